What follows belongs to an exercise in optimizing a design on an open flow for small area, a short achievable clock period and few clock cycles per item; a production flow would make more cautious choices.
Function was checked by simulation only, so behaviour that the tests miss may differ from the original.
Order is by start time. A run may have started before the one above it ended, and the first run may already hold edits.
Not every run is shown, and edits may drop behaviour that the tests do not exercise.
Power is estimated from default activity; no workload was simulated.

==> design/flow/design.v <==
module CONFIG (
	input clk,
	input rst_n,
	input [7:0] data_in,
	input config_data_enable,
	input config_enable,
	output reg [7:0] h_0, h_1, h_2, h_3, h_4, h_5, h_6, h_7, h_8, h_9, h_10, h_11, h_12, h_13, h_14, h_15,
	output reg [3:0] tap_num		
);
always @ (posedge clk)
    begin
        if(!rst_n)
        	begin 
        		h_0 <= 8'b0100_0000;
        		h_1 <= 8'b0100_0000;
        		h_2 <= 8'b0100_0000;
        		h_3 <= 8'b0100_0000;
        		h_4 <= 8'b0100_0000;
        		h_5 <= 8'b0100_0000;
        		h_6 <= 8'b0100_0000;
        		h_7 <= 8'b0100_0000;
        		h_8 <= 8'b0100_0000;
        		h_9 <= 8'b0100_0000;
        		h_10 <= 8'b0100_0000;
        		h_11 <= 8'b0100_0000;
        		h_12 <= 8'b0100_0000;
        		h_13 <= 8'b0100_0000;
        		h_14 <= 8'b0100_0000;
        		h_15 <= 8'b0100_0000;
        		tap_num <= 4'd15; 
        	end
        else
        	begin
        		if (config_enable) 
        		    begin
        		        if (config_data_enable) 
        		            begin
        		                h_0 <= data_in;
								h_1 <=  h_0;
								h_2 <= h_1;
								h_3 <= h_2;
								h_4 <= h_3;
								h_5 <= h_4;
								h_6 <= h_5;
								h_7 <= h_6;
								h_8 <= h_7;
								h_9 <= h_8;
								h_10 <=h_9;
								h_11 <=h_10;
								h_12 <=h_11;
								h_13 <=h_12;
								h_14 <=h_13;
								h_15 <= h_14;
								tap_num <=h_15[3:0];
        		            end
        		        else 
        		            begin
        		                h_0 <=  h_0;
								h_1 <= h_1;
								h_2 <= h_2;
								h_3 <= h_3;
								h_4 <= h_4;
								h_5 <= h_5;
								h_6 <= h_6;
								h_7 <= h_7;
								h_8 <= h_8;
								h_9 <= h_9;
								h_10 <=h_10;
								h_11 <=h_11;
								h_12 <=h_12;
								h_13 <=h_13;
								h_14 <=h_14;
								h_15 <=h_15;
								tap_num <= tap_num;
        		            end
        		    end
        		else 
        		    begin
        		         h_0 <= h_0;
						 h_1 <= h_1;
						 h_2 <= h_2;
						 h_3 <= h_3;
						 h_4 <= h_4;
						 h_5 <= h_5;
						 h_6 <= h_6;
						 h_7 <= h_7;
						 h_8 <= h_8;
						 h_9 <= h_9;
						 h_10 <=h_10;
						 h_11 <=h_11;
						 h_12 <=h_12;
						 h_13 <=h_13;
						 h_14 <=h_14;
						 h_15 <=h_15;
						 tap_num <= tap_num;
        		    end
        	end
    end
endmodule
module FIR_control (
	input clk,
	input rst_n,
	input [0:0] enable,
	input [3:0] tap_num, 
	input [0:0] mac_done, 
	input [0:0] configuration, 
	output reg done, 
	output reg load_enable,
	output reg add_enable,
    output reg expand_enable,
    output reg judge_enable, 
	output reg mac_1_enable, 
	output reg mac_2_enable, 
	output reg mac_3_enable, 
	output reg mac_4_enable, 
	output reg config_enable		
);
reg [7:0] state, next_state;
localparam 
IDLE = 8'b00000001,
LOAD = 8'b00000010,
CALCU = 8'b00000100,
EXPAND = 8'b00001000,
ADD = 8'b00010000,
JUDGE = 8'b00100000,
DONE = 8'b01000000,
CONFIG = 8'b10000000;
always @ (*)
     begin
     	next_state = state;
        case (state)
            IDLE:
                begin
                	if (configuration == 1'b0) 
                	    begin
                    		if (enable) 
                    		    begin
                    		        next_state = LOAD;
                    		    end
                    		else 
                    		    begin
                    		        next_state = IDLE;
                    		    end
			    end
                    else
                    	begin
                    		next_state = CONFIG;
                    	end
                end
            LOAD:
                begin
                	if (configuration == 1'b0) 
                	    begin
                	        next_state = CALCU;
                	    end
                	else 
                	    begin
                	        next_state =  CONFIG;
                	    end
                end
            CALCU:
                begin
                    if(configuration == 1'b0)
                    	if (mac_done) 
                    	    begin
                    	        next_state = EXPAND;
                    	    end
                    	else 
                    	    begin
                    	        next_state = state;
                    	    end
                    else 
                        begin
                            next_state = CONFIG;
                        end
                end
            EXPAND:
            	begin
            		if (configuration == 1'b0) 
            		    begin
            		        next_state = ADD;
            		    end
            		else 
            		    begin
            		        next_state = CONFIG;
            		    end
            	end
            ADD:
                begin
                    if (configuration == 1'b0) 
                        begin
                            next_state = JUDGE;
                        end
                    else 
                        begin
                            next_state = CONFIG;
                        end
                end
            JUDGE:
                begin
                    if (configuration == 1'b0) 
                        begin
                            next_state = DONE;
                        end
                    else 
                        begin
                            next_state = CONFIG;
                        end
                end
            DONE:
                begin
                    if (configuration == 1'b0) 
                        begin
                            next_state =  IDLE;
                        end
                    else 
                        begin
                            next_state = CONFIG;
                        end
                end
            CONFIG:
                begin
                    if (configuration == 1'b0) 
                        begin
                            next_state = IDLE;
                        end
                    else 
                        begin
                            next_state = state;
                        end
                end
        endcase
     end
always @ (posedge clk)
	begin
		if (!rst_n) 
		    begin
		      	state <= IDLE;		  
		    end
		else 
		    begin
		        state <= next_state;
		    end
	end
always @ (*) 
     begin
          case (state)
               IDLE:
               	    begin
                    	mac_1_enable = 1'b0;
                    	mac_2_enable = 1'b0;
                    	mac_3_enable = 1'b0;
                    	mac_4_enable = 1'b0;
                    	load_enable = 1'b0;
                    	add_enable = 1'b0;
                    	done = 1'b0;
                    	config_enable = 1'b0;
                        expand_enable = 1'b0;
                        judge_enable = 1'b0;
                    end
               LOAD:
               		begin
                     	mac_1_enable = 1'b0;
                    	mac_2_enable = 1'b0;
                    	mac_3_enable = 1'b0;
                    	mac_4_enable = 1'b0;
                    	load_enable = 1'b1;
                    	add_enable = 1'b0;
                    	done = 1'b0;
                    	config_enable = 1'b0;  
                        expand_enable = 1'b0;
                        judge_enable = 1'b0;            			
               		end
               CALCU:
                    begin
                    	load_enable = 1'b0;
                    	add_enable = 1'b0;
                    	done = 1'b0;
                    	config_enable = 1'b0;
                        expand_enable = 1'b0;
                        judge_enable =1'b0;
                    	if (tap_num ==4'd15 | tap_num == 4'd14 | tap_num == 4'd13 | tap_num == 4'd12) 
                    	    begin
                    			mac_1_enable = 1'b1;
                    			mac_2_enable = 1'b1;
                    			mac_3_enable = 1'b1;
                    			mac_4_enable = 1'b1;                    	        
                    	    end
                    	else if(tap_num ==4'd11 | tap_num == 4'd10 | tap_num == 4'd9 | tap_num == 4'd8) 
                    		begin
                    			mac_1_enable = 1'b1;
                    			mac_2_enable = 1'b1;
                    			mac_3_enable = 1'b1;
                    			mac_4_enable = 1'b0;
                    		end
                    	else if (tap_num ==4'd4 | tap_num == 4'd7 | tap_num == 4'd6 | tap_num == 4'd5) 
                    		begin
                        		mac_1_enable = 1'b1;
                    			mac_2_enable = 1'b1;
                    			mac_3_enable = 1'b0;
                    			mac_4_enable = 1'b0;
                    		end
                    	else if(tap_num ==4'd0 | tap_num == 4'd1 | tap_num == 4'd2 | tap_num == 4'd3) 
                    	    begin
                    			mac_1_enable = 1'b1;
                    			mac_2_enable = 1'b0;
                    			mac_3_enable = 1'b0;
                    			mac_4_enable = 1'b0;
                    	    end
                        else 
                            begin
                                mac_1_enable = 1'b0;
                                mac_2_enable = 1'b0;
                                mac_3_enable = 1'b0;
                                mac_4_enable = 1'b0;                               
                            end
                    end
               EXPAND:
                    begin
                        mac_1_enable = 1'b0;
                        mac_2_enable = 1'b0;
                        mac_3_enable = 1'b0;
                        mac_4_enable = 1'b0;
                        load_enable = 1'b0;
                        add_enable = 1'b0;
                        done = 1'b0;
                        config_enable = 1'b0;  
                        expand_enable = 1'b1;
                        judge_enable = 1'b0;                     
                    end
               ADD:
                    begin
                      	mac_1_enable = 1'b0;
                    	mac_2_enable = 1'b0;
                    	mac_3_enable = 1'b0;
                    	mac_4_enable = 1'b0;
                    	load_enable = 1'b0;
                    	add_enable = 1'b1;
                    	done = 1'b0;
                    	config_enable = 1'b0;
                        expand_enable = 1'b0;
                        judge_enable = 1'b0;                  
                    end
               JUDGE:
                    begin
                        mac_1_enable = 1'b0;
                        mac_2_enable = 1'b0;
                        mac_3_enable = 1'b0;
                        mac_4_enable = 1'b0;
                        load_enable = 1'b0;
                        add_enable = 1'b0;
                        done = 1'b0;
                        config_enable = 1'b0;
                        expand_enable = 1'b0;
                        judge_enable = 1'b1;                         
                    end
               DONE:
                    begin
                     	mac_1_enable = 1'b0;
                    	mac_2_enable = 1'b0;
                    	mac_3_enable = 1'b0;
                    	mac_4_enable = 1'b0;
                    	load_enable = 1'b0;
                    	add_enable = 1'b0;
                    	done = 1'b1;
                    	config_enable = 1'b0; 
                        expand_enable = 1'b0;
                        judge_enable = 1'b0;                  
                    end
               CONFIG:
               		begin
                    	mac_1_enable = 1'b0;
                    	mac_2_enable = 1'b0;
                    	mac_3_enable = 1'b0;
                    	mac_4_enable = 1'b0;
                    	load_enable = 1'b0;
                    	add_enable = 1'b0;
                    	done = 1'b0;
                    	config_enable = 1'b1; 
                        expand_enable = 1'b0;
                        judge_enable =1'b0;              		            		
               		end
               default:
                    begin
                        mac_1_enable = 1'b0;
                        mac_2_enable = 1'b0;
                        mac_3_enable = 1'b0;
                        mac_4_enable = 1'b0;
                        load_enable = 1'b0;
                        add_enable = 1'b0;
                        done = 1'b0;
                        config_enable = 1'b0;
                        expand_enable = 1'b0;
                        judge_enable = 1'b0;
                    end
          endcase
     end
endmodule
module MAC (
	input clk,
	input rst_n,
	input [0:0] mac_enable, 
	input [7:0] h_0,
	input [7:0] h_1,
	input [7:0] h_2,
	input [7:0] h_3,
	input [7:0] data_0,
	input [7:0] data_1,
	input [7:0] data_2,
	input [7:0] data_3,
	output reg[10:0] data_out, 
	output reg [0:0] mac_done 
);
reg [2:0] cnt;
reg [7:0] op_1;
reg [7:0] op_2;
reg [10:0] ac_sum_old;
wire [10:0] ac_sum_new;
always @ (posedge clk)
    begin
        if(!rst_n)
        	begin
        		cnt <= 3'd0;
        	end
        else if(mac_enable)
        	begin
        		if (cnt == 3'd4) 
        		    begin
        		        cnt <= 0;
        		    end
        		else 
        		    begin
        		        cnt <= cnt +1'b1;
        		    end
        	end
        else 
            begin
                cnt <= 0;
            end
    end
always @ (posedge clk)
    begin
        if(!rst_n)
        	begin
        		op_1 <= 0;
        		op_2 <= 0;
        		ac_sum_old <= 0;
        		mac_done <= 0;
        	end
        else if(cnt == 3'd0 && mac_enable)
        	begin
        		op_1 <= h_0;
        		op_2 <= data_0;
        		ac_sum_old <= 0;
        		mac_done <= 1'b0;
        	end
        else if (cnt == 3'd1 && mac_enable) 
            begin
                op_1 <= h_1;
                op_2 <= data_1;
                ac_sum_old <= ac_sum_new;
                mac_done <= 1'b0;
            end
        else if(cnt == 3'd2 && mac_enable)
            begin
                op_1 <= h_2;
                op_2 <= data_2;
                ac_sum_old <= ac_sum_new;
                mac_done <= 1'b0;
            end
        else if(cnt == 3'd3 && mac_enable)
        	begin
        		op_1 <= h_3;
        		op_2 <= data_3;
        		ac_sum_old <= ac_sum_new;
        		mac_done <= 1'b0;
        	end
        else  if(cnt == 3'd4 && mac_enable)
            begin
                mac_done <= 1'b1;
                data_out <= ac_sum_new;
            end
        else  
            begin
                mac_done <= 1'b0; 
                data_out <= 0;
            end
    end
mac_operate mac_operate_inst(
	.op_1(op_1),
	.op_2(op_2),
	.ac_sum_old(ac_sum_old),
	.ac_sum_new(ac_sum_new)
	);
endmodule
module mac_operate(
	input [7:0] op_1,
	input [7:0] op_2,
	input [10:0] ac_sum_old,
	output wire[10:0] ac_sum_new
	);
    wire [7:0] op_1_ori; 
    wire [7:0] op_2_ori; 
    wire [15:0] mul_temp;
    wire [7:0] mul_cut;
    wire [10:0] mul; 
    wire flag;
    assign op_1_ori = (op_1[7] == 1) ? (~op_1 + 8'd1) : (op_1); 
    assign op_2_ori = (op_2[7] == 1) ? (~op_2 + 8'd1) : (op_2); 
    assign flag = op_1[7] ^ op_2[7];
    assign mul_temp = op_1_ori * op_2_ori;
    assign mul_cut = mul_temp[14:7]; 
    assign mul = (flag == 1'b1) ? (11'd0 - {3'b000,mul_cut}) : ({3'b000,mul_cut}); 
	assign ac_sum_new = ac_sum_old + mul;
endmodule
module FIR (
	input clk,
	input rst_n,
	input [7:0] data_in,
	input enable,
	input configuration, 
	input config_data_enable, 
	output reg [7:0] data_out,
	output reg [1:0] overflow_flag, 
	output [0:0] done
);
wire [3:0] tap_num; 
wire [7:0] h_0, h_1, h_2, h_3, h_4, h_5, h_6, h_7, h_8, h_9, h_10, h_11, h_12, h_13, h_14, h_15; 
reg [7:0] data_0, data_1, data_2, data_3, data_4, data_5, data_6, data_7, data_8, data_9, data_10, data_11, data_12, data_13, data_14, data_15; 
wire[10:0] sum_1, sum_2, sum_3, sum_4; 
reg [12:0] sum_1_1, sum_2_2, sum_3_3, sum_4_4; 
reg [12:0] sum; 
wire mac_1_enable, mac_2_enable, mac_3_enable, mac_4_enable;
wire mac_1_done, mac_2_done, mac_3_done, mac_4_done;
wire mac_done;
assign mac_done = mac_1_done || mac_2_done || mac_3_done || mac_4_done; 
wire load_enable;
wire add_enable;
wire config_enable;
wire expand_enable;
wire judge_enable;
FIR_control FIR_control_inst(
	.clk(clk),
	.rst_n(rst_n),
	.enable(enable),
	.tap_num(tap_num), 
	.mac_done(mac_done), 
	.configuration(configuration), 
	.done(done), 
	.load_enable(load_enable),
	.add_enable(add_enable),
	.mac_1_enable(mac_1_enable), 
	.mac_2_enable(mac_2_enable), 
	.mac_3_enable(mac_3_enable), 
	.mac_4_enable(mac_4_enable), 
	.config_enable(config_enable),
	.expand_enable(expand_enable),
	.judge_enable(judge_enable)		
);
always @ (posedge clk)
    begin
        if(!rst_n)
        	begin
        		data_0 <= 0;
        		data_1 <= 0;
        		data_2 <= 0;
        		data_3 <= 0;
        		data_4 <= 0;
        		data_5 <= 0;
        		data_6 <= 0;
        		data_7 <= 0;
        		data_8 <= 0;
        		data_9 <= 0;
        		data_10 <= 0;
        		data_11 <= 0;
        		data_12 <= 0;
        		data_13 <= 0;
        		data_14<= 0;
        		data_15<= 0;
        	end
        else
        	begin
        		if (load_enable) 
        		    begin
        				data_0  <= data_in;
        				data_1  <= data_0;
        				data_2  <= data_1;
        				data_3  <= data_2;
        				data_4  <= data_3; 
        				data_5  <= data_4; 
        				data_6  <= data_5; 
        				data_7  <= data_6; 
        				data_8  <= data_7; 
        				data_9  <= data_8; 
        				data_10 <= data_9; 
        				data_11 <= data_10;
        				data_12 <= data_11;
        				data_13 <= data_12;
        				data_14 <= data_13;
        				data_15 <= data_14;      		        
        		    end
        		else 
        		    begin
						data_0  <= data_0; 
						data_1  <= data_1; 
						data_2  <= data_2; 
						data_3  <= data_3; 
						data_4  <= data_4; 
						data_5  <= data_5; 
						data_6  <= data_6; 
						data_7  <= data_7; 
						data_8  <= data_8; 
						data_9  <= data_9; 
						data_10 <= data_10;
						data_11 <= data_11;
						data_12 <= data_12;
						data_13 <= data_13;
						data_14 <= data_14;
						data_15 <= data_15;       		        
        		    end
        	end
    end
MAC MAC_inst_1(
	.clk(clk),
	.rst_n(rst_n),
	.mac_enable(mac_1_enable), 
	.h_0(h_0),
	.h_1(h_1),
	.h_2(h_2),
	.h_3(h_3),
	.data_0(data_0),
	.data_1(data_1),
	.data_2(data_2),
	.data_3(data_3),
	.data_out(sum_1), 
	.mac_done(mac_1_done) 
);
MAC MAC_inst_2(
	.clk(clk),
	.rst_n(rst_n),
	.mac_enable(mac_2_enable), 
	.h_0(h_4),
	.h_1(h_5),
	.h_2(h_6),
	.h_3(h_7),
	.data_0(data_4),
	.data_1(data_5),
	.data_2(data_6),
	.data_3(data_7),
	.data_out(sum_2), 
	.mac_done(mac_2_done) 
);
MAC MAC_inst_3(
	.clk(clk),
	.rst_n(rst_n),
	.mac_enable(mac_3_enable), 
	.h_0(h_8),
	.h_1(h_9),
	.h_2(h_10),
	.h_3(h_11),
	.data_0(data_8),
	.data_1(data_9),
	.data_2(data_10),
	.data_3(data_11),
	.data_out(sum_3), 
	.mac_done(mac_3_done) 
);
MAC MAC_inst_4(
	.clk(clk),
	.rst_n(rst_n),
	.mac_enable(mac_4_enable), 
	.h_0(h_12),
	.h_1(h_13),
	.h_2(h_14),
	.h_3(h_15),
	.data_0(data_12),
	.data_1(data_13),
	.data_2(data_14),
	.data_3(data_15),
	.data_out(sum_4), 
	.mac_done(mac_4_done) 
);
always @ (posedge clk)
    begin
        if(!rst_n)
        	begin
        		sum_1_1 <= 0;
        		sum_2_2 <= 0;
        		sum_3_3 <= 0;
        		sum_4_4 <= 0;
        	end
        else 
        	begin
        		if (expand_enable) 
        		    begin
        		    	sum_1_1 <= (sum_1[10]==1) ? ({1'b1,1'b1,sum_1}) : ({1'b0,1'b0,sum_1});
        		    	sum_2_2 <= (sum_2[10]==1) ? ({1'b1,1'b1,sum_2}) : ({1'b0,1'b0,sum_2});
        		    	sum_3_3 <= (sum_3[10]==1) ? ({1'b1,1'b1,sum_3}) : ({1'b0,1'b0,sum_3});
        		    	sum_4_4 <= (sum_4[10]==1) ? ({1'b1,1'b1,sum_4}) : ({1'b0,1'b0,sum_4});
        		    end
        		else 
        		    begin
       		            sum_1_1 <= sum_1_1;
						sum_2_2 <= sum_2_2;
						sum_3_3 <= sum_3_3;
       		            sum_4_4 <= sum_4_4;
        		    end
        	end
    end
always @ (posedge clk)
    begin
        if(!rst_n)
        	begin
        		sum <= 0;
        	end
        else
        	begin
        		if (add_enable) 
        		    begin
        		         sum <= sum_1_1 + sum_2_2 + sum_3_3 + sum_4_4;
        		    end
        		else 
        		    begin
        		        sum <= sum;
        		    end
        	end
    end
always @ (posedge clk)
   begin
        if(!rst_n)
        	begin
        		data_out <= 0;
        		overflow_flag <= 0;
        	end
        else
        	begin
        		if (judge_enable) 
        		    begin
        		        if (sum[12] == 1) 
        		            begin
        		                if (sum[11]==0||sum[10]==0||sum[9]==0||sum[8]==0||sum[7]==0) 
        		                    begin
        		                        data_out <= 8'b1000_0000; 
        		                        overflow_flag <= 2'b10;
        		                    end
        		                else 
        		                    begin
        		                        data_out <= sum[7:0];
        		                        overflow_flag <= 2'b00;
        		                    end
        		            end
        		        else 
        		            begin
        		                if (sum[11]==1||sum[10]==1||sum[9]==1||sum[8]==1||sum[7]==1) 
        		                    begin
        		                        data_out <= 8'b0111_1111; 
        		                        overflow_flag <= 2'b01;
        		                    end
        		                else 
        		                    begin
        		                        data_out <= sum[7:0];
        		                        overflow_flag <= 2'b00;
        		                    end
        		            end
        		    end
        		else 
        		    begin
        		        overflow_flag <= overflow_flag;
        		        data_out <= data_out;
        		    end
        	end
    end
CONFIG CONFIG_inst(
	.clk(clk),
	.rst_n(rst_n),
	.data_in(data_in),
	.config_data_enable(config_data_enable),
	.config_enable(config_enable),
	.h_0(h_0), 
	.h_1(h_1), 
	.h_2(h_2), 
	.h_3(h_3), 
	.h_4(h_4), 
	.h_5(h_5), 
	.h_6(h_6), 
	.h_7(h_7), 
	.h_8(h_8), 
	.h_9(h_9), 
	.h_10(h_10), 
	.h_11(h_11), 
	.h_12(h_12), 
	.h_13(h_13), 
	.h_14(h_14), 
	.h_15(h_15),
	.tap_num(tap_num)		
);
endmodule
==> design/flow/run.sh <==
#!/bin/bash
# synth_recipe.tcl (not shown) runs the flow's synth.tcl, then flattens the netlist and writes it again
# the make line also repeats each setting of config.mk as NAME=value (left out here)
make -C /OpenROAD-flow-scripts/flow DESIGN_CONFIG=/design/flow/config.mk WORK_HOME=/design/flow/orfs CLKGATE_MAP_FILE= SYNTH_SCRIPT=/design/flow/synth_recipe.tcl finish
==> design/flow/config.mk <==
export PLATFORM = sky130hd
export DESIGN_NAME = FIR
export DESIGN_NICKNAME = FIR
export VERILOG_FILES = /design/flow/design.v
export SDC_FILE = /design/flow/constraint.sdc
export NUM_CORES = 4
export LEC_CHECK = 0
export CAP_MARGIN = 20
export CORE_MARGIN = 2
export CORE_UTILIZATION = 40
export SLEW_MARGIN = 20
==> design/flow/constraint.sdc <==
create_clock -name core_clock -period 10.0 [get_ports {clk}]
set_input_delay 2.0000 -clock core_clock [delete_from_list [all_inputs] [get_ports {clk}]]
set_output_delay 2.0000 -clock core_clock [all_outputs]
set_load 0.01 [all_outputs]
==> results of run 1 <==
[stage by stage]
step | power [W] | instance area, µm² | cells | setup slack [ns]
after global routing | 0.00448 | 34100 | 4810 | 1.25
after global placement | 0.00223 | 32200 | 4705 | 1.88
after detailed placement | 0.00223 | 32200 | 4705 | 1.81
after floorplan | 0.00219 | 31100 | 3805 | 2.29
final | 0.00434 | 34100 | 4810 | 1.80
after CTS | 0.00439 | 34100 | 4810 | 1.83
[where the power goes]
group          leakage (nW)  switching, W  total, W  internal [W]
clock network         0.952      0.000864   0.00215       0.00129
logic                  8.88      0.000108  0.000138     0.0000300
registers              4.14     0.0000150   0.00205       0.00204
total                  14.0      0.000987   0.00434       0.00336
[area by class of cell]
type	instances	area [µm²]
multi-input cells	2842	18900
repair buffers	51	448
inverters	271	1020
well taps	1040	1300
clock buffers	82	1620
clock inverters	23	335
flip-flops and latches	501	10500
fillers	7759	43100
[cells by family after synthesis]
group / synth area share (%)
multiplexers: 3.16
flip-flops: 33.6
AO/OA/AOI/OAI: 14.6
AND/OR/NAND/NOR: 19.2
adder cells (fa/ha/maj): 19.0
XOR/XNOR: 4.66
buffers and inverters: 5.72
[placed cells by master, fill, tap and decap left out, types with 22 or more instances in the layout]
master / synthesis / final
xnor2_1: 96 / 96
xor2_1: 68 / 68
inv_1: 268 / 268
o21ai_0: 33 / 32
clkdlybuf4s50_1: 0 / 22
ha_1: 212 / 212
a211oi_1: 72 / 72
a22oi_1: 23 / 23
buf_4: 3 / 27
edfxtp_1: 44 / 44
o211ai_1: 26 / 26
nand3_1: 30 / 30
fa_1: 163 / 163
o21ai_1: 33 / 32
nor2_1: 472 / 472
dfxtp_1: 457 / 457
clkbuf_16: 0 / 58
nand2_1: 754 / 753
or2_2: 28 / 28
a21oi_1: 447 / 447
mux2i_1: 96 / 96
[per-layer routing]
metal	GRT usage, %	part of all wire, %	wire length, µm	up-vias
li1	-	-	-	12500
met1	24.9	48	34700	11700
met2	29.7	47	33800	352
met3	2.27	3.3	2370	84
met4	3.63	1.7	1240	0
met5	0	0	0	-
[state kept, by name, indices dropped and copies added, names as in the netlist, 11 cells and up]
signal,flops
MAC_inst_4.data_out,11
MAC_inst_1.data_out,11
MAC_inst_2.ac_sum_old,11
sum_2_2,11
sum_1_1,11
sum,13
sum_3_3,11
MAC_inst_1.ac_sum_old,11
sum_4_4,11
MAC_inst_3.ac_sum_old,11
MAC_inst_4.ac_sum_old,11
MAC_inst_2.data_out,11
MAC_inst_3.data_out,11
[worst paths after layout]
check | end | slack [ns] | depth (start not counted) | startpoint
worst max-delay path | MAC_inst_4.data_out[10] | 1.80 | 28 | MAC_inst_4.op_2[0]
worst min-delay path | CONFIG_inst.h_12[0] | 0.45 | 2 | CONFIG_inst.h_11[0]
worst max register to register | MAC_inst_4.data_out[10] | 1.80 | 28 | MAC_inst_4.op_2[0]
worst min register to register | CONFIG_inst.h_12[0] | 0.45 | 2 | CONFIG_inst.h_11[0]
[synth_stat cells, types with 28 or more instances]
cell type	count	area, µm²
nand2_1	754	2830
nor2_1	472	1770
dfxtp_1	457	9150
a21oi_1	447	2240
inv_1	268	1010
ha_1	212	2650
clkbuf_1	175	657
fa_1	163	3260
mux2i_1	96	961
xnor2_1	96	841
a211oi_1	72	541
xor2_1	68	596
edfxtp_1	44	1320
o21ai_0	33	165
o21ai_1	33	165
nand3_1	30	150
or2_2	28	175
[worst max-delay path: cells and delay by family, from the launching register on]
family          cells  cell delay [ns]
fa+ha+maj           6             2.74
simple gates        9             2.57
compound gates      8             1.83
flops               1             0.35
xor+xnor            2             0.33
buf+inv             3             0.14
==> results_dict.tcl, run 1 <==
set metrics [dict create \
    critPathMaxStageDelay_ns 0.66 \
    leakage_nw 14.0 \
    port-buffer-count 23 \
    drt_wl_total_um 72200 \
    power.density_nw_per_um2 127 \
    antenna_found_initial 0 \
    maxSlewViolCount 0 \
    vias_per_cell 5.11 \
    tightest_slew_ns 1.11 \
    vias 24600 \
    cts_max_level 2 \
    die_h_um 283 \
    cts_root_buf "clkbuf_16" \
    core_area_um2 77200 \
    synth_nets 4193 \
    crit_path_end_kind "register" \
    arrival_ns 8.57 \
    critical_path_required_ns 10.37 \
    max_clock_freq_mhz 122 \
    cts-buffers-inserted 56 \
    synth_warnings 4 \
    finalCritPeriodShare_pct 82.0 \
    grt_max_degree 223 \
    syn_avg_cell_area_um2 8.18 \
    synthFlopType "dfxtp_1" \
    first_iter_violations 1723 \
    area_growth_pct 9.65 \
    cts_hold_buf 0 \
    fin_setup_tns_ns 0 \
    wl_per_cell_um 15.0 \
    critPathKind "reg2reg" \
    n_antenna_cell 0 \
    grt_pass1_wl_um 121000 \
    critPathMaxFanout 8 \
    cts_buffer_depth 3 \
    ys_types 91 \
    crit_slowest_cell "or4b_1" \
    clk_latency_ns 0.63 \
    timing.hold.ws_ns 0.447 \
    overflow 0 \
    fin_util_pct 44.2 \
    synth-edff-count 44 \
    cts-resized-gates 0 \
    rsz0062_at_grt "no" \
    async_flop_share_pct 0 \
    die_w_um 283 \
    period_minus_slack_ns 8.20 \
    num_rows 102 \
    synthesis.instances 3805 \
    drt_first_pass_iters 5 \
    syn_area_um2 31100 \
    synth-seq-cells 501 \
    ios 24 \
    place_congestion 0.839 \
    cap_viol_max_count 0 \
    layout-drive-gt1-share_pct 4.75 \
    peakVddDrop_uv 122 \
    hp-class "reg2reg" \
    cts_sinks 501 \
    nets 4111 \
    status "no timing/DRC/antenna violations" \
    postRouteAntennaNets 0 \
    relSlewSlack_pct 26.0 \
    cts_tree "built" \
    crit_path_frequent_cell "fa_1" \
    initial_utilization_pct 40.3 \
    die_area_um2 80100 \
    grt_use_total_pct 17.9 \
    setup_viol_count_final 0 \
    seq_area_frac_synth_pct 33.6 \
    dpl.hpwl_um 51200 \
    grt_pass1_vias 23900 \
    cp-start-kind "register" \
    hold_violations 0 \
    fin_worst_skew_ns 0.0557 \
    post_cts_buffers 0 \
    drc_errors 0 \
    clkTransAtPathRegs_ns 0.06 \
]
Testbench counts, summed over its fixed seeds: cycles 57,600, items 4,800.
==> run 2, diff against run 1 <==
==> design/flow/design.v (replaced) <==
module CONFIG (
	input clk,
	input rst_n,
	input [7:0] data_in,
	input config_data_enable,
	input config_enable,
	output reg [7:0] h_0, h_1, h_2, h_3, h_4, h_5, h_6, h_7, h_8, h_9, h_10, h_11, h_12, h_13, h_14, h_15,
	output reg [3:0] tap_num
);
always @ (posedge clk) begin
	if (!rst_n) begin
		h_0 <= 8'h40; h_1 <= 8'h40; h_2 <= 8'h40; h_3 <= 8'h40;
		h_4 <= 8'h40; h_5 <= 8'h40; h_6 <= 8'h40; h_7 <= 8'h40;
		h_8 <= 8'h40; h_9 <= 8'h40; h_10 <= 8'h40; h_11 <= 8'h40;
		h_12 <= 8'h40; h_13 <= 8'h40; h_14 <= 8'h40; h_15 <= 8'h40;
		tap_num <= 4'd15;
	end else if (config_enable && config_data_enable) begin
		h_0 <= data_in; h_1 <= h_0; h_2 <= h_1; h_3 <= h_2;
		h_4 <= h_3; h_5 <= h_4; h_6 <= h_5; h_7 <= h_6;
		h_8 <= h_7; h_9 <= h_8; h_10 <= h_9; h_11 <= h_10;
		h_12 <= h_11; h_13 <= h_12; h_14 <= h_13; h_15 <= h_14;
		tap_num <= h_15[3:0];
	end
end
endmodule
module FIR_control (
	input clk,
	input rst_n,
	input enable,
	input configuration,
	input config_data_enable,
	output reg done,
	output config_enable
);
reg cfg_q; 
always @ (posedge clk) begin
	if (!rst_n) begin
		done <= 1'b0;
		cfg_q <= 1'b0;
	end else begin
		done <= enable;
		cfg_q <= configuration;
	end
end
assign config_enable = cfg_q & configuration & rst_n;
endmodule
module MAC (
	input [7:0] a,
	input [7:0] b,
	output [8:0] p
);
wire signed [7:0] sa = a;
wire signed [7:0] sb = b;
wire signed [15:0] prod = sa * sb;
assign p = prod[15:7] + {8'd0, prod[15] & (|prod[6:0])};
endmodule
module MAC4 (
	input [7:0] h_0, h_1, h_2, h_3,
	input [7:0] d_0, d_1, d_2, d_3,
	output [10:0] s
);
wire [8:0] p0, p1, p2, p3;
MAC m0 (.a(h_0), .b(d_0), .p(p0));
MAC m1 (.a(h_1), .b(d_1), .p(p1));
MAC m2 (.a(h_2), .b(d_2), .p(p2));
MAC m3 (.a(h_3), .b(d_3), .p(p3));
assign s = {{2{p0[8]}}, p0} + {{2{p1[8]}}, p1} + {{2{p2[8]}}, p2} + {{2{p3[8]}}, p3};
endmodule
module FIR (
	input clk,
	input rst_n,
	input [7:0] data_in,
	input enable,
	input configuration, 
	input config_data_enable,
	output [7:0] data_out,
	output [1:0] overflow_flag, 
	output [0:0] done
);
wire [3:0] tap_num;
wire [7:0] h_0, h_1, h_2, h_3, h_4, h_5, h_6, h_7, h_8, h_9, h_10, h_11, h_12, h_13, h_14, h_15;
wire config_enable;
reg [7:0] x_1, x_2, x_3, x_4, x_5, x_6, x_7, x_8, x_9, x_10, x_11, x_12, x_13, x_14, x_15;
FIR_control FIR_control_inst (
	.clk(clk),
	.rst_n(rst_n),
	.enable(enable),
	.configuration(configuration),
	.config_data_enable(config_data_enable),
	.done(done),
	.config_enable(config_enable)
);
CONFIG CONFIG_inst (
	.clk(clk),
	.rst_n(rst_n),
	.data_in(data_in),
	.config_data_enable(config_data_enable),
	.config_enable(config_enable),
	.h_0(h_0), .h_1(h_1), .h_2(h_2), .h_3(h_3),
	.h_4(h_4), .h_5(h_5), .h_6(h_6), .h_7(h_7),
	.h_8(h_8), .h_9(h_9), .h_10(h_10), .h_11(h_11),
	.h_12(h_12), .h_13(h_13), .h_14(h_14), .h_15(h_15),
	.tap_num(tap_num)
);
always @ (posedge clk) begin
	if (!rst_n) begin
		x_1 <= 0; x_2 <= 0; x_3 <= 0; x_4 <= 0; x_5 <= 0;
		x_6 <= 0; x_7 <= 0; x_8 <= 0; x_9 <= 0; x_10 <= 0;
		x_11 <= 0; x_12 <= 0; x_13 <= 0; x_14 <= 0; x_15 <= 0;
	end else if (enable) begin
		x_1 <= data_in; x_2 <= x_1; x_3 <= x_2; x_4 <= x_3; x_5 <= x_4;
		x_6 <= x_5; x_7 <= x_6; x_8 <= x_7; x_9 <= x_8; x_10 <= x_9;
		x_11 <= x_10; x_12 <= x_11; x_13 <= x_12; x_14 <= x_13; x_15 <= x_14;
	end
end
wire [10:0] g_0, g_1, g_2, g_3;
MAC4 group_0 (.h_0(8'd0), .h_1(h_1), .h_2(h_2), .h_3(h_3),
	.d_0(8'd0), .d_1(x_1), .d_2(x_2), .d_3(x_3), .s(g_0));
MAC4 group_1 (.h_0(h_4), .h_1(h_5), .h_2(h_6), .h_3(h_7),
	.d_0(x_4), .d_1(x_5), .d_2(x_6), .d_3(x_7), .s(g_1));
MAC4 group_2 (.h_0(h_8), .h_1(h_9), .h_2(h_10), .h_3(h_11),
	.d_0(x_8), .d_1(x_9), .d_2(x_10), .d_3(x_11), .s(g_2));
MAC4 group_3 (.h_0(h_12), .h_1(h_13), .h_2(h_14), .h_3(h_15),
	.d_0(x_12), .d_1(x_13), .d_2(x_14), .d_3(x_15), .s(g_3));
reg [10:0] gs_0, gs_1, gs_2, gs_3;
always @ (posedge clk) begin
	if (!rst_n) begin
		gs_0 <= 0; gs_1 <= 0; gs_2 <= 0; gs_3 <= 0;
	end else begin
		gs_0 <= g_0;
		gs_1 <= (tap_num[3:2] != 2'd0) ? g_1 : 11'd0;
		gs_2 <= tap_num[3] ? g_2 : 11'd0;
		gs_3 <= (tap_num[3:2] == 2'd3) ? g_3 : 11'd0;
	end
end
wire [12:0] s_rest = {{2{gs_0[10]}}, gs_0} + {{2{gs_1[10]}}, gs_1} + {{2{gs_2[10]}}, gs_2} + {{2{gs_3[10]}}, gs_3};
wire [8:0] p_0;
MAC tap_0 (.a(h_0), .b(data_in), .p(p_0));
reg [12:0] rest;
reg [8:0] prod_0;
always @ (posedge clk) begin
	if (!rst_n) begin
		rest <= 0;
		prod_0 <= 0;
	end else if (enable) begin
		rest <= s_rest;
		prod_0 <= p_0;
	end
end
wire [12:0] sum = rest + {{4{prod_0[8]}}, prod_0};
wire pos_ovf = !sum[12] && (sum[11:7] != 5'b00000);
wire neg_ovf = sum[12] && (sum[11:7] != 5'b11111);
assign data_out = pos_ovf ? 8'h7f : (neg_ovf ? 8'h80 : sum[7:0]);
assign overflow_flag = {neg_ovf, pos_ovf};
endmodule
==> run 2 against run 1 <==
Net effect: still clean on timing, DRC and antenna; clock skew fell by 0.033 ns; flip-flop and latch count fell by 183; clock-buffer cell count fell by 28; wire length rose by 89%; largest power group unchanged.
==> results_dict.tcl, run 2 <==
set metrics [dict create \
    status "no timing/DRC/antenna violations" \
    die_w_um 386 \
    layout-drive-gt1-share_pct 2.07 \
    drt_wl_total_um 136000 \
    hold_depth 2 \
    post_cts_buffers 0 \
    core_area_um2 145000 \
    reg2reg_depth 32 \
    yosys.area_share.simple_pct 17.8 \
    tightest_slew_ns 1.16 \
    vias_per_cell 5.03 \
    postRouteAntennaNets 0 \
    hold_violations 0 \
    cts_root_buf "clkbuf_16" \
    grt_use_total_pct 18.9 \
    synthesis.instances 6700 \
    die_area_um2 149000 \
    clk_latency_ns 0.63 \
    cts_max_level 2 \
    largest_reg_flops 13 \
    fin_worst_skew_ns 0.0228 \
    drt_first_pass_iters 7 \
    synth_most_common_cell "inv_1" \
    grt_max_degree 113 \
    synth_nets 8248 \
    synth_fa_ha_area_share_pct 45.1 \
    rrSetupSlack_ns 1.60 \
    timing.rr.start "x_9[3]" \
    cp-start-kind "register" \
    synth.top_cells.by_count "inv_1, fa_1, nand2_1" \
    nets 8030 \
    cts_hold_buf 0 \
    cap_viol_max_count 0 \
    ios 24 \
    vias 42400 \
    drc_errors 0 \
    worstReg2RegEnd "gs_2[9]" \
    muxShareOfSynthArea_pct 2.42 \
    critPathMaxFanout 10 \
    maxSlewViolCount 0 \
    async_flop_share_pct 0 \
    regMostFlops "rest" \
    cts-buffers-inserted 43 \
    synth-edff-count 0 \
    synth-seq-cells 318 \
    relSlewSlack_pct 22.4 \
    wl_per_cell_um 16.2 \
    arrival_ns 8.92 \
    period_minus_slack_ns 8.40 \
    cts_buffer_depth 3 \
    cts-resized-gates 0 \
    cts_sinks 318 \
    critPathKind "reg2reg" \
    critical_path_required_ns 10.52 \
    synth_top_family_by_area "adder cells" \
    ys_types 86 \
    critPathMaxStageDelay_ns 0.64 \
    hp-class "reg2reg" \
    overflow 0 \
    max_clock_freq_mhz 119 \
    cts_tree "built" \
    initial_utilization_pct 40.2 \
    leakage_nw 28.9 \
    seq_area_frac_synth_pct 10.9 \
    met3_usage_pct 1.58 \
    mostFrequentLayoutCell "inv_1" \
    grtUsageMet1_pct 25.2 \
    synth_xor_area_share_pct 6.37 \
    place_congestion 0.867 \
    synthDominantCellAreaShare_pct 32.3 \
    antenna_found_initial 1 \
    synth_compound_area_share_pct 7.57 \
    n_antenna_cell 0 \
    synth_warnings 3 \
    area_growth_pct 5.27 \
    met2_usage_pct 33.3 \
    crit_path_end_kind "register" \
    num_rows 140 \
    synth_area_leaders "fa_1, ha_1, dfxtp_1, inv_1, and2_1" \
    layout_common_cells "inv_1, fa_1, nand2_1" \
    dpl.hpwl_um 109000 \
    power.density_nw_per_um2 56.6 \
    finalCritPeriodShare_pct 84.0 \
    grt_pass1_wl_um 230000 \
    die_h_um 386 \
    syn_avg_cell_area_um2 8.71 \
    port-buffer-count 23 \
    fin_setup_tns_ns 0 \
    clkTransAtPathRegs_ns 0.06 \
    synthFlopType "dfxtp_1" \
    yosys.area.top_type "fa_1" \
    first_iter_violations 2101 \
    rsz0062_at_grt "no" \
    hp-start "prod_0[3]" \
    syn_area_um2 58300 \
    setup_viol_count_final 0 \
    holdPathEnd "prod_0[3]" \
    crit_slowest_cell "dfxtp_1" \
    grt_pass1_vias 44200 \
    timing.hold.ws_ns 0.493 \
    grt-busiest-layer "met2" \
    peakVddDrop_uv 101 \
]
run 2: changes by cell type in the layout (fill, tap and decap cells not counted), moves of 168 or more:
cell     previous run  this run
and2_1              7       626
a21oi_1           447       276
ha_1              212       593
fa_1              163       942
inv_1             268      1244
nor2_1            472       304
xnor2_1            96       310
run 2: logic make-up (layout without fill, tap and decap cells):
group                      count (synthesis)  in the layout
DFF                                      318            318
adders and majority gates               1535           1535
buffers and inverters                   1540           1354
and+or+nand+nor                         2047           2047
AOI/OAI and AO/OA                        696            696
muxes                                    140            140
xor gates and xnor gates                 424            424
run 2: report_power, final:
| part | total (W) | internal [W] | switching, W | leakage (nW) |
|---|---|---|---|---|
| Sequential | 0.00132 | 0.00129 | 0.0000328 | 2.57 |
| Clock | 0.00165 | 0.000959 | 0.000696 | 0.693 |
| Combinational | 0.000497 | 0.000206 | 0.000291 | 25.6 |
run 2: worst max-delay path by stage:
stage / start / to / cells after the start
4_1_cts: CONFIG_inst.h_8[6] / gs_2[10] / 33
5_1_grt: x_13[2] / gs_3[10] / 34
2_1_floorplan: CONFIG_inst.h_4[7] / gs_1[10] / 35
3_5_place_dp: CONFIG_inst.h_8[6] / gs_2[10] / 33
3_3_place_gp: x_9[2] / gs_2[9] / 33
6_report: x_9[3] / gs_2[9] / 32
run 2: area by class of cell:
type / count / area [µm²]
Tap cell: 1917 / 2400
Clock inverter: 23 / 272
Sequential cell: 318 / 6370
Multi-Input combinational cell: 4842 / 46200
Clock buffer: 54 / 1200
Inverter: 1245 / 4680
Fill cell: 14300 / 83800
Timing Repair Buffer: 32 / 297
run 2: critical path, delay by kind of cell (launching register included):
family / cells / cell delay (ns)
adders and majority gates: 10 / 3.80
xor gates and xnor gates: 2 / 0.64
and+or+nand+nor: 5 / 0.98
DFF: 1 / 0.64
buffers and inverters: 3 / 0.14
AOI/OAI and AO/OA: 12 / 2.09
run 2: per-layer routing:
layer  wire length, µm  share of wire [%]
met5                13             0.0095
met4              2970                2.2
met3              4630                3.4
met2             67400                 49
met1             61200                 45
run 2: per-stage QoR:
stage               total power [W]  utilization (%)  cells  instance area (µm²)  setup slack [ns]
floorplan                   0.00170                -   6700                58300              2.19
global placement            0.00184             41.3   8354                59900              1.66
detailed placement          0.00185             41.3   8354                59900              1.57
CTS                         0.00352             42.3   8431                61400              1.54
global route                0.00362             42.3   8431                61400             0.829
finish                      0.00347             42.3   8431                61400              1.60
Testbench counts for the RTL of run 2, summed over its fixed seeds: cycles 9,600, items 4,800.
==> run 3, diff against run 2 <==
==> design/flow/design.v (replaced) <==
module CONFIG (
	input clk,
	input rst_n,
	input [7:0] data_in,
	input config_data_enable,
	input config_enable,
	output reg [7:0] h_0, h_1, h_2, h_3, h_4, h_5, h_6, h_7, h_8, h_9, h_10, h_11, h_12, h_13, h_14, h_15,
	output reg [3:0] tap_num
);
always @ (posedge clk) begin
	if (!rst_n) begin
		h_0 <= 8'h40; h_1 <= 8'h40; h_2 <= 8'h40; h_3 <= 8'h40;
		h_4 <= 8'h40; h_5 <= 8'h40; h_6 <= 8'h40; h_7 <= 8'h40;
		h_8 <= 8'h40; h_9 <= 8'h40; h_10 <= 8'h40; h_11 <= 8'h40;
		h_12 <= 8'h40; h_13 <= 8'h40; h_14 <= 8'h40; h_15 <= 8'h40;
		tap_num <= 4'd15;
	end else if (config_enable && config_data_enable) begin
		h_0 <= data_in; h_1 <= h_0; h_2 <= h_1; h_3 <= h_2;
		h_4 <= h_3; h_5 <= h_4; h_6 <= h_5; h_7 <= h_6;
		h_8 <= h_7; h_9 <= h_8; h_10 <= h_9; h_11 <= h_10;
		h_12 <= h_11; h_13 <= h_12; h_14 <= h_13; h_15 <= h_14;
		tap_num <= h_15[3:0];
	end
end
endmodule
module FIR_control (
	input clk,
	input rst_n,
	input enable,
	input configuration,
	input [3:0] tap_num,
	output reg done,
	output config_enable,
	output reg sel_a, sel_bo, sel_be, sel_co, sel_ce, sel_do, sel_de,
	output reg fresh,
	output n_sel_a, n_sel_b, n_sel_c, n_sel_d, 
	output p_load,
	output v_e, 
	output q_load, 
	output q2_load
);
reg cfg_q; 
reg busy;
reg recomp;
reg ve;
reg dirty;
reg [1:0] k;
wire [1:0] g = tap_num[3:2];
wire g0 = (g == 2'd0);
wire m_a = done | cfg_q;
wire m_e = !m_a && !busy && !recomp; 
assign p_load = m_a || busy || recomp || ((enable || ve) && m_e && !g0);
assign v_e = (enable && !busy && !recomp && !ve && !(dirty && !g0)) || ve;
assign q_load = (v_e && !g[1]) || (busy && k == g - 2'd1);
assign q2_load = v_e && g[1];
assign config_enable = cfg_q & configuration & rst_n;
reg n_busy, n_recomp, n_ve, n_dirty;
reg [1:0] n_k;
always @ (*) begin
	n_busy = busy;
	n_recomp = recomp;
	n_ve = 1'b0;
	n_k = k;
	n_dirty = dirty;
	if (cfg_q) n_dirty = 1'b1;
	else if (v_e) n_dirty = 1'b0;
	if (v_e) begin
		n_busy = g[1];
		n_k = 2'd1;
	end else if (busy) begin
		if (k == g - 2'd1) n_busy = 1'b0;
		n_k = k + 2'd1;
	end else if (recomp) begin
		if (k == g) begin
			n_recomp = 1'b0;
			n_ve = 1'b1;
		end
		n_k = k + 2'd1;
	end else if (enable && dirty && !g0) begin
		if (g == 2'd1) n_ve = 1'b1;
		else begin
			n_recomp = 1'b1;
			n_k = 2'd2;
		end
	end
end
wire n_m_a = q_load | configuration;
wire n_m_e = !n_m_a && !n_busy && !n_recomp;
wire n_rec_e = n_m_e && n_dirty && !n_ve && !g0;
wire [1:0] n_gk = g - n_k;
wire n_sel_bo = (n_busy && n_gk == 2'd1) || (n_recomp && n_k == 2'd1) || n_rec_e;
wire n_sel_co = (n_busy && n_gk == 2'd2) || (n_recomp && n_k == 2'd2);
wire n_sel_do = n_recomp && n_k == 2'd3;
wire n_sel_be = n_m_e && !n_rec_e && g == 2'd1;
wire n_sel_ce = n_m_e && !n_rec_e && g == 2'd2;
wire n_sel_de = n_m_e && !n_rec_e && g == 2'd3;
assign n_sel_a = n_m_a;
assign n_sel_b = n_sel_bo | n_sel_be;
assign n_sel_c = n_sel_co | n_sel_ce;
assign n_sel_d = n_sel_do | n_sel_de;
always @ (posedge clk) begin
	if (!rst_n) begin
		done <= 1'b0;
		cfg_q <= 1'b0;
		busy <= 1'b0;
		recomp <= 1'b0;
		ve <= 1'b0;
		dirty <= 1'b0;
		k <= 2'd0;
		sel_a <= 1'b0; sel_bo <= 1'b0; sel_be <= 1'b0; sel_co <= 1'b0;
		sel_ce <= 1'b0; sel_do <= 1'b0; sel_de <= 1'b1; 
		fresh <= 1'b1;
	end else begin
		done <= q_load;
		cfg_q <= configuration;
		busy <= n_busy;
		recomp <= n_recomp;
		ve <= n_ve;
		dirty <= n_dirty;
		k <= n_k;
		sel_a <= n_m_a;
		sel_bo <= n_sel_bo;
		sel_co <= n_sel_co;
		sel_do <= n_sel_do;
		sel_be <= n_sel_be;
		sel_ce <= n_sel_ce;
		sel_de <= n_sel_de;
		fresh <= configuration || (q_load && g0) || (n_m_e && !n_rec_e);
	end
end
endmodule
module MAC_group (
	input [7:0] a0, a1, a2, a3,
	input [7:0] b0, b1, b2, b3,
	input [12:0] pin_s, pin_c,
	output [12:0] ps, pc
);
wire m0_one0 = a0[0] ^ 1'b0;
wire m0_two0 = (a0[1] & ~a0[0] & ~1'b0) | (~a0[1] & a0[0] & 1'b0);
wire m0_r0_0 = ((m0_one0 & b0[0]) | (m0_two0 & 1'b0)) ^ a0[1];
wire m0_r0_1 = ((m0_one0 & b0[1]) | (m0_two0 & b0[0])) ^ a0[1];
wire m0_r0_2 = ((m0_one0 & b0[2]) | (m0_two0 & b0[1])) ^ a0[1];
wire m0_r0_3 = ((m0_one0 & b0[3]) | (m0_two0 & b0[2])) ^ a0[1];
wire m0_r0_4 = ((m0_one0 & b0[4]) | (m0_two0 & b0[3])) ^ a0[1];
wire m0_r0_5 = ((m0_one0 & b0[5]) | (m0_two0 & b0[4])) ^ a0[1];
wire m0_r0_6 = ((m0_one0 & b0[6]) | (m0_two0 & b0[5])) ^ a0[1];
wire m0_r0_7 = ((m0_one0 & b0[7]) | (m0_two0 & b0[6])) ^ a0[1];
wire m0_r0_8 = ~(((m0_one0 | m0_two0) & b0[7]) ^ a0[1]);
wire m0_one1 = a0[2] ^ a0[1];
wire m0_two1 = (a0[3] & ~a0[2] & ~a0[1]) | (~a0[3] & a0[2] & a0[1]);
wire m0_r1_0 = ((m0_one1 & b0[0]) | (m0_two1 & 1'b0)) ^ a0[3];
wire m0_r1_1 = ((m0_one1 & b0[1]) | (m0_two1 & b0[0])) ^ a0[3];
wire m0_r1_2 = ((m0_one1 & b0[2]) | (m0_two1 & b0[1])) ^ a0[3];
wire m0_r1_3 = ((m0_one1 & b0[3]) | (m0_two1 & b0[2])) ^ a0[3];
wire m0_r1_4 = ((m0_one1 & b0[4]) | (m0_two1 & b0[3])) ^ a0[3];
wire m0_r1_5 = ((m0_one1 & b0[5]) | (m0_two1 & b0[4])) ^ a0[3];
wire m0_r1_6 = ((m0_one1 & b0[6]) | (m0_two1 & b0[5])) ^ a0[3];
wire m0_r1_7 = ((m0_one1 & b0[7]) | (m0_two1 & b0[6])) ^ a0[3];
wire m0_r1_8 = ~(((m0_one1 | m0_two1) & b0[7]) ^ a0[3]);
wire m0_one2 = a0[4] ^ a0[3];
wire m0_two2 = (a0[5] & ~a0[4] & ~a0[3]) | (~a0[5] & a0[4] & a0[3]);
wire m0_r2_0 = ((m0_one2 & b0[0]) | (m0_two2 & 1'b0)) ^ a0[5];
wire m0_r2_1 = ((m0_one2 & b0[1]) | (m0_two2 & b0[0])) ^ a0[5];
wire m0_r2_2 = ((m0_one2 & b0[2]) | (m0_two2 & b0[1])) ^ a0[5];
wire m0_r2_3 = ((m0_one2 & b0[3]) | (m0_two2 & b0[2])) ^ a0[5];
wire m0_r2_4 = ((m0_one2 & b0[4]) | (m0_two2 & b0[3])) ^ a0[5];
wire m0_r2_5 = ((m0_one2 & b0[5]) | (m0_two2 & b0[4])) ^ a0[5];
wire m0_r2_6 = ((m0_one2 & b0[6]) | (m0_two2 & b0[5])) ^ a0[5];
wire m0_r2_7 = ((m0_one2 & b0[7]) | (m0_two2 & b0[6])) ^ a0[5];
wire m0_r2_8 = ~(((m0_one2 | m0_two2) & b0[7]) ^ a0[5]);
wire m0_one3 = a0[6] ^ a0[5];
wire m0_two3 = (a0[7] & ~a0[6] & ~a0[5]) | (~a0[7] & a0[6] & a0[5]);
wire m0_r3_0 = ((m0_one3 & b0[0]) | (m0_two3 & 1'b0)) ^ a0[7];
wire m0_r3_1 = ((m0_one3 & b0[1]) | (m0_two3 & b0[0])) ^ a0[7];
wire m0_r3_2 = ((m0_one3 & b0[2]) | (m0_two3 & b0[1])) ^ a0[7];
wire m0_r3_3 = ((m0_one3 & b0[3]) | (m0_two3 & b0[2])) ^ a0[7];
wire m0_r3_4 = ((m0_one3 & b0[4]) | (m0_two3 & b0[3])) ^ a0[7];
wire m0_r3_5 = ((m0_one3 & b0[5]) | (m0_two3 & b0[4])) ^ a0[7];
wire m0_r3_6 = ((m0_one3 & b0[6]) | (m0_two3 & b0[5])) ^ a0[7];
wire m0_r3_7 = ((m0_one3 & b0[7]) | (m0_two3 & b0[6])) ^ a0[7];
wire m0_r3_8 = ~(((m0_one3 | m0_two3) & b0[7]) ^ a0[7]);
wire m0_bias = a0[7] ^ b0[7];
wire m0l_s1 = a0[1] ^ m0_bias;
wire m0l_c1 = a0[1] & m0_bias;
wire m0l_s2 = m0_bias ^ m0l_c1;
wire m0l_c2 = m0_bias & m0l_c1;
wire m0l_s3 = a0[3] ^ m0_bias ^ m0_r0_2;
wire m0l_c3 = (a0[3] & m0_bias) | (a0[3] & m0_r0_2) | (m0_bias & m0_r0_2);
wire m0l_s4 = m0_r1_0 ^ m0l_c2;
wire m0l_c4 = m0_r1_0 & m0l_c2;
wire m0l_s5 = m0_bias ^ m0_r0_3 ^ m0_r1_1;
wire m0l_c5 = (m0_bias & m0_r0_3) | (m0_bias & m0_r1_1) | (m0_r0_3 & m0_r1_1);
wire m0l_s6 = m0l_c4 ^ m0l_c3;
wire m0l_c6 = m0l_c4 & m0l_c3;
wire m0l_s7 = a0[5] ^ m0_bias ^ m0_r0_4;
wire m0l_c7 = (a0[5] & m0_bias) | (a0[5] & m0_r0_4) | (m0_bias & m0_r0_4);
wire m0l_s8 = m0_r1_2 ^ m0_r2_0 ^ m0l_c5;
wire m0l_c8 = (m0_r1_2 & m0_r2_0) | (m0_r1_2 & m0l_c5) | (m0_r2_0 & m0l_c5);
wire m0l_s9 = m0l_s7 ^ m0l_c6;
wire m0l_c9 = m0l_s7 & m0l_c6;
wire m0l_s10 = m0_bias ^ m0_r0_5 ^ m0_r1_3;
wire m0l_c10 = (m0_bias & m0_r0_5) | (m0_bias & m0_r1_3) | (m0_r0_5 & m0_r1_3);
wire m0l_s11 = m0_r2_1 ^ m0l_c7 ^ m0l_s10;
wire m0l_c11 = (m0_r2_1 & m0l_c7) | (m0_r2_1 & m0l_s10) | (m0l_c7 & m0l_s10);
wire m0l_s12 = m0l_c8 ^ m0l_c9;
wire m0l_c12 = m0l_c8 & m0l_c9;
wire m0l_s13 = a0[7] ^ m0_bias ^ m0_r0_6;
wire m0l_c13 = (a0[7] & m0_bias) | (a0[7] & m0_r0_6) | (m0_bias & m0_r0_6);
wire m0l_s14 = m0_r1_4 ^ m0_r2_2 ^ m0_r3_0;
wire m0l_c14 = (m0_r1_4 & m0_r2_2) | (m0_r1_4 & m0_r3_0) | (m0_r2_2 & m0_r3_0);
wire m0l_s15 = m0l_c10 ^ m0l_s13 ^ m0l_s14;
wire m0l_c15 = (m0l_c10 & m0l_s13) | (m0l_c10 & m0l_s14) | (m0l_s13 & m0l_s14);
wire m0l_s16 = m0l_c11 ^ m0l_s15;
wire m0l_c16 = m0l_c11 & m0l_s15;
wire m0_lc = ((m0l_c12 & m0l_s16) | ((m0l_c12 | m0l_s16) & ((m0l_s11 & m0l_s12) | ((m0l_s11 | m0l_s12) & ((m0l_s8 & m0l_s9) | ((m0l_s8 | m0l_s9) & ((m0l_s5 & m0l_s6) | ((m0l_s5 | m0l_s6) & ((m0l_s3 & m0l_s4) | ((m0l_s3 | m0l_s4) & ((m0_r0_1 & m0l_s2) | ((m0_r0_1 | m0l_s2) & ((m0_r0_0 & m0l_s1) | ((m0_r0_0 | m0l_s1) & 1'b0))))))))))))));
wire m1_one0 = a1[0] ^ 1'b0;
wire m1_two0 = (a1[1] & ~a1[0] & ~1'b0) | (~a1[1] & a1[0] & 1'b0);
wire m1_r0_0 = ((m1_one0 & b1[0]) | (m1_two0 & 1'b0)) ^ a1[1];
wire m1_r0_1 = ((m1_one0 & b1[1]) | (m1_two0 & b1[0])) ^ a1[1];
wire m1_r0_2 = ((m1_one0 & b1[2]) | (m1_two0 & b1[1])) ^ a1[1];
wire m1_r0_3 = ((m1_one0 & b1[3]) | (m1_two0 & b1[2])) ^ a1[1];
wire m1_r0_4 = ((m1_one0 & b1[4]) | (m1_two0 & b1[3])) ^ a1[1];
wire m1_r0_5 = ((m1_one0 & b1[5]) | (m1_two0 & b1[4])) ^ a1[1];
wire m1_r0_6 = ((m1_one0 & b1[6]) | (m1_two0 & b1[5])) ^ a1[1];
wire m1_r0_7 = ((m1_one0 & b1[7]) | (m1_two0 & b1[6])) ^ a1[1];
wire m1_r0_8 = ~(((m1_one0 | m1_two0) & b1[7]) ^ a1[1]);
wire m1_one1 = a1[2] ^ a1[1];
wire m1_two1 = (a1[3] & ~a1[2] & ~a1[1]) | (~a1[3] & a1[2] & a1[1]);
wire m1_r1_0 = ((m1_one1 & b1[0]) | (m1_two1 & 1'b0)) ^ a1[3];
wire m1_r1_1 = ((m1_one1 & b1[1]) | (m1_two1 & b1[0])) ^ a1[3];
wire m1_r1_2 = ((m1_one1 & b1[2]) | (m1_two1 & b1[1])) ^ a1[3];
wire m1_r1_3 = ((m1_one1 & b1[3]) | (m1_two1 & b1[2])) ^ a1[3];
wire m1_r1_4 = ((m1_one1 & b1[4]) | (m1_two1 & b1[3])) ^ a1[3];
wire m1_r1_5 = ((m1_one1 & b1[5]) | (m1_two1 & b1[4])) ^ a1[3];
wire m1_r1_6 = ((m1_one1 & b1[6]) | (m1_two1 & b1[5])) ^ a1[3];
wire m1_r1_7 = ((m1_one1 & b1[7]) | (m1_two1 & b1[6])) ^ a1[3];
wire m1_r1_8 = ~(((m1_one1 | m1_two1) & b1[7]) ^ a1[3]);
wire m1_one2 = a1[4] ^ a1[3];
wire m1_two2 = (a1[5] & ~a1[4] & ~a1[3]) | (~a1[5] & a1[4] & a1[3]);
wire m1_r2_0 = ((m1_one2 & b1[0]) | (m1_two2 & 1'b0)) ^ a1[5];
wire m1_r2_1 = ((m1_one2 & b1[1]) | (m1_two2 & b1[0])) ^ a1[5];
wire m1_r2_2 = ((m1_one2 & b1[2]) | (m1_two2 & b1[1])) ^ a1[5];
wire m1_r2_3 = ((m1_one2 & b1[3]) | (m1_two2 & b1[2])) ^ a1[5];
wire m1_r2_4 = ((m1_one2 & b1[4]) | (m1_two2 & b1[3])) ^ a1[5];
wire m1_r2_5 = ((m1_one2 & b1[5]) | (m1_two2 & b1[4])) ^ a1[5];
wire m1_r2_6 = ((m1_one2 & b1[6]) | (m1_two2 & b1[5])) ^ a1[5];
wire m1_r2_7 = ((m1_one2 & b1[7]) | (m1_two2 & b1[6])) ^ a1[5];
wire m1_r2_8 = ~(((m1_one2 | m1_two2) & b1[7]) ^ a1[5]);
wire m1_one3 = a1[6] ^ a1[5];
wire m1_two3 = (a1[7] & ~a1[6] & ~a1[5]) | (~a1[7] & a1[6] & a1[5]);
wire m1_r3_0 = ((m1_one3 & b1[0]) | (m1_two3 & 1'b0)) ^ a1[7];
wire m1_r3_1 = ((m1_one3 & b1[1]) | (m1_two3 & b1[0])) ^ a1[7];
wire m1_r3_2 = ((m1_one3 & b1[2]) | (m1_two3 & b1[1])) ^ a1[7];
wire m1_r3_3 = ((m1_one3 & b1[3]) | (m1_two3 & b1[2])) ^ a1[7];
wire m1_r3_4 = ((m1_one3 & b1[4]) | (m1_two3 & b1[3])) ^ a1[7];
wire m1_r3_5 = ((m1_one3 & b1[5]) | (m1_two3 & b1[4])) ^ a1[7];
wire m1_r3_6 = ((m1_one3 & b1[6]) | (m1_two3 & b1[5])) ^ a1[7];
wire m1_r3_7 = ((m1_one3 & b1[7]) | (m1_two3 & b1[6])) ^ a1[7];
wire m1_r3_8 = ~(((m1_one3 | m1_two3) & b1[7]) ^ a1[7]);
wire m1_bias = a1[7] ^ b1[7];
wire m1l_s1 = a1[1] ^ m1_bias;
wire m1l_c1 = a1[1] & m1_bias;
wire m1l_s2 = m1_bias ^ m1l_c1;
wire m1l_c2 = m1_bias & m1l_c1;
wire m1l_s3 = a1[3] ^ m1_bias ^ m1_r0_2;
wire m1l_c3 = (a1[3] & m1_bias) | (a1[3] & m1_r0_2) | (m1_bias & m1_r0_2);
wire m1l_s4 = m1_r1_0 ^ m1l_c2;
wire m1l_c4 = m1_r1_0 & m1l_c2;
wire m1l_s5 = m1_bias ^ m1_r0_3 ^ m1_r1_1;
wire m1l_c5 = (m1_bias & m1_r0_3) | (m1_bias & m1_r1_1) | (m1_r0_3 & m1_r1_1);
wire m1l_s6 = m1l_c4 ^ m1l_c3;
wire m1l_c6 = m1l_c4 & m1l_c3;
wire m1l_s7 = a1[5] ^ m1_bias ^ m1_r0_4;
wire m1l_c7 = (a1[5] & m1_bias) | (a1[5] & m1_r0_4) | (m1_bias & m1_r0_4);
wire m1l_s8 = m1_r1_2 ^ m1_r2_0 ^ m1l_c5;
wire m1l_c8 = (m1_r1_2 & m1_r2_0) | (m1_r1_2 & m1l_c5) | (m1_r2_0 & m1l_c5);
wire m1l_s9 = m1l_s7 ^ m1l_c6;
wire m1l_c9 = m1l_s7 & m1l_c6;
wire m1l_s10 = m1_bias ^ m1_r0_5 ^ m1_r1_3;
wire m1l_c10 = (m1_bias & m1_r0_5) | (m1_bias & m1_r1_3) | (m1_r0_5 & m1_r1_3);
wire m1l_s11 = m1_r2_1 ^ m1l_c7 ^ m1l_s10;
wire m1l_c11 = (m1_r2_1 & m1l_c7) | (m1_r2_1 & m1l_s10) | (m1l_c7 & m1l_s10);
wire m1l_s12 = m1l_c8 ^ m1l_c9;
wire m1l_c12 = m1l_c8 & m1l_c9;
wire m1l_s13 = a1[7] ^ m1_bias ^ m1_r0_6;
wire m1l_c13 = (a1[7] & m1_bias) | (a1[7] & m1_r0_6) | (m1_bias & m1_r0_6);
wire m1l_s14 = m1_r1_4 ^ m1_r2_2 ^ m1_r3_0;
wire m1l_c14 = (m1_r1_4 & m1_r2_2) | (m1_r1_4 & m1_r3_0) | (m1_r2_2 & m1_r3_0);
wire m1l_s15 = m1l_c10 ^ m1l_s13 ^ m1l_s14;
wire m1l_c15 = (m1l_c10 & m1l_s13) | (m1l_c10 & m1l_s14) | (m1l_s13 & m1l_s14);
wire m1l_s16 = m1l_c11 ^ m1l_s15;
wire m1l_c16 = m1l_c11 & m1l_s15;
wire m1_lc = ((m1l_c12 & m1l_s16) | ((m1l_c12 | m1l_s16) & ((m1l_s11 & m1l_s12) | ((m1l_s11 | m1l_s12) & ((m1l_s8 & m1l_s9) | ((m1l_s8 | m1l_s9) & ((m1l_s5 & m1l_s6) | ((m1l_s5 | m1l_s6) & ((m1l_s3 & m1l_s4) | ((m1l_s3 | m1l_s4) & ((m1_r0_1 & m1l_s2) | ((m1_r0_1 | m1l_s2) & ((m1_r0_0 & m1l_s1) | ((m1_r0_0 | m1l_s1) & 1'b0))))))))))))));
wire m2_one0 = a2[0] ^ 1'b0;
wire m2_two0 = (a2[1] & ~a2[0] & ~1'b0) | (~a2[1] & a2[0] & 1'b0);
wire m2_r0_0 = ((m2_one0 & b2[0]) | (m2_two0 & 1'b0)) ^ a2[1];
wire m2_r0_1 = ((m2_one0 & b2[1]) | (m2_two0 & b2[0])) ^ a2[1];
wire m2_r0_2 = ((m2_one0 & b2[2]) | (m2_two0 & b2[1])) ^ a2[1];
wire m2_r0_3 = ((m2_one0 & b2[3]) | (m2_two0 & b2[2])) ^ a2[1];
wire m2_r0_4 = ((m2_one0 & b2[4]) | (m2_two0 & b2[3])) ^ a2[1];
wire m2_r0_5 = ((m2_one0 & b2[5]) | (m2_two0 & b2[4])) ^ a2[1];
wire m2_r0_6 = ((m2_one0 & b2[6]) | (m2_two0 & b2[5])) ^ a2[1];
wire m2_r0_7 = ((m2_one0 & b2[7]) | (m2_two0 & b2[6])) ^ a2[1];
wire m2_r0_8 = ~(((m2_one0 | m2_two0) & b2[7]) ^ a2[1]);
wire m2_one1 = a2[2] ^ a2[1];
wire m2_two1 = (a2[3] & ~a2[2] & ~a2[1]) | (~a2[3] & a2[2] & a2[1]);
wire m2_r1_0 = ((m2_one1 & b2[0]) | (m2_two1 & 1'b0)) ^ a2[3];
wire m2_r1_1 = ((m2_one1 & b2[1]) | (m2_two1 & b2[0])) ^ a2[3];
wire m2_r1_2 = ((m2_one1 & b2[2]) | (m2_two1 & b2[1])) ^ a2[3];
wire m2_r1_3 = ((m2_one1 & b2[3]) | (m2_two1 & b2[2])) ^ a2[3];
wire m2_r1_4 = ((m2_one1 & b2[4]) | (m2_two1 & b2[3])) ^ a2[3];
wire m2_r1_5 = ((m2_one1 & b2[5]) | (m2_two1 & b2[4])) ^ a2[3];
wire m2_r1_6 = ((m2_one1 & b2[6]) | (m2_two1 & b2[5])) ^ a2[3];
wire m2_r1_7 = ((m2_one1 & b2[7]) | (m2_two1 & b2[6])) ^ a2[3];
wire m2_r1_8 = ~(((m2_one1 | m2_two1) & b2[7]) ^ a2[3]);
wire m2_one2 = a2[4] ^ a2[3];
wire m2_two2 = (a2[5] & ~a2[4] & ~a2[3]) | (~a2[5] & a2[4] & a2[3]);
wire m2_r2_0 = ((m2_one2 & b2[0]) | (m2_two2 & 1'b0)) ^ a2[5];
wire m2_r2_1 = ((m2_one2 & b2[1]) | (m2_two2 & b2[0])) ^ a2[5];
wire m2_r2_2 = ((m2_one2 & b2[2]) | (m2_two2 & b2[1])) ^ a2[5];
wire m2_r2_3 = ((m2_one2 & b2[3]) | (m2_two2 & b2[2])) ^ a2[5];
wire m2_r2_4 = ((m2_one2 & b2[4]) | (m2_two2 & b2[3])) ^ a2[5];
wire m2_r2_5 = ((m2_one2 & b2[5]) | (m2_two2 & b2[4])) ^ a2[5];
wire m2_r2_6 = ((m2_one2 & b2[6]) | (m2_two2 & b2[5])) ^ a2[5];
wire m2_r2_7 = ((m2_one2 & b2[7]) | (m2_two2 & b2[6])) ^ a2[5];
wire m2_r2_8 = ~(((m2_one2 | m2_two2) & b2[7]) ^ a2[5]);
wire m2_one3 = a2[6] ^ a2[5];
wire m2_two3 = (a2[7] & ~a2[6] & ~a2[5]) | (~a2[7] & a2[6] & a2[5]);
wire m2_r3_0 = ((m2_one3 & b2[0]) | (m2_two3 & 1'b0)) ^ a2[7];
wire m2_r3_1 = ((m2_one3 & b2[1]) | (m2_two3 & b2[0])) ^ a2[7];
wire m2_r3_2 = ((m2_one3 & b2[2]) | (m2_two3 & b2[1])) ^ a2[7];
wire m2_r3_3 = ((m2_one3 & b2[3]) | (m2_two3 & b2[2])) ^ a2[7];
wire m2_r3_4 = ((m2_one3 & b2[4]) | (m2_two3 & b2[3])) ^ a2[7];
wire m2_r3_5 = ((m2_one3 & b2[5]) | (m2_two3 & b2[4])) ^ a2[7];
wire m2_r3_6 = ((m2_one3 & b2[6]) | (m2_two3 & b2[5])) ^ a2[7];
wire m2_r3_7 = ((m2_one3 & b2[7]) | (m2_two3 & b2[6])) ^ a2[7];
wire m2_r3_8 = ~(((m2_one3 | m2_two3) & b2[7]) ^ a2[7]);
wire m2_bias = a2[7] ^ b2[7];
wire m2l_s1 = a2[1] ^ m2_bias;
wire m2l_c1 = a2[1] & m2_bias;
wire m2l_s2 = m2_bias ^ m2l_c1;
wire m2l_c2 = m2_bias & m2l_c1;
wire m2l_s3 = a2[3] ^ m2_bias ^ m2_r0_2;
wire m2l_c3 = (a2[3] & m2_bias) | (a2[3] & m2_r0_2) | (m2_bias & m2_r0_2);
wire m2l_s4 = m2_r1_0 ^ m2l_c2;
wire m2l_c4 = m2_r1_0 & m2l_c2;
wire m2l_s5 = m2_bias ^ m2_r0_3 ^ m2_r1_1;
wire m2l_c5 = (m2_bias & m2_r0_3) | (m2_bias & m2_r1_1) | (m2_r0_3 & m2_r1_1);
wire m2l_s6 = m2l_c4 ^ m2l_c3;
wire m2l_c6 = m2l_c4 & m2l_c3;
wire m2l_s7 = a2[5] ^ m2_bias ^ m2_r0_4;
wire m2l_c7 = (a2[5] & m2_bias) | (a2[5] & m2_r0_4) | (m2_bias & m2_r0_4);
wire m2l_s8 = m2_r1_2 ^ m2_r2_0 ^ m2l_c5;
wire m2l_c8 = (m2_r1_2 & m2_r2_0) | (m2_r1_2 & m2l_c5) | (m2_r2_0 & m2l_c5);
wire m2l_s9 = m2l_s7 ^ m2l_c6;
wire m2l_c9 = m2l_s7 & m2l_c6;
wire m2l_s10 = m2_bias ^ m2_r0_5 ^ m2_r1_3;
wire m2l_c10 = (m2_bias & m2_r0_5) | (m2_bias & m2_r1_3) | (m2_r0_5 & m2_r1_3);
wire m2l_s11 = m2_r2_1 ^ m2l_c7 ^ m2l_s10;
wire m2l_c11 = (m2_r2_1 & m2l_c7) | (m2_r2_1 & m2l_s10) | (m2l_c7 & m2l_s10);
wire m2l_s12 = m2l_c8 ^ m2l_c9;
wire m2l_c12 = m2l_c8 & m2l_c9;
wire m2l_s13 = a2[7] ^ m2_bias ^ m2_r0_6;
wire m2l_c13 = (a2[7] & m2_bias) | (a2[7] & m2_r0_6) | (m2_bias & m2_r0_6);
wire m2l_s14 = m2_r1_4 ^ m2_r2_2 ^ m2_r3_0;
wire m2l_c14 = (m2_r1_4 & m2_r2_2) | (m2_r1_4 & m2_r3_0) | (m2_r2_2 & m2_r3_0);
wire m2l_s15 = m2l_c10 ^ m2l_s13 ^ m2l_s14;
wire m2l_c15 = (m2l_c10 & m2l_s13) | (m2l_c10 & m2l_s14) | (m2l_s13 & m2l_s14);
wire m2l_s16 = m2l_c11 ^ m2l_s15;
wire m2l_c16 = m2l_c11 & m2l_s15;
wire m2_lc = ((m2l_c12 & m2l_s16) | ((m2l_c12 | m2l_s16) & ((m2l_s11 & m2l_s12) | ((m2l_s11 | m2l_s12) & ((m2l_s8 & m2l_s9) | ((m2l_s8 | m2l_s9) & ((m2l_s5 & m2l_s6) | ((m2l_s5 | m2l_s6) & ((m2l_s3 & m2l_s4) | ((m2l_s3 | m2l_s4) & ((m2_r0_1 & m2l_s2) | ((m2_r0_1 | m2l_s2) & ((m2_r0_0 & m2l_s1) | ((m2_r0_0 | m2l_s1) & 1'b0))))))))))))));
wire m3_one0 = a3[0] ^ 1'b0;
wire m3_two0 = (a3[1] & ~a3[0] & ~1'b0) | (~a3[1] & a3[0] & 1'b0);
wire m3_r0_0 = ((m3_one0 & b3[0]) | (m3_two0 & 1'b0)) ^ a3[1];
wire m3_r0_1 = ((m3_one0 & b3[1]) | (m3_two0 & b3[0])) ^ a3[1];
wire m3_r0_2 = ((m3_one0 & b3[2]) | (m3_two0 & b3[1])) ^ a3[1];
wire m3_r0_3 = ((m3_one0 & b3[3]) | (m3_two0 & b3[2])) ^ a3[1];
wire m3_r0_4 = ((m3_one0 & b3[4]) | (m3_two0 & b3[3])) ^ a3[1];
wire m3_r0_5 = ((m3_one0 & b3[5]) | (m3_two0 & b3[4])) ^ a3[1];
wire m3_r0_6 = ((m3_one0 & b3[6]) | (m3_two0 & b3[5])) ^ a3[1];
wire m3_r0_7 = ((m3_one0 & b3[7]) | (m3_two0 & b3[6])) ^ a3[1];
wire m3_r0_8 = ~(((m3_one0 | m3_two0) & b3[7]) ^ a3[1]);
wire m3_one1 = a3[2] ^ a3[1];
wire m3_two1 = (a3[3] & ~a3[2] & ~a3[1]) | (~a3[3] & a3[2] & a3[1]);
wire m3_r1_0 = ((m3_one1 & b3[0]) | (m3_two1 & 1'b0)) ^ a3[3];
wire m3_r1_1 = ((m3_one1 & b3[1]) | (m3_two1 & b3[0])) ^ a3[3];
wire m3_r1_2 = ((m3_one1 & b3[2]) | (m3_two1 & b3[1])) ^ a3[3];
wire m3_r1_3 = ((m3_one1 & b3[3]) | (m3_two1 & b3[2])) ^ a3[3];
wire m3_r1_4 = ((m3_one1 & b3[4]) | (m3_two1 & b3[3])) ^ a3[3];
wire m3_r1_5 = ((m3_one1 & b3[5]) | (m3_two1 & b3[4])) ^ a3[3];
wire m3_r1_6 = ((m3_one1 & b3[6]) | (m3_two1 & b3[5])) ^ a3[3];
wire m3_r1_7 = ((m3_one1 & b3[7]) | (m3_two1 & b3[6])) ^ a3[3];
wire m3_r1_8 = ~(((m3_one1 | m3_two1) & b3[7]) ^ a3[3]);
wire m3_one2 = a3[4] ^ a3[3];
wire m3_two2 = (a3[5] & ~a3[4] & ~a3[3]) | (~a3[5] & a3[4] & a3[3]);
wire m3_r2_0 = ((m3_one2 & b3[0]) | (m3_two2 & 1'b0)) ^ a3[5];
wire m3_r2_1 = ((m3_one2 & b3[1]) | (m3_two2 & b3[0])) ^ a3[5];
wire m3_r2_2 = ((m3_one2 & b3[2]) | (m3_two2 & b3[1])) ^ a3[5];
wire m3_r2_3 = ((m3_one2 & b3[3]) | (m3_two2 & b3[2])) ^ a3[5];
wire m3_r2_4 = ((m3_one2 & b3[4]) | (m3_two2 & b3[3])) ^ a3[5];
wire m3_r2_5 = ((m3_one2 & b3[5]) | (m3_two2 & b3[4])) ^ a3[5];
wire m3_r2_6 = ((m3_one2 & b3[6]) | (m3_two2 & b3[5])) ^ a3[5];
wire m3_r2_7 = ((m3_one2 & b3[7]) | (m3_two2 & b3[6])) ^ a3[5];
wire m3_r2_8 = ~(((m3_one2 | m3_two2) & b3[7]) ^ a3[5]);
wire m3_one3 = a3[6] ^ a3[5];
wire m3_two3 = (a3[7] & ~a3[6] & ~a3[5]) | (~a3[7] & a3[6] & a3[5]);
wire m3_r3_0 = ((m3_one3 & b3[0]) | (m3_two3 & 1'b0)) ^ a3[7];
wire m3_r3_1 = ((m3_one3 & b3[1]) | (m3_two3 & b3[0])) ^ a3[7];
wire m3_r3_2 = ((m3_one3 & b3[2]) | (m3_two3 & b3[1])) ^ a3[7];
wire m3_r3_3 = ((m3_one3 & b3[3]) | (m3_two3 & b3[2])) ^ a3[7];
wire m3_r3_4 = ((m3_one3 & b3[4]) | (m3_two3 & b3[3])) ^ a3[7];
wire m3_r3_5 = ((m3_one3 & b3[5]) | (m3_two3 & b3[4])) ^ a3[7];
wire m3_r3_6 = ((m3_one3 & b3[6]) | (m3_two3 & b3[5])) ^ a3[7];
wire m3_r3_7 = ((m3_one3 & b3[7]) | (m3_two3 & b3[6])) ^ a3[7];
wire m3_r3_8 = ~(((m3_one3 | m3_two3) & b3[7]) ^ a3[7]);
wire m3_bias = a3[7] ^ b3[7];
wire m3l_s1 = a3[1] ^ m3_bias;
wire m3l_c1 = a3[1] & m3_bias;
wire m3l_s2 = m3_bias ^ m3l_c1;
wire m3l_c2 = m3_bias & m3l_c1;
wire m3l_s3 = a3[3] ^ m3_bias ^ m3_r0_2;
wire m3l_c3 = (a3[3] & m3_bias) | (a3[3] & m3_r0_2) | (m3_bias & m3_r0_2);
wire m3l_s4 = m3_r1_0 ^ m3l_c2;
wire m3l_c4 = m3_r1_0 & m3l_c2;
wire m3l_s5 = m3_bias ^ m3_r0_3 ^ m3_r1_1;
wire m3l_c5 = (m3_bias & m3_r0_3) | (m3_bias & m3_r1_1) | (m3_r0_3 & m3_r1_1);
wire m3l_s6 = m3l_c4 ^ m3l_c3;
wire m3l_c6 = m3l_c4 & m3l_c3;
wire m3l_s7 = a3[5] ^ m3_bias ^ m3_r0_4;
wire m3l_c7 = (a3[5] & m3_bias) | (a3[5] & m3_r0_4) | (m3_bias & m3_r0_4);
wire m3l_s8 = m3_r1_2 ^ m3_r2_0 ^ m3l_c5;
wire m3l_c8 = (m3_r1_2 & m3_r2_0) | (m3_r1_2 & m3l_c5) | (m3_r2_0 & m3l_c5);
wire m3l_s9 = m3l_s7 ^ m3l_c6;
wire m3l_c9 = m3l_s7 & m3l_c6;
wire m3l_s10 = m3_bias ^ m3_r0_5 ^ m3_r1_3;
wire m3l_c10 = (m3_bias & m3_r0_5) | (m3_bias & m3_r1_3) | (m3_r0_5 & m3_r1_3);
wire m3l_s11 = m3_r2_1 ^ m3l_c7 ^ m3l_s10;
wire m3l_c11 = (m3_r2_1 & m3l_c7) | (m3_r2_1 & m3l_s10) | (m3l_c7 & m3l_s10);
wire m3l_s12 = m3l_c8 ^ m3l_c9;
wire m3l_c12 = m3l_c8 & m3l_c9;
wire m3l_s13 = a3[7] ^ m3_bias ^ m3_r0_6;
wire m3l_c13 = (a3[7] & m3_bias) | (a3[7] & m3_r0_6) | (m3_bias & m3_r0_6);
wire m3l_s14 = m3_r1_4 ^ m3_r2_2 ^ m3_r3_0;
wire m3l_c14 = (m3_r1_4 & m3_r2_2) | (m3_r1_4 & m3_r3_0) | (m3_r2_2 & m3_r3_0);
wire m3l_s15 = m3l_c10 ^ m3l_s13 ^ m3l_s14;
wire m3l_c15 = (m3l_c10 & m3l_s13) | (m3l_c10 & m3l_s14) | (m3l_s13 & m3l_s14);
wire m3l_s16 = m3l_c11 ^ m3l_s15;
wire m3l_c16 = m3l_c11 & m3l_s15;
wire m3_lc = ((m3l_c12 & m3l_s16) | ((m3l_c12 | m3l_s16) & ((m3l_s11 & m3l_s12) | ((m3l_s11 | m3l_s12) & ((m3l_s8 & m3l_s9) | ((m3l_s8 | m3l_s9) & ((m3l_s5 & m3l_s6) | ((m3l_s5 | m3l_s6) & ((m3l_s3 & m3l_s4) | ((m3l_s3 | m3l_s4) & ((m3_r0_1 & m3l_s2) | ((m3_r0_1 | m3l_s2) & ((m3_r0_0 & m3l_s1) | ((m3_r0_0 | m3l_s1) & 1'b0))))))))))))));
wire t1_s1 = pin_s[0] ^ pin_c[0] ^ m0_r0_7;
wire t1_c1 = (pin_s[0] & pin_c[0]) | (pin_s[0] & m0_r0_7) | (pin_c[0] & m0_r0_7);
wire t1_s2 = m0_r1_5 ^ m0_r2_3 ^ m0_r3_1;
wire t1_c2 = (m0_r1_5 & m0_r2_3) | (m0_r1_5 & m0_r3_1) | (m0_r2_3 & m0_r3_1);
wire t1_s3 = m1_r0_7 ^ m1_r1_5 ^ m1_r2_3;
wire t1_c3 = (m1_r0_7 & m1_r1_5) | (m1_r0_7 & m1_r2_3) | (m1_r1_5 & m1_r2_3);
wire t1_s4 = m1_r3_1 ^ m2_r0_7 ^ m2_r1_5;
wire t1_c4 = (m1_r3_1 & m2_r0_7) | (m1_r3_1 & m2_r1_5) | (m2_r0_7 & m2_r1_5);
wire t1_s5 = m2_r2_3 ^ m2_r3_1 ^ m3_r0_7;
wire t1_c5 = (m2_r2_3 & m2_r3_1) | (m2_r2_3 & m3_r0_7) | (m2_r3_1 & m3_r0_7);
wire t1_s6 = m3_r1_5 ^ m3_r2_3 ^ m3_r3_1;
wire t1_c6 = (m3_r1_5 & m3_r2_3) | (m3_r1_5 & m3_r3_1) | (m3_r2_3 & m3_r3_1);
wire t1_s7 = m0l_c13 ^ m0l_c14 ^ m1l_c13;
wire t1_c7 = (m0l_c13 & m0l_c14) | (m0l_c13 & m1l_c13) | (m0l_c14 & m1l_c13);
wire t1_s8 = m1l_c14 ^ m2l_c13 ^ m2l_c14;
wire t1_c8 = (m1l_c14 & m2l_c13) | (m1l_c14 & m2l_c14) | (m2l_c13 & m2l_c14);
wire t1_s9 = m3l_c13 ^ m3l_c14 ^ t1_s1;
wire t1_c9 = (m3l_c13 & m3l_c14) | (m3l_c13 & t1_s1) | (m3l_c14 & t1_s1);
wire t1_s10 = t1_s2 ^ t1_s3 ^ t1_s4;
wire t1_c10 = (t1_s2 & t1_s3) | (t1_s2 & t1_s4) | (t1_s3 & t1_s4);
wire t1_s11 = t1_s5 ^ t1_s6 ^ m0l_c15;
wire t1_c11 = (t1_s5 & t1_s6) | (t1_s5 & m0l_c15) | (t1_s6 & m0l_c15);
wire t1_s12 = m1l_c15 ^ m2l_c15 ^ m3l_c15;
wire t1_c12 = (m1l_c15 & m2l_c15) | (m1l_c15 & m3l_c15) | (m2l_c15 & m3l_c15);
wire t1_s13 = t1_s7 ^ t1_s8 ^ t1_s9;
wire t1_c13 = (t1_s7 & t1_s8) | (t1_s7 & t1_s9) | (t1_s8 & t1_s9);
wire t1_s14 = t1_s10 ^ m0l_c16 ^ m1l_c16;
wire t1_c14 = (t1_s10 & m0l_c16) | (t1_s10 & m1l_c16) | (m0l_c16 & m1l_c16);
wire t1_s15 = m2l_c16 ^ m3l_c16 ^ t1_s11;
wire t1_c15 = (m2l_c16 & m3l_c16) | (m2l_c16 & t1_s11) | (m3l_c16 & t1_s11);
wire t1_s16 = t1_s12 ^ t1_s13 ^ t1_s14;
wire t1_c16 = (t1_s12 & t1_s13) | (t1_s12 & t1_s14) | (t1_s13 & t1_s14);
wire t1_s17 = m0_lc ^ m1_lc ^ m2_lc;
wire t1_c17 = (m0_lc & m1_lc) | (m0_lc & m2_lc) | (m1_lc & m2_lc);
wire t1_s18 = m3_lc ^ t1_s15 ^ t1_s16;
wire t1_c18 = (m3_lc & t1_s15) | (m3_lc & t1_s16) | (t1_s15 & t1_s16);
wire t1_s19 = pin_s[1] ^ pin_c[1] ^ m0_r0_8;
wire t1_c19 = (pin_s[1] & pin_c[1]) | (pin_s[1] & m0_r0_8) | (pin_c[1] & m0_r0_8);
wire t1_s20 = m0_r1_6 ^ m0_r2_4 ^ m0_r3_2;
wire t1_c20 = (m0_r1_6 & m0_r2_4) | (m0_r1_6 & m0_r3_2) | (m0_r2_4 & m0_r3_2);
wire t1_s21 = m1_r0_8 ^ m1_r1_6 ^ m1_r2_4;
wire t1_c21 = (m1_r0_8 & m1_r1_6) | (m1_r0_8 & m1_r2_4) | (m1_r1_6 & m1_r2_4);
wire t1_s22 = m1_r3_2 ^ m2_r0_8 ^ m2_r1_6;
wire t1_c22 = (m1_r3_2 & m2_r0_8) | (m1_r3_2 & m2_r1_6) | (m2_r0_8 & m2_r1_6);
wire t1_s23 = m2_r2_4 ^ m2_r3_2 ^ m3_r0_8;
wire t1_c23 = (m2_r2_4 & m2_r3_2) | (m2_r2_4 & m3_r0_8) | (m2_r3_2 & m3_r0_8);
wire t1_s24 = m3_r1_6 ^ m3_r2_4 ^ m3_r3_2;
wire t1_c24 = (m3_r1_6 & m3_r2_4) | (m3_r1_6 & m3_r3_2) | (m3_r2_4 & m3_r3_2);
wire t1_s25 = t1_c1 ^ t1_c2 ^ t1_c3;
wire t1_c25 = (t1_c1 & t1_c2) | (t1_c1 & t1_c3) | (t1_c2 & t1_c3);
wire t1_s26 = t1_c4 ^ t1_c5 ^ t1_c6;
wire t1_c26 = (t1_c4 & t1_c5) | (t1_c4 & t1_c6) | (t1_c5 & t1_c6);
wire t1_s27 = t1_s19 ^ t1_s20 ^ t1_s21;
wire t1_c27 = (t1_s19 & t1_s20) | (t1_s19 & t1_s21) | (t1_s20 & t1_s21);
wire t1_s28 = t1_s22 ^ t1_s23 ^ t1_s24;
wire t1_c28 = (t1_s22 & t1_s23) | (t1_s22 & t1_s24) | (t1_s23 & t1_s24);
wire t1_s29 = t1_c7 ^ t1_c8 ^ t1_c9;
wire t1_c29 = (t1_c7 & t1_c8) | (t1_c7 & t1_c9) | (t1_c8 & t1_c9);
wire t1_s30 = t1_c10 ^ t1_s25 ^ t1_s26;
wire t1_c30 = (t1_c10 & t1_s25) | (t1_c10 & t1_s26) | (t1_s25 & t1_s26);
wire t1_s31 = t1_s27 ^ t1_s28 ^ t1_c11;
wire t1_c31 = (t1_s27 & t1_s28) | (t1_s27 & t1_c11) | (t1_s28 & t1_c11);
wire t1_s32 = t1_c12 ^ t1_c13 ^ t1_s29;
wire t1_c32 = (t1_c12 & t1_c13) | (t1_c12 & t1_s29) | (t1_c13 & t1_s29);
wire t1_s33 = t1_s30 ^ t1_c14 ^ t1_c15;
wire t1_c33 = (t1_s30 & t1_c14) | (t1_s30 & t1_c15) | (t1_c14 & t1_c15);
wire t1_s34 = t1_s31 ^ t1_s32 ^ t1_c16;
wire t1_c34 = (t1_s31 & t1_s32) | (t1_s31 & t1_c16) | (t1_s32 & t1_c16);
wire t1_s35 = t1_c17 ^ t1_s33 ^ t1_c18;
wire t1_c35 = (t1_c17 & t1_s33) | (t1_c17 & t1_c18) | (t1_s33 & t1_c18);
wire t1_s36 = pin_s[2] ^ pin_c[2] ^ m0_r1_7;
wire t1_c36 = (pin_s[2] & pin_c[2]) | (pin_s[2] & m0_r1_7) | (pin_c[2] & m0_r1_7);
wire t1_s37 = m0_r2_5 ^ m0_r3_3 ^ m1_r1_7;
wire t1_c37 = (m0_r2_5 & m0_r3_3) | (m0_r2_5 & m1_r1_7) | (m0_r3_3 & m1_r1_7);
wire t1_s38 = m1_r2_5 ^ m1_r3_3 ^ m2_r1_7;
wire t1_c38 = (m1_r2_5 & m1_r3_3) | (m1_r2_5 & m2_r1_7) | (m1_r3_3 & m2_r1_7);
wire t1_s39 = m2_r2_5 ^ m2_r3_3 ^ m3_r1_7;
wire t1_c39 = (m2_r2_5 & m2_r3_3) | (m2_r2_5 & m3_r1_7) | (m2_r3_3 & m3_r1_7);
wire t1_s40 = m3_r2_5 ^ m3_r3_3 ^ t1_c19;
wire t1_c40 = (m3_r2_5 & m3_r3_3) | (m3_r2_5 & t1_c19) | (m3_r3_3 & t1_c19);
wire t1_s41 = t1_c20 ^ t1_c21 ^ t1_c22;
wire t1_c41 = (t1_c20 & t1_c21) | (t1_c20 & t1_c22) | (t1_c21 & t1_c22);
wire t1_s42 = t1_c23 ^ t1_c24 ^ t1_s36;
wire t1_c42 = (t1_c23 & t1_c24) | (t1_c23 & t1_s36) | (t1_c24 & t1_s36);
wire t1_s43 = t1_s37 ^ t1_s38 ^ t1_s39;
wire t1_c43 = (t1_s37 & t1_s38) | (t1_s37 & t1_s39) | (t1_s38 & t1_s39);
wire t1_s44 = t1_c25 ^ t1_c26 ^ t1_c27;
wire t1_c44 = (t1_c25 & t1_c26) | (t1_c25 & t1_c27) | (t1_c26 & t1_c27);
wire t1_s45 = t1_c28 ^ t1_s40 ^ t1_s41;
wire t1_c45 = (t1_c28 & t1_s40) | (t1_c28 & t1_s41) | (t1_s40 & t1_s41);
wire t1_s46 = t1_s42 ^ t1_s43 ^ t1_c29;
wire t1_c46 = (t1_s42 & t1_s43) | (t1_s42 & t1_c29) | (t1_s43 & t1_c29);
wire t1_s47 = t1_c30 ^ t1_s44 ^ t1_s45;
wire t1_c47 = (t1_c30 & t1_s44) | (t1_c30 & t1_s45) | (t1_s44 & t1_s45);
wire t1_s48 = t1_c31 ^ t1_c32 ^ t1_s46;
wire t1_c48 = (t1_c31 & t1_c32) | (t1_c31 & t1_s46) | (t1_c32 & t1_s46);
wire t1_s49 = t1_s47 ^ t1_c33 ^ t1_s48;
wire t1_c49 = (t1_s47 & t1_c33) | (t1_s47 & t1_s48) | (t1_c33 & t1_s48);
wire t1_s50 = t1_c34 ^ t1_s49;
wire t1_c50 = t1_c34 & t1_s49;
wire t1_s51 = 1'b1 ^ pin_s[3] ^ pin_c[3];
wire t1_c51 = (1'b1 & pin_s[3]) | (1'b1 & pin_c[3]) | (pin_s[3] & pin_c[3]);
wire t1_s52 = t1_s51 ^ m0_r1_8 ^ m0_r2_6;
wire t1_c52 = (t1_s51 & m0_r1_8) | (t1_s51 & m0_r2_6) | (m0_r1_8 & m0_r2_6);
wire t1_s53 = m0_r3_4 ^ m1_r1_8 ^ m1_r2_6;
wire t1_c53 = (m0_r3_4 & m1_r1_8) | (m0_r3_4 & m1_r2_6) | (m1_r1_8 & m1_r2_6);
wire t1_s54 = m1_r3_4 ^ m2_r1_8 ^ m2_r2_6;
wire t1_c54 = (m1_r3_4 & m2_r1_8) | (m1_r3_4 & m2_r2_6) | (m2_r1_8 & m2_r2_6);
wire t1_s55 = m2_r3_4 ^ m3_r1_8 ^ m3_r2_6;
wire t1_c55 = (m2_r3_4 & m3_r1_8) | (m2_r3_4 & m3_r2_6) | (m3_r1_8 & m3_r2_6);
wire t1_s56 = m3_r3_4 ^ t1_c36 ^ t1_c37;
wire t1_c56 = (m3_r3_4 & t1_c36) | (m3_r3_4 & t1_c37) | (t1_c36 & t1_c37);
wire t1_s57 = t1_c38 ^ t1_c39 ^ t1_s52;
wire t1_c57 = (t1_c38 & t1_c39) | (t1_c38 & t1_s52) | (t1_c39 & t1_s52);
wire t1_s58 = t1_s53 ^ t1_s54 ^ t1_s55;
wire t1_c58 = (t1_s53 & t1_s54) | (t1_s53 & t1_s55) | (t1_s54 & t1_s55);
wire t1_s59 = t1_c40 ^ t1_c41 ^ t1_c42;
wire t1_c59 = (t1_c40 & t1_c41) | (t1_c40 & t1_c42) | (t1_c41 & t1_c42);
wire t1_s60 = t1_c43 ^ t1_s56 ^ t1_s57;
wire t1_c60 = (t1_c43 & t1_s56) | (t1_c43 & t1_s57) | (t1_s56 & t1_s57);
wire t1_s61 = t1_s58 ^ t1_c44 ^ t1_c45;
wire t1_c61 = (t1_s58 & t1_c44) | (t1_s58 & t1_c45) | (t1_c44 & t1_c45);
wire t1_s62 = t1_s59 ^ t1_s60 ^ t1_c46;
wire t1_c62 = (t1_s59 & t1_s60) | (t1_s59 & t1_c46) | (t1_s60 & t1_c46);
wire t1_s63 = t1_c47 ^ t1_s61 ^ t1_c48;
wire t1_c63 = (t1_c47 & t1_s61) | (t1_c47 & t1_c48) | (t1_s61 & t1_c48);
wire t1_s64 = t1_s62 ^ t1_s63 ^ t1_c49;
wire t1_c64 = (t1_s62 & t1_s63) | (t1_s62 & t1_c49) | (t1_s63 & t1_c49);
wire t1_s65 = 1'b1 ^ pin_s[4] ^ pin_c[4];
wire t1_c65 = (1'b1 & pin_s[4]) | (1'b1 & pin_c[4]) | (pin_s[4] & pin_c[4]);
wire t1_s66 = t1_c51 ^ t1_s65 ^ m0_r2_7;
wire t1_c66 = (t1_c51 & t1_s65) | (t1_c51 & m0_r2_7) | (t1_s65 & m0_r2_7);
wire t1_s67 = m0_r3_5 ^ m1_r2_7 ^ m1_r3_5;
wire t1_c67 = (m0_r3_5 & m1_r2_7) | (m0_r3_5 & m1_r3_5) | (m1_r2_7 & m1_r3_5);
wire t1_s68 = m2_r2_7 ^ m2_r3_5 ^ m3_r2_7;
wire t1_c68 = (m2_r2_7 & m2_r3_5) | (m2_r2_7 & m3_r2_7) | (m2_r3_5 & m3_r2_7);
wire t1_s69 = m3_r3_5 ^ t1_c52 ^ t1_c53;
wire t1_c69 = (m3_r3_5 & t1_c52) | (m3_r3_5 & t1_c53) | (t1_c52 & t1_c53);
wire t1_s70 = t1_c54 ^ t1_c55 ^ t1_s66;
wire t1_c70 = (t1_c54 & t1_c55) | (t1_c54 & t1_s66) | (t1_c55 & t1_s66);
wire t1_s71 = t1_s67 ^ t1_s68 ^ t1_c56;
wire t1_c71 = (t1_s67 & t1_s68) | (t1_s67 & t1_c56) | (t1_s68 & t1_c56);
wire t1_s72 = t1_c57 ^ t1_c58 ^ t1_s69;
wire t1_c72 = (t1_c57 & t1_c58) | (t1_c57 & t1_s69) | (t1_c58 & t1_s69);
wire t1_s73 = t1_s70 ^ t1_c59 ^ t1_s71;
wire t1_c73 = (t1_s70 & t1_c59) | (t1_s70 & t1_s71) | (t1_c59 & t1_s71);
wire t1_s74 = t1_c60 ^ t1_s72 ^ t1_c61;
wire t1_c74 = (t1_c60 & t1_s72) | (t1_c60 & t1_c61) | (t1_s72 & t1_c61);
wire t1_s75 = t1_s73 ^ t1_c62 ^ t1_s74;
wire t1_c75 = (t1_s73 & t1_c62) | (t1_s73 & t1_s74) | (t1_c62 & t1_s74);
wire t1_s76 = t1_c63 ^ t1_s75;
wire t1_c76 = t1_c63 & t1_s75;
wire t1_s77 = pin_s[5] ^ pin_c[5] ^ t1_c65;
wire t1_c77 = (pin_s[5] & pin_c[5]) | (pin_s[5] & t1_c65) | (pin_c[5] & t1_c65);
wire t1_s78 = t1_s77 ^ m0_r2_8 ^ m0_r3_6;
wire t1_c78 = (t1_s77 & m0_r2_8) | (t1_s77 & m0_r3_6) | (m0_r2_8 & m0_r3_6);
wire t1_s79 = m1_r2_8 ^ m1_r3_6 ^ m2_r2_8;
wire t1_c79 = (m1_r2_8 & m1_r3_6) | (m1_r2_8 & m2_r2_8) | (m1_r3_6 & m2_r2_8);
wire t1_s80 = m2_r3_6 ^ m3_r2_8 ^ m3_r3_6;
wire t1_c80 = (m2_r3_6 & m3_r2_8) | (m2_r3_6 & m3_r3_6) | (m3_r2_8 & m3_r3_6);
wire t1_s81 = t1_c66 ^ t1_c67 ^ t1_c68;
wire t1_c81 = (t1_c66 & t1_c67) | (t1_c66 & t1_c68) | (t1_c67 & t1_c68);
wire t1_s82 = t1_s78 ^ t1_s79 ^ t1_s80;
wire t1_c82 = (t1_s78 & t1_s79) | (t1_s78 & t1_s80) | (t1_s79 & t1_s80);
wire t1_s83 = t1_c69 ^ t1_c70 ^ t1_s81;
wire t1_c83 = (t1_c69 & t1_c70) | (t1_c69 & t1_s81) | (t1_c70 & t1_s81);
wire t1_s84 = t1_s82 ^ t1_c71 ^ t1_c72;
wire t1_c84 = (t1_s82 & t1_c71) | (t1_s82 & t1_c72) | (t1_c71 & t1_c72);
wire t1_s85 = t1_s83 ^ t1_c73 ^ t1_s84;
wire t1_c85 = (t1_s83 & t1_c73) | (t1_s83 & t1_s84) | (t1_c73 & t1_s84);
wire t1_s86 = t1_c74 ^ t1_s85 ^ t1_c75;
wire t1_c86 = (t1_c74 & t1_s85) | (t1_c74 & t1_c75) | (t1_s85 & t1_c75);
wire t1_s87 = 1'b1 ^ pin_s[6] ^ pin_c[6];
wire t1_c87 = (1'b1 & pin_s[6]) | (1'b1 & pin_c[6]) | (pin_s[6] & pin_c[6]);
wire t1_s88 = t1_s87 ^ t1_c77 ^ m0_r3_7;
wire t1_c88 = (t1_s87 & t1_c77) | (t1_s87 & m0_r3_7) | (t1_c77 & m0_r3_7);
wire t1_s89 = m1_r3_7 ^ m2_r3_7 ^ m3_r3_7;
wire t1_c89 = (m1_r3_7 & m2_r3_7) | (m1_r3_7 & m3_r3_7) | (m2_r3_7 & m3_r3_7);
wire t1_s90 = t1_c78 ^ t1_c79 ^ t1_c80;
wire t1_c90 = (t1_c78 & t1_c79) | (t1_c78 & t1_c80) | (t1_c79 & t1_c80);
wire t1_s91 = t1_s88 ^ t1_s89 ^ t1_c81;
wire t1_c91 = (t1_s88 & t1_s89) | (t1_s88 & t1_c81) | (t1_s89 & t1_c81);
wire t1_s92 = t1_c82 ^ t1_s90 ^ t1_c83;
wire t1_c92 = (t1_c82 & t1_s90) | (t1_c82 & t1_c83) | (t1_s90 & t1_c83);
wire t1_s93 = t1_s91 ^ t1_c84 ^ t1_s92;
wire t1_c93 = (t1_s91 & t1_c84) | (t1_s91 & t1_s92) | (t1_c84 & t1_s92);
wire t1_s94 = t1_c85 ^ t1_s93;
wire t1_c94 = t1_c85 & t1_s93;
wire t1_s95 = pin_s[7] ^ pin_c[7] ^ t1_c87;
wire t1_c95 = (pin_s[7] & pin_c[7]) | (pin_s[7] & t1_c87) | (pin_c[7] & t1_c87);
wire t1_s96 = t1_s95 ^ m0_r3_8 ^ m1_r3_8;
wire t1_c96 = (t1_s95 & m0_r3_8) | (t1_s95 & m1_r3_8) | (m0_r3_8 & m1_r3_8);
wire t1_s97 = m2_r3_8 ^ m3_r3_8 ^ t1_c88;
wire t1_c97 = (m2_r3_8 & m3_r3_8) | (m2_r3_8 & t1_c88) | (m3_r3_8 & t1_c88);
wire t1_s98 = t1_c89 ^ t1_s96 ^ t1_c90;
wire t1_c98 = (t1_c89 & t1_s96) | (t1_c89 & t1_c90) | (t1_s96 & t1_c90);
wire t1_s99 = t1_s97 ^ t1_c91 ^ t1_s98;
wire t1_c99 = (t1_s97 & t1_c91) | (t1_s97 & t1_s98) | (t1_c91 & t1_s98);
wire t1_s100 = t1_c92 ^ t1_s99 ^ t1_c93;
wire t1_c100 = (t1_c92 & t1_s99) | (t1_c92 & t1_c93) | (t1_s99 & t1_c93);
wire t1_s101 = 1'b1 ^ pin_s[8] ^ pin_c[8];
wire t1_c101 = (1'b1 & pin_s[8]) | (1'b1 & pin_c[8]) | (pin_s[8] & pin_c[8]);
wire t1_s102 = t1_s101 ^ t1_c95 ^ t1_c96;
wire t1_c102 = (t1_s101 & t1_c95) | (t1_s101 & t1_c96) | (t1_c95 & t1_c96);
wire t1_s103 = t1_c97 ^ t1_s102 ^ t1_c98;
wire t1_c103 = (t1_c97 & t1_s102) | (t1_c97 & t1_c98) | (t1_s102 & t1_c98);
wire t1_s104 = t1_c99 ^ t1_s103;
wire t1_c104 = t1_c99 & t1_s103;
wire t1_s105 = pin_s[9] ^ pin_c[9] ^ t1_c101;
wire t1_c105 = (pin_s[9] & pin_c[9]) | (pin_s[9] & t1_c101) | (pin_c[9] & t1_c101);
wire t1_s106 = t1_s105 ^ t1_c102 ^ t1_c103;
wire t1_c106 = (t1_s105 & t1_c102) | (t1_s105 & t1_c103) | (t1_c102 & t1_c103);
wire t1_s107 = 1'b1 ^ pin_s[10] ^ pin_c[10];
wire t1_c107 = (1'b1 & pin_s[10]) | (1'b1 & pin_c[10]) | (pin_s[10] & pin_c[10]);
wire t1_s108 = t1_s107 ^ t1_c105;
wire t1_c108 = t1_s107 & t1_c105;
wire t1_s109 = 1'b1 ^ pin_s[11] ^ pin_c[11];
wire t1_c109 = (1'b1 & pin_s[11]) | (1'b1 & pin_c[11]) | (pin_s[11] & pin_c[11]);
wire t1_s110 = t1_c107 ^ t1_s109;
wire t1_c110 = t1_c107 & t1_s109;
wire t1_s111 = 1'b1 ^ pin_s[12] ^ pin_c[12];
wire t1_c111 = (1'b1 & pin_s[12]) | (1'b1 & pin_c[12]) | (pin_s[12] & pin_c[12]);
wire t1_s112 = t1_c109 ^ t1_s111;
wire t1_c112 = t1_c109 & t1_s111;
assign ps = {t1_c110, t1_c108, t1_c106, t1_c104, t1_c100, t1_c94, t1_c86, t1_c76, t1_c64, t1_c50, t1_c35, t1_s34, t1_s17};
assign pc = {t1_s112, t1_s110, t1_s108, t1_s106, t1_s104, t1_s100, t1_s94, t1_s86, t1_s76, t1_s64, t1_s50, t1_s35, t1_s18};
endmodule
module MAC_tap0 (
	input [7:0] h,
	input [7:0] x,
	input [12:0] qin_s, qin_c,
	output [19:0] qs, qc
);
wire t_one0 = h[0] ^ 1'b0;
wire t_two0 = (h[1] & ~h[0] & ~1'b0) | (~h[1] & h[0] & 1'b0);
wire t_r0_0 = ((t_one0 & x[0]) | (t_two0 & 1'b0)) ^ h[1];
wire t_r0_1 = ((t_one0 & x[1]) | (t_two0 & x[0])) ^ h[1];
wire t_r0_2 = ((t_one0 & x[2]) | (t_two0 & x[1])) ^ h[1];
wire t_r0_3 = ((t_one0 & x[3]) | (t_two0 & x[2])) ^ h[1];
wire t_r0_4 = ((t_one0 & x[4]) | (t_two0 & x[3])) ^ h[1];
wire t_r0_5 = ((t_one0 & x[5]) | (t_two0 & x[4])) ^ h[1];
wire t_r0_6 = ((t_one0 & x[6]) | (t_two0 & x[5])) ^ h[1];
wire t_r0_7 = ((t_one0 & x[7]) | (t_two0 & x[6])) ^ h[1];
wire t_r0_8 = ~(((t_one0 | t_two0) & x[7]) ^ h[1]);
wire t_one1 = h[2] ^ h[1];
wire t_two1 = (h[3] & ~h[2] & ~h[1]) | (~h[3] & h[2] & h[1]);
wire t_r1_0 = ((t_one1 & x[0]) | (t_two1 & 1'b0)) ^ h[3];
wire t_r1_1 = ((t_one1 & x[1]) | (t_two1 & x[0])) ^ h[3];
wire t_r1_2 = ((t_one1 & x[2]) | (t_two1 & x[1])) ^ h[3];
wire t_r1_3 = ((t_one1 & x[3]) | (t_two1 & x[2])) ^ h[3];
wire t_r1_4 = ((t_one1 & x[4]) | (t_two1 & x[3])) ^ h[3];
wire t_r1_5 = ((t_one1 & x[5]) | (t_two1 & x[4])) ^ h[3];
wire t_r1_6 = ((t_one1 & x[6]) | (t_two1 & x[5])) ^ h[3];
wire t_r1_7 = ((t_one1 & x[7]) | (t_two1 & x[6])) ^ h[3];
wire t_r1_8 = ~(((t_one1 | t_two1) & x[7]) ^ h[3]);
wire t_one2 = h[4] ^ h[3];
wire t_two2 = (h[5] & ~h[4] & ~h[3]) | (~h[5] & h[4] & h[3]);
wire t_r2_0 = ((t_one2 & x[0]) | (t_two2 & 1'b0)) ^ h[5];
wire t_r2_1 = ((t_one2 & x[1]) | (t_two2 & x[0])) ^ h[5];
wire t_r2_2 = ((t_one2 & x[2]) | (t_two2 & x[1])) ^ h[5];
wire t_r2_3 = ((t_one2 & x[3]) | (t_two2 & x[2])) ^ h[5];
wire t_r2_4 = ((t_one2 & x[4]) | (t_two2 & x[3])) ^ h[5];
wire t_r2_5 = ((t_one2 & x[5]) | (t_two2 & x[4])) ^ h[5];
wire t_r2_6 = ((t_one2 & x[6]) | (t_two2 & x[5])) ^ h[5];
wire t_r2_7 = ((t_one2 & x[7]) | (t_two2 & x[6])) ^ h[5];
wire t_r2_8 = ~(((t_one2 | t_two2) & x[7]) ^ h[5]);
wire t_one3 = h[6] ^ h[5];
wire t_two3 = (h[7] & ~h[6] & ~h[5]) | (~h[7] & h[6] & h[5]);
wire t_r3_0 = ((t_one3 & x[0]) | (t_two3 & 1'b0)) ^ h[7];
wire t_r3_1 = ((t_one3 & x[1]) | (t_two3 & x[0])) ^ h[7];
wire t_r3_2 = ((t_one3 & x[2]) | (t_two3 & x[1])) ^ h[7];
wire t_r3_3 = ((t_one3 & x[3]) | (t_two3 & x[2])) ^ h[7];
wire t_r3_4 = ((t_one3 & x[4]) | (t_two3 & x[3])) ^ h[7];
wire t_r3_5 = ((t_one3 & x[5]) | (t_two3 & x[4])) ^ h[7];
wire t_r3_6 = ((t_one3 & x[6]) | (t_two3 & x[5])) ^ h[7];
wire t_r3_7 = ((t_one3 & x[7]) | (t_two3 & x[6])) ^ h[7];
wire t_r3_8 = ~(((t_one3 | t_two3) & x[7]) ^ h[7]);
wire t_bias = h[7] ^ x[7];
wire t2_s1 = h[1] ^ t_bias;
wire t2_c1 = h[1] & t_bias;
wire t2_s2 = t_bias ^ t_r0_1;
wire t2_c2 = t_bias & t_r0_1;
wire t2_s3 = h[3] ^ t_bias ^ t_r0_2;
wire t2_c3 = (h[3] & t_bias) | (h[3] & t_r0_2) | (t_bias & t_r0_2);
wire t2_s4 = t_r1_0 ^ t2_c2;
wire t2_c4 = t_r1_0 & t2_c2;
wire t2_s5 = t_bias ^ t_r0_3 ^ t_r1_1;
wire t2_c5 = (t_bias & t_r0_3) | (t_bias & t_r1_1) | (t_r0_3 & t_r1_1);
wire t2_s6 = t2_c3 ^ t2_c4;
wire t2_c6 = t2_c3 & t2_c4;
wire t2_s7 = h[5] ^ t_bias ^ t_r0_4;
wire t2_c7 = (h[5] & t_bias) | (h[5] & t_r0_4) | (t_bias & t_r0_4);
wire t2_s8 = t_r1_2 ^ t_r2_0 ^ t2_c5;
wire t2_c8 = (t_r1_2 & t_r2_0) | (t_r1_2 & t2_c5) | (t_r2_0 & t2_c5);
wire t2_s9 = t2_s7 ^ t2_c6;
wire t2_c9 = t2_s7 & t2_c6;
wire t2_s10 = t_bias ^ t_r0_5 ^ t_r1_3;
wire t2_c10 = (t_bias & t_r0_5) | (t_bias & t_r1_3) | (t_r0_5 & t_r1_3);
wire t2_s11 = t_r2_1 ^ t2_c7 ^ t2_s10;
wire t2_c11 = (t_r2_1 & t2_c7) | (t_r2_1 & t2_s10) | (t2_c7 & t2_s10);
wire t2_s12 = t2_c8 ^ t2_c9;
wire t2_c12 = t2_c8 & t2_c9;
wire t2_s13 = h[7] ^ t_bias ^ t_r0_6;
wire t2_c13 = (h[7] & t_bias) | (h[7] & t_r0_6) | (t_bias & t_r0_6);
wire t2_s14 = t_r1_4 ^ t_r2_2 ^ t_r3_0;
wire t2_c14 = (t_r1_4 & t_r2_2) | (t_r1_4 & t_r3_0) | (t_r2_2 & t_r3_0);
wire t2_s15 = t2_c10 ^ t2_s13 ^ t2_s14;
wire t2_c15 = (t2_c10 & t2_s13) | (t2_c10 & t2_s14) | (t2_s13 & t2_s14);
wire t2_s16 = t2_c11 ^ t2_s15;
wire t2_c16 = t2_c11 & t2_s15;
wire t2_s17 = qin_s[0] ^ qin_c[0] ^ t_r0_7;
wire t2_c17 = (qin_s[0] & qin_c[0]) | (qin_s[0] & t_r0_7) | (qin_c[0] & t_r0_7);
wire t2_s18 = t_r1_5 ^ t_r2_3 ^ t_r3_1;
wire t2_c18 = (t_r1_5 & t_r2_3) | (t_r1_5 & t_r3_1) | (t_r2_3 & t_r3_1);
wire t2_s19 = t2_c13 ^ t2_c14 ^ t2_s17;
wire t2_c19 = (t2_c13 & t2_c14) | (t2_c13 & t2_s17) | (t2_c14 & t2_s17);
wire t2_s20 = t2_s18 ^ t2_c15 ^ t2_s19;
wire t2_c20 = (t2_s18 & t2_c15) | (t2_s18 & t2_s19) | (t2_c15 & t2_s19);
wire t2_s21 = qin_s[1] ^ qin_c[1] ^ t_r0_8;
wire t2_c21 = (qin_s[1] & qin_c[1]) | (qin_s[1] & t_r0_8) | (qin_c[1] & t_r0_8);
wire t2_s22 = t_r1_6 ^ t_r2_4 ^ t_r3_2;
wire t2_c22 = (t_r1_6 & t_r2_4) | (t_r1_6 & t_r3_2) | (t_r2_4 & t_r3_2);
wire t2_s23 = t2_c17 ^ t2_c18 ^ t2_s21;
wire t2_c23 = (t2_c17 & t2_c18) | (t2_c17 & t2_s21) | (t2_c18 & t2_s21);
wire t2_s24 = t2_s22 ^ t2_c19 ^ t2_s23;
wire t2_c24 = (t2_s22 & t2_c19) | (t2_s22 & t2_s23) | (t2_c19 & t2_s23);
wire t2_s25 = qin_s[2] ^ qin_c[2] ^ t_r1_7;
wire t2_c25 = (qin_s[2] & qin_c[2]) | (qin_s[2] & t_r1_7) | (qin_c[2] & t_r1_7);
wire t2_s26 = t_r2_5 ^ t_r3_3 ^ t2_c21;
wire t2_c26 = (t_r2_5 & t_r3_3) | (t_r2_5 & t2_c21) | (t_r3_3 & t2_c21);
wire t2_s27 = t2_c22 ^ t2_s25 ^ t2_c23;
wire t2_c27 = (t2_c22 & t2_s25) | (t2_c22 & t2_c23) | (t2_s25 & t2_c23);
wire t2_s28 = t2_s26 ^ t2_c24;
wire t2_c28 = t2_s26 & t2_c24;
wire t2_s29 = qin_s[3] ^ qin_c[3] ^ t_r1_8;
wire t2_c29 = (qin_s[3] & qin_c[3]) | (qin_s[3] & t_r1_8) | (qin_c[3] & t_r1_8);
wire t2_s30 = t_r2_6 ^ t_r3_4 ^ t2_c25;
wire t2_c30 = (t_r2_6 & t_r3_4) | (t_r2_6 & t2_c25) | (t_r3_4 & t2_c25);
wire t2_s31 = t2_s29 ^ t2_c26 ^ t2_s30;
wire t2_c31 = (t2_s29 & t2_c26) | (t2_s29 & t2_s30) | (t2_c26 & t2_s30);
wire t2_s32 = t2_c27 ^ t2_s31;
wire t2_c32 = t2_c27 & t2_s31;
wire t2_s33 = qin_s[4] ^ qin_c[4] ^ t_r2_7;
wire t2_c33 = (qin_s[4] & qin_c[4]) | (qin_s[4] & t_r2_7) | (qin_c[4] & t_r2_7);
wire t2_s34 = t_r3_5 ^ t2_c29 ^ t2_s33;
wire t2_c34 = (t_r3_5 & t2_c29) | (t_r3_5 & t2_s33) | (t2_c29 & t2_s33);
wire t2_s35 = t2_c30 ^ t2_s34 ^ t2_c31;
wire t2_c35 = (t2_c30 & t2_s34) | (t2_c30 & t2_c31) | (t2_s34 & t2_c31);
wire t2_s36 = qin_s[5] ^ qin_c[5] ^ t_r2_8;
wire t2_c36 = (qin_s[5] & qin_c[5]) | (qin_s[5] & t_r2_8) | (qin_c[5] & t_r2_8);
wire t2_s37 = t_r3_6 ^ t2_c33 ^ t2_s36;
wire t2_c37 = (t_r3_6 & t2_c33) | (t_r3_6 & t2_s36) | (t2_c33 & t2_s36);
wire t2_s38 = t2_c34 ^ t2_s37;
wire t2_c38 = t2_c34 & t2_s37;
wire t2_s39 = qin_s[6] ^ qin_c[6] ^ t_r3_7;
wire t2_c39 = (qin_s[6] & qin_c[6]) | (qin_s[6] & t_r3_7) | (qin_c[6] & t_r3_7);
wire t2_s40 = t2_c36 ^ t2_s39 ^ t2_c37;
wire t2_c40 = (t2_c36 & t2_s39) | (t2_c36 & t2_c37) | (t2_s39 & t2_c37);
wire t2_s41 = qin_s[7] ^ qin_c[7] ^ t_r3_8;
wire t2_c41 = (qin_s[7] & qin_c[7]) | (qin_s[7] & t_r3_8) | (qin_c[7] & t_r3_8);
wire t2_s42 = t2_c39 ^ t2_s41;
wire t2_c42 = t2_c39 & t2_s41;
wire t2_s43 = qin_s[8] ^ qin_c[8] ^ t2_c41;
wire t2_c43 = (qin_s[8] & qin_c[8]) | (qin_s[8] & t2_c41) | (qin_c[8] & t2_c41);
wire t2_s44 = qin_s[9] ^ qin_c[9];
wire t2_c44 = qin_s[9] & qin_c[9];
wire t2_s45 = qin_s[10] ^ qin_c[10];
wire t2_c45 = qin_s[10] & qin_c[10];
wire t2_s46 = qin_s[11] ^ qin_c[11];
wire t2_c46 = qin_s[11] & qin_c[11];
wire t2_s47 = qin_s[12] ^ qin_c[12];
wire t2_c47 = qin_s[12] & qin_c[12];
assign qs = {t2_c46, t2_c45, t2_c44, t2_c43, t2_c42, t2_c40, t2_c38, t2_c35, t2_c32, t2_c28, t2_s27, t2_c20, t2_c16, t2_c12, t2_s11, t2_s8, t2_s5, t2_s3, t2_c1, t_r0_0};
assign qc = {t2_s47, t2_s46, t2_s45, t2_s44, t2_s43, t2_s42, t2_s40, t2_s38, t2_s35, t2_s32, t2_s28, t2_s24, t2_s20, t2_s16, t2_s12, t2_s9, t2_s6, t2_s4, t2_s2, t2_s1};
endmodule
module FIR (
	input clk,
	input rst_n,
	input [7:0] data_in,
	input enable,
	input configuration, 
	input config_data_enable,
	output [7:0] data_out,
	output [1:0] overflow_flag, 
	output [0:0] done
);
wire [3:0] tap_num;
wire [7:0] h_0, h_1, h_2, h_3, h_4, h_5, h_6, h_7, h_8, h_9, h_10, h_11, h_12, h_13, h_14, h_15;
wire config_enable;
wire sel_a, sel_bo, sel_be, sel_co, sel_ce, sel_do, sel_de;
wire fresh, p_load, v_e, q_load, q2_load;
wire n_sel_a, n_sel_b, n_sel_c, n_sel_d;
FIR_control FIR_control_inst (
	.clk(clk),
	.rst_n(rst_n),
	.enable(enable),
	.configuration(configuration),
	.tap_num(tap_num),
	.done(done),
	.config_enable(config_enable),
	.sel_a(sel_a), .sel_bo(sel_bo), .sel_be(sel_be), .sel_co(sel_co),
	.sel_ce(sel_ce), .sel_do(sel_do), .sel_de(sel_de),
	.fresh(fresh),
	.n_sel_a(n_sel_a), .n_sel_b(n_sel_b), .n_sel_c(n_sel_c), .n_sel_d(n_sel_d),
	.p_load(p_load),
	.v_e(v_e),
	.q_load(q_load),
	.q2_load(q2_load)
);
CONFIG CONFIG_inst (
	.clk(clk),
	.rst_n(rst_n),
	.data_in(data_in),
	.config_data_enable(config_data_enable),
	.config_enable(config_enable),
	.h_0(h_0), .h_1(h_1), .h_2(h_2), .h_3(h_3),
	.h_4(h_4), .h_5(h_5), .h_6(h_6), .h_7(h_7),
	.h_8(h_8), .h_9(h_9), .h_10(h_10), .h_11(h_11),
	.h_12(h_12), .h_13(h_13), .h_14(h_14), .h_15(h_15),
	.tap_num(tap_num)
);
reg [7:0] x_1, x_2, x_3, x_4, x_5, x_6, x_7, x_8, x_9, x_10, x_11, x_12, x_13, x_14, x_15;
always @ (posedge clk) begin
	if (!rst_n) begin
		x_1 <= 0; x_2 <= 0; x_3 <= 0; x_4 <= 0; x_5 <= 0;
		x_6 <= 0; x_7 <= 0; x_8 <= 0; x_9 <= 0; x_10 <= 0;
		x_11 <= 0; x_12 <= 0; x_13 <= 0; x_14 <= 0; x_15 <= 0;
	end else if (v_e) begin
		x_1 <= data_in; x_2 <= x_1; x_3 <= x_2; x_4 <= x_3; x_5 <= x_4;
		x_6 <= x_5; x_7 <= x_6; x_8 <= x_7; x_9 <= x_8; x_10 <= x_9;
		x_11 <= x_10; x_12 <= x_11; x_13 <= x_12; x_14 <= x_13; x_15 <= x_14;
	end
end
wire cfg_write = config_enable & config_data_enable;
reg [7:0] a0, a1, a2, a3;
always @ (posedge clk) begin
	if (cfg_write) begin
		a0 <= h_0; a1 <= h_1; a2 <= h_2; a3 <= 8'd0;
	end else begin
		a0 <= ({8{n_sel_a}} & h_1) | ({8{n_sel_b}} & h_4) | ({8{n_sel_c}} & h_8) | ({8{n_sel_d}} & h_12);
		a1 <= ({8{n_sel_a}} & h_2) | ({8{n_sel_b}} & h_5) | ({8{n_sel_c}} & h_9) | ({8{n_sel_d}} & h_13);
		a2 <= ({8{n_sel_a}} & h_3) | ({8{n_sel_b}} & h_6) | ({8{n_sel_c}} & h_10) | ({8{n_sel_d}} & h_14);
		a3 <= ({8{n_sel_b}} & h_7) | ({8{n_sel_c}} & h_11) | ({8{n_sel_d}} & h_15);
	end
end
wire [7:0] b0 = ({8{sel_a}} & x_1) | ({8{sel_bo}} & x_4) | ({8{sel_be}} & x_3) | ({8{sel_co}} & x_8) | ({8{sel_ce}} & x_7) | ({8{sel_do}} & x_12) | ({8{sel_de}} & x_11);
wire [7:0] b1 = ({8{sel_a}} & x_2) | ({8{sel_bo}} & x_5) | ({8{sel_be}} & x_4) | ({8{sel_co}} & x_9) | ({8{sel_ce}} & x_8) | ({8{sel_do}} & x_13) | ({8{sel_de}} & x_12);
wire [7:0] b2 = ({8{sel_a}} & x_3) | ({8{sel_bo}} & x_6) | ({8{sel_be}} & x_5) | ({8{sel_co}} & x_10) | ({8{sel_ce}} & x_9) | ({8{sel_do}} & x_14) | ({8{sel_de}} & x_13);
wire [7:0] b3 = ({8{sel_bo}} & x_7) | ({8{sel_be}} & x_6) | ({8{sel_co}} & x_11) | ({8{sel_ce}} & x_10) | ({8{sel_do}} & x_15) | ({8{sel_de}} & x_14);
reg [12:0] p_s, p_c;
wire [12:0] pin_s = fresh ? 13'd8022 : p_s; 
wire [12:0] pin_c = fresh ? 13'd0 : p_c;
wire [12:0] ps, pc;
MAC_group MAC_group_inst (.a0(a0), .a1(a1), .a2(a2), .a3(a3),
	.b0(b0), .b1(b1), .b2(b2), .b3(b3),
	.pin_s(pin_s), .pin_c(pin_c), .ps(ps), .pc(pc));
reg [12:0] q2_s, q2_c;
reg [19:0] q_s, q_c;
wire [12:0] qin_s = tap_num[3] ? q2_s : p_s;
wire [12:0] qin_c = tap_num[3] ? q2_c : p_c;
wire [19:0] qs, qc;
MAC_tap0 MAC_tap0_inst (.h(h_0), .x(data_in), .qin_s(qin_s), .qin_c(qin_c), .qs(qs), .qc(qc));
always @ (posedge clk) begin
	if (!rst_n) begin
		p_s <= 13'd8022;
		p_c <= 0;
		q2_s <= 0;
		q2_c <= 0;
		q_s <= 0;
		q_c <= 0;
	end else begin
		if (p_load) begin
			p_s <= ps;
			p_c <= pc;
		end
		if (q2_load) begin
			q2_s <= p_s;
			q2_c <= p_c;
		end
		if (q_load) begin
			q_s <= qs;
			q_c <= qc;
		end
	end
end
wire [12:0] ra = q_s[19:7];
wire [12:0] rb = q_c[19:7];
wire [7:0] lo = {1'b0, q_s[6:0]} + {1'b0, q_c[6:0]};
wire cin = lo[7];
wire [7:0] r_lo = {1'b0, ra[6:0]} + {1'b0, rb[6:0]} + {7'd0, cin}; 
wire c = r_lo[7];
wire [5:0] t = ra[12:7] + rb[12:7];
wire [5:0] t1 = t + 6'd1;
wire in_range = c ? (t == 6'd63 || t == 6'd62) : (t == 6'd0 || t == 6'd63);
wire r12 = c ? t1[5] : t[5];
wire r7 = ra[7] ^ rb[7] ^ c;
wire pos_ovf = !in_range && !r12;
wire neg_ovf = !in_range && r12;
assign data_out = in_range ? {r7, r_lo[6:0]} : (r12 ? 8'h80 : 8'h7f);
assign overflow_flag = {neg_ovf, pos_ovf};
endmodule
--- a/design/flow/config.mk
+++ b/design/flow/config.mk
@@ -9,3 +9,4 @@
 export CORE_MARGIN = 2
 export CORE_UTILIZATION = 40
+export SETUP_SLACK_MARGIN = 5
 export SLEW_MARGIN = 20
==> run 3 against run 2 <==
Net effect: still clean on timing, DRC and antenna; fmax is 36% higher; cell area shrank 48%; final cell count decreased by 47%; clock power grew 4%; sequential share of layout area is 14 points higher; via count is 40% lower; clock skew down 0.0041 ns; non-clock buffer count up 177; critical endpoint is now data_out[0]; largest power group unchanged.
==> results_dict.tcl, run 3 <==
set metrics [dict create \
    first_iter_violations 2788 \
    stdcell_count 4430 \
    leakage_nw 12.0 \
    register_area_um2 7840 \
    setup_viol_count_final 0 \
    crit_path_end_kind "output pin" \
    die_h_um 265 \
    layout-drive-gt1-share_pct 15.6 \
    fin_setup_tns_ns 0 \
    seq_area_frac_synth_pct 28.7 \
    nets 3777 \
    finalCritPeriodShare_pct 61.9 \
    hold_violations 0 \
    largestRegisters "q_c x20, q_s x20" \
    syn_area_um2 27200 \
    initial_utilization_pct 40.5 \
    timing.hold.ws_ns 0.452 \
    cp-start-kind "register" \
    ios 24 \
    critical_path_required_ns 8.00 \
    wl_per_cell_um 19.1 \
    drc_errors 0 \
    vias_per_cell 5.71 \
    multi_input_area_um2 18500 \
    dpl.hpwl_um 55200 \
    core_area_um2 67300 \
    drt_wl_total_um 84800 \
    synthesis.instances 3586 \
    cts-buffers-inserted 45 \
    met3_usage_pct 3.17 \
    critPathKind "reg2out" \
    n_antenna_cell 0 \
    critPathMaxStageDelay_ns 0.34 \
    die_w_um 265 \
    layout_common_cells "nand2_1, a21oi_1, dfxtp_1" \
    period_minus_slack_ns 6.19 \
    synthFlopType "dfxtp_1" \
    synth_area_leaders "dfxtp_1, fa_1, nand2_1, a21oi_1, a22oi_1" \
    cts_sinks 390 \
    dp.cells 4202 \
    status "no timing/DRC/antenna violations" \
    antenna_found_initial 2 \
    die_area_um2 70200 \
    cts_tree "built" \
    max_clock_freq_mhz 162 \
    synth-seq-cells 390 \
    synth.top_cells.by_count "nand2_1, a21oi_1, dfxtp_1" \
    port-buffer-count 23 \
    cts_buffer_depth 3 \
    grt_pass1_wl_um 132000 \
    postRouteAntennaNets 0 \
    synth-edff-count 0 \
    overflow 0 \
    arrival_ns 4.19 \
    syn_avg_cell_area_um2 7.60 \
    tightest_slew_ns 1.10 \
    synthDominantCellAreaShare_pct 28.7 \
    crit_slowest_cell "dfxtp_2" \
    rsz0062_at_grt "yes" \
    synth_warnings 3 \
    grt_max_degree 153 \
    synth_most_common_cell "nand2_1" \
    area_growth_pct 16.4 \
    async_flop_share_pct 0 \
    clk_latency_ns 0.60 \
    relSlewSlack_pct 26.5 \
    ys_types 78 \
    hp-class "reg2reg" \
    grt-busiest-layer "met2" \
    maxSlewViolCount 0 \
    num_rows 95 \
    mostFrequentLayoutCell "nand2_1" \
    synth_nets 3839 \
    grt_use_total_pct 23.3 \
    stdcell_area_um2 31700 \
    power_w 0.00424 \
    clkTransAtPathRegs_ns 0.07 \
    met2_usage_pct 36.3 \
    fin_worst_skew_ns 0.0187 \
    grtUsageMet1_pct 33.0 \
    drt_first_pass_iters 6 \
    place_area_um2 27700 \
    place_congestion 0.888 \
    cap_viol_max_count 0 \
    critPathMaxFanout 4 \
    path_cells "ha_4 > a31o_2 > a21o_1 > a21oi_2 > nor2b_1 > o21ai_1 > nand2b_1 > a21o_1 > fa_2 > a21o_1 > a21oi_2 > o21bai_1 > a21oi_2 > o21ai_2 > o211ai_1 > o41ai_4 > buf_4 > clkbuf_16 > mux2_4 > buf_6" \
    yosys.area.top_type "dfxtp_1" \
    peakVddDrop_uv 141 \
    grt_pass1_vias 22900 \
    power.density_nw_per_um2 134 \
    vias 25300 \
    fill_cells 6561 \
    cts_root_buf "clkbuf_16" \
    cts_max_level 2 \
]
run 3: changes by cell type after synthesis, sizes merged, moves of 89 or more:
cell,previous run,this run
ha,593,76
xnor2,310,62
fa,942,164
a21oi,278,447
nand2,639,873
a22oi,3,135
and2,626,14
inv,1245,181
xor2,114,25
nor2,304,201
mux2i,133,13
run 3: report_power, final:
group | internal (W) | leakage, nW | switching [W]
combinational | 0.000327 | 8.07 | 0.000511
sequential | 0.00161 | 3.16 | 0.0000761
clock | 0.00102 | 0.752 | 0.000704
total | 0.00295 | 12.0 | 0.00129
run 3: layer usage:
layer	up-vias	wire (µm)
li1	12200	-
met1	12200	37800
met2	837	38700
met3	126	5620
met4	0	2650
met5	-	0
run 3: cells by family (layout without fill, tap and decap cells):
logic type / after synthesis / count (layout) / share of synthesized area [%]
AO/OA/AOI/OAI: 1002 / 1003 / 23.2
AND/OR/NAND/NOR: 1268 / 1268 / 19.0
multiplexers: 35 / 35 / 1.39
adder cells (fa/ha/maj): 299 / 299 / 17.7
XOR/XNOR: 87 / 87 / 2.80
flip-flops: 390 / 390 / 28.7
buffers and inverters: 505 / 475 / 7.19
run 3: through the flow:
| stage | setup slack [ns] | utilization [%] |
|---|---|---|
| 2_1_floorplan | 4.65 | - |
| 3_3_place_gp | 3.93 | 41.2 |
| 3_5_place_dp | 3.91 | 41.2 |
| 4_1_cts | 3.66 | 45.7 |
| 5_1_grt | 3.62 | 47.1 |
| 6_report | 3.81 | 47.1 |
run 3: path summary, 6_finish.rpt:
kind / startpoint / end / slack [ns] / cells after the start
min: q2_c[3] / q2_c[3] / 0.45 / 2
max: q_c[1] / data_out[0] / 3.81 / 20
min reg2reg: q2_c[3] / q2_c[3] / 0.45 / 2
max reg2reg: FIR_control_inst.sel_a / p_c[3] / 4.75 / 16
run 3: critical path: cells and delay by family (launching register included):
kind / cells / cell delay, ns
fa+ha+maj: 2 / 0.56
buf+inv: 3 / 0.44
flops: 1 / 0.34
compound gates: 12 / 1.82
simple gates: 2 / 0.12
mux: 1 / 0.29
run 3: final cells by class:
class	instances	share of cell area [%]
Clock inverter	16	0.683
Clock buffer	64	4.13
Timing Repair Buffer	209	6.56
Multi-Input combinational cell	2692	58.2
Inverter	186	2.24
Sequential cell	390	24.7
Tap cell	873	3.44
run 3: what timing repair did:
item,in CTS,in global routing
cloned,5,5
hold buffers,0,0
buffers inserted,91,47
resized for setup,220,139
pin swaps,79,93
endpoints found under the setup margin,31,38
Testbench counts for the RTL of run 3, summed over its fixed seeds: cycles 12,191, items 4,800.
==> run 4, diff against run 3 <==
==> design/flow/design.v (replaced) <==
module CONFIG (
	input clk,
	input rst_n,
	input [7:0] data_in,
	input config_data_enable,
	input config_enable,
	output reg [7:0] h_0, h_1, h_2, h_3, h_4, h_5, h_6, h_7, h_8, h_9, h_10, h_11, h_12, h_13, h_14, h_15,
	output reg [3:0] tap_num
);
always @ (posedge clk) begin
	if (!rst_n) begin
		h_0 <= 8'h40; h_1 <= 8'h40; h_2 <= 8'h40; h_3 <= 8'h40;
		h_4 <= 8'h40; h_5 <= 8'h40; h_6 <= 8'h40; h_7 <= 8'h40;
		h_8 <= 8'h40; h_9 <= 8'h40; h_10 <= 8'h40; h_11 <= 8'h40;
		h_12 <= 8'h40; h_13 <= 8'h40; h_14 <= 8'h40; h_15 <= 8'h40;
		tap_num <= 4'd15;
	end else if (config_enable && config_data_enable) begin
		h_0 <= data_in; h_1 <= h_0; h_2 <= h_1; h_3 <= h_2;
		h_4 <= h_3; h_5 <= h_4; h_6 <= h_5; h_7 <= h_6;
		h_8 <= h_7; h_9 <= h_8; h_10 <= h_9; h_11 <= h_10;
		h_12 <= h_11; h_13 <= h_12; h_14 <= h_13; h_15 <= h_14;
		tap_num <= h_15[3:0];
	end
end
endmodule
module FIR_control (
	input clk,
	input rst_n,
	input enable,
	input configuration,
	input [3:0] tap_num,
	output reg done,
	output config_enable,
	output reg fresh,
	output n_sel_a, n_sel_b, n_sel_c, n_sel_d, 
	output n_sel_be, n_sel_ce, n_sel_de, 
	output p_load,
	output v_e, 
	output q_load, 
	output q2_load
);
reg cfg_q; 
reg busy;
reg recomp;
reg ve;
reg dirty;
reg [1:0] k;
wire [1:0] g = tap_num[3:2];
wire g0 = (g == 2'd0);
wire m_a = done | cfg_q;
wire m_e = !m_a && !busy && !recomp; 
assign p_load = m_a || busy || recomp || ((enable || ve) && m_e && !g0);
assign v_e = (enable && !busy && !recomp && !ve && !(dirty && !g0)) || ve;
assign q_load = (v_e && !g[1]) || (busy && k == g - 2'd1);
assign q2_load = v_e && g[1];
assign config_enable = cfg_q & configuration & rst_n;
reg n_busy, n_recomp, n_ve, n_dirty;
reg [1:0] n_k;
always @ (*) begin
	n_busy = busy;
	n_recomp = recomp;
	n_ve = 1'b0;
	n_k = k;
	n_dirty = dirty;
	if (cfg_q) n_dirty = 1'b1;
	else if (v_e) n_dirty = 1'b0;
	if (v_e) begin
		n_busy = g[1];
		n_k = 2'd1;
	end else if (busy) begin
		if (k == g - 2'd1) n_busy = 1'b0;
		n_k = k + 2'd1;
	end else if (recomp) begin
		if (k == g) begin
			n_recomp = 1'b0;
			n_ve = 1'b1;
		end
		n_k = k + 2'd1;
	end else if (enable && dirty && !g0) begin
		if (g == 2'd1) n_ve = 1'b1;
		else begin
			n_recomp = 1'b1;
			n_k = 2'd2;
		end
	end
end
wire n_m_a = q_load | configuration;
wire n_m_e = !n_m_a && !n_busy && !n_recomp;
wire n_rec_e = n_m_e && n_dirty && !n_ve && !g0;
wire [1:0] n_gk = g - n_k;
wire n_sel_bo = (n_busy && n_gk == 2'd1) || (n_recomp && n_k == 2'd1) || n_rec_e;
wire n_sel_co = (n_busy && n_gk == 2'd2) || (n_recomp && n_k == 2'd2);
wire n_sel_do = n_recomp && n_k == 2'd3;
assign n_sel_be = n_m_e && !n_rec_e && g == 2'd1;
assign n_sel_ce = n_m_e && !n_rec_e && g == 2'd2;
assign n_sel_de = n_m_e && !n_rec_e && g == 2'd3;
assign n_sel_a = n_m_a;
assign n_sel_b = n_sel_bo | n_sel_be;
assign n_sel_c = n_sel_co | n_sel_ce;
assign n_sel_d = n_sel_do | n_sel_de;
always @ (posedge clk) begin
	if (!rst_n) begin
		done <= 1'b0;
		cfg_q <= 1'b0;
		busy <= 1'b0;
		recomp <= 1'b0;
		ve <= 1'b0;
		dirty <= 1'b0;
		k <= 2'd0;
		fresh <= 1'b1;
	end else begin
		done <= q_load;
		cfg_q <= configuration;
		busy <= n_busy;
		recomp <= n_recomp;
		ve <= n_ve;
		dirty <= n_dirty;
		k <= n_k;
		fresh <= configuration || (q_load && g0) || (n_m_e && !n_rec_e);
	end
end
endmodule
module MAC_group (
	input [3:0] one0, one1, one2, one3, 
	input [3:0] two0, two1, two2, two3,
	input [3:0] neg0, neg1, neg2, neg3,
	input [7:0] b0, b1, b2, b3,
	input [12:0] pin_s, pin_c,
	output [12:0] ps, pc
);
wire m0_r0_0 = ((one0[0] & b0[0]) | (two0[0] & 1'b0)) ^ neg0[0];
wire m0_r0_1 = ((one0[0] & b0[1]) | (two0[0] & b0[0])) ^ neg0[0];
wire m0_r0_2 = ((one0[0] & b0[2]) | (two0[0] & b0[1])) ^ neg0[0];
wire m0_r0_3 = ((one0[0] & b0[3]) | (two0[0] & b0[2])) ^ neg0[0];
wire m0_r0_4 = ((one0[0] & b0[4]) | (two0[0] & b0[3])) ^ neg0[0];
wire m0_r0_5 = ((one0[0] & b0[5]) | (two0[0] & b0[4])) ^ neg0[0];
wire m0_r0_6 = ((one0[0] & b0[6]) | (two0[0] & b0[5])) ^ neg0[0];
wire m0_r0_7 = ((one0[0] & b0[7]) | (two0[0] & b0[6])) ^ neg0[0];
wire m0_r0_8 = ~(((one0[0] | two0[0]) & b0[7]) ^ neg0[0]);
wire m0_r1_0 = ((one0[1] & b0[0]) | (two0[1] & 1'b0)) ^ neg0[1];
wire m0_r1_1 = ((one0[1] & b0[1]) | (two0[1] & b0[0])) ^ neg0[1];
wire m0_r1_2 = ((one0[1] & b0[2]) | (two0[1] & b0[1])) ^ neg0[1];
wire m0_r1_3 = ((one0[1] & b0[3]) | (two0[1] & b0[2])) ^ neg0[1];
wire m0_r1_4 = ((one0[1] & b0[4]) | (two0[1] & b0[3])) ^ neg0[1];
wire m0_r1_5 = ((one0[1] & b0[5]) | (two0[1] & b0[4])) ^ neg0[1];
wire m0_r1_6 = ((one0[1] & b0[6]) | (two0[1] & b0[5])) ^ neg0[1];
wire m0_r1_7 = ((one0[1] & b0[7]) | (two0[1] & b0[6])) ^ neg0[1];
wire m0_r1_8 = ~(((one0[1] | two0[1]) & b0[7]) ^ neg0[1]);
wire m0_r2_0 = ((one0[2] & b0[0]) | (two0[2] & 1'b0)) ^ neg0[2];
wire m0_r2_1 = ((one0[2] & b0[1]) | (two0[2] & b0[0])) ^ neg0[2];
wire m0_r2_2 = ((one0[2] & b0[2]) | (two0[2] & b0[1])) ^ neg0[2];
wire m0_r2_3 = ((one0[2] & b0[3]) | (two0[2] & b0[2])) ^ neg0[2];
wire m0_r2_4 = ((one0[2] & b0[4]) | (two0[2] & b0[3])) ^ neg0[2];
wire m0_r2_5 = ((one0[2] & b0[5]) | (two0[2] & b0[4])) ^ neg0[2];
wire m0_r2_6 = ((one0[2] & b0[6]) | (two0[2] & b0[5])) ^ neg0[2];
wire m0_r2_7 = ((one0[2] & b0[7]) | (two0[2] & b0[6])) ^ neg0[2];
wire m0_r2_8 = ~(((one0[2] | two0[2]) & b0[7]) ^ neg0[2]);
wire m0_r3_0 = ((one0[3] & b0[0]) | (two0[3] & 1'b0)) ^ neg0[3];
wire m0_r3_1 = ((one0[3] & b0[1]) | (two0[3] & b0[0])) ^ neg0[3];
wire m0_r3_2 = ((one0[3] & b0[2]) | (two0[3] & b0[1])) ^ neg0[3];
wire m0_r3_3 = ((one0[3] & b0[3]) | (two0[3] & b0[2])) ^ neg0[3];
wire m0_r3_4 = ((one0[3] & b0[4]) | (two0[3] & b0[3])) ^ neg0[3];
wire m0_r3_5 = ((one0[3] & b0[5]) | (two0[3] & b0[4])) ^ neg0[3];
wire m0_r3_6 = ((one0[3] & b0[6]) | (two0[3] & b0[5])) ^ neg0[3];
wire m0_r3_7 = ((one0[3] & b0[7]) | (two0[3] & b0[6])) ^ neg0[3];
wire m0_r3_8 = ~(((one0[3] | two0[3]) & b0[7]) ^ neg0[3]);
wire m0_bias = neg0[3] ^ b0[7];
wire m0l_s1 = neg0[0] ^ m0_bias;
wire m0l_c1 = neg0[0] & m0_bias;
wire m0l_s2 = m0_bias ^ m0_r0_1;
wire m0l_c2 = m0_bias & m0_r0_1;
wire m0l_s3 = neg0[1] ^ m0_bias ^ m0_r0_2;
wire m0l_c3 = (neg0[1] & m0_bias) | (neg0[1] & m0_r0_2) | (m0_bias & m0_r0_2);
wire m0l_s4 = m0_r1_0 ^ m0l_c2;
wire m0l_c4 = m0_r1_0 & m0l_c2;
wire m0l_s5 = m0_bias ^ m0_r0_3 ^ m0_r1_1;
wire m0l_c5 = (m0_bias & m0_r0_3) | (m0_bias & m0_r1_1) | (m0_r0_3 & m0_r1_1);
wire m0l_s6 = m0l_c3 ^ m0l_c4;
wire m0l_c6 = m0l_c3 & m0l_c4;
wire m0l_s7 = neg0[2] ^ m0_bias ^ m0_r0_4;
wire m0l_c7 = (neg0[2] & m0_bias) | (neg0[2] & m0_r0_4) | (m0_bias & m0_r0_4);
wire m0l_s8 = m0_r1_2 ^ m0_r2_0 ^ m0l_c5;
wire m0l_c8 = (m0_r1_2 & m0_r2_0) | (m0_r1_2 & m0l_c5) | (m0_r2_0 & m0l_c5);
wire m0l_s9 = m0l_s7 ^ m0l_c6;
wire m0l_c9 = m0l_s7 & m0l_c6;
wire m0l_s10 = m0_bias ^ m0_r0_5 ^ m0_r1_3;
wire m0l_c10 = (m0_bias & m0_r0_5) | (m0_bias & m0_r1_3) | (m0_r0_5 & m0_r1_3);
wire m0l_s11 = m0_r2_1 ^ m0l_c7 ^ m0l_s10;
wire m0l_c11 = (m0_r2_1 & m0l_c7) | (m0_r2_1 & m0l_s10) | (m0l_c7 & m0l_s10);
wire m0l_s12 = m0l_c8 ^ m0l_c9;
wire m0l_c12 = m0l_c8 & m0l_c9;
wire m0l_s13 = neg0[3] ^ m0_bias ^ m0_r0_6;
wire m0l_c13 = (neg0[3] & m0_bias) | (neg0[3] & m0_r0_6) | (m0_bias & m0_r0_6);
wire m0l_s14 = m0_r1_4 ^ m0_r2_2 ^ m0_r3_0;
wire m0l_c14 = (m0_r1_4 & m0_r2_2) | (m0_r1_4 & m0_r3_0) | (m0_r2_2 & m0_r3_0);
wire m0l_s15 = m0l_c10 ^ m0l_s13 ^ m0l_s14;
wire m0l_c15 = (m0l_c10 & m0l_s13) | (m0l_c10 & m0l_s14) | (m0l_s13 & m0l_s14);
wire m0l_s16 = m0l_c11 ^ m0l_s15;
wire m0l_c16 = m0l_c11 & m0l_s15;
wire m0_lc = ((m0l_c12 & m0l_s16) | ((m0l_c12 | m0l_s16) & ((m0l_s11 & m0l_s12) | ((m0l_s11 | m0l_s12) & ((m0l_s8 & m0l_s9) | ((m0l_s8 | m0l_s9) & ((m0l_s5 & m0l_s6) | ((m0l_s5 | m0l_s6) & ((m0l_s3 & m0l_s4) | ((m0l_s3 | m0l_s4) & ((m0l_c1 & m0l_s2) | ((m0l_c1 | m0l_s2) & ((m0_r0_0 & m0l_s1) | ((m0_r0_0 | m0l_s1) & 1'b0))))))))))))));
wire m1_r0_0 = ((one1[0] & b1[0]) | (two1[0] & 1'b0)) ^ neg1[0];
wire m1_r0_1 = ((one1[0] & b1[1]) | (two1[0] & b1[0])) ^ neg1[0];
wire m1_r0_2 = ((one1[0] & b1[2]) | (two1[0] & b1[1])) ^ neg1[0];
wire m1_r0_3 = ((one1[0] & b1[3]) | (two1[0] & b1[2])) ^ neg1[0];
wire m1_r0_4 = ((one1[0] & b1[4]) | (two1[0] & b1[3])) ^ neg1[0];
wire m1_r0_5 = ((one1[0] & b1[5]) | (two1[0] & b1[4])) ^ neg1[0];
wire m1_r0_6 = ((one1[0] & b1[6]) | (two1[0] & b1[5])) ^ neg1[0];
wire m1_r0_7 = ((one1[0] & b1[7]) | (two1[0] & b1[6])) ^ neg1[0];
wire m1_r0_8 = ~(((one1[0] | two1[0]) & b1[7]) ^ neg1[0]);
wire m1_r1_0 = ((one1[1] & b1[0]) | (two1[1] & 1'b0)) ^ neg1[1];
wire m1_r1_1 = ((one1[1] & b1[1]) | (two1[1] & b1[0])) ^ neg1[1];
wire m1_r1_2 = ((one1[1] & b1[2]) | (two1[1] & b1[1])) ^ neg1[1];
wire m1_r1_3 = ((one1[1] & b1[3]) | (two1[1] & b1[2])) ^ neg1[1];
wire m1_r1_4 = ((one1[1] & b1[4]) | (two1[1] & b1[3])) ^ neg1[1];
wire m1_r1_5 = ((one1[1] & b1[5]) | (two1[1] & b1[4])) ^ neg1[1];
wire m1_r1_6 = ((one1[1] & b1[6]) | (two1[1] & b1[5])) ^ neg1[1];
wire m1_r1_7 = ((one1[1] & b1[7]) | (two1[1] & b1[6])) ^ neg1[1];
wire m1_r1_8 = ~(((one1[1] | two1[1]) & b1[7]) ^ neg1[1]);
wire m1_r2_0 = ((one1[2] & b1[0]) | (two1[2] & 1'b0)) ^ neg1[2];
wire m1_r2_1 = ((one1[2] & b1[1]) | (two1[2] & b1[0])) ^ neg1[2];
wire m1_r2_2 = ((one1[2] & b1[2]) | (two1[2] & b1[1])) ^ neg1[2];
wire m1_r2_3 = ((one1[2] & b1[3]) | (two1[2] & b1[2])) ^ neg1[2];
wire m1_r2_4 = ((one1[2] & b1[4]) | (two1[2] & b1[3])) ^ neg1[2];
wire m1_r2_5 = ((one1[2] & b1[5]) | (two1[2] & b1[4])) ^ neg1[2];
wire m1_r2_6 = ((one1[2] & b1[6]) | (two1[2] & b1[5])) ^ neg1[2];
wire m1_r2_7 = ((one1[2] & b1[7]) | (two1[2] & b1[6])) ^ neg1[2];
wire m1_r2_8 = ~(((one1[2] | two1[2]) & b1[7]) ^ neg1[2]);
wire m1_r3_0 = ((one1[3] & b1[0]) | (two1[3] & 1'b0)) ^ neg1[3];
wire m1_r3_1 = ((one1[3] & b1[1]) | (two1[3] & b1[0])) ^ neg1[3];
wire m1_r3_2 = ((one1[3] & b1[2]) | (two1[3] & b1[1])) ^ neg1[3];
wire m1_r3_3 = ((one1[3] & b1[3]) | (two1[3] & b1[2])) ^ neg1[3];
wire m1_r3_4 = ((one1[3] & b1[4]) | (two1[3] & b1[3])) ^ neg1[3];
wire m1_r3_5 = ((one1[3] & b1[5]) | (two1[3] & b1[4])) ^ neg1[3];
wire m1_r3_6 = ((one1[3] & b1[6]) | (two1[3] & b1[5])) ^ neg1[3];
wire m1_r3_7 = ((one1[3] & b1[7]) | (two1[3] & b1[6])) ^ neg1[3];
wire m1_r3_8 = ~(((one1[3] | two1[3]) & b1[7]) ^ neg1[3]);
wire m1_bias = neg1[3] ^ b1[7];
wire m1l_s1 = neg1[0] ^ m1_bias;
wire m1l_c1 = neg1[0] & m1_bias;
wire m1l_s2 = m1_bias ^ m1_r0_1;
wire m1l_c2 = m1_bias & m1_r0_1;
wire m1l_s3 = neg1[1] ^ m1_bias ^ m1_r0_2;
wire m1l_c3 = (neg1[1] & m1_bias) | (neg1[1] & m1_r0_2) | (m1_bias & m1_r0_2);
wire m1l_s4 = m1_r1_0 ^ m1l_c2;
wire m1l_c4 = m1_r1_0 & m1l_c2;
wire m1l_s5 = m1_bias ^ m1_r0_3 ^ m1_r1_1;
wire m1l_c5 = (m1_bias & m1_r0_3) | (m1_bias & m1_r1_1) | (m1_r0_3 & m1_r1_1);
wire m1l_s6 = m1l_c3 ^ m1l_c4;
wire m1l_c6 = m1l_c3 & m1l_c4;
wire m1l_s7 = neg1[2] ^ m1_bias ^ m1_r0_4;
wire m1l_c7 = (neg1[2] & m1_bias) | (neg1[2] & m1_r0_4) | (m1_bias & m1_r0_4);
wire m1l_s8 = m1_r1_2 ^ m1_r2_0 ^ m1l_c5;
wire m1l_c8 = (m1_r1_2 & m1_r2_0) | (m1_r1_2 & m1l_c5) | (m1_r2_0 & m1l_c5);
wire m1l_s9 = m1l_s7 ^ m1l_c6;
wire m1l_c9 = m1l_s7 & m1l_c6;
wire m1l_s10 = m1_bias ^ m1_r0_5 ^ m1_r1_3;
wire m1l_c10 = (m1_bias & m1_r0_5) | (m1_bias & m1_r1_3) | (m1_r0_5 & m1_r1_3);
wire m1l_s11 = m1_r2_1 ^ m1l_c7 ^ m1l_s10;
wire m1l_c11 = (m1_r2_1 & m1l_c7) | (m1_r2_1 & m1l_s10) | (m1l_c7 & m1l_s10);
wire m1l_s12 = m1l_c8 ^ m1l_c9;
wire m1l_c12 = m1l_c8 & m1l_c9;
wire m1l_s13 = neg1[3] ^ m1_bias ^ m1_r0_6;
wire m1l_c13 = (neg1[3] & m1_bias) | (neg1[3] & m1_r0_6) | (m1_bias & m1_r0_6);
wire m1l_s14 = m1_r1_4 ^ m1_r2_2 ^ m1_r3_0;
wire m1l_c14 = (m1_r1_4 & m1_r2_2) | (m1_r1_4 & m1_r3_0) | (m1_r2_2 & m1_r3_0);
wire m1l_s15 = m1l_c10 ^ m1l_s13 ^ m1l_s14;
wire m1l_c15 = (m1l_c10 & m1l_s13) | (m1l_c10 & m1l_s14) | (m1l_s13 & m1l_s14);
wire m1l_s16 = m1l_c11 ^ m1l_s15;
wire m1l_c16 = m1l_c11 & m1l_s15;
wire m1_lc = ((m1l_c12 & m1l_s16) | ((m1l_c12 | m1l_s16) & ((m1l_s11 & m1l_s12) | ((m1l_s11 | m1l_s12) & ((m1l_s8 & m1l_s9) | ((m1l_s8 | m1l_s9) & ((m1l_s5 & m1l_s6) | ((m1l_s5 | m1l_s6) & ((m1l_s3 & m1l_s4) | ((m1l_s3 | m1l_s4) & ((m1l_c1 & m1l_s2) | ((m1l_c1 | m1l_s2) & ((m1_r0_0 & m1l_s1) | ((m1_r0_0 | m1l_s1) & 1'b0))))))))))))));
wire m2_r0_0 = ((one2[0] & b2[0]) | (two2[0] & 1'b0)) ^ neg2[0];
wire m2_r0_1 = ((one2[0] & b2[1]) | (two2[0] & b2[0])) ^ neg2[0];
wire m2_r0_2 = ((one2[0] & b2[2]) | (two2[0] & b2[1])) ^ neg2[0];
wire m2_r0_3 = ((one2[0] & b2[3]) | (two2[0] & b2[2])) ^ neg2[0];
wire m2_r0_4 = ((one2[0] & b2[4]) | (two2[0] & b2[3])) ^ neg2[0];
wire m2_r0_5 = ((one2[0] & b2[5]) | (two2[0] & b2[4])) ^ neg2[0];
wire m2_r0_6 = ((one2[0] & b2[6]) | (two2[0] & b2[5])) ^ neg2[0];
wire m2_r0_7 = ((one2[0] & b2[7]) | (two2[0] & b2[6])) ^ neg2[0];
wire m2_r0_8 = ~(((one2[0] | two2[0]) & b2[7]) ^ neg2[0]);
wire m2_r1_0 = ((one2[1] & b2[0]) | (two2[1] & 1'b0)) ^ neg2[1];
wire m2_r1_1 = ((one2[1] & b2[1]) | (two2[1] & b2[0])) ^ neg2[1];
wire m2_r1_2 = ((one2[1] & b2[2]) | (two2[1] & b2[1])) ^ neg2[1];
wire m2_r1_3 = ((one2[1] & b2[3]) | (two2[1] & b2[2])) ^ neg2[1];
wire m2_r1_4 = ((one2[1] & b2[4]) | (two2[1] & b2[3])) ^ neg2[1];
wire m2_r1_5 = ((one2[1] & b2[5]) | (two2[1] & b2[4])) ^ neg2[1];
wire m2_r1_6 = ((one2[1] & b2[6]) | (two2[1] & b2[5])) ^ neg2[1];
wire m2_r1_7 = ((one2[1] & b2[7]) | (two2[1] & b2[6])) ^ neg2[1];
wire m2_r1_8 = ~(((one2[1] | two2[1]) & b2[7]) ^ neg2[1]);
wire m2_r2_0 = ((one2[2] & b2[0]) | (two2[2] & 1'b0)) ^ neg2[2];
wire m2_r2_1 = ((one2[2] & b2[1]) | (two2[2] & b2[0])) ^ neg2[2];
wire m2_r2_2 = ((one2[2] & b2[2]) | (two2[2] & b2[1])) ^ neg2[2];
wire m2_r2_3 = ((one2[2] & b2[3]) | (two2[2] & b2[2])) ^ neg2[2];
wire m2_r2_4 = ((one2[2] & b2[4]) | (two2[2] & b2[3])) ^ neg2[2];
wire m2_r2_5 = ((one2[2] & b2[5]) | (two2[2] & b2[4])) ^ neg2[2];
wire m2_r2_6 = ((one2[2] & b2[6]) | (two2[2] & b2[5])) ^ neg2[2];
wire m2_r2_7 = ((one2[2] & b2[7]) | (two2[2] & b2[6])) ^ neg2[2];
wire m2_r2_8 = ~(((one2[2] | two2[2]) & b2[7]) ^ neg2[2]);
wire m2_r3_0 = ((one2[3] & b2[0]) | (two2[3] & 1'b0)) ^ neg2[3];
wire m2_r3_1 = ((one2[3] & b2[1]) | (two2[3] & b2[0])) ^ neg2[3];
wire m2_r3_2 = ((one2[3] & b2[2]) | (two2[3] & b2[1])) ^ neg2[3];
wire m2_r3_3 = ((one2[3] & b2[3]) | (two2[3] & b2[2])) ^ neg2[3];
wire m2_r3_4 = ((one2[3] & b2[4]) | (two2[3] & b2[3])) ^ neg2[3];
wire m2_r3_5 = ((one2[3] & b2[5]) | (two2[3] & b2[4])) ^ neg2[3];
wire m2_r3_6 = ((one2[3] & b2[6]) | (two2[3] & b2[5])) ^ neg2[3];
wire m2_r3_7 = ((one2[3] & b2[7]) | (two2[3] & b2[6])) ^ neg2[3];
wire m2_r3_8 = ~(((one2[3] | two2[3]) & b2[7]) ^ neg2[3]);
wire m2_bias = neg2[3] ^ b2[7];
wire m2l_s1 = neg2[0] ^ m2_bias;
wire m2l_c1 = neg2[0] & m2_bias;
wire m2l_s2 = m2_bias ^ m2_r0_1;
wire m2l_c2 = m2_bias & m2_r0_1;
wire m2l_s3 = neg2[1] ^ m2_bias ^ m2_r0_2;
wire m2l_c3 = (neg2[1] & m2_bias) | (neg2[1] & m2_r0_2) | (m2_bias & m2_r0_2);
wire m2l_s4 = m2_r1_0 ^ m2l_c2;
wire m2l_c4 = m2_r1_0 & m2l_c2;
wire m2l_s5 = m2_bias ^ m2_r0_3 ^ m2_r1_1;
wire m2l_c5 = (m2_bias & m2_r0_3) | (m2_bias & m2_r1_1) | (m2_r0_3 & m2_r1_1);
wire m2l_s6 = m2l_c3 ^ m2l_c4;
wire m2l_c6 = m2l_c3 & m2l_c4;
wire m2l_s7 = neg2[2] ^ m2_bias ^ m2_r0_4;
wire m2l_c7 = (neg2[2] & m2_bias) | (neg2[2] & m2_r0_4) | (m2_bias & m2_r0_4);
wire m2l_s8 = m2_r1_2 ^ m2_r2_0 ^ m2l_c5;
wire m2l_c8 = (m2_r1_2 & m2_r2_0) | (m2_r1_2 & m2l_c5) | (m2_r2_0 & m2l_c5);
wire m2l_s9 = m2l_s7 ^ m2l_c6;
wire m2l_c9 = m2l_s7 & m2l_c6;
wire m2l_s10 = m2_bias ^ m2_r0_5 ^ m2_r1_3;
wire m2l_c10 = (m2_bias & m2_r0_5) | (m2_bias & m2_r1_3) | (m2_r0_5 & m2_r1_3);
wire m2l_s11 = m2_r2_1 ^ m2l_c7 ^ m2l_s10;
wire m2l_c11 = (m2_r2_1 & m2l_c7) | (m2_r2_1 & m2l_s10) | (m2l_c7 & m2l_s10);
wire m2l_s12 = m2l_c8 ^ m2l_c9;
wire m2l_c12 = m2l_c8 & m2l_c9;
wire m2l_s13 = neg2[3] ^ m2_bias ^ m2_r0_6;
wire m2l_c13 = (neg2[3] & m2_bias) | (neg2[3] & m2_r0_6) | (m2_bias & m2_r0_6);
wire m2l_s14 = m2_r1_4 ^ m2_r2_2 ^ m2_r3_0;
wire m2l_c14 = (m2_r1_4 & m2_r2_2) | (m2_r1_4 & m2_r3_0) | (m2_r2_2 & m2_r3_0);
wire m2l_s15 = m2l_c10 ^ m2l_s13 ^ m2l_s14;
wire m2l_c15 = (m2l_c10 & m2l_s13) | (m2l_c10 & m2l_s14) | (m2l_s13 & m2l_s14);
wire m2l_s16 = m2l_c11 ^ m2l_s15;
wire m2l_c16 = m2l_c11 & m2l_s15;
wire m2_lc = ((m2l_c12 & m2l_s16) | ((m2l_c12 | m2l_s16) & ((m2l_s11 & m2l_s12) | ((m2l_s11 | m2l_s12) & ((m2l_s8 & m2l_s9) | ((m2l_s8 | m2l_s9) & ((m2l_s5 & m2l_s6) | ((m2l_s5 | m2l_s6) & ((m2l_s3 & m2l_s4) | ((m2l_s3 | m2l_s4) & ((m2l_c1 & m2l_s2) | ((m2l_c1 | m2l_s2) & ((m2_r0_0 & m2l_s1) | ((m2_r0_0 | m2l_s1) & 1'b0))))))))))))));
wire m3_r0_0 = ((one3[0] & b3[0]) | (two3[0] & 1'b0)) ^ neg3[0];
wire m3_r0_1 = ((one3[0] & b3[1]) | (two3[0] & b3[0])) ^ neg3[0];
wire m3_r0_2 = ((one3[0] & b3[2]) | (two3[0] & b3[1])) ^ neg3[0];
wire m3_r0_3 = ((one3[0] & b3[3]) | (two3[0] & b3[2])) ^ neg3[0];
wire m3_r0_4 = ((one3[0] & b3[4]) | (two3[0] & b3[3])) ^ neg3[0];
wire m3_r0_5 = ((one3[0] & b3[5]) | (two3[0] & b3[4])) ^ neg3[0];
wire m3_r0_6 = ((one3[0] & b3[6]) | (two3[0] & b3[5])) ^ neg3[0];
wire m3_r0_7 = ((one3[0] & b3[7]) | (two3[0] & b3[6])) ^ neg3[0];
wire m3_r0_8 = ~(((one3[0] | two3[0]) & b3[7]) ^ neg3[0]);
wire m3_r1_0 = ((one3[1] & b3[0]) | (two3[1] & 1'b0)) ^ neg3[1];
wire m3_r1_1 = ((one3[1] & b3[1]) | (two3[1] & b3[0])) ^ neg3[1];
wire m3_r1_2 = ((one3[1] & b3[2]) | (two3[1] & b3[1])) ^ neg3[1];
wire m3_r1_3 = ((one3[1] & b3[3]) | (two3[1] & b3[2])) ^ neg3[1];
wire m3_r1_4 = ((one3[1] & b3[4]) | (two3[1] & b3[3])) ^ neg3[1];
wire m3_r1_5 = ((one3[1] & b3[5]) | (two3[1] & b3[4])) ^ neg3[1];
wire m3_r1_6 = ((one3[1] & b3[6]) | (two3[1] & b3[5])) ^ neg3[1];
wire m3_r1_7 = ((one3[1] & b3[7]) | (two3[1] & b3[6])) ^ neg3[1];
wire m3_r1_8 = ~(((one3[1] | two3[1]) & b3[7]) ^ neg3[1]);
wire m3_r2_0 = ((one3[2] & b3[0]) | (two3[2] & 1'b0)) ^ neg3[2];
wire m3_r2_1 = ((one3[2] & b3[1]) | (two3[2] & b3[0])) ^ neg3[2];
wire m3_r2_2 = ((one3[2] & b3[2]) | (two3[2] & b3[1])) ^ neg3[2];
wire m3_r2_3 = ((one3[2] & b3[3]) | (two3[2] & b3[2])) ^ neg3[2];
wire m3_r2_4 = ((one3[2] & b3[4]) | (two3[2] & b3[3])) ^ neg3[2];
wire m3_r2_5 = ((one3[2] & b3[5]) | (two3[2] & b3[4])) ^ neg3[2];
wire m3_r2_6 = ((one3[2] & b3[6]) | (two3[2] & b3[5])) ^ neg3[2];
wire m3_r2_7 = ((one3[2] & b3[7]) | (two3[2] & b3[6])) ^ neg3[2];
wire m3_r2_8 = ~(((one3[2] | two3[2]) & b3[7]) ^ neg3[2]);
wire m3_r3_0 = ((one3[3] & b3[0]) | (two3[3] & 1'b0)) ^ neg3[3];
wire m3_r3_1 = ((one3[3] & b3[1]) | (two3[3] & b3[0])) ^ neg3[3];
wire m3_r3_2 = ((one3[3] & b3[2]) | (two3[3] & b3[1])) ^ neg3[3];
wire m3_r3_3 = ((one3[3] & b3[3]) | (two3[3] & b3[2])) ^ neg3[3];
wire m3_r3_4 = ((one3[3] & b3[4]) | (two3[3] & b3[3])) ^ neg3[3];
wire m3_r3_5 = ((one3[3] & b3[5]) | (two3[3] & b3[4])) ^ neg3[3];
wire m3_r3_6 = ((one3[3] & b3[6]) | (two3[3] & b3[5])) ^ neg3[3];
wire m3_r3_7 = ((one3[3] & b3[7]) | (two3[3] & b3[6])) ^ neg3[3];
wire m3_r3_8 = ~(((one3[3] | two3[3]) & b3[7]) ^ neg3[3]);
wire m3_bias = neg3[3] ^ b3[7];
wire m3l_s1 = neg3[0] ^ m3_bias;
wire m3l_c1 = neg3[0] & m3_bias;
wire m3l_s2 = m3_bias ^ m3_r0_1;
wire m3l_c2 = m3_bias & m3_r0_1;
wire m3l_s3 = neg3[1] ^ m3_bias ^ m3_r0_2;
wire m3l_c3 = (neg3[1] & m3_bias) | (neg3[1] & m3_r0_2) | (m3_bias & m3_r0_2);
wire m3l_s4 = m3_r1_0 ^ m3l_c2;
wire m3l_c4 = m3_r1_0 & m3l_c2;
wire m3l_s5 = m3_bias ^ m3_r0_3 ^ m3_r1_1;
wire m3l_c5 = (m3_bias & m3_r0_3) | (m3_bias & m3_r1_1) | (m3_r0_3 & m3_r1_1);
wire m3l_s6 = m3l_c3 ^ m3l_c4;
wire m3l_c6 = m3l_c3 & m3l_c4;
wire m3l_s7 = neg3[2] ^ m3_bias ^ m3_r0_4;
wire m3l_c7 = (neg3[2] & m3_bias) | (neg3[2] & m3_r0_4) | (m3_bias & m3_r0_4);
wire m3l_s8 = m3_r1_2 ^ m3_r2_0 ^ m3l_c5;
wire m3l_c8 = (m3_r1_2 & m3_r2_0) | (m3_r1_2 & m3l_c5) | (m3_r2_0 & m3l_c5);
wire m3l_s9 = m3l_s7 ^ m3l_c6;
wire m3l_c9 = m3l_s7 & m3l_c6;
wire m3l_s10 = m3_bias ^ m3_r0_5 ^ m3_r1_3;
wire m3l_c10 = (m3_bias & m3_r0_5) | (m3_bias & m3_r1_3) | (m3_r0_5 & m3_r1_3);
wire m3l_s11 = m3_r2_1 ^ m3l_c7 ^ m3l_s10;
wire m3l_c11 = (m3_r2_1 & m3l_c7) | (m3_r2_1 & m3l_s10) | (m3l_c7 & m3l_s10);
wire m3l_s12 = m3l_c8 ^ m3l_c9;
wire m3l_c12 = m3l_c8 & m3l_c9;
wire m3l_s13 = neg3[3] ^ m3_bias ^ m3_r0_6;
wire m3l_c13 = (neg3[3] & m3_bias) | (neg3[3] & m3_r0_6) | (m3_bias & m3_r0_6);
wire m3l_s14 = m3_r1_4 ^ m3_r2_2 ^ m3_r3_0;
wire m3l_c14 = (m3_r1_4 & m3_r2_2) | (m3_r1_4 & m3_r3_0) | (m3_r2_2 & m3_r3_0);
wire m3l_s15 = m3l_c10 ^ m3l_s13 ^ m3l_s14;
wire m3l_c15 = (m3l_c10 & m3l_s13) | (m3l_c10 & m3l_s14) | (m3l_s13 & m3l_s14);
wire m3l_s16 = m3l_c11 ^ m3l_s15;
wire m3l_c16 = m3l_c11 & m3l_s15;
wire m3_lc = ((m3l_c12 & m3l_s16) | ((m3l_c12 | m3l_s16) & ((m3l_s11 & m3l_s12) | ((m3l_s11 | m3l_s12) & ((m3l_s8 & m3l_s9) | ((m3l_s8 | m3l_s9) & ((m3l_s5 & m3l_s6) | ((m3l_s5 | m3l_s6) & ((m3l_s3 & m3l_s4) | ((m3l_s3 | m3l_s4) & ((m3l_c1 & m3l_s2) | ((m3l_c1 | m3l_s2) & ((m3_r0_0 & m3l_s1) | ((m3_r0_0 | m3l_s1) & 1'b0))))))))))))));
wire t1_s1 = pin_s[0] ^ pin_c[0] ^ m0_r0_7;
wire t1_c1 = (pin_s[0] & pin_c[0]) | (pin_s[0] & m0_r0_7) | (pin_c[0] & m0_r0_7);
wire t1_s2 = m0_r1_5 ^ m0_r2_3 ^ m0_r3_1;
wire t1_c2 = (m0_r1_5 & m0_r2_3) | (m0_r1_5 & m0_r3_1) | (m0_r2_3 & m0_r3_1);
wire t1_s3 = m1_r0_7 ^ m1_r1_5 ^ m1_r2_3;
wire t1_c3 = (m1_r0_7 & m1_r1_5) | (m1_r0_7 & m1_r2_3) | (m1_r1_5 & m1_r2_3);
wire t1_s4 = m1_r3_1 ^ m2_r0_7 ^ m2_r1_5;
wire t1_c4 = (m1_r3_1 & m2_r0_7) | (m1_r3_1 & m2_r1_5) | (m2_r0_7 & m2_r1_5);
wire t1_s5 = m2_r2_3 ^ m2_r3_1 ^ m3_r0_7;
wire t1_c5 = (m2_r2_3 & m2_r3_1) | (m2_r2_3 & m3_r0_7) | (m2_r3_1 & m3_r0_7);
wire t1_s6 = m3_r1_5 ^ m3_r2_3 ^ m3_r3_1;
wire t1_c6 = (m3_r1_5 & m3_r2_3) | (m3_r1_5 & m3_r3_1) | (m3_r2_3 & m3_r3_1);
wire t1_s7 = m0l_c13 ^ m0l_c14 ^ m1l_c13;
wire t1_c7 = (m0l_c13 & m0l_c14) | (m0l_c13 & m1l_c13) | (m0l_c14 & m1l_c13);
wire t1_s8 = m1l_c14 ^ m2l_c13 ^ m2l_c14;
wire t1_c8 = (m1l_c14 & m2l_c13) | (m1l_c14 & m2l_c14) | (m2l_c13 & m2l_c14);
wire t1_s9 = m3l_c13 ^ m3l_c14 ^ t1_s1;
wire t1_c9 = (m3l_c13 & m3l_c14) | (m3l_c13 & t1_s1) | (m3l_c14 & t1_s1);
wire t1_s10 = t1_s2 ^ t1_s3 ^ t1_s4;
wire t1_c10 = (t1_s2 & t1_s3) | (t1_s2 & t1_s4) | (t1_s3 & t1_s4);
wire t1_s11 = t1_s5 ^ t1_s6 ^ m0l_c15;
wire t1_c11 = (t1_s5 & t1_s6) | (t1_s5 & m0l_c15) | (t1_s6 & m0l_c15);
wire t1_s12 = m1l_c15 ^ m2l_c15 ^ m3l_c15;
wire t1_c12 = (m1l_c15 & m2l_c15) | (m1l_c15 & m3l_c15) | (m2l_c15 & m3l_c15);
wire t1_s13 = t1_s7 ^ t1_s8 ^ t1_s9;
wire t1_c13 = (t1_s7 & t1_s8) | (t1_s7 & t1_s9) | (t1_s8 & t1_s9);
wire t1_s14 = t1_s10 ^ m0l_c16 ^ m1l_c16;
wire t1_c14 = (t1_s10 & m0l_c16) | (t1_s10 & m1l_c16) | (m0l_c16 & m1l_c16);
wire t1_s15 = m2l_c16 ^ m3l_c16 ^ t1_s11;
wire t1_c15 = (m2l_c16 & m3l_c16) | (m2l_c16 & t1_s11) | (m3l_c16 & t1_s11);
wire t1_s16 = t1_s12 ^ t1_s13 ^ t1_s14;
wire t1_c16 = (t1_s12 & t1_s13) | (t1_s12 & t1_s14) | (t1_s13 & t1_s14);
wire t1_s17 = m0_lc ^ m1_lc ^ m2_lc;
wire t1_c17 = (m0_lc & m1_lc) | (m0_lc & m2_lc) | (m1_lc & m2_lc);
wire t1_s18 = m3_lc ^ t1_s15 ^ t1_s16;
wire t1_c18 = (m3_lc & t1_s15) | (m3_lc & t1_s16) | (t1_s15 & t1_s16);
wire t1_s19 = pin_s[1] ^ pin_c[1] ^ m0_r0_8;
wire t1_c19 = (pin_s[1] & pin_c[1]) | (pin_s[1] & m0_r0_8) | (pin_c[1] & m0_r0_8);
wire t1_s20 = m0_r1_6 ^ m0_r2_4 ^ m0_r3_2;
wire t1_c20 = (m0_r1_6 & m0_r2_4) | (m0_r1_6 & m0_r3_2) | (m0_r2_4 & m0_r3_2);
wire t1_s21 = m1_r0_8 ^ m1_r1_6 ^ m1_r2_4;
wire t1_c21 = (m1_r0_8 & m1_r1_6) | (m1_r0_8 & m1_r2_4) | (m1_r1_6 & m1_r2_4);
wire t1_s22 = m1_r3_2 ^ m2_r0_8 ^ m2_r1_6;
wire t1_c22 = (m1_r3_2 & m2_r0_8) | (m1_r3_2 & m2_r1_6) | (m2_r0_8 & m2_r1_6);
wire t1_s23 = m2_r2_4 ^ m2_r3_2 ^ m3_r0_8;
wire t1_c23 = (m2_r2_4 & m2_r3_2) | (m2_r2_4 & m3_r0_8) | (m2_r3_2 & m3_r0_8);
wire t1_s24 = m3_r1_6 ^ m3_r2_4 ^ m3_r3_2;
wire t1_c24 = (m3_r1_6 & m3_r2_4) | (m3_r1_6 & m3_r3_2) | (m3_r2_4 & m3_r3_2);
wire t1_s25 = t1_c1 ^ t1_c2 ^ t1_c3;
wire t1_c25 = (t1_c1 & t1_c2) | (t1_c1 & t1_c3) | (t1_c2 & t1_c3);
wire t1_s26 = t1_c4 ^ t1_c5 ^ t1_c6;
wire t1_c26 = (t1_c4 & t1_c5) | (t1_c4 & t1_c6) | (t1_c5 & t1_c6);
wire t1_s27 = t1_s19 ^ t1_s20 ^ t1_s21;
wire t1_c27 = (t1_s19 & t1_s20) | (t1_s19 & t1_s21) | (t1_s20 & t1_s21);
wire t1_s28 = t1_s22 ^ t1_s23 ^ t1_s24;
wire t1_c28 = (t1_s22 & t1_s23) | (t1_s22 & t1_s24) | (t1_s23 & t1_s24);
wire t1_s29 = t1_c7 ^ t1_c8 ^ t1_c9;
wire t1_c29 = (t1_c7 & t1_c8) | (t1_c7 & t1_c9) | (t1_c8 & t1_c9);
wire t1_s30 = t1_c10 ^ t1_s25 ^ t1_s26;
wire t1_c30 = (t1_c10 & t1_s25) | (t1_c10 & t1_s26) | (t1_s25 & t1_s26);
wire t1_s31 = t1_s27 ^ t1_s28 ^ t1_c11;
wire t1_c31 = (t1_s27 & t1_s28) | (t1_s27 & t1_c11) | (t1_s28 & t1_c11);
wire t1_s32 = t1_c12 ^ t1_c13 ^ t1_s29;
wire t1_c32 = (t1_c12 & t1_c13) | (t1_c12 & t1_s29) | (t1_c13 & t1_s29);
wire t1_s33 = t1_s30 ^ t1_c14 ^ t1_c15;
wire t1_c33 = (t1_s30 & t1_c14) | (t1_s30 & t1_c15) | (t1_c14 & t1_c15);
wire t1_s34 = t1_s31 ^ t1_s32 ^ t1_c16;
wire t1_c34 = (t1_s31 & t1_s32) | (t1_s31 & t1_c16) | (t1_s32 & t1_c16);
wire t1_s35 = t1_c17 ^ t1_s33 ^ t1_c18;
wire t1_c35 = (t1_c17 & t1_s33) | (t1_c17 & t1_c18) | (t1_s33 & t1_c18);
wire t1_s36 = pin_s[2] ^ pin_c[2] ^ m0_r1_7;
wire t1_c36 = (pin_s[2] & pin_c[2]) | (pin_s[2] & m0_r1_7) | (pin_c[2] & m0_r1_7);
wire t1_s37 = m0_r2_5 ^ m0_r3_3 ^ m1_r1_7;
wire t1_c37 = (m0_r2_5 & m0_r3_3) | (m0_r2_5 & m1_r1_7) | (m0_r3_3 & m1_r1_7);
wire t1_s38 = m1_r2_5 ^ m1_r3_3 ^ m2_r1_7;
wire t1_c38 = (m1_r2_5 & m1_r3_3) | (m1_r2_5 & m2_r1_7) | (m1_r3_3 & m2_r1_7);
wire t1_s39 = m2_r2_5 ^ m2_r3_3 ^ m3_r1_7;
wire t1_c39 = (m2_r2_5 & m2_r3_3) | (m2_r2_5 & m3_r1_7) | (m2_r3_3 & m3_r1_7);
wire t1_s40 = m3_r2_5 ^ m3_r3_3 ^ t1_c19;
wire t1_c40 = (m3_r2_5 & m3_r3_3) | (m3_r2_5 & t1_c19) | (m3_r3_3 & t1_c19);
wire t1_s41 = t1_c20 ^ t1_c21 ^ t1_c22;
wire t1_c41 = (t1_c20 & t1_c21) | (t1_c20 & t1_c22) | (t1_c21 & t1_c22);
wire t1_s42 = t1_c23 ^ t1_c24 ^ t1_s36;
wire t1_c42 = (t1_c23 & t1_c24) | (t1_c23 & t1_s36) | (t1_c24 & t1_s36);
wire t1_s43 = t1_s37 ^ t1_s38 ^ t1_s39;
wire t1_c43 = (t1_s37 & t1_s38) | (t1_s37 & t1_s39) | (t1_s38 & t1_s39);
wire t1_s44 = t1_c25 ^ t1_c26 ^ t1_c27;
wire t1_c44 = (t1_c25 & t1_c26) | (t1_c25 & t1_c27) | (t1_c26 & t1_c27);
wire t1_s45 = t1_c28 ^ t1_s40 ^ t1_s41;
wire t1_c45 = (t1_c28 & t1_s40) | (t1_c28 & t1_s41) | (t1_s40 & t1_s41);
wire t1_s46 = t1_s42 ^ t1_s43 ^ t1_c29;
wire t1_c46 = (t1_s42 & t1_s43) | (t1_s42 & t1_c29) | (t1_s43 & t1_c29);
wire t1_s47 = t1_c30 ^ t1_s44 ^ t1_s45;
wire t1_c47 = (t1_c30 & t1_s44) | (t1_c30 & t1_s45) | (t1_s44 & t1_s45);
wire t1_s48 = t1_c31 ^ t1_c32 ^ t1_s46;
wire t1_c48 = (t1_c31 & t1_c32) | (t1_c31 & t1_s46) | (t1_c32 & t1_s46);
wire t1_s49 = t1_s47 ^ t1_c33 ^ t1_s48;
wire t1_c49 = (t1_s47 & t1_c33) | (t1_s47 & t1_s48) | (t1_c33 & t1_s48);
wire t1_s50 = t1_c34 ^ t1_s49;
wire t1_c50 = t1_c34 & t1_s49;
wire t1_s51 = 1'b1 ^ pin_s[3] ^ pin_c[3];
wire t1_c51 = (1'b1 & pin_s[3]) | (1'b1 & pin_c[3]) | (pin_s[3] & pin_c[3]);
wire t1_s52 = m0_r1_8 ^ m0_r2_6 ^ m0_r3_4;
wire t1_c52 = (m0_r1_8 & m0_r2_6) | (m0_r1_8 & m0_r3_4) | (m0_r2_6 & m0_r3_4);
wire t1_s53 = m1_r1_8 ^ m1_r2_6 ^ m1_r3_4;
wire t1_c53 = (m1_r1_8 & m1_r2_6) | (m1_r1_8 & m1_r3_4) | (m1_r2_6 & m1_r3_4);
wire t1_s54 = m2_r1_8 ^ m2_r2_6 ^ m2_r3_4;
wire t1_c54 = (m2_r1_8 & m2_r2_6) | (m2_r1_8 & m2_r3_4) | (m2_r2_6 & m2_r3_4);
wire t1_s55 = m3_r1_8 ^ m3_r2_6 ^ m3_r3_4;
wire t1_c55 = (m3_r1_8 & m3_r2_6) | (m3_r1_8 & m3_r3_4) | (m3_r2_6 & m3_r3_4);
wire t1_s56 = t1_s51 ^ t1_c36 ^ t1_c37;
wire t1_c56 = (t1_s51 & t1_c36) | (t1_s51 & t1_c37) | (t1_c36 & t1_c37);
wire t1_s57 = t1_c38 ^ t1_c39 ^ t1_s52;
wire t1_c57 = (t1_c38 & t1_c39) | (t1_c38 & t1_s52) | (t1_c39 & t1_s52);
wire t1_s58 = t1_s53 ^ t1_s54 ^ t1_s55;
wire t1_c58 = (t1_s53 & t1_s54) | (t1_s53 & t1_s55) | (t1_s54 & t1_s55);
wire t1_s59 = t1_c40 ^ t1_c41 ^ t1_c42;
wire t1_c59 = (t1_c40 & t1_c41) | (t1_c40 & t1_c42) | (t1_c41 & t1_c42);
wire t1_s60 = t1_c43 ^ t1_s56 ^ t1_s57;
wire t1_c60 = (t1_c43 & t1_s56) | (t1_c43 & t1_s57) | (t1_s56 & t1_s57);
wire t1_s61 = t1_s58 ^ t1_c44 ^ t1_c45;
wire t1_c61 = (t1_s58 & t1_c44) | (t1_s58 & t1_c45) | (t1_c44 & t1_c45);
wire t1_s62 = t1_s59 ^ t1_s60 ^ t1_c46;
wire t1_c62 = (t1_s59 & t1_s60) | (t1_s59 & t1_c46) | (t1_s60 & t1_c46);
wire t1_s63 = t1_c47 ^ t1_s61 ^ t1_c48;
wire t1_c63 = (t1_c47 & t1_s61) | (t1_c47 & t1_c48) | (t1_s61 & t1_c48);
wire t1_s64 = t1_s62 ^ t1_c49 ^ t1_s63;
wire t1_c64 = (t1_s62 & t1_c49) | (t1_s62 & t1_s63) | (t1_c49 & t1_s63);
wire t1_s65 = 1'b1 ^ pin_s[4] ^ pin_c[4];
wire t1_c65 = (1'b1 & pin_s[4]) | (1'b1 & pin_c[4]) | (pin_s[4] & pin_c[4]);
wire t1_s66 = m0_r2_7 ^ m0_r3_5 ^ m1_r2_7;
wire t1_c66 = (m0_r2_7 & m0_r3_5) | (m0_r2_7 & m1_r2_7) | (m0_r3_5 & m1_r2_7);
wire t1_s67 = m1_r3_5 ^ m2_r2_7 ^ m2_r3_5;
wire t1_c67 = (m1_r3_5 & m2_r2_7) | (m1_r3_5 & m2_r3_5) | (m2_r2_7 & m2_r3_5);
wire t1_s68 = m3_r2_7 ^ m3_r3_5 ^ t1_c51;
wire t1_c68 = (m3_r2_7 & m3_r3_5) | (m3_r2_7 & t1_c51) | (m3_r3_5 & t1_c51);
wire t1_s69 = t1_s65 ^ t1_c52 ^ t1_c53;
wire t1_c69 = (t1_s65 & t1_c52) | (t1_s65 & t1_c53) | (t1_c52 & t1_c53);
wire t1_s70 = t1_c54 ^ t1_c55 ^ t1_s66;
wire t1_c70 = (t1_c54 & t1_c55) | (t1_c54 & t1_s66) | (t1_c55 & t1_s66);
wire t1_s71 = t1_s67 ^ t1_s68 ^ t1_c56;
wire t1_c71 = (t1_s67 & t1_s68) | (t1_s67 & t1_c56) | (t1_s68 & t1_c56);
wire t1_s72 = t1_c57 ^ t1_c58 ^ t1_s69;
wire t1_c72 = (t1_c57 & t1_c58) | (t1_c57 & t1_s69) | (t1_c58 & t1_s69);
wire t1_s73 = t1_s70 ^ t1_c59 ^ t1_s71;
wire t1_c73 = (t1_s70 & t1_c59) | (t1_s70 & t1_s71) | (t1_c59 & t1_s71);
wire t1_s74 = t1_c60 ^ t1_s72 ^ t1_c61;
wire t1_c74 = (t1_c60 & t1_s72) | (t1_c60 & t1_c61) | (t1_s72 & t1_c61);
wire t1_s75 = t1_s73 ^ t1_c62 ^ t1_s74;
wire t1_c75 = (t1_s73 & t1_c62) | (t1_s73 & t1_s74) | (t1_c62 & t1_s74);
wire t1_s76 = t1_c63 ^ t1_s75;
wire t1_c76 = t1_c63 & t1_s75;
wire t1_s77 = pin_s[5] ^ pin_c[5] ^ m0_r2_8;
wire t1_c77 = (pin_s[5] & pin_c[5]) | (pin_s[5] & m0_r2_8) | (pin_c[5] & m0_r2_8);
wire t1_s78 = m0_r3_6 ^ m1_r2_8 ^ m1_r3_6;
wire t1_c78 = (m0_r3_6 & m1_r2_8) | (m0_r3_6 & m1_r3_6) | (m1_r2_8 & m1_r3_6);
wire t1_s79 = m2_r2_8 ^ m2_r3_6 ^ m3_r2_8;
wire t1_c79 = (m2_r2_8 & m2_r3_6) | (m2_r2_8 & m3_r2_8) | (m2_r3_6 & m3_r2_8);
wire t1_s80 = m3_r3_6 ^ t1_c65 ^ t1_c66;
wire t1_c80 = (m3_r3_6 & t1_c65) | (m3_r3_6 & t1_c66) | (t1_c65 & t1_c66);
wire t1_s81 = t1_c67 ^ t1_s77 ^ t1_s78;
wire t1_c81 = (t1_c67 & t1_s77) | (t1_c67 & t1_s78) | (t1_s77 & t1_s78);
wire t1_s82 = t1_s79 ^ t1_c68 ^ t1_c69;
wire t1_c82 = (t1_s79 & t1_c68) | (t1_s79 & t1_c69) | (t1_c68 & t1_c69);
wire t1_s83 = t1_c70 ^ t1_s80 ^ t1_s81;
wire t1_c83 = (t1_c70 & t1_s80) | (t1_c70 & t1_s81) | (t1_s80 & t1_s81);
wire t1_s84 = t1_c71 ^ t1_c72 ^ t1_s82;
wire t1_c84 = (t1_c71 & t1_c72) | (t1_c71 & t1_s82) | (t1_c72 & t1_s82);
wire t1_s85 = t1_s83 ^ t1_c73 ^ t1_s84;
wire t1_c85 = (t1_s83 & t1_c73) | (t1_s83 & t1_s84) | (t1_c73 & t1_s84);
wire t1_s86 = t1_c74 ^ t1_s85 ^ t1_c75;
wire t1_c86 = (t1_c74 & t1_s85) | (t1_c74 & t1_c75) | (t1_s85 & t1_c75);
wire t1_s87 = 1'b1 ^ pin_s[6] ^ pin_c[6];
wire t1_c87 = (1'b1 & pin_s[6]) | (1'b1 & pin_c[6]) | (pin_s[6] & pin_c[6]);
wire t1_s88 = m0_r3_7 ^ m1_r3_7 ^ m2_r3_7;
wire t1_c88 = (m0_r3_7 & m1_r3_7) | (m0_r3_7 & m2_r3_7) | (m1_r3_7 & m2_r3_7);
wire t1_s89 = m3_r3_7 ^ t1_s87 ^ t1_c77;
wire t1_c89 = (m3_r3_7 & t1_s87) | (m3_r3_7 & t1_c77) | (t1_s87 & t1_c77);
wire t1_s90 = t1_c78 ^ t1_c79 ^ t1_s88;
wire t1_c90 = (t1_c78 & t1_c79) | (t1_c78 & t1_s88) | (t1_c79 & t1_s88);
wire t1_s91 = t1_c80 ^ t1_c81 ^ t1_s89;
wire t1_c91 = (t1_c80 & t1_c81) | (t1_c80 & t1_s89) | (t1_c81 & t1_s89);
wire t1_s92 = t1_s90 ^ t1_c82 ^ t1_c83;
wire t1_c92 = (t1_s90 & t1_c82) | (t1_s90 & t1_c83) | (t1_c82 & t1_c83);
wire t1_s93 = t1_s91 ^ t1_c84 ^ t1_s92;
wire t1_c93 = (t1_s91 & t1_c84) | (t1_s91 & t1_s92) | (t1_c84 & t1_s92);
wire t1_s94 = t1_c85 ^ t1_s93;
wire t1_c94 = t1_c85 & t1_s93;
wire t1_s95 = pin_s[7] ^ pin_c[7] ^ m0_r3_8;
wire t1_c95 = (pin_s[7] & pin_c[7]) | (pin_s[7] & m0_r3_8) | (pin_c[7] & m0_r3_8);
wire t1_s96 = m1_r3_8 ^ m2_r3_8 ^ m3_r3_8;
wire t1_c96 = (m1_r3_8 & m2_r3_8) | (m1_r3_8 & m3_r3_8) | (m2_r3_8 & m3_r3_8);
wire t1_s97 = t1_c87 ^ t1_c88 ^ t1_s95;
wire t1_c97 = (t1_c87 & t1_c88) | (t1_c87 & t1_s95) | (t1_c88 & t1_s95);
wire t1_s98 = t1_s96 ^ t1_c89 ^ t1_c90;
wire t1_c98 = (t1_s96 & t1_c89) | (t1_s96 & t1_c90) | (t1_c89 & t1_c90);
wire t1_s99 = t1_s97 ^ t1_c91 ^ t1_s98;
wire t1_c99 = (t1_s97 & t1_c91) | (t1_s97 & t1_s98) | (t1_c91 & t1_s98);
wire t1_s100 = t1_c92 ^ t1_s99 ^ t1_c93;
wire t1_c100 = (t1_c92 & t1_s99) | (t1_c92 & t1_c93) | (t1_s99 & t1_c93);
wire t1_s101 = 1'b1 ^ pin_s[8] ^ pin_c[8];
wire t1_c101 = (1'b1 & pin_s[8]) | (1'b1 & pin_c[8]) | (pin_s[8] & pin_c[8]);
wire t1_s102 = t1_s101 ^ t1_c95 ^ t1_c96;
wire t1_c102 = (t1_s101 & t1_c95) | (t1_s101 & t1_c96) | (t1_c95 & t1_c96);
wire t1_s103 = t1_c97 ^ t1_s102 ^ t1_c98;
wire t1_c103 = (t1_c97 & t1_s102) | (t1_c97 & t1_c98) | (t1_s102 & t1_c98);
wire t1_s104 = t1_c99 ^ t1_s103;
wire t1_c104 = t1_c99 & t1_s103;
wire t1_s105 = pin_s[9] ^ pin_c[9] ^ t1_c101;
wire t1_c105 = (pin_s[9] & pin_c[9]) | (pin_s[9] & t1_c101) | (pin_c[9] & t1_c101);
wire t1_s106 = t1_s105 ^ t1_c102 ^ t1_c103;
wire t1_c106 = (t1_s105 & t1_c102) | (t1_s105 & t1_c103) | (t1_c102 & t1_c103);
wire t1_s107 = 1'b1 ^ pin_s[10] ^ pin_c[10];
wire t1_c107 = (1'b1 & pin_s[10]) | (1'b1 & pin_c[10]) | (pin_s[10] & pin_c[10]);
wire t1_s108 = t1_s107 ^ t1_c105;
wire t1_c108 = t1_s107 & t1_c105;
wire t1_s109 = 1'b1 ^ pin_s[11] ^ pin_c[11];
wire t1_c109 = (1'b1 & pin_s[11]) | (1'b1 & pin_c[11]) | (pin_s[11] & pin_c[11]);
wire t1_s110 = t1_c107 ^ t1_s109;
wire t1_c110 = t1_c107 & t1_s109;
wire t1_s111 = 1'b1 ^ pin_s[12] ^ pin_c[12];
wire t1_c111 = (1'b1 & pin_s[12]) | (1'b1 & pin_c[12]) | (pin_s[12] & pin_c[12]);
wire t1_s112 = t1_c109 ^ t1_s111;
wire t1_c112 = t1_c109 & t1_s111;
assign ps = {t1_c110, t1_c108, t1_c106, t1_c104, t1_c100, t1_c94, t1_c86, t1_c76, t1_c64, t1_c50, t1_c35, t1_s34, t1_s17};
assign pc = {t1_s112, t1_s110, t1_s108, t1_s106, t1_s104, t1_s100, t1_s94, t1_s86, t1_s76, t1_s64, t1_s50, t1_s35, t1_s18};
endmodule
module MAC_tap0 (
	input [7:0] h,
	input [7:0] x,
	input [12:0] qin_s, qin_c,
	output [12:0] qs, qc,
	output qcin
);
wire t_one0 = h[0] ^ 1'b0;
wire t_two0 = (h[1] & ~h[0] & ~1'b0) | (~h[1] & h[0] & 1'b0);
wire t_r0_0 = ((t_one0 & x[0]) | (t_two0 & 1'b0)) ^ h[1];
wire t_r0_1 = ((t_one0 & x[1]) | (t_two0 & x[0])) ^ h[1];
wire t_r0_2 = ((t_one0 & x[2]) | (t_two0 & x[1])) ^ h[1];
wire t_r0_3 = ((t_one0 & x[3]) | (t_two0 & x[2])) ^ h[1];
wire t_r0_4 = ((t_one0 & x[4]) | (t_two0 & x[3])) ^ h[1];
wire t_r0_5 = ((t_one0 & x[5]) | (t_two0 & x[4])) ^ h[1];
wire t_r0_6 = ((t_one0 & x[6]) | (t_two0 & x[5])) ^ h[1];
wire t_r0_7 = ((t_one0 & x[7]) | (t_two0 & x[6])) ^ h[1];
wire t_r0_8 = ~(((t_one0 | t_two0) & x[7]) ^ h[1]);
wire t_one1 = h[2] ^ h[1];
wire t_two1 = (h[3] & ~h[2] & ~h[1]) | (~h[3] & h[2] & h[1]);
wire t_r1_0 = ((t_one1 & x[0]) | (t_two1 & 1'b0)) ^ h[3];
wire t_r1_1 = ((t_one1 & x[1]) | (t_two1 & x[0])) ^ h[3];
wire t_r1_2 = ((t_one1 & x[2]) | (t_two1 & x[1])) ^ h[3];
wire t_r1_3 = ((t_one1 & x[3]) | (t_two1 & x[2])) ^ h[3];
wire t_r1_4 = ((t_one1 & x[4]) | (t_two1 & x[3])) ^ h[3];
wire t_r1_5 = ((t_one1 & x[5]) | (t_two1 & x[4])) ^ h[3];
wire t_r1_6 = ((t_one1 & x[6]) | (t_two1 & x[5])) ^ h[3];
wire t_r1_7 = ((t_one1 & x[7]) | (t_two1 & x[6])) ^ h[3];
wire t_r1_8 = ~(((t_one1 | t_two1) & x[7]) ^ h[3]);
wire t_one2 = h[4] ^ h[3];
wire t_two2 = (h[5] & ~h[4] & ~h[3]) | (~h[5] & h[4] & h[3]);
wire t_r2_0 = ((t_one2 & x[0]) | (t_two2 & 1'b0)) ^ h[5];
wire t_r2_1 = ((t_one2 & x[1]) | (t_two2 & x[0])) ^ h[5];
wire t_r2_2 = ((t_one2 & x[2]) | (t_two2 & x[1])) ^ h[5];
wire t_r2_3 = ((t_one2 & x[3]) | (t_two2 & x[2])) ^ h[5];
wire t_r2_4 = ((t_one2 & x[4]) | (t_two2 & x[3])) ^ h[5];
wire t_r2_5 = ((t_one2 & x[5]) | (t_two2 & x[4])) ^ h[5];
wire t_r2_6 = ((t_one2 & x[6]) | (t_two2 & x[5])) ^ h[5];
wire t_r2_7 = ((t_one2 & x[7]) | (t_two2 & x[6])) ^ h[5];
wire t_r2_8 = ~(((t_one2 | t_two2) & x[7]) ^ h[5]);
wire t_one3 = h[6] ^ h[5];
wire t_two3 = (h[7] & ~h[6] & ~h[5]) | (~h[7] & h[6] & h[5]);
wire t_r3_0 = ((t_one3 & x[0]) | (t_two3 & 1'b0)) ^ h[7];
wire t_r3_1 = ((t_one3 & x[1]) | (t_two3 & x[0])) ^ h[7];
wire t_r3_2 = ((t_one3 & x[2]) | (t_two3 & x[1])) ^ h[7];
wire t_r3_3 = ((t_one3 & x[3]) | (t_two3 & x[2])) ^ h[7];
wire t_r3_4 = ((t_one3 & x[4]) | (t_two3 & x[3])) ^ h[7];
wire t_r3_5 = ((t_one3 & x[5]) | (t_two3 & x[4])) ^ h[7];
wire t_r3_6 = ((t_one3 & x[6]) | (t_two3 & x[5])) ^ h[7];
wire t_r3_7 = ((t_one3 & x[7]) | (t_two3 & x[6])) ^ h[7];
wire t_r3_8 = ~(((t_one3 | t_two3) & x[7]) ^ h[7]);
wire t_bias = h[7] ^ x[7];
wire t2l_s1 = h[1] ^ t_bias;
wire t2l_c1 = h[1] & t_bias;
wire t2l_s2 = t_bias ^ t_r0_1;
wire t2l_c2 = t_bias & t_r0_1;
wire t2l_s3 = h[3] ^ t_bias ^ t_r0_2;
wire t2l_c3 = (h[3] & t_bias) | (h[3] & t_r0_2) | (t_bias & t_r0_2);
wire t2l_s4 = t_r1_0 ^ t2l_c2;
wire t2l_c4 = t_r1_0 & t2l_c2;
wire t2l_s5 = t_bias ^ t_r0_3 ^ t_r1_1;
wire t2l_c5 = (t_bias & t_r0_3) | (t_bias & t_r1_1) | (t_r0_3 & t_r1_1);
wire t2l_s6 = t2l_c3 ^ t2l_c4;
wire t2l_c6 = t2l_c3 & t2l_c4;
wire t2l_s7 = h[5] ^ t_bias ^ t_r0_4;
wire t2l_c7 = (h[5] & t_bias) | (h[5] & t_r0_4) | (t_bias & t_r0_4);
wire t2l_s8 = t_r1_2 ^ t_r2_0 ^ t2l_c5;
wire t2l_c8 = (t_r1_2 & t_r2_0) | (t_r1_2 & t2l_c5) | (t_r2_0 & t2l_c5);
wire t2l_s9 = t2l_s7 ^ t2l_c6;
wire t2l_c9 = t2l_s7 & t2l_c6;
wire t2l_s10 = t_bias ^ t_r0_5 ^ t_r1_3;
wire t2l_c10 = (t_bias & t_r0_5) | (t_bias & t_r1_3) | (t_r0_5 & t_r1_3);
wire t2l_s11 = t_r2_1 ^ t2l_c7 ^ t2l_s10;
wire t2l_c11 = (t_r2_1 & t2l_c7) | (t_r2_1 & t2l_s10) | (t2l_c7 & t2l_s10);
wire t2l_s12 = t2l_c8 ^ t2l_c9;
wire t2l_c12 = t2l_c8 & t2l_c9;
wire t2l_s13 = h[7] ^ t_bias ^ t_r0_6;
wire t2l_c13 = (h[7] & t_bias) | (h[7] & t_r0_6) | (t_bias & t_r0_6);
wire t2l_s14 = t_r1_4 ^ t_r2_2 ^ t_r3_0;
wire t2l_c14 = (t_r1_4 & t_r2_2) | (t_r1_4 & t_r3_0) | (t_r2_2 & t_r3_0);
wire t2l_s15 = t2l_c10 ^ t2l_s13 ^ t2l_s14;
wire t2l_c15 = (t2l_c10 & t2l_s13) | (t2l_c10 & t2l_s14) | (t2l_s13 & t2l_s14);
wire t2l_s16 = t2l_c11 ^ t2l_s15;
wire t2l_c16 = t2l_c11 & t2l_s15;
wire t2_s1 = qin_s[0] ^ qin_c[0] ^ t_r0_7;
wire t2_c1 = (qin_s[0] & qin_c[0]) | (qin_s[0] & t_r0_7) | (qin_c[0] & t_r0_7);
wire t2_s2 = t_r1_5 ^ t_r2_3 ^ t_r3_1;
wire t2_c2 = (t_r1_5 & t_r2_3) | (t_r1_5 & t_r3_1) | (t_r2_3 & t_r3_1);
wire t2_s3 = t2l_c13 ^ t2l_c14 ^ t2_s1;
wire t2_c3 = (t2l_c13 & t2l_c14) | (t2l_c13 & t2_s1) | (t2l_c14 & t2_s1);
wire t2_s4 = t2_s2 ^ t2l_c15 ^ t2_s3;
wire t2_c4 = (t2_s2 & t2l_c15) | (t2_s2 & t2_s3) | (t2l_c15 & t2_s3);
wire t2_s5 = qin_s[1] ^ qin_c[1] ^ t_r0_8;
wire t2_c5 = (qin_s[1] & qin_c[1]) | (qin_s[1] & t_r0_8) | (qin_c[1] & t_r0_8);
wire t2_s6 = t_r1_6 ^ t_r2_4 ^ t_r3_2;
wire t2_c6 = (t_r1_6 & t_r2_4) | (t_r1_6 & t_r3_2) | (t_r2_4 & t_r3_2);
wire t2_s7 = t2_c1 ^ t2_c2 ^ t2_s5;
wire t2_c7 = (t2_c1 & t2_c2) | (t2_c1 & t2_s5) | (t2_c2 & t2_s5);
wire t2_s8 = t2_s6 ^ t2_c3 ^ t2_s7;
wire t2_c8 = (t2_s6 & t2_c3) | (t2_s6 & t2_s7) | (t2_c3 & t2_s7);
wire t2_s9 = qin_s[2] ^ qin_c[2] ^ t_r1_7;
wire t2_c9 = (qin_s[2] & qin_c[2]) | (qin_s[2] & t_r1_7) | (qin_c[2] & t_r1_7);
wire t2_s10 = t_r2_5 ^ t_r3_3 ^ t2_c5;
wire t2_c10 = (t_r2_5 & t_r3_3) | (t_r2_5 & t2_c5) | (t_r3_3 & t2_c5);
wire t2_s11 = t2_c6 ^ t2_s9 ^ t2_c7;
wire t2_c11 = (t2_c6 & t2_s9) | (t2_c6 & t2_c7) | (t2_s9 & t2_c7);
wire t2_s12 = t2_s10 ^ t2_c8;
wire t2_c12 = t2_s10 & t2_c8;
wire t2_s13 = qin_s[3] ^ qin_c[3] ^ t_r1_8;
wire t2_c13 = (qin_s[3] & qin_c[3]) | (qin_s[3] & t_r1_8) | (qin_c[3] & t_r1_8);
wire t2_s14 = t_r2_6 ^ t_r3_4 ^ t2_c9;
wire t2_c14 = (t_r2_6 & t_r3_4) | (t_r2_6 & t2_c9) | (t_r3_4 & t2_c9);
wire t2_s15 = t2_s13 ^ t2_c10 ^ t2_s14;
wire t2_c15 = (t2_s13 & t2_c10) | (t2_s13 & t2_s14) | (t2_c10 & t2_s14);
wire t2_s16 = t2_c11 ^ t2_s15;
wire t2_c16 = t2_c11 & t2_s15;
wire t2_s17 = qin_s[4] ^ qin_c[4] ^ t_r2_7;
wire t2_c17 = (qin_s[4] & qin_c[4]) | (qin_s[4] & t_r2_7) | (qin_c[4] & t_r2_7);
wire t2_s18 = t_r3_5 ^ t2_c13 ^ t2_s17;
wire t2_c18 = (t_r3_5 & t2_c13) | (t_r3_5 & t2_s17) | (t2_c13 & t2_s17);
wire t2_s19 = t2_c14 ^ t2_s18 ^ t2_c15;
wire t2_c19 = (t2_c14 & t2_s18) | (t2_c14 & t2_c15) | (t2_s18 & t2_c15);
wire t2_s20 = qin_s[5] ^ qin_c[5] ^ t_r2_8;
wire t2_c20 = (qin_s[5] & qin_c[5]) | (qin_s[5] & t_r2_8) | (qin_c[5] & t_r2_8);
wire t2_s21 = t_r3_6 ^ t2_c17 ^ t2_s20;
wire t2_c21 = (t_r3_6 & t2_c17) | (t_r3_6 & t2_s20) | (t2_c17 & t2_s20);
wire t2_s22 = t2_c18 ^ t2_s21;
wire t2_c22 = t2_c18 & t2_s21;
wire t2_s23 = qin_s[6] ^ qin_c[6] ^ t_r3_7;
wire t2_c23 = (qin_s[6] & qin_c[6]) | (qin_s[6] & t_r3_7) | (qin_c[6] & t_r3_7);
wire t2_s24 = t2_c20 ^ t2_s23 ^ t2_c21;
wire t2_c24 = (t2_c20 & t2_s23) | (t2_c20 & t2_c21) | (t2_s23 & t2_c21);
wire t2_s25 = qin_s[7] ^ qin_c[7] ^ t_r3_8;
wire t2_c25 = (qin_s[7] & qin_c[7]) | (qin_s[7] & t_r3_8) | (qin_c[7] & t_r3_8);
wire t2_s26 = t2_c23 ^ t2_s25;
wire t2_c26 = t2_c23 & t2_s25;
wire t2_s27 = qin_s[8] ^ qin_c[8] ^ t2_c25;
wire t2_c27 = (qin_s[8] & qin_c[8]) | (qin_s[8] & t2_c25) | (qin_c[8] & t2_c25);
wire t2_s28 = qin_s[9] ^ qin_c[9];
wire t2_c28 = qin_s[9] & qin_c[9];
wire t2_s29 = qin_s[10] ^ qin_c[10];
wire t2_c29 = qin_s[10] & qin_c[10];
wire t2_s30 = qin_s[11] ^ qin_c[11];
wire t2_c30 = qin_s[11] & qin_c[11];
wire t2_s31 = qin_s[12] ^ qin_c[12];
wire t2_c31 = qin_s[12] & qin_c[12];
assign qcin = ((t2l_c12 & t2l_s16) | ((t2l_c12 | t2l_s16) & ((t2l_s11 & t2l_s12) | ((t2l_s11 | t2l_s12) & ((t2l_s8 & t2l_s9) | ((t2l_s8 | t2l_s9) & ((t2l_s5 & t2l_s6) | ((t2l_s5 | t2l_s6) & ((t2l_s3 & t2l_s4) | ((t2l_s3 | t2l_s4) & ((t2l_c1 & t2l_s2) | ((t2l_c1 | t2l_s2) & ((t_r0_0 & t2l_s1) | ((t_r0_0 | t2l_s1) & 1'b0))))))))))))));
assign qs = {t2_c30, t2_c29, t2_c28, t2_c27, t2_c26, t2_c24, t2_c22, t2_c19, t2_c16, t2_c12, t2_s11, t2_c4, t2l_c16};
assign qc = {t2_s31, t2_s30, t2_s29, t2_s28, t2_s27, t2_s26, t2_s24, t2_s22, t2_s19, t2_s16, t2_s12, t2_s8, t2_s4};
endmodule
module BOOTH_ENC (
	input [7:0] a,
	output [3:0] one, two, neg
);
wire [8:0] aa = {a, 1'b0};
genvar i;
generate
	for (i = 0; i < 4; i = i + 1) begin : digit
		assign one[i] = aa[2*i+1] ^ aa[2*i];
		assign two[i] = (aa[2*i+2] & ~aa[2*i+1] & ~aa[2*i]) | (~aa[2*i+2] & aa[2*i+1] & aa[2*i]);
		assign neg[i] = aa[2*i+2];
	end
endgenerate
endmodule
module FIR (
	input clk,
	input rst_n,
	input [7:0] data_in,
	input enable,
	input configuration, 
	input config_data_enable,
	output [7:0] data_out,
	output [1:0] overflow_flag, 
	output [0:0] done
);
wire [3:0] tap_num;
wire [7:0] h_0, h_1, h_2, h_3, h_4, h_5, h_6, h_7, h_8, h_9, h_10, h_11, h_12, h_13, h_14, h_15;
wire config_enable;
wire fresh, p_load, v_e, q_load, q2_load;
wire n_sel_a, n_sel_b, n_sel_c, n_sel_d, n_sel_be, n_sel_ce, n_sel_de;
FIR_control FIR_control_inst (
	.clk(clk),
	.rst_n(rst_n),
	.enable(enable),
	.configuration(configuration),
	.tap_num(tap_num),
	.done(done),
	.config_enable(config_enable),
	.fresh(fresh),
	.n_sel_a(n_sel_a), .n_sel_b(n_sel_b), .n_sel_c(n_sel_c), .n_sel_d(n_sel_d),
	.n_sel_be(n_sel_be), .n_sel_ce(n_sel_ce), .n_sel_de(n_sel_de),
	.p_load(p_load),
	.v_e(v_e),
	.q_load(q_load),
	.q2_load(q2_load)
);
CONFIG CONFIG_inst (
	.clk(clk),
	.rst_n(rst_n),
	.data_in(data_in),
	.config_data_enable(config_data_enable),
	.config_enable(config_enable),
	.h_0(h_0), .h_1(h_1), .h_2(h_2), .h_3(h_3),
	.h_4(h_4), .h_5(h_5), .h_6(h_6), .h_7(h_7),
	.h_8(h_8), .h_9(h_9), .h_10(h_10), .h_11(h_11),
	.h_12(h_12), .h_13(h_13), .h_14(h_14), .h_15(h_15),
	.tap_num(tap_num)
);
reg [7:0] x_1, x_2, x_3, x_4, x_5, x_6, x_7, x_8, x_9, x_10, x_11, x_12, x_13, x_14, x_15;
always @ (posedge clk) begin
	if (!rst_n) begin
		x_1 <= 0; x_2 <= 0; x_3 <= 0; x_4 <= 0; x_5 <= 0;
		x_6 <= 0; x_7 <= 0; x_8 <= 0; x_9 <= 0; x_10 <= 0;
		x_11 <= 0; x_12 <= 0; x_13 <= 0; x_14 <= 0; x_15 <= 0;
	end else if (v_e) begin
		x_1 <= data_in; x_2 <= x_1; x_3 <= x_2; x_4 <= x_3; x_5 <= x_4;
		x_6 <= x_5; x_7 <= x_6; x_8 <= x_7; x_9 <= x_8; x_10 <= x_9;
		x_11 <= x_10; x_12 <= x_11; x_13 <= x_12; x_14 <= x_13; x_15 <= x_14;
	end
end
wire cfg_write = config_enable & config_data_enable;
reg [7:0] an0, an1, an2, an3;
always @ (*) begin
	if (cfg_write) begin
		an0 = h_0; an1 = h_1; an2 = h_2; an3 = 8'd0;
	end else begin
		an0 = ({8{n_sel_a}} & h_1) | ({8{n_sel_b}} & h_4) | ({8{n_sel_c}} & h_8) | ({8{n_sel_d}} & h_12);
		an1 = ({8{n_sel_a}} & h_2) | ({8{n_sel_b}} & h_5) | ({8{n_sel_c}} & h_9) | ({8{n_sel_d}} & h_13);
		an2 = ({8{n_sel_a}} & h_3) | ({8{n_sel_b}} & h_6) | ({8{n_sel_c}} & h_10) | ({8{n_sel_d}} & h_14);
		an3 = ({8{n_sel_b}} & h_7) | ({8{n_sel_c}} & h_11) | ({8{n_sel_d}} & h_15);
	end
end
wire [3:0] one_n0, one_n1, one_n2, one_n3, two_n0, two_n1, two_n2, two_n3, neg_n0, neg_n1, neg_n2, neg_n3;
BOOTH_ENC enc_0 (.a(an0), .one(one_n0), .two(two_n0), .neg(neg_n0));
BOOTH_ENC enc_1 (.a(an1), .one(one_n1), .two(two_n1), .neg(neg_n1));
BOOTH_ENC enc_2 (.a(an2), .one(one_n2), .two(two_n2), .neg(neg_n2));
BOOTH_ENC enc_3 (.a(an3), .one(one_n3), .two(two_n3), .neg(neg_n3));
reg [3:0] one0, one1, one2, one3, two0, two1, two2, two3, neg0, neg1, neg2, neg3;
always @ (posedge clk) begin
	one0 <= one_n0; one1 <= one_n1; one2 <= one_n2; one3 <= one_n3;
	two0 <= two_n0; two1 <= two_n1; two2 <= two_n2; two3 <= two_n3;
	neg0 <= neg_n0; neg1 <= neg_n1; neg2 <= neg_n2; neg3 <= neg_n3;
end
wire sh_a = n_sel_a & v_e;
wire n_sel_a0 = n_sel_a & !v_e;
wire sh_b = n_sel_be | (n_sel_b & !n_sel_be & v_e);
wire n_sel_b0 = n_sel_b & !sh_b;
wire sh_c = n_sel_ce | (n_sel_c & !n_sel_ce & v_e);
wire n_sel_c0 = n_sel_c & !sh_c;
wire sh_d = n_sel_de;
wire n_sel_d0 = n_sel_d & !sh_d;
reg [7:0] b0, b1, b2, b3;
always @ (posedge clk) begin
	if (!rst_n) begin
		b0 <= 0; b1 <= 0; b2 <= 0; b3 <= 0;
	end else begin
		b0 <= ({8{sh_a}} & data_in) | ({8{n_sel_a0}} & x_1) | ({8{sh_b}} & x_3) | ({8{n_sel_b0}} & x_4)
			| ({8{sh_c}} & x_7) | ({8{n_sel_c0}} & x_8) | ({8{sh_d}} & x_11) | ({8{n_sel_d0}} & x_12);
		b1 <= ({8{sh_a}} & x_1) | ({8{n_sel_a0}} & x_2) | ({8{sh_b}} & x_4) | ({8{n_sel_b0}} & x_5)
			| ({8{sh_c}} & x_8) | ({8{n_sel_c0}} & x_9) | ({8{sh_d}} & x_12) | ({8{n_sel_d0}} & x_13);
		b2 <= ({8{sh_a}} & x_2) | ({8{n_sel_a0}} & x_3) | ({8{sh_b}} & x_5) | ({8{n_sel_b0}} & x_6)
			| ({8{sh_c}} & x_9) | ({8{n_sel_c0}} & x_10) | ({8{sh_d}} & x_13) | ({8{n_sel_d0}} & x_14);
		b3 <= ({8{sh_b}} & x_6) | ({8{n_sel_b0}} & x_7)
			| ({8{sh_c}} & x_10) | ({8{n_sel_c0}} & x_11) | ({8{sh_d}} & x_14) | ({8{n_sel_d0}} & x_15);
	end
end
reg [12:0] p_s, p_c;
wire [12:0] pin_s = fresh ? 13'd8022 : p_s; 
wire [12:0] pin_c = fresh ? 13'd0 : p_c;
wire [12:0] ps, pc;
MAC_group MAC_group_inst (
	.one0(one0), .one1(one1), .one2(one2), .one3(one3),
	.two0(two0), .two1(two1), .two2(two2), .two3(two3),
	.neg0(neg0), .neg1(neg1), .neg2(neg2), .neg3(neg3),
	.b0(b0), .b1(b1), .b2(b2), .b3(b3),
	.pin_s(pin_s), .pin_c(pin_c), .ps(ps), .pc(pc));
reg [12:0] q2_s, q2_c;
reg [12:0] q_s, q_c;
reg q_cin;
wire [12:0] qin_s = tap_num[3] ? q2_s : p_s;
wire [12:0] qin_c = tap_num[3] ? q2_c : p_c;
wire [12:0] qs, qc;
wire qcin;
MAC_tap0 MAC_tap0_inst (.h(h_0), .x(data_in), .qin_s(qin_s), .qin_c(qin_c), .qs(qs), .qc(qc), .qcin(qcin));
always @ (posedge clk) begin
	if (!rst_n) begin
		p_s <= 13'd8022;
		p_c <= 0;
		q2_s <= 0;
		q2_c <= 0;
		q_s <= 0;
		q_c <= 0;
		q_cin <= 0;
	end else begin
		if (p_load) begin
			p_s <= ps;
			p_c <= pc;
		end
		if (q2_load) begin
			q2_s <= p_s;
			q2_c <= p_c;
		end
		if (q_load) begin
			q_s <= qs;
			q_c <= qc;
			q_cin <= qcin;
		end
	end
end
wire [12:0] ra = q_s;
wire [12:0] rb = q_c;
wire [7:0] pg = ra[7:0] ^ rb[7:0];
wire [6:0] g0 = {ra[6:1] & rb[6:1], (ra[0] & rb[0]) | (pg[0] & q_cin)};
wire [6:0] p0 = pg[6:0];
wire [6:0] g1 = {g0[6:1] | (p0[6:1] & g0[5:0]), g0[0]};
wire [6:0] p1 = {p0[6:1] & p0[5:0], p0[0]};
wire [6:0] g2 = {g1[6:2] | (p1[6:2] & g1[4:0]), g1[1:0]};
wire [6:0] p2 = {p1[6:2] & p1[4:0], p1[1:0]};
wire [6:0] g3 = {g2[6:4] | (p2[6:4] & g2[2:0]), g2[3:0]};
wire [7:0] cy = {g3, q_cin}; 
wire [7:0] r = pg ^ cy;
wire c = cy[7];
wire [5:0] ha = ra[12:7], hb = rb[12:7];
wire [5:0] hx = ha ^ hb, ho = ha | hb, hn = ha & hb;
wire t_is63 = &hx;
wire t_is0 = !hx[0] && (hx[5:1] == ho[4:0]);
wire t_is62 = !hx[0] && (hx[1] != ho[0]) && (hx[5:2] == ~hn[4:1]);
wire ir0 = t_is0 | t_is63; 
wire ir1 = t_is63 | t_is62; 
wire [5:0] hg0 = hn, hp0 = hx;
wire hc5_0 = hg0[4] | (hp0[4] & (hg0[3] | (hp0[3] & (hg0[2] | (hp0[2] & (hg0[1] | (hp0[1] & hg0[0])))))));
wire hc5_1 = hg0[4] | (hp0[4] & (hg0[3] | (hp0[3] & (hg0[2] | (hp0[2] & (hg0[1] | (hp0[1] & (hg0[0] | hp0[0]))))))));
wire s0 = hx[5] ^ hc5_0;
wire s1 = hx[5] ^ hc5_1;
wire in_range = c ? ir1 : ir0;
wire r12 = c ? s1 : s0;
wire pos_ovf = !in_range && !r12;
wire neg_ovf = !in_range && r12;
assign data_out = in_range ? r : (r12 ? 8'h80 : 8'h7f);
assign overflow_flag = {neg_ovf, pos_ovf};
endmodule
==> run 4 against run 3 <==
Net effect: still clean; area after synthesis down 4.6%; worst setup slack better by 1.1 ns; sequential power up 7%; synthesized cell count down 12%; critical endpoint is now data_out[5]; largest power group is now registers; highest routed layer unchanged.
==> results_dict.tcl, run 4 <==
set metrics [dict create \
    path_cells "inv_2 > fa_2 > nor2b_2 > o21ai_2 > a21oi_2 > o21ai_2 > a21oi_2 > buf_4 > mux2_4 > nand4b_1 > buf_6 > buf_6 > mux2i_1 > buf_2" \
    vias 21700 \
    synth_nets 3424 \
    cp-start-kind "register" \
    synth-edff-count 0 \
    tightest_slew_ns 0.990 \
    cts_buffer_depth 3 \
    hold_depth 2 \
    clk_latency_ns 0.58 \
    place_congestion 0.925 \
    holdPathEnd "q_s[0]" \
    place_area_um2 26600 \
    cts_tree "built" \
    layout_common_cells "nand2_1, dfxtp_1, a21oi_1" \
    wl_per_cell_um 18.6 \
    critPathKind "reg2out" \
    synthDominantCellAreaShare_pct 32.2 \
    synth_warnings 3 \
    synth_area_leaders "dfxtp_1, fa_1, nand2_1, a21oi_1, a22oi_1" \
    power.density_nw_per_um2 149 \
    hp-start "q_s[0]" \
    timing.rr.start "b0[7]" \
    synth_most_common_cell "nand2_1" \
    cts-buffers-inserted 47 \
    die_h_um 259 \
    ios 24 \
    mostFrequentLayoutCell "nand2_1" \
    fin_setup_tns_ns 0 \
    grt_pass1_vias 20400 \
    finalCritPeriodShare_pct 50.5 \
    leakage_nw 10.6 \
    cts_max_level 2 \
    synthFlopType "dfxtp_1" \
    syn_avg_cell_area_um2 8.19 \
    critical_path_required_ns 8.00 \
    num_rows 93 \
    nets 3268 \
    status "no timing/DRC/antenna violations" \
    fin_worst_skew_ns 0.0155 \
    crit_family "buffers and inverters" \
    fill_cells 6273 \
    cts_sinks 418 \
    drt_first_pass_iters 6 \
    postRouteAntennaNets 0 \
    hp-class "reg2reg" \
    n_antenna_cell 0 \
    reg2reg_depth 15 \
    antenna_found_initial 0 \
    rsz0062_at_grt "yes" \
    cts_hold_buf 0 \
    synth-seq-cells 418 \
    drc_errors 0 \
    period_minus_slack_ns 5.05 \
    die_w_um 259 \
    die_area_um2 67100 \
    port-buffer-count 23 \
    grt_pass1_wl_um 114000 \
    stdcell_area_um2 28400 \
    async_flop_share_pct 0 \
    maxSlewViolCount 0 \
    area_growth_pct 9.35 \
    first_iter_violations 1868 \
    dpl.hpwl_um 51000 \
    arrival_ns 3.05 \
    cap_viol_max_count 0 \
    ys_types 71 \
    grt_max_degree 184 \
    layout-drive-gt1-share_pct 6.59 \
    crit_path_end_kind "output pin" \
    drt_wl_total_um 72400 \
    synth.top_cells.by_count "nand2_1, dfxtp_1, a21oi_1" \
    syn_area_um2 26000 \
    initial_utilization_pct 40.4 \
    hold_violations 0 \
    core_area_um2 64300 \
    setup_viol_count_final 0 \
    cts_root_buf "clkbuf_16" \
    max_clock_freq_mhz 198 \
    worstReg2RegEnd "p_c[3]" \
    synthesis.instances 3173 \
    grt_use_total_pct 21.1 \
    rrSetupSlack_ns 5.20 \
    overflow 0 \
    peakVddDrop_uv 127 \
    relSlewSlack_pct 34.0 \
    yosys.area.top_type "dfxtp_1" \
    vias_per_cell 5.56 \
    critPathBufInv 5 \
    seq_area_frac_synth_pct 32.2 \
    crit_slowest_cell "fa_2" \
    clkTransAtPathRegs_ns 0.06 \
    critPathMaxFanout 8 \
    critPathMaxStageDelay_ns 0.41 \
]
[run 4: changes by cell type after synthesis, moves of 42 or more]
| cell | before | now |
|---|---|---|
| a22oi_1 | 135 | 184 |
| nor2_1 | 200 | 154 |
| nand2_1 | 873 | 676 |
| nand3_1 | 74 | 31 |
| mux2i_1 | 13 | 55 |
| a21oi_1 | 445 | 330 |
| o21ai_0 | 134 | 82 |
| xor2_1 | 25 | 102 |
[run 4: worst max-delay path by stage]
| stage | from | end | slack [ns] | cells past startpoint |
|---|---|---|---|---|
| 3_3_place_gp | enable | two3[2] | 3.70 | 12 |
| 3_5_place_dp | enable | two3[2] | 3.56 | 12 |
| 4_1_cts | q_c[0] | data_out[6] | 4.91 | 14 |
| 5_1_grt | q_cin | data_out[6] | 4.80 | 14 |
| 2_1_floorplan | enable | two3[1] | 4.66 | 15 |
| 6_report | q_cin | data_out[5] | 4.95 | 14 |
[run 4: metal layers]
metal  part of all wire, %  GRT usage, %  up-vias
met5                     0             0        -
met4                   3.9          8.73        0
met3                   6.7          3.75      117
met2                    46          32.8      703
met1                    44          29.0    10500
li1                      -             -    10300
[run 4: layout make-up]
cell class | count | area [µm²] | share of cell area (%)
clock inverters | 13 | 175 | 0.616
well taps | 855 | 1070 | 3.76
clock buffers | 67 | 1370 | 4.83
flip-flops and latches | 418 | 8370 | 29.5
inverters | 185 | 702 | 2.47
multi-input cells | 2288 | 16100 | 56.5
repair buffers | 77 | 679 | 2.39
[run 4: report_power, final]
group	switching [W]	leakage [nW]	total [W]	internal [W]
combinational	0.000435	6.45	0.000697	0.000262
sequential	0.0000801	3.38	0.00180	0.00172
clock	0.000688	0.762	0.00174	0.00105
[run 4: worst reg2reg max path, delay by kind of cell (launching register included)]
kind | cells | cell delay [ns]
AOI/OAI and AO/OA | 2 | 0.31
xor gates and xnor gates | 1 | 0.19
adders and majority gates | 7 | 3.02
buffers and inverters | 4 | 0.31
DFF | 1 | 0.72
and+or+nand+nor | 1 | 0.07
[run 4: timing repair]
item                                   in CTS  in global routing
setup endpoints to repair                  86                 63
gates resized for setup                    62                 35
endpoints found under the hold margin       0                  0
buffers inserted                           20                  2
pin swaps                                  10                  8
[run 4: logic make-up (layout without fill, tap and decap cells)]
| kind of cell | count (synthesis) | after routing | synth area share (%) |
|---|---|---|---|
| XOR/XNOR | 201 | 201 | 6.77 |
| AO/OA/AOI/OAI | 789 | 789 | 19.1 |
| AND/OR/NAND/NOR | 969 | 969 | 15.4 |
| multiplexers | 71 | 71 | 2.81 |
| adder cells (fa/ha/maj) | 258 | 258 | 16.9 |
| buffers and inverters | 467 | 342 | 6.85 |
| flip-flops | 418 | 418 | 32.2 |
[run 4: through the flow]
step | hold WS (ns) | worst slack (ns) | total power, W | util, % | std cells
finish | 0.449 | 4.95 | 0.00424 | 44.2 | 3903
global route | 0.469 | 4.80 | 0.00444 | 44.2 | 3903
CTS | 0.451 | 4.91 | 0.00427 | 44.0 | 3901
detailed placement | 0.445 | 3.56 | 0.00253 | 41.3 | 3801
global placement | 0.438 | 3.70 | 0.00251 | 41.3 | 3801
floorplan | 0.431 | 4.66 | 0.00231 | - | 3173
Testbench counts for the RTL of run 4, summed over its fixed seeds: cycles 12,191, items 4,800.
==> run 5, diff against run 4 <==
--- a/design/flow/design.v
+++ b/design/flow/design.v
@@ -50,11 +50,67 @@
 wire m_a = done | cfg_q;
 wire m_e = !m_a && !busy && !recomp; 
+wire start = !busy && !recomp && !ve; 
 assign p_load = m_a || busy || recomp || ((enable || ve) && m_e && !g0);
-assign v_e = (enable && !busy && !recomp && !ve && !(dirty && !g0)) || ve;
+assign v_e = (enable && start && !(dirty && !g0)) || ve;
 assign q_load = (v_e && !g[1]) || (busy && k == g - 2'd1);
 assign q2_load = v_e && g[1];
 assign config_enable = cfg_q & configuration & rst_n;
-reg n_busy, n_recomp, n_ve, n_dirty;
-reg [1:0] n_k;
+wire e_busy, e_recomp, e_ve, e_dirty, e_a, e_bo, e_be, e_co, e_ce, e_do, e_de, e_fresh;
+wire [1:0] e_k;
+wire i_busy, i_recomp, i_ve, i_dirty, i_a, i_bo, i_be, i_co, i_ce, i_do, i_de, i_fresh;
+wire [1:0] i_k;
+FIR_next next_e (.en(1'b1), .cfg_q(cfg_q), .done(done), .busy(busy), .recomp(recomp), .ve(ve),
+	.dirty(dirty), .k(k), .g(g),
+	.n_busy(e_busy), .n_recomp(e_recomp), .n_ve(e_ve), .n_dirty(e_dirty), .n_k(e_k),
+	.s_a(e_a), .s_bo(e_bo), .s_be(e_be), .s_co(e_co), .s_ce(e_ce), .s_do(e_do), .s_de(e_de), .s_fresh(e_fresh));
+FIR_next next_i (.en(1'b0), .cfg_q(cfg_q), .done(done), .busy(busy), .recomp(recomp), .ve(ve),
+	.dirty(dirty), .k(k), .g(g),
+	.n_busy(i_busy), .n_recomp(i_recomp), .n_ve(i_ve), .n_dirty(i_dirty), .n_k(i_k),
+	.s_a(i_a), .s_bo(i_bo), .s_be(i_be), .s_co(i_co), .s_ce(i_ce), .s_do(i_do), .s_de(i_de), .s_fresh(i_fresh));
+wire n_bo = !configuration && (enable ? e_bo : i_bo);
+wire n_co = !configuration && (enable ? e_co : i_co);
+wire n_do = !configuration && (enable ? e_do : i_do);
+assign n_sel_be = !configuration && (enable ? e_be : i_be);
+assign n_sel_ce = !configuration && (enable ? e_ce : i_ce);
+assign n_sel_de = !configuration && (enable ? e_de : i_de);
+assign n_sel_a = configuration || (enable ? e_a : i_a);
+assign n_sel_b = n_bo | n_sel_be;
+assign n_sel_c = n_co | n_sel_ce;
+assign n_sel_d = n_do | n_sel_de;
+always @ (posedge clk) begin
+	if (!rst_n) begin
+		done <= 1'b0;
+		cfg_q <= 1'b0;
+		busy <= 1'b0;
+		recomp <= 1'b0;
+		ve <= 1'b0;
+		dirty <= 1'b0;
+		k <= 2'd0;
+		fresh <= 1'b1;
+	end else begin
+		done <= q_load;
+		cfg_q <= configuration;
+		busy <= enable ? e_busy : i_busy;
+		recomp <= enable ? e_recomp : i_recomp;
+		ve <= enable ? e_ve : i_ve;
+		dirty <= enable ? e_dirty : i_dirty;
+		k <= enable ? e_k : i_k;
+		fresh <= configuration || (enable ? e_fresh : i_fresh);
+	end
+end
+endmodule
+module FIR_next (
+	input en,
+	input cfg_q, done, busy, recomp, ve, dirty,
+	input [1:0] k,
+	input [1:0] g,
+	output reg n_busy, n_recomp, n_ve, n_dirty,
+	output reg [1:0] n_k,
+	output s_a, s_bo, s_be, s_co, s_ce, s_do, s_de, s_fresh
+);
+wire g0 = (g == 2'd0);
+wire start = !busy && !recomp && !ve;
+wire v_e = (en && start && !(dirty && !g0)) || ve;
+wire q_load = (v_e && !g[1]) || (busy && k == g - 2'd1);
 always @ (*) begin
 	n_busy = busy;
@@ -77,5 +133,5 @@
 		end
 		n_k = k + 2'd1;
-	end else if (enable && dirty && !g0) begin
+	end else if (en && dirty && !g0) begin
 		if (g == 2'd1) n_ve = 1'b1;
 		else begin
@@ -85,39 +141,16 @@
 	end
 end
-wire n_m_a = q_load | configuration;
+wire n_m_a = q_load;
 wire n_m_e = !n_m_a && !n_busy && !n_recomp;
 wire n_rec_e = n_m_e && n_dirty && !n_ve && !g0;
 wire [1:0] n_gk = g - n_k;
-wire n_sel_bo = (n_busy && n_gk == 2'd1) || (n_recomp && n_k == 2'd1) || n_rec_e;
-wire n_sel_co = (n_busy && n_gk == 2'd2) || (n_recomp && n_k == 2'd2);
-wire n_sel_do = n_recomp && n_k == 2'd3;
-assign n_sel_be = n_m_e && !n_rec_e && g == 2'd1;
-assign n_sel_ce = n_m_e && !n_rec_e && g == 2'd2;
-assign n_sel_de = n_m_e && !n_rec_e && g == 2'd3;
-assign n_sel_a = n_m_a;
-assign n_sel_b = n_sel_bo | n_sel_be;
-assign n_sel_c = n_sel_co | n_sel_ce;
-assign n_sel_d = n_sel_do | n_sel_de;
-always @ (posedge clk) begin
-	if (!rst_n) begin
-		done <= 1'b0;
-		cfg_q <= 1'b0;
-		busy <= 1'b0;
-		recomp <= 1'b0;
-		ve <= 1'b0;
-		dirty <= 1'b0;
-		k <= 2'd0;
-		fresh <= 1'b1;
-	end else begin
-		done <= q_load;
-		cfg_q <= configuration;
-		busy <= n_busy;
-		recomp <= n_recomp;
-		ve <= n_ve;
-		dirty <= n_dirty;
-		k <= n_k;
-		fresh <= configuration || (q_load && g0) || (n_m_e && !n_rec_e);
-	end
-end
+assign s_a = n_m_a;
+assign s_bo = (n_busy && n_gk == 2'd1) || (n_recomp && n_k == 2'd1) || n_rec_e;
+assign s_co = (n_busy && n_gk == 2'd2) || (n_recomp && n_k == 2'd2);
+assign s_do = n_recomp && n_k == 2'd3;
+assign s_be = n_m_e && !n_rec_e && g == 2'd1;
+assign s_ce = n_m_e && !n_rec_e && g == 2'd2;
+assign s_de = n_m_e && !n_rec_e && g == 2'd3;
+assign s_fresh = (q_load && g0) || (n_m_e && !n_rec_e);
 endmodule
 module MAC_group (
@@ -913,6 +946,5 @@
 	.pin_s(pin_s), .pin_c(pin_c), .ps(ps), .pc(pc));
 reg [12:0] q2_s, q2_c;
-reg [12:0] q_s, q_c;
-reg q_cin;
+reg [12:0] q_g, q_p;
 wire [12:0] qin_s = tap_num[3] ? q2_s : p_s;
 wire [12:0] qin_c = tap_num[3] ? q2_c : p_c;
@@ -926,7 +958,6 @@
 		q2_s <= 0;
 		q2_c <= 0;
-		q_s <= 0;
-		q_c <= 0;
-		q_cin <= 0;
+		q_g <= 0;
+		q_p <= 0;
 	end else begin
 		if (p_load) begin
@@ -939,15 +970,11 @@
 		end
 		if (q_load) begin
-			q_s <= qs;
-			q_c <= qc;
-			q_cin <= qcin;
+			q_g <= {qs[12:1] & qc[12:1], (qs[0] & qc[0]) | ((qs[0] ^ qc[0]) & qcin)};
+			q_p <= {qs[12:1] ^ qc[12:1], qs[0] ^ qc[0] ^ qcin};
 		end
 	end
 end
-wire [12:0] ra = q_s;
-wire [12:0] rb = q_c;
-wire [7:0] pg = ra[7:0] ^ rb[7:0];
-wire [6:0] g0 = {ra[6:1] & rb[6:1], (ra[0] & rb[0]) | (pg[0] & q_cin)};
-wire [6:0] p0 = pg[6:0];
+wire [6:0] g0 = q_g[6:0];
+wire [6:0] p0 = q_p[6:0];
 wire [6:0] g1 = {g0[6:1] | (p0[6:1] & g0[5:0]), g0[0]};
 wire [6:0] p1 = {p0[6:1] & p0[5:0], p0[0]};
@@ -955,9 +982,9 @@
 wire [6:0] p2 = {p1[6:2] & p1[4:0], p1[1:0]};
 wire [6:0] g3 = {g2[6:4] | (p2[6:4] & g2[2:0]), g2[3:0]};
-wire [7:0] cy = {g3, q_cin}; 
-wire [7:0] r = pg ^ cy;
+wire [7:0] cy = {g3, 1'b0}; 
+wire [7:0] r = q_p[7:0] ^ cy;
 wire c = cy[7];
-wire [5:0] ha = ra[12:7], hb = rb[12:7];
-wire [5:0] hx = ha ^ hb, ho = ha | hb, hn = ha & hb;
+wire [5:0] hx = q_p[12:7], hn = q_g[12:7];
+wire [5:0] ho = hx | hn;
 wire t_is63 = &hx;
 wire t_is0 = !hx[0] && (hx[5:1] == ho[4:0]);
@@ -965,14 +992,13 @@
 wire ir0 = t_is0 | t_is63; 
 wire ir1 = t_is63 | t_is62; 
-wire [5:0] hg0 = hn, hp0 = hx;
-wire hc5_0 = hg0[4] | (hp0[4] & (hg0[3] | (hp0[3] & (hg0[2] | (hp0[2] & (hg0[1] | (hp0[1] & hg0[0])))))));
-wire hc5_1 = hg0[4] | (hp0[4] & (hg0[3] | (hp0[3] & (hg0[2] | (hp0[2] & (hg0[1] | (hp0[1] & (hg0[0] | hp0[0]))))))));
+wire hc5_0 = hn[4] | (hx[4] & (hn[3] | (hx[3] & (hn[2] | (hx[2] & (hn[1] | (hx[1] & hn[0])))))));
+wire hc5_1 = hn[4] | (hx[4] & (hn[3] | (hx[3] & (hn[2] | (hx[2] & (hn[1] | (hx[1] & (hn[0] | hx[0]))))))));
 wire s0 = hx[5] ^ hc5_0;
 wire s1 = hx[5] ^ hc5_1;
-wire in_range = c ? ir1 : ir0;
-wire r12 = c ? s1 : s0;
-wire pos_ovf = !in_range && !r12;
-wire neg_ovf = !in_range && r12;
-assign data_out = in_range ? r : (r12 ? 8'h80 : 8'h7f);
-assign overflow_flag = {neg_ovf, pos_ovf};
+wire [7:0] x1 = ir1 ? {~q_p[7], r[6:0]} : (s1 ? 8'h80 : 8'h7f); 
+wire [7:0] x0 = ir0 ? {q_p[7], r[6:0]} : (s0 ? 8'h80 : 8'h7f);
+wire [1:0] f1 = ir1 ? 2'b00 : (s1 ? 2'b10 : 2'b01);
+wire [1:0] f0 = ir0 ? 2'b00 : (s0 ? 2'b10 : 2'b01);
+assign data_out = c ? x1 : x0;
+assign overflow_flag = c ? f1 : f0;
 endmodule
--- a/design/flow/config.mk
+++ b/design/flow/config.mk
@@ -9,4 +9,5 @@
 export CORE_MARGIN = 2
 export CORE_UTILIZATION = 40
+export CTS_BUF_LIST = sky130_fd_sc_hd__clkbuf_4 sky130_fd_sc_hd__clkbuf_8
 export SETUP_SLACK_MARGIN = 5
 export SLEW_MARGIN = 20
==> run 5 against run 4 <==
Net effect: worst setup slack improved by 0.12 ns; first-iteration DRC count decreased by 2.1%; core utilization decreased by 0.28 points; combinational power decreased by 5.2%; register-to-register slack improved by 0.08 ns; largest cell class unchanged; fmax increased by 2.3%; critical endpoint is now overflow_flag[1]; clock skew increased by 0.031 ns; final cell count increased by 0.15%.
==> results_dict.tcl, run 5 <==
set metrics [dict create \
    status "no timing/DRC/antenna violations" \
    p_clk_share_pct 40.9 \
    synth_most_common_cell "nand2_1" \
    cts_sinks 416 \
    hold_violations 0 \
    grt_use_total_pct 21.4 \
    cts-buffers-inserted 74 \
    mostFrequentLayoutCell "nand2_1" \
    syn_avg_cell_area_um2 8.22 \
    dpl.hpwl_um 51600 \
    hp-class "reg2reg" \
    cts_tree "built" \
    fin_util_pct 43.9 \
    cp-start-kind "register" \
    period_minus_slack_ns 4.93 \
    synth_area_leaders "dfxtp_1, fa_1, nand2_1, a21oi_1, a22oi_1" \
    drt_wl_total_um 73900 \
    wl_met1_um 32700 \
    layout_common_cells "nand2_1, dfxtp_1, a21oi_1" \
    reg2reg_depth 14 \
    synthFlopType "dfxtp_1" \
    route.met3.wl_um 4080 \
    port-buffer-count 23 \
    ios 24 \
    maxSlewViolCount 0 \
    cts_max_level 3 \
    num_rows 93 \
    cts_root_buf "clkbuf_8" \
    critPathMaxFanout 2 \
    setup_viol_count_final 0 \
    grt_pass1_wl_um 114000 \
    comb_power_share_pct 15.9 \
    dp.cells 3765 \
    internal_power_w 0.00295 \
    layout-drive-gt1-share_pct 8.04 \
    ys_types 63 \
    async_flop_share_pct 0 \
    syn_area_um2 25800 \
    die_w_um 258 \
    fin_setup_tns_ns 0 \
    postRouteAntennaNets 0 \
    seq_area_frac_synth_pct 32.2 \
    synth-edff-count 0 \
    leakage_nw 10.4 \
    core_area_um2 64100 \
    synth_warnings 4 \
    switching_power_w 0.00119 \
    timing.hold.ws_ns 0.452 \
    vias 21700 \
    tightest_slew_ns 1.14 \
    drc_errors 0 \
    crit_path_end_kind "output pin" \
    relSlewSlack_pct 24.2 \
    area_growth_pct 8.95 \
    fill_cells 6244 \
    top_layer "met4" \
    finalCritPeriodShare_pct 49.3 \
    cap_viol_max_count 0 \
    synth_nets 3392 \
    stdcell_count 3909 \
    seq_power_share_pct 43.2 \
    first_iter_violations 1829 \
    max_clock_freq_mhz 203 \
    vias_per_cell 5.55 \
    register_area_um2 8330 \
    place_area_um2 26300 \
    yosys.area.top_type "dfxtp_1" \
    antenna_found_initial 1 \
    cts_buffer_depth 3 \
    die_area_um2 66600 \
    place_congestion 0.928 \
    wl_per_cell_um 18.9 \
    arrival_ns 2.93 \
    clkTransAtPathRegs_ns 0.06 \
    grt_max_degree 108 \
    critPathKind "reg2out" \
    fin_worst_skew_ns 0.0463 \
    synth-seq-cells 416 \
    rsz0062_at_grt "yes" \
    synthesis.instances 3144 \
    stdcell_area_um2 28200 \
    die_h_um 258 \
    initial_utilization_pct 40.3 \
    nets 3251 \
    grt_pass1_vias 20400 \
    drt_first_pass_iters 6 \
    clk_latency_ns 0.67 \
    peakVddDrop_uv 121 \
    overflow 0 \
    met2_length_um 34800 \
    power.density_nw_per_um2 147 \
    hold_depth 2 \
    multi_input_area_um2 16000 \
    p_sw_share_pct 28.7 \
    critical_path_required_ns 8.00 \
    synthDominantCellAreaShare_pct 32.2 \
    synth.top_cells.by_count "nand2_1, dfxtp_1, a21oi_1" \
]
run 5: cell types whose count changed in the layout (fill, tap and decap cells not counted), moves of 13 or more:
| cell | before | now |
|---|---|---|
| clkbuf_8 | 8 | 96 |
| clkbuf_16 | 49 | 0 |
| a31oi_1 | 47 | 7 |
| o21ai_0 | 79 | 115 |
| nor2_1 | 153 | 133 |
| clkbuf_4 | 0 | 18 |
| a41oi_1 | 0 | 16 |
| inv_1 | 179 | 166 |
run 5: path summary, 6_finish.rpt:
path,start,to,slack (ns)
min,q2_s[10],q2_s[10],0.45
min reg2reg,q2_s[10],q2_s[10],0.45
max,q_g[7],overflow_flag[1],5.07
max reg2reg,one0[1],p_c[3],5.28
run 5: kinds of logic (layout without fill, tap and decap cells):
group                      Yosys count  in the layout  share of synthesized area [%]
other                                0              5                              0
and+or+nand+nor                    949            951                           14.9
muxes                               87             87                           3.46
DFF                                416            416                           32.2
buffers and inverters              449            352                           6.67
xor gates and xnor gates           202            202                           6.85
AOI/OAI and AO/OA                  796            796                           19.4
adders and majority gates          245            245                           16.5
run 5: layer usage:
layer / up-vias / global-route usage, %
met5: - / 0
met4: 0 / 8.75
met3: 110 / 3.15
met2: 706 / 34.8
met1: 10600 / 28.6
li1: 10300 / -
run 5: layout make-up:
| type | count | area share, % |
|---|---|---|
| flip-flops and latches | 416 | 29.6 |
| clock inverters | 9 | 0.489 |
| repair buffers | 62 | 1.72 |
| diodes | 5 | 0.0444 |
| clock buffers | 113 | 5.12 |
| inverters | 168 | 2.28 |
| multi-input cells | 2281 | 56.9 |
| well taps | 855 | 3.80 |
run 5: what timing repair did:
action	in CTS	in global routing
hold buffers	0	0
buffers inserted	7	8
gates cloned	1	1
endpoints found under the setup margin	99	67
gates resized for setup	60	41
pin swaps	4	8
run 5: worst max-delay path: stages (launching register included):
cell and delay (ns):
dfxtp_2 0.32, or2_4 0.25, ha_4 0.15, o21a_1 0.16, o21ai_1 0.11, nand2b_1 0.09, a21oi_2 0.15, xor2_1 0.09
nor3b_1 0.26, a31oi_2 0.08, inv_1 0.08, clkdlybuf4s50_1 0.54
run 5: power groups by stage:
stage | clock network [W] | logic (W) | registers [W]
floorplan | 0 | 0.000500 | 0.00177
global placement | 0 | 0.000640 | 0.00182
detailed placement | 0 | 0.000651 | 0.00182
CTS | 0.00174 | 0.000659 | 0.00179
global route | 0.00181 | 0.000745 | 0.00179
finish | 0.00170 | 0.000661 | 0.00179
run 5: through the flow:
stage | worst slack, ns | total power [W]
2_1_floorplan | 4.97 | 0.00228
3_3_place_gp | 3.58 | 0.00246
3_5_place_dp | 3.50 | 0.00247
4_1_cts | 5.00 | 0.00419
5_1_grt | 4.94 | 0.00435
6_report | 5.07 | 0.00414
Testbench counts for the RTL of run 5, summed over its fixed seeds: cycles 12,191, items 4,800.
==> run 6, diff against run 5 <==
--- a/design/flow/design.v
+++ b/design/flow/design.v
@@ -231,5 +231,37 @@
 wire m0l_s16 = m0l_c11 ^ m0l_s15;
 wire m0l_c16 = m0l_c11 & m0l_s15;
-wire m0_lc = ((m0l_c12 & m0l_s16) | ((m0l_c12 | m0l_s16) & ((m0l_s11 & m0l_s12) | ((m0l_s11 | m0l_s12) & ((m0l_s8 & m0l_s9) | ((m0l_s8 | m0l_s9) & ((m0l_s5 & m0l_s6) | ((m0l_s5 | m0l_s6) & ((m0l_s3 & m0l_s4) | ((m0l_s3 | m0l_s4) & ((m0l_c1 & m0l_s2) | ((m0l_c1 | m0l_s2) & ((m0_r0_0 & m0l_s1) | ((m0_r0_0 | m0l_s1) & 1'b0))))))))))))));
+wire m0_cl_g0 = (m0_r0_0 & m0l_s1);
+wire m0_cl_g1 = (m0l_c1 & m0l_s2);
+wire m0_cl_g2 = (m0l_s3 & m0l_s4);
+wire m0_cl_g3 = (m0l_s5 & m0l_s6);
+wire m0_cl_g4 = (m0l_s8 & m0l_s9);
+wire m0_cl_g5 = (m0l_s11 & m0l_s12);
+wire m0_cl_g6 = (m0l_c12 & m0l_s16);
+wire m0_cl_p0 = (m0_r0_0 | m0l_s1);
+wire m0_cl_p1 = (m0l_c1 | m0l_s2);
+wire m0_cl_p2 = (m0l_s3 | m0l_s4);
+wire m0_cl_p3 = (m0l_s5 | m0l_s6);
+wire m0_cl_p4 = (m0l_s8 | m0l_s9);
+wire m0_cl_p5 = (m0l_s11 | m0l_s12);
+wire m0_cl_p6 = (m0l_c12 | m0l_s16);
+wire m0_cl_G1_1 = m0_cl_g1 | (m0_cl_p1 & m0_cl_g0);
+wire m0_cl_P1_1 = m0_cl_p1 & m0_cl_p0;
+wire m0_cl_G1_3 = m0_cl_g3 | (m0_cl_p3 & m0_cl_g2);
+wire m0_cl_P1_3 = m0_cl_p3 & m0_cl_p2;
+wire m0_cl_G1_5 = m0_cl_g5 | (m0_cl_p5 & m0_cl_g4);
+wire m0_cl_P1_5 = m0_cl_p5 & m0_cl_p4;
+wire m0_cl_G2_2 = m0_cl_g2 | (m0_cl_p2 & m0_cl_G1_1);
+wire m0_cl_P2_2 = m0_cl_p2 & m0_cl_P1_1;
+wire m0_cl_G2_3 = m0_cl_G1_3 | (m0_cl_P1_3 & m0_cl_G1_1);
+wire m0_cl_P2_3 = m0_cl_P1_3 & m0_cl_P1_1;
+wire m0_cl_G2_6 = m0_cl_g6 | (m0_cl_p6 & m0_cl_G1_5);
+wire m0_cl_P2_6 = m0_cl_p6 & m0_cl_P1_5;
+wire m0_cl_G3_4 = m0_cl_g4 | (m0_cl_p4 & m0_cl_G2_3);
+wire m0_cl_P3_4 = m0_cl_p4 & m0_cl_P2_3;
+wire m0_cl_G3_5 = m0_cl_G1_5 | (m0_cl_P1_5 & m0_cl_G2_3);
+wire m0_cl_P3_5 = m0_cl_P1_5 & m0_cl_P2_3;
+wire m0_cl_G3_6 = m0_cl_G2_6 | (m0_cl_P2_6 & m0_cl_G2_3);
+wire m0_cl_P3_6 = m0_cl_P2_6 & m0_cl_P2_3;
+wire m0_lc = m0_cl_G3_6;
 wire m1_r0_0 = ((one1[0] & b1[0]) | (two1[0] & 1'b0)) ^ neg1[0];
 wire m1_r0_1 = ((one1[0] & b1[1]) | (two1[0] & b1[0])) ^ neg1[0];
@@ -301,5 +333,37 @@
 wire m1l_s16 = m1l_c11 ^ m1l_s15;
 wire m1l_c16 = m1l_c11 & m1l_s15;
-wire m1_lc = ((m1l_c12 & m1l_s16) | ((m1l_c12 | m1l_s16) & ((m1l_s11 & m1l_s12) | ((m1l_s11 | m1l_s12) & ((m1l_s8 & m1l_s9) | ((m1l_s8 | m1l_s9) & ((m1l_s5 & m1l_s6) | ((m1l_s5 | m1l_s6) & ((m1l_s3 & m1l_s4) | ((m1l_s3 | m1l_s4) & ((m1l_c1 & m1l_s2) | ((m1l_c1 | m1l_s2) & ((m1_r0_0 & m1l_s1) | ((m1_r0_0 | m1l_s1) & 1'b0))))))))))))));
+wire m1_cl_g0 = (m1_r0_0 & m1l_s1);
+wire m1_cl_g1 = (m1l_c1 & m1l_s2);
+wire m1_cl_g2 = (m1l_s3 & m1l_s4);
+wire m1_cl_g3 = (m1l_s5 & m1l_s6);
+wire m1_cl_g4 = (m1l_s8 & m1l_s9);
+wire m1_cl_g5 = (m1l_s11 & m1l_s12);
+wire m1_cl_g6 = (m1l_c12 & m1l_s16);
+wire m1_cl_p0 = (m1_r0_0 | m1l_s1);
+wire m1_cl_p1 = (m1l_c1 | m1l_s2);
+wire m1_cl_p2 = (m1l_s3 | m1l_s4);
+wire m1_cl_p3 = (m1l_s5 | m1l_s6);
+wire m1_cl_p4 = (m1l_s8 | m1l_s9);
+wire m1_cl_p5 = (m1l_s11 | m1l_s12);
+wire m1_cl_p6 = (m1l_c12 | m1l_s16);
+wire m1_cl_G1_1 = m1_cl_g1 | (m1_cl_p1 & m1_cl_g0);
+wire m1_cl_P1_1 = m1_cl_p1 & m1_cl_p0;
+wire m1_cl_G1_3 = m1_cl_g3 | (m1_cl_p3 & m1_cl_g2);
+wire m1_cl_P1_3 = m1_cl_p3 & m1_cl_p2;
+wire m1_cl_G1_5 = m1_cl_g5 | (m1_cl_p5 & m1_cl_g4);
+wire m1_cl_P1_5 = m1_cl_p5 & m1_cl_p4;
+wire m1_cl_G2_2 = m1_cl_g2 | (m1_cl_p2 & m1_cl_G1_1);
+wire m1_cl_P2_2 = m1_cl_p2 & m1_cl_P1_1;
+wire m1_cl_G2_3 = m1_cl_G1_3 | (m1_cl_P1_3 & m1_cl_G1_1);
+wire m1_cl_P2_3 = m1_cl_P1_3 & m1_cl_P1_1;
+wire m1_cl_G2_6 = m1_cl_g6 | (m1_cl_p6 & m1_cl_G1_5);
+wire m1_cl_P2_6 = m1_cl_p6 & m1_cl_P1_5;
+wire m1_cl_G3_4 = m1_cl_g4 | (m1_cl_p4 & m1_cl_G2_3);
+wire m1_cl_P3_4 = m1_cl_p4 & m1_cl_P2_3;
+wire m1_cl_G3_5 = m1_cl_G1_5 | (m1_cl_P1_5 & m1_cl_G2_3);
+wire m1_cl_P3_5 = m1_cl_P1_5 & m1_cl_P2_3;
+wire m1_cl_G3_6 = m1_cl_G2_6 | (m1_cl_P2_6 & m1_cl_G2_3);
+wire m1_cl_P3_6 = m1_cl_P2_6 & m1_cl_P2_3;
+wire m1_lc = m1_cl_G3_6;
 wire m2_r0_0 = ((one2[0] & b2[0]) | (two2[0] & 1'b0)) ^ neg2[0];
 wire m2_r0_1 = ((one2[0] & b2[1]) | (two2[0] & b2[0])) ^ neg2[0];
@@ -371,5 +435,37 @@
 wire m2l_s16 = m2l_c11 ^ m2l_s15;
 wire m2l_c16 = m2l_c11 & m2l_s15;
-wire m2_lc = ((m2l_c12 & m2l_s16) | ((m2l_c12 | m2l_s16) & ((m2l_s11 & m2l_s12) | ((m2l_s11 | m2l_s12) & ((m2l_s8 & m2l_s9) | ((m2l_s8 | m2l_s9) & ((m2l_s5 & m2l_s6) | ((m2l_s5 | m2l_s6) & ((m2l_s3 & m2l_s4) | ((m2l_s3 | m2l_s4) & ((m2l_c1 & m2l_s2) | ((m2l_c1 | m2l_s2) & ((m2_r0_0 & m2l_s1) | ((m2_r0_0 | m2l_s1) & 1'b0))))))))))))));
+wire m2_cl_g0 = (m2_r0_0 & m2l_s1);
+wire m2_cl_g1 = (m2l_c1 & m2l_s2);
+wire m2_cl_g2 = (m2l_s3 & m2l_s4);
+wire m2_cl_g3 = (m2l_s5 & m2l_s6);
+wire m2_cl_g4 = (m2l_s8 & m2l_s9);
+wire m2_cl_g5 = (m2l_s11 & m2l_s12);
+wire m2_cl_g6 = (m2l_c12 & m2l_s16);
+wire m2_cl_p0 = (m2_r0_0 | m2l_s1);
+wire m2_cl_p1 = (m2l_c1 | m2l_s2);
+wire m2_cl_p2 = (m2l_s3 | m2l_s4);
+wire m2_cl_p3 = (m2l_s5 | m2l_s6);
+wire m2_cl_p4 = (m2l_s8 | m2l_s9);
+wire m2_cl_p5 = (m2l_s11 | m2l_s12);
+wire m2_cl_p6 = (m2l_c12 | m2l_s16);
+wire m2_cl_G1_1 = m2_cl_g1 | (m2_cl_p1 & m2_cl_g0);
+wire m2_cl_P1_1 = m2_cl_p1 & m2_cl_p0;
+wire m2_cl_G1_3 = m2_cl_g3 | (m2_cl_p3 & m2_cl_g2);
+wire m2_cl_P1_3 = m2_cl_p3 & m2_cl_p2;
+wire m2_cl_G1_5 = m2_cl_g5 | (m2_cl_p5 & m2_cl_g4);
+wire m2_cl_P1_5 = m2_cl_p5 & m2_cl_p4;
+wire m2_cl_G2_2 = m2_cl_g2 | (m2_cl_p2 & m2_cl_G1_1);
+wire m2_cl_P2_2 = m2_cl_p2 & m2_cl_P1_1;
+wire m2_cl_G2_3 = m2_cl_G1_3 | (m2_cl_P1_3 & m2_cl_G1_1);
+wire m2_cl_P2_3 = m2_cl_P1_3 & m2_cl_P1_1;
+wire m2_cl_G2_6 = m2_cl_g6 | (m2_cl_p6 & m2_cl_G1_5);
+wire m2_cl_P2_6 = m2_cl_p6 & m2_cl_P1_5;
+wire m2_cl_G3_4 = m2_cl_g4 | (m2_cl_p4 & m2_cl_G2_3);
+wire m2_cl_P3_4 = m2_cl_p4 & m2_cl_P2_3;
+wire m2_cl_G3_5 = m2_cl_G1_5 | (m2_cl_P1_5 & m2_cl_G2_3);
+wire m2_cl_P3_5 = m2_cl_P1_5 & m2_cl_P2_3;
+wire m2_cl_G3_6 = m2_cl_G2_6 | (m2_cl_P2_6 & m2_cl_G2_3);
+wire m2_cl_P3_6 = m2_cl_P2_6 & m2_cl_P2_3;
+wire m2_lc = m2_cl_G3_6;
 wire m3_r0_0 = ((one3[0] & b3[0]) | (two3[0] & 1'b0)) ^ neg3[0];
 wire m3_r0_1 = ((one3[0] & b3[1]) | (two3[0] & b3[0])) ^ neg3[0];
@@ -441,5 +537,37 @@
 wire m3l_s16 = m3l_c11 ^ m3l_s15;
 wire m3l_c16 = m3l_c11 & m3l_s15;
-wire m3_lc = ((m3l_c12 & m3l_s16) | ((m3l_c12 | m3l_s16) & ((m3l_s11 & m3l_s12) | ((m3l_s11 | m3l_s12) & ((m3l_s8 & m3l_s9) | ((m3l_s8 | m3l_s9) & ((m3l_s5 & m3l_s6) | ((m3l_s5 | m3l_s6) & ((m3l_s3 & m3l_s4) | ((m3l_s3 | m3l_s4) & ((m3l_c1 & m3l_s2) | ((m3l_c1 | m3l_s2) & ((m3_r0_0 & m3l_s1) | ((m3_r0_0 | m3l_s1) & 1'b0))))))))))))));
+wire m3_cl_g0 = (m3_r0_0 & m3l_s1);
+wire m3_cl_g1 = (m3l_c1 & m3l_s2);
+wire m3_cl_g2 = (m3l_s3 & m3l_s4);
+wire m3_cl_g3 = (m3l_s5 & m3l_s6);
+wire m3_cl_g4 = (m3l_s8 & m3l_s9);
+wire m3_cl_g5 = (m3l_s11 & m3l_s12);
+wire m3_cl_g6 = (m3l_c12 & m3l_s16);
+wire m3_cl_p0 = (m3_r0_0 | m3l_s1);
+wire m3_cl_p1 = (m3l_c1 | m3l_s2);
+wire m3_cl_p2 = (m3l_s3 | m3l_s4);
+wire m3_cl_p3 = (m3l_s5 | m3l_s6);
+wire m3_cl_p4 = (m3l_s8 | m3l_s9);
+wire m3_cl_p5 = (m3l_s11 | m3l_s12);
+wire m3_cl_p6 = (m3l_c12 | m3l_s16);
+wire m3_cl_G1_1 = m3_cl_g1 | (m3_cl_p1 & m3_cl_g0);
+wire m3_cl_P1_1 = m3_cl_p1 & m3_cl_p0;
+wire m3_cl_G1_3 = m3_cl_g3 | (m3_cl_p3 & m3_cl_g2);
+wire m3_cl_P1_3 = m3_cl_p3 & m3_cl_p2;
+wire m3_cl_G1_5 = m3_cl_g5 | (m3_cl_p5 & m3_cl_g4);
+wire m3_cl_P1_5 = m3_cl_p5 & m3_cl_p4;
+wire m3_cl_G2_2 = m3_cl_g2 | (m3_cl_p2 & m3_cl_G1_1);
+wire m3_cl_P2_2 = m3_cl_p2 & m3_cl_P1_1;
+wire m3_cl_G2_3 = m3_cl_G1_3 | (m3_cl_P1_3 & m3_cl_G1_1);
+wire m3_cl_P2_3 = m3_cl_P1_3 & m3_cl_P1_1;
+wire m3_cl_G2_6 = m3_cl_g6 | (m3_cl_p6 & m3_cl_G1_5);
+wire m3_cl_P2_6 = m3_cl_p6 & m3_cl_P1_5;
+wire m3_cl_G3_4 = m3_cl_g4 | (m3_cl_p4 & m3_cl_G2_3);
+wire m3_cl_P3_4 = m3_cl_p4 & m3_cl_P2_3;
+wire m3_cl_G3_5 = m3_cl_G1_5 | (m3_cl_P1_5 & m3_cl_G2_3);
+wire m3_cl_P3_5 = m3_cl_P1_5 & m3_cl_P2_3;
+wire m3_cl_G3_6 = m3_cl_G2_6 | (m3_cl_P2_6 & m3_cl_G2_3);
+wire m3_cl_P3_6 = m3_cl_P2_6 & m3_cl_P2_3;
+wire m3_lc = m3_cl_G3_6;
 wire t1_s1 = pin_s[0] ^ pin_c[0] ^ m0_r0_7;
 wire t1_c1 = (pin_s[0] & pin_c[0]) | (pin_s[0] & m0_r0_7) | (pin_c[0] & m0_r0_7);
@@ -753,4 +881,36 @@
 wire t2l_s16 = t2l_c11 ^ t2l_s15;
 wire t2l_c16 = t2l_c11 & t2l_s15;
+wire t_cl_g0 = (t_r0_0 & t2l_s1);
+wire t_cl_g1 = (t2l_c1 & t2l_s2);
+wire t_cl_g2 = (t2l_s3 & t2l_s4);
+wire t_cl_g3 = (t2l_s5 & t2l_s6);
+wire t_cl_g4 = (t2l_s8 & t2l_s9);
+wire t_cl_g5 = (t2l_s11 & t2l_s12);
+wire t_cl_g6 = (t2l_c12 & t2l_s16);
+wire t_cl_p0 = (t_r0_0 | t2l_s1);
+wire t_cl_p1 = (t2l_c1 | t2l_s2);
+wire t_cl_p2 = (t2l_s3 | t2l_s4);
+wire t_cl_p3 = (t2l_s5 | t2l_s6);
+wire t_cl_p4 = (t2l_s8 | t2l_s9);
+wire t_cl_p5 = (t2l_s11 | t2l_s12);
+wire t_cl_p6 = (t2l_c12 | t2l_s16);
+wire t_cl_G1_1 = t_cl_g1 | (t_cl_p1 & t_cl_g0);
+wire t_cl_P1_1 = t_cl_p1 & t_cl_p0;
+wire t_cl_G1_3 = t_cl_g3 | (t_cl_p3 & t_cl_g2);
+wire t_cl_P1_3 = t_cl_p3 & t_cl_p2;
+wire t_cl_G1_5 = t_cl_g5 | (t_cl_p5 & t_cl_g4);
+wire t_cl_P1_5 = t_cl_p5 & t_cl_p4;
+wire t_cl_G2_2 = t_cl_g2 | (t_cl_p2 & t_cl_G1_1);
+wire t_cl_P2_2 = t_cl_p2 & t_cl_P1_1;
+wire t_cl_G2_3 = t_cl_G1_3 | (t_cl_P1_3 & t_cl_G1_1);
+wire t_cl_P2_3 = t_cl_P1_3 & t_cl_P1_1;
+wire t_cl_G2_6 = t_cl_g6 | (t_cl_p6 & t_cl_G1_5);
+wire t_cl_P2_6 = t_cl_p6 & t_cl_P1_5;
+wire t_cl_G3_4 = t_cl_g4 | (t_cl_p4 & t_cl_G2_3);
+wire t_cl_P3_4 = t_cl_p4 & t_cl_P2_3;
+wire t_cl_G3_5 = t_cl_G1_5 | (t_cl_P1_5 & t_cl_G2_3);
+wire t_cl_P3_5 = t_cl_P1_5 & t_cl_P2_3;
+wire t_cl_G3_6 = t_cl_G2_6 | (t_cl_P2_6 & t_cl_G2_3);
+wire t_cl_P3_6 = t_cl_P2_6 & t_cl_P2_3;
 wire t2_s1 = qin_s[0] ^ qin_c[0] ^ t_r0_7;
 wire t2_c1 = (qin_s[0] & qin_c[0]) | (qin_s[0] & t_r0_7) | (qin_c[0] & t_r0_7);
@@ -815,5 +975,5 @@
 wire t2_s31 = qin_s[12] ^ qin_c[12];
 wire t2_c31 = qin_s[12] & qin_c[12];
-assign qcin = ((t2l_c12 & t2l_s16) | ((t2l_c12 | t2l_s16) & ((t2l_s11 & t2l_s12) | ((t2l_s11 | t2l_s12) & ((t2l_s8 & t2l_s9) | ((t2l_s8 | t2l_s9) & ((t2l_s5 & t2l_s6) | ((t2l_s5 | t2l_s6) & ((t2l_s3 & t2l_s4) | ((t2l_s3 | t2l_s4) & ((t2l_c1 & t2l_s2) | ((t2l_c1 | t2l_s2) & ((t_r0_0 & t2l_s1) | ((t_r0_0 | t2l_s1) & 1'b0))))))))))))));
+assign qcin = t_cl_G3_6;
 assign qs = {t2_c30, t2_c29, t2_c28, t2_c27, t2_c26, t2_c24, t2_c22, t2_c19, t2_c16, t2_c12, t2_s11, t2_c4, t2l_c16};
 assign qc = {t2_s31, t2_s30, t2_s29, t2_s28, t2_s27, t2_s26, t2_s24, t2_s22, t2_s19, t2_s16, t2_s12, t2_s8, t2_s4};
--- a/design/flow/config.mk
+++ b/design/flow/config.mk
@@ -9,5 +9,6 @@
 export CORE_MARGIN = 2
 export CORE_UTILIZATION = 40
-export CTS_BUF_LIST = sky130_fd_sc_hd__clkbuf_4 sky130_fd_sc_hd__clkbuf_8
+export CTS_CLUSTER_DIAMETER = 150
+export CTS_CLUSTER_SIZE = 30
 export SETUP_SLACK_MARGIN = 5
 export SLEW_MARGIN = 20
==> run 6 against run 5 <==
Net effect: clock power shrank 49%; non-clock buffer count grew 6; cell area fell by 3.4%; area after synthesis hardly changed; core utilization down 1.5 points; largest cell class unchanged.
==> results_dict.tcl, run 6 <==
set metrics [dict create \
    drt_wl_total_um 75700 \
    antenna_found_initial 0 \
    area_growth_pct 5.26 \
    port-buffer-count 23 \
    synth_compound_area_share_pct 19.6 \
    synth_fa_ha_area_share_pct 16.5 \
    hp-class "reg2reg" \
    maxSlewViolCount 0 \
    synth.top_cells.by_count "nand2_1, dfxtp_1, a21oi_1" \
    power.density_nw_per_um2 126 \
    synth-seq-cells 416 \
    timing.hold.ws_ns 0.460 \
    cts_max_level 1 \
    crit_path_end_kind "output pin" \
    path_cells "a21o_1 > a21oi_1 > o21bai_1 > a21oi_1 > o21bai_1 > a21oi_4 > mux2i_2 > a21o_1 > dlygate4sd2_1" \
    clk_latency_ns 0.55 \
    finalCritPeriodShare_pct 48.6 \
    vias 21300 \
    num_rows 93 \
    cts_root_buf "clkbuf_16" \
    crit_family "compound AO/OA/AOI/OAI gates" \
    critPathBufInv 1 \
    wl_per_cell_um 19.8 \
    nets 3223 \
    hold_violations 0 \
    power_w 0.00343 \
    synthFlopType "dfxtp_1" \
    crit_end "data_out[6]" \
    syn_area_um2 25800 \
    arrival_ns 2.86 \
    fin_setup_tns_ns 0 \
    status "no timing/DRC/antenna violations" \
    overflow 0 \
    fill_cells 6426 \
    setup_viol_count_final 0 \
    synth_top_family_by_area "compound AO/OA/AOI/OAI gates" \
    worstReg2RegEnd "p_c[3]" \
    critPathMaxStageDelay_ns 0.37 \
    dpl.hpwl_um 52100 \
    leakage_nw 9.99 \
    cp.depth 9 \
    rsz0062_at_grt "yes" \
    grt_use_total_pct 22.4 \
    drt_first_pass_iters 6 \
    synth_nets 3402 \
    relSlewSlack_pct 29.9 \
    layout_common_cells "nand2_1, dfxtp_1, a21oi_1" \
    postRouteAntennaNets 0 \
    fin_util_pct 42.4 \
    yosys.area_share.simple_pct 15.0 \
    layout-drive-gt1-share_pct 5.35 \
    multi_input_area_um2 16000 \
    yosys.area.top_type "dfxtp_1" \
    cp-start-kind "register" \
    critPathKind "reg2out" \
    die_w_um 258 \
    vias_per_cell 5.55 \
    synth_area_leaders "dfxtp_1, fa_1, nand2_1, a21oi_1, a22oi_1" \
    cts_sinks 416 \
    synth_most_common_cell "nand2_1" \
    n_antenna_cell 0 \
    crit_slowest_cell "mux2i_2" \
    clkTransAtPathRegs_ns 0.12 \
    synth_warnings 4 \
    cap_viol_max_count 0 \
    first_iter_violations 2134 \
    place_area_um2 26400 \
    stdcell_area_um2 27200 \
    cts_tree "built" \
    die_h_um 258 \
    mostFrequentLayoutCell "nand2_1" \
    max_clock_freq_mhz 206 \
    critPathMaxFanout 7 \
    fin_worst_skew_ns 0.0214 \
    tightest_slew_ns 1.05 \
    synthDominantCellAreaShare_pct 32.3 \
    async_flop_share_pct 0 \
    cts_buffer_depth 3 \
    drc_errors 0 \
    period_minus_slack_ns 4.86 \
    grt_pass1_wl_um 119000 \
    ios 24 \
    timing.rr.start "neg2[2]" \
    seq_area_frac_synth_pct 32.3 \
    syn_avg_cell_area_um2 8.19 \
    setup.worst_path.start "q_g[0]" \
    cts-buffers-inserted 17 \
    synthesis.instances 3154 \
    grt_max_degree 212 \
    die_area_um2 66600 \
    critical_path_required_ns 8.00 \
    place_congestion 0.932 \
    synth-edff-count 0 \
    register_area_um2 8330 \
    peakVddDrop_uv 90.0 \
    muxShareOfSynthArea_pct 2.68 \
    reg2reg_depth 14 \
    initial_utilization_pct 40.3 \
    ys_types 71 \
    core_area_um2 64100 \
    synth_xor_area_share_pct 6.87 \
    grt_pass1_vias 19700 \
    rrSetupSlack_ns 5.27 \
]
[run 6: changes by cell type after synthesis, sizes merged, moves of 8 or more]
cell	delta
xor2	-39
a221oi	+22
a22oi	+8
a41oi	-9
inv	+25
nand2b	-13
nand2	+50
o21ai	-29
nor2	-17
mux2i	-19
a21oi	+26
xnor2	+37
[run 6: stage by stage]
stage	worst slack [ns]	instances
floorplan	5.00	3154
global placement	3.94	3781
detailed placement	3.86	3782
CTS	4.89	3816
global route	4.95	3829
finish	5.14	3829
[run 6: cell type report]
class	count	area share, %
clock buffer	17	1.57
clock inverter	1	0.110
inverter	196	2.77
multi-input combinational	2276	58.7
sequential	416	30.7
tap	855	3.94
timing repair buffer	68	2.23
[run 6: worst min-delay path by stage]
stage                                    from  slack [ns]                   to  depth (start not counted)
after global placement                q2_s[6]        0.44              q2_s[6]                          2
after floorplan                       x_15[0]        0.43              x_15[0]                          2
final                                 q2_c[6]        0.46              q2_c[6]                          2
after CTS                 CONFIG_inst.h_15[7]        0.46  CONFIG_inst.h_15[7]                          2
after detailed placement  CONFIG_inst.h_15[7]        0.44  CONFIG_inst.h_15[7]                          2
after global routing                  q2_c[8]        0.48              q2_c[8]                          2
[run 6: per-layer routing]
layer | up-vias | wire (µm) | track usage (%) | share of wire, %
met5 | - | 0 | 0 | 0
li1 | 10200 | - | - | -
met1 | 10300 | 34500 | 32.3 | 46
met2 | 693 | 34500 | 35.4 | 46
met4 | 0 | 1590 | 4.58 | 2.1
met3 | 78 | 5160 | 3.33 | 6.8
[run 6: logic make-up (layout without fill, tap and decap cells)]
logic type,Yosys count,in the layout
AO/OA/AOI/OAI,796,800
XOR/XNOR,201,201
adder cells (fa/ha/maj),246,246
buffers and inverters,469,282
flip-flops,416,416
multiplexers,67,67
AND/OR/NAND/NOR,959,962
[run 6: tightest hold or removal path, cell delays in order (launching register included)]
cell and delay, ns:
dfxtp_1 0.32, nand2_1 0.05, a21oi_1 0.05
[run 6: power breakdown]
group	internal, W	total [W]	switching [W]	leakage [nW]
registers	0.00171	0.00180	0.0000883	3.37
clock network	0.000337	0.000865	0.000527	0.224
logic	0.000295	0.000767	0.000472	6.40
total	0.00235	0.00343	0.00109	9.99
[run 6: what timing repair did]
action,4_1_cts,5_1_grt
setup buffers,10,11
pin swaps,5,4
endpoints found under the setup margin,113,43
gates resized for setup,41,43
hold buffers,0,0
gates cloned,6,1
Testbench counts for the RTL of run 6, summed over its fixed seeds: cycles 12,191, items 4,800.
==> run 7, diff against run 6 <==
--- a/design/flow/design.v
+++ b/design/flow/design.v
@@ -1105,8 +1105,11 @@
 	.b0(b0), .b1(b1), .b2(b2), .b3(b3),
 	.pin_s(pin_s), .pin_c(pin_c), .ps(ps), .pc(pc));
-reg [12:0] q2_s, q2_c;
+reg [12:0] q2;
+always @ (posedge clk) begin
+	if (q2_load) q2 <= p_s + p_c;
+end
 reg [12:0] q_g, q_p;
-wire [12:0] qin_s = tap_num[3] ? q2_s : p_s;
-wire [12:0] qin_c = tap_num[3] ? q2_c : p_c;
+wire [12:0] qin_s = tap_num[3] ? q2 : p_s;
+wire [12:0] qin_c = tap_num[3] ? 13'd0 : p_c;
 wire [12:0] qs, qc;
 wire qcin;
@@ -1116,6 +1119,4 @@
 		p_s <= 13'd8022;
 		p_c <= 0;
-		q2_s <= 0;
-		q2_c <= 0;
 		q_g <= 0;
 		q_p <= 0;
@@ -1125,8 +1126,4 @@
 			p_c <= pc;
 		end
-		if (q2_load) begin
-			q2_s <= p_s;
-			q2_c <= p_c;
-		end
 		if (q_load) begin
 			q_g <= {qs[12:1] & qc[12:1], (qs[0] & qc[0]) | ((qs[0] ^ qc[0]) & qcin)};
==> run 7 against run 6 <==
Net effect: area after synthesis shrank 0.65%; critical endpoint is now data_out[0]; clock skew shrank 0.0017 ns; flip-flop and latch count shrank 13; largest power group unchanged.
==> results_dict.tcl, run 7 <==
set metrics [dict create \
    overflow 0 \
    worstReg2RegEnd "p_c[4]" \
    critPathKind "reg2out" \
    grt_use_total_pct 20.8 \
    holdPathEnd "x_4[4]" \
    dpl.hpwl_um 50100 \
    cts_root_buf "clkbuf_16" \
    critPathBufInv 3 \
    hp-start "x_3[4]" \
    tightest_slew_ns 1.07 \
    cap_viol_max_count 0 \
    power.density_nw_per_um2 128 \
    crit_path_end_kind "output pin" \
    synthesis.instances 3092 \
    path_cells "or2_2 > ha_1 > o21a_1 > o21ai_1 > nand2b_1 > a21oi_2 > xor2_2 > nand2_2 > o21ai_4 > buf_4 > buf_4 > o21a_1 > clkbuf_2" \
    layout_common_cells "nand2_1, dfxtp_1, a21oi_1" \
    cts_buffer_depth 3 \
    arrival_ns 2.89 \
    critPathMaxFanout 4 \
    timing.hold.ws_ns 0.461 \
    fin_setup_tns_ns 0 \
    synth.top_cells.by_count "nand2_1, dfxtp_1, a21oi_1" \
    timing.rr.start "b2[7]" \
    rrSetupSlack_ns 5.28 \
    cts_hold_buf 0 \
    synth_nets 3353 \
    syn_avg_cell_area_um2 8.30 \
    critPathMaxStageDelay_ns 0.35 \
    cts-buffers-inserted 17 \
    port-buffer-count 23 \
    max_clock_freq_mhz 204 \
    hp-class "reg2reg" \
    layout-drive-gt1-share_pct 5.01 \
    peakVddDrop_uv 101 \
    leakage_nw 10.0 \
    wl_per_cell_um 18.8 \
    initial_utilization_pct 40.6 \
    mostFrequentLayoutCell "nand2_1" \
    drt_first_pass_iters 7 \
    yosys.area.top_type "dfxtp_1" \
    nets 3171 \
    vias 21000 \
    antenna_found_initial 0 \
    relSlewSlack_pct 28.6 \
    drt_wl_total_um 70800 \
    period_minus_slack_ns 4.89 \
    drc_errors 0 \
    maxSlewViolCount 0 \
    synthFlopType "dfxtp_1" \
    synth_area_leaders "dfxtp_1, fa_1, nand2_1, a21oi_1, a22oi_1" \
    rsz0062_at_grt "yes" \
    synth-seq-cells 403 \
    postRouteAntennaNets 0 \
    core_area_um2 63200 \
    hold_depth 2 \
    grt_max_degree 127 \
    die_w_um 257 \
    die_h_um 257 \
    ios 24 \
    grt_pass1_wl_um 112000 \
    synth_warnings 4 \
    finalCritPeriodShare_pct 48.9 \
    cts_max_level 1 \
    synthDominantCellAreaShare_pct 30.4 \
    cts_tree "built" \
    n_antenna_cell 0 \
    grt_pass1_vias 19900 \
    area_growth_pct 5.08 \
    synth-edff-count 13 \
    vias_per_cell 5.59 \
    fin_worst_skew_ns 0.0197 \
    syn_area_um2 25700 \
    first_iter_violations 1941 \
    critical_path_required_ns 8.00 \
    place_congestion 0.899 \
    async_flop_share_pct 0 \
    dp_slack_ns 3.67 \
    synth_most_common_cell "nand2_1" \
    cts_sinks 403 \
    fin_ws_ns 5.11 \
    seq_area_frac_synth_pct 32.0 \
    num_rows 92 \
    clk_latency_ns 0.55 \
    setup_viol_count_final 0 \
    reg2reg_depth 14 \
    crit_slowest_cell "dfxtp_2" \
    hold_violations 0 \
    crit_family "compound AO/OA/AOI/OAI gates" \
    status "no timing/DRC/antenna violations" \
    clkTransAtPathRegs_ns 0.12 \
    die_area_um2 66200 \
    cp-start-kind "register" \
    ys_types 76 \
    power_w 0.00345 \
]
[run 7: cell types whose count changed after synthesis, moves of 10 or more]
cell      before  now
nand2_1      734  661
a21oi_1      352  325
dfxtp_1      416  390
edfxtp_1       0   13
ha_1          73   85
nor2b_1       11   21
[run 7: power by group]
part           internal [W]  total [W]  switching (W)
clock              0.000345   0.000863       0.000518
sequential          0.00168    0.00176      0.0000767
combinational      0.000330   0.000822       0.000493
total               0.00236    0.00345        0.00109
[run 7: repair_timing]
action	in CTS	in global routing
setup endpoints to repair	95	32
gates cloned	4	1
gates resized for setup	49	39
setup buffers	7	4
pin swaps	3	5
[run 7: final cells by class]
type / count / area, µm²
Inverter: 202 / 771
Fill cell: 6246 / 36200
Timing Repair Buffer: 59 / 485
Clock inverter: 2 / 46.3
Tap cell: 846 / 1060
Clock buffer: 20 / 437
Sequential cell: 403 / 8200
Multi-Input combinational cell: 2227 / 16000
[run 7: how the worst max path moves through the flow]
stage / cells after the start / end / start
floorplan: 13 / q_p[4] / data_in[6]
global placement: 11 / two0[2] / enable
detailed placement: 11 / two2[1] / enable
CTS: 10 / data_out[2] / q_p[7]
global route: 13 / data_out[2] / q_p[7]
finish: 13 / data_out[0] / q_p[7]
[run 7: logic make-up after synthesis]
| logic type | synth area share (%) |
|---|---|
| and+or+nand+nor | 14.5 |
| AOI/OAI and AO/OA | 20.1 |
| buffers and inverters | 7.02 |
| DFF | 32.0 |
| adders and majority gates | 17.3 |
| xor gates and xnor gates | 7.20 |
| muxes | 2.03 |
[run 7: per-layer routing]
layer  up-vias  GRT usage (%)  share of wire, %
met3        79           2.37               5.4
met1     10300           28.6                45
li1      10000              -                 -
met4         0           4.67               1.8
met2       601           35.1                48
met5         -              0                 0
[run 7: metrics by stage]
stage                     utilization, %  cells  instance area [µm²]
after floorplan                        -   3092                25700
final                               42.7   3759                27000
after detailed placement            41.5   3720                26200
after global routing                42.7   3759                27000
after CTS                           42.5   3753                26900
after global placement              41.5   3720                26200
[run 7: tightest hold or removal path, delay by kind of cell (launching register included)]
family           cells  cell delay (ns)
flip-flops           1             0.34
AO/OA/AOI/OAI        1             0.05
AND/OR/NAND/NOR      1             0.05
Testbench counts for the RTL of run 7, summed over its fixed seeds: cycles 12,191, items 4,800.
==> run 8, diff against run 7 <==
--- a/design/flow/design.v
+++ b/design/flow/design.v
@@ -1109,9 +1109,13 @@
 	if (q2_load) q2 <= p_s + p_c;
 end
-reg [12:0] q_g, q_p;
+reg [12:1] q_p;
+reg [12:7] q_g;
+reg q_r0, q_c1, q_g1, q_g3, q_g5;
+reg q_g21, q_p21, q_g43, q_p43, q_g65, q_p65;
 wire [12:0] qin_s = tap_num[3] ? q2 : p_s;
 wire [12:0] qin_c = tap_num[3] ? 13'd0 : p_c;
 wire [12:0] qs, qc;
 wire qcin;
+wire [12:0] qg = qs & qc, qp = qs ^ qc;
 MAC_tap0 MAC_tap0_inst (.h(h_0), .x(data_in), .qin_s(qin_s), .qin_c(qin_c), .qs(qs), .qc(qc), .qcin(qcin));
 always @ (posedge clk) begin
@@ -1119,6 +1123,8 @@
 		p_s <= 13'd8022;
 		p_c <= 0;
-		q_g <= 0;
 		q_p <= 0;
+		q_g <= 0;
+		q_r0 <= 0; q_c1 <= 0; q_g1 <= 0; q_g3 <= 0; q_g5 <= 0;
+		q_g21 <= 0; q_p21 <= 0; q_g43 <= 0; q_p43 <= 0; q_g65 <= 0; q_p65 <= 0;
 	end else begin
 		if (p_load) begin
@@ -1127,20 +1133,30 @@
 		end
 		if (q_load) begin
-			q_g <= {qs[12:1] & qc[12:1], (qs[0] & qc[0]) | ((qs[0] ^ qc[0]) & qcin)};
-			q_p <= {qs[12:1] ^ qc[12:1], qs[0] ^ qc[0] ^ qcin};
+			q_p <= qp[12:1];
+			q_g <= qg[12:7];
+			q_r0 <= qp[0] ^ qcin;
+			q_c1 <= qg[0] | (qp[0] & qcin);
+			q_g1 <= qg[1]; q_g3 <= qg[3]; q_g5 <= qg[5];
+			q_g21 <= qg[2] | (qp[2] & qg[1]); q_p21 <= qp[2] & qp[1];
+			q_g43 <= qg[4] | (qp[4] & qg[3]); q_p43 <= qp[4] & qp[3];
+			q_g65 <= qg[6] | (qp[6] & qg[5]); q_p65 <= qp[6] & qp[5];
 		end
 	end
 end
-wire [6:0] g0 = q_g[6:0];
-wire [6:0] p0 = q_p[6:0];
-wire [6:0] g1 = {g0[6:1] | (p0[6:1] & g0[5:0]), g0[0]};
-wire [6:0] p1 = {p0[6:1] & p0[5:0], p0[0]};
-wire [6:0] g2 = {g1[6:2] | (p1[6:2] & g1[4:0]), g1[1:0]};
-wire [6:0] p2 = {p1[6:2] & p1[4:0], p1[1:0]};
-wire [6:0] g3 = {g2[6:4] | (p2[6:4] & g2[2:0]), g2[3:0]};
-wire [7:0] cy = {g3, 1'b0}; 
-wire [7:0] r = q_p[7:0] ^ cy;
+wire x3 = q_g21 | (q_p21 & q_c1); 
+wire y75 = q_g65 | (q_p65 & q_g43), yp75 = q_p65 & q_p43;
+wire z64 = q_g5 | (q_p[5] & q_g43), zp64 = q_p[5] & q_p43;
+wire [7:0] cy;
+assign cy[0] = 1'b0;
+assign cy[1] = q_c1;
+assign cy[2] = q_g1 | (q_p[1] & q_c1);
+assign cy[3] = x3;
+assign cy[4] = q_g3 | (q_p[3] & x3);
+assign cy[5] = q_g43 | (q_p43 & x3);
+assign cy[6] = z64 | (zp64 & x3);
+assign cy[7] = y75 | (yp75 & x3);
+wire [7:0] r = {q_p[7:1], q_r0} ^ cy;
 wire c = cy[7];
-wire [5:0] hx = q_p[12:7], hn = q_g[12:7];
+wire [5:0] hx = q_p[12:7], hn = q_g;
 wire [5:0] ho = hx | hn;
 wire t_is63 = &hx;
==> design/flow/flow/run.sh (new file) <==
#!/bin/bash
set -euo pipefail
W=$(pwd)
MARGIN=5.5
make -C "$FLOW_HOME" DESIGN_CONFIG="$FLOW_CONFIG" WORK_HOME="$W/orfs" CLKGATE_MAP_FILE= \
  SYNTH_SCRIPT="$W/synth_recipe.tcl" CAP_MARGIN=20 CORE_MARGIN=2 CORE_UTILIZATION=40 \
  SETUP_SLACK_MARGIN=$MARGIN SLEW_MARGIN=20 finish > "$W/make.log" 2>&1
: # left out here: write the final layout as DEF
==> design/flow/standard.sh (new file) <==
#!/bin/bash
# synth_recipe.tcl (not shown) runs the flow's synth.tcl, then flattens the netlist and writes it again
# the make line also repeats each setting of config.mk as NAME=value (left out here)
make -C /OpenROAD-flow-scripts/flow DESIGN_CONFIG=/design/flow/config.mk WORK_HOME=/design/flow/orfs CLKGATE_MAP_FILE= SYNTH_SCRIPT=/design/flow/synth_recipe.tcl "${@:-finish}"
--- a/design/flow/config.mk
+++ b/design/flow/config.mk
@@ -9,6 +9,6 @@
 export CORE_MARGIN = 2
 export CORE_UTILIZATION = 40
-export CTS_CLUSTER_DIAMETER = 150
-export CTS_CLUSTER_SIZE = 30
+export CTS_CLUSTER_DIAMETER = 100
+export CTS_CLUSTER_SIZE = 20
 export SETUP_SLACK_MARGIN = 5
 export SLEW_MARGIN = 20
removed: design/flow/run.sh
==> run 8 against run 7 <==
Net effect: via count increased by 2.0%; wire length increased by 9.3%; area after synthesis increased by 1.8%; synthesized cell count decreased by 0.16%; flip-flop and latch count increased by 3; largest cell class unchanged; largest power group unchanged.
==> results_dict.tcl, run 8 <==
set metrics [dict create \
    area_growth_pct 8.88 \
    synth_xor_area_share_pct 7.04 \
    drc_errors 0 \
    critical_path_required_ns 8.00 \
    cts-buffers-inserted 24 \
    num_rows 93 \
    grt_use_total_pct 22.6 \
    finalCritPeriodShare_pct 46.0 \
    mostFrequentLayoutCell "nand2_1" \
    critPathMaxStageDelay_ns 0.35 \
    max_clock_freq_mhz 218 \
    hp-class "reg2reg" \
    yosys.area_share.simple_pct 14.8 \
    grtUsageMet1_pct 30.6 \
    synthFlopType "dfxtp_1" \
    layout_common_cells "nand2_1, dfxtp_1, inv_1" \
    overflow 0 \
    synth_nets 3349 \
    grt_pass1_wl_um 121000 \
    seq_area_frac_synth_pct 31.6 \
    status "no timing/DRC/antenna violations" \
    drt_wl_total_um 77400 \
    fill_cells 6351 \
    postRouteAntennaNets 0 \
    grt_max_degree 76 \
    hold_violations 0 \
    cp-start-kind "register" \
    initial_utilization_pct 40.5 \
    wl_per_cell_um 20.4 \
    leakage_nw 10.5 \
    synth_fa_ha_area_share_pct 17.0 \
    relSlewSlack_pct 29.9 \
    antenna_found_initial 2 \
    ys_types 70 \
    synth_top_family_by_area "compound AO/OA/AOI/OAI gates" \
    cts_max_level 1 \
    fin_worst_skew_ns 0.0287 \
    nets 3202 \
    cap_viol_max_count 0 \
    first_iter_violations 1943 \
    critPathMaxFanout 8 \
    die_w_um 260 \
    power.density_nw_per_um2 131 \
    tightest_slew_ns 1.05 \
    crit_path_end_kind "output pin" \
    period_minus_slack_ns 4.60 \
    synthesis.instances 3087 \
    rsz0062_at_grt "yes" \
    clk_latency_ns 0.57 \
    met2_usage_pct 36.1 \
    ios 24 \
    peakVddDrop_uv 120 \
    yosys.area.top_type "dfxtp_1" \
    crit_slowest_cell "dfxtp_2" \
    cts_sinks 406 \
    cts_hold_buf 0 \
    vias_per_cell 5.64 \
    critPathBufInv 3 \
    syn_area_um2 26100 \
    clkTransAtPathRegs_ns 0.09 \
    crit_path_frequent_cell "a21o_1" \
    arrival_ns 2.60 \
    vias 21400 \
    syn_avg_cell_area_um2 8.46 \
    synth-edff-count 13 \
    grt-busiest-layer "met2" \
    synthDominantCellAreaShare_pct 30.1 \
    core_area_um2 64500 \
    cts_buffer_depth 3 \
    die_area_um2 67400 \
    critPathKind "reg2out" \
    drt_first_pass_iters 6 \
    port-buffer-count 23 \
    crit_family "compound AO/OA/AOI/OAI gates" \
    synth_most_common_cell "nand2_1" \
    synth_area_leaders "dfxtp_1, fa_1, nand2_1, xnor2_1, a22oi_1" \
    synth-seq-cells 406 \
    place_congestion 0.945 \
    grt_pass1_vias 20800 \
    met3_usage_pct 2.79 \
    die_h_um 260 \
    cts_tree "built" \
    path_cells "buf_4 > a21o_1 > a21oi_1 > o21ai_0 > xor2_1 > nand2b_1 > o31ai_4 > buf_6 > a21o_1 > buf_2" \
    setup_viol_count_final 0 \
    largestRegisters "p_c x13, p_s x13, q2 x13" \
    n_antenna_cell 0 \
    synth_warnings 4 \
    cts_root_buf "clkbuf_16" \
    fin_ws_ns 5.40 \
    fin_setup_tns_ns 0 \
    dpl.hpwl_um 53600 \
    async_flop_share_pct 0 \
    synth_compound_area_share_pct 20.7 \
    synth.top_cells.by_count "nand2_1, dfxtp_1, clkbuf_1" \
    muxShareOfSynthArea_pct 2.12 \
    maxSlewViolCount 0 \
    dp_slack_ns 3.78 \
    layout-drive-gt1-share_pct 9.71 \
]
==> run 8: through the flow <==
stage	utilization [%]	hold slack (ns)	total power [W]	area, µm²	instances
final	44.1	0.454	0.00373	28400	3800
after global routing	44.1	0.485	0.00393	28400	3800
after detailed placement	41.6	0.445	0.00268	26800	3729
after floorplan	-	0.432	0.00241	26300	3087
after global placement	41.6	0.445	0.00266	26800	3729
after CTS	43.4	0.456	0.00374	28000	3784
==> run 8: power breakdown <==
part	switching (W)	total, W	leakage (nW)	internal [W]
sequential	0.0000800	0.00178	3.33	0.00170
combinational	0.000543	0.000920	6.86	0.000377
clock	0.000554	0.00103	0.334	0.000477
total	0.00118	0.00373	10.5	0.00255
==> run 8: routing by layer <==
layer	vias up	part of all wire [%]
met4	2	4.9
met1	10600	43
li1	10100	-
met3	119	6.1
met5	-	0.016
met2	682	46
==> run 8: logic make-up after synthesis <==
logic type      Yosys count
flops                   406
xor+xnor                210
compound gates          764
simple gates            932
fa+ha+maj               259
buf+inv                 462
mux                      54
==> run 8: what timing repair did <==
action                     4_1_cts  5_1_grt
buffers inserted                18       16
cloned                           6        0
setup endpoints to repair      171       69
gates resized for setup        166      104
pin swaps                       17       22
==> run 8: cell type report <==
cell class	count	area [µm²]	share of cell area, %
flip-flops and latches	406	8340	29.3
repair buffers	82	779	2.74
inverters	201	774	2.72
clock buffers	28	637	2.24
well taps	855	1070	3.76
clock inverters	3	43.8	0.154
multi-input cells	2225	16800	59.1
==> run 8: worst reg2reg max path, cell delays in order, from the launching register on <==
cell and delay (ns):
dfxtp_1 0.52, a22oi_1 0.15, xnor2_1 0.18, fa_1 0.46
fa_1 0.46, fa_1 0.52, inv_1 0.05, fa_1 0.36
inv_1 0.09, fa_1 0.45, fa_1 0.38, inv_1 0.10
fa_1 0.41, nand2_1 0.08, a21oi_1 0.07
==> run 8: worst paths after layout <==
kind         start     endpoint  slack, ns  cells after the start
max          hn[3]  data_out[3]       5.40                     10
min           q_g1         q_g1       0.45                      2
max reg2reg  b2[3]       p_c[3]       5.62                     14
min reg2reg   q_g1         q_g1       0.45                      2
Testbench counts for the RTL of run 8, summed over its fixed seeds: cycles 12,191, items 4,800.

## afterwards: timing with drivers on the ports
No port has a modelled driver above. Below, the same layouts with a new extraction and two added sets of constraints.
Step 1 (the two cells are an assumption about what drives the block):
set clk [get_ports {clk}]
set_driving_cell -lib_cell sky130_fd_sc_hd__clkbuf_16 $clk
set_driving_cell -lib_cell sky130_fd_sc_hd__buf_2 [delete_from_list [all_inputs] $clk]
Step 2 moves the port delays by t, midway between the first and last clock arrival at a register: inputs arrive t later, outputs are due t later. That takes back most of the time a late clock gives input paths.
a / b / c = no drivers / after step 1 / after step 2; a / b = the first two.
| run | shift t [ns] | slack for setup (ns) | hold slack, ns | cell pins on the clock port's net |
|---|---|---|---|---|
| run 1 | 0.665 | 1.797 / 1.797 / 1.797 | 0.447 / 0.447 / 0.447 | 1 |
| run 2 | 0.675 | 1.601 / 1.601 / 1.593 | 0.493 / 0.493 / 0.493 | 1 |
| run 3 | 0.652 | 3.813 / 3.754 / 4.406 | 0.452 / 0.452 / 0.452 | 1 |
| run 4 | 0.633 | 4.951 / 4.888 / 4.569 | 0.449 / 0.449 / 0.449 | 1 |
| run 5 | 0.704 | 5.067 / 5.007 / 4.517 | 0.452 / 0.452 / 0.452 | 1 |
| run 6 | 0.603 | 5.136 / 5.074 / 4.588 | 0.460 / 0.460 / 0.460 | 1 |
| run 7 | 0.597 | 5.106 / 5.047 / 4.620 | 0.461 / 0.461 / 0.461 | 1 |
| run 8 | 0.615 | 5.403 / 5.346 / 4.931 | 0.454 / 0.454 / 0.454 | 1 |
After both steps every run listed still meets setup and hold. For run 5, which loses most, drivers alone change the setup slack by -0.060 ns; drivers and shift together by -0.550 ns.
